From an optimization exercise on the open Yosys and OpenROAD flow, aimed at small area and a short achievable clock period; shortcuts taken in it are not production practice. RTL that was checked went through simulation tests only; none was proved equivalent to the original. Runs are listed by start time; runs that overlapped did not see each other's results, and the first one shown may already differ from the original design. Not every run is shown, and edits may drop behaviour that the tests do not exercise. No functional check of the RTL was part of run 1. Power and IR drop assume default switching activity.

### flow/run.sh
#!/bin/bash
# synth_recipe.tcl (not shown) runs the flow's synth.tcl, then flattens the netlist and writes it again
# the make line also repeats each setting of config.mk as NAME=value (left out here)
make -C /OpenROAD-flow-scripts/flow DESIGN_CONFIG=/design/flow/config.mk WORK_HOME=/design/flow/orfs CLKGATE_MAP_FILE= SYNTH_SCRIPT=/design/flow/synth_recipe.tcl finish
### flow/config.mk
export PLATFORM = sky130hd
export DESIGN_NAME = single_cycle
export DESIGN_NICKNAME = single_cycle
export VERILOG_FILES = /design/flow/design.v
export SDC_FILE = /design/flow/constraint.sdc
export NUM_CORES = 4
export LEC_CHECK = 0
export CAP_MARGIN = 30
export CORE_MARGIN = 2
export CORE_UTILIZATION = 30
export SLEW_MARGIN = 40
### flow/constraint.sdc
create_clock -name core_clock -period 33.0 [get_ports {i_clk}]
set_input_delay 6.6000 -clock core_clock [delete_from_list [all_inputs] [get_ports {i_clk}]]
set_output_delay 6.6000 -clock core_clock [all_outputs]
set_load 0.01 [all_outputs]
### flow/design.v
module single_cycle (
    input  wire        i_clk,    
    input  wire        i_reset,
    input  wire  [31:0] i_io_sw,
    input  wire  [31:0] i_inst,    
    output reg  [31:0] o_io_ledr,
    output reg  [31:0] o_io_ledg,
    output reg  [31:0] o_io_lcd,
    output reg  [6:0]  o_io_hex0,
    output reg  [6:0]  o_io_hex1,
    output reg  [6:0]  o_io_hex2,
    output reg  [6:0]  o_io_hex3,
    output reg  [6:0]  o_io_hex4,
    output reg  [6:0]  o_io_hex5,
    output reg  [6:0]  o_io_hex6,
    output reg  [6:0]  o_io_hex7,
    output reg  [31:0] o_pc_debug,
    output reg         o_insn_vld
  );
  reg   [31:0]  inst;
  reg   [31:0]  next_pc;
  reg   [31:0]  jmp_pc;
  wire  [31:0]  pc_plus4;
  wire          pc_sel;
  wire  [1:0]   wb_sel;
  reg           op1_sel;
  wire          op2_sel;
  wire  [3:0]   alu_op;
  wire          rd_wren;
  wire          mem_wren;
  wire          br_unsign;
  wire          br_less;
  wire          br_equal;
  wire  [31:0]  rs1_data;
  reg   [31:0]  op1;
  wire  [31:0]  rs2_data;
  wire  [31:0]  op2;
  wire  [31:0]  imm_ex;
  reg   [31:0]  wb_data_o;
  reg   [31:0]  rd_data_o;
  reg   [31:0]  wr_data;
  reg   [31:0]  read_data;
  always_ff @(posedge i_clk or negedge i_reset) begin: pc_reg
    if (~i_reset) begin
        o_pc_debug <= 32'b0;
    end else begin
        o_pc_debug <= next_pc;
    end
  end
  pc_reg PCplus4 (
                  .pc_reg(o_pc_debug),
                  .pc_o(pc_plus4)
                 );
  assign next_pc = (pc_sel) ? jmp_pc : pc_plus4;
  assign inst = i_inst;
  regfile       regfile      (
                              .i_clk      (i_clk       ),
                              .i_reset    (i_reset     ),
                              .i_rs1_addr (inst[19:15] ),
                              .i_rs2_addr (inst[24:20] ),
                              .i_rd_addr  (inst[11:7]  ),
                              .i_rd_data  (wb_data_o   ),
                              .i_rd_wren  (rd_wren     ),
                              .o_rs1_data (rs1_data    ),
                              .o_rs2_data (rs2_data    )
                             );
  control_unit  control_unit (
                              .instruction(inst      ),
                              .pc_sel     (pc_sel    ),
                              .o_inst_vld(o_insn_vld),
                              .br_unsign  (br_unsign ),
                              .op1_sel    (op1_sel   ),
                              .op2_sel    (op2_sel   ),
                              .alu_opcode (alu_op    ),
                              .rd_wren    (rd_wren   ),
                              .wb_sel     (wb_sel    ),
                              .mem_wren   (mem_wren  )
                              );
  immgen        immgen       (
                              .inst_i (inst   ),
                              .imm_o  (imm_ex )
                             );
  brcomp        branch_compare (
                              .i_rs1_data (rs1_data),
                              .i_rs2_data (rs2_data),
                              .i_br_un    (br_unsign),
                              .o_br_less  (br_less),
                              .o_br_equal (br_equal)
                              );
  always_comb begin : op1_sel_branch
    op1 = rs1_data;
    if(inst[6:0] == 7'b0100011 && op1_sel) begin
      case (inst[14:12])
        3'b000: op1 = ( br_equal                         ) ? o_pc_debug : rs1_data;  
        3'b001: op1 = (~br_equal                         ) ? o_pc_debug : rs1_data;  
        3'b100: op1 = ( br_less                          ) ? o_pc_debug : rs1_data;  
        3'b101: op1 = (~br_less || br_equal              ) ? o_pc_debug : rs1_data;  
        3'b110: op1 = ( br_less && br_unsign             ) ? o_pc_debug : rs1_data;  
        3'b111: op1 = (~br_less || br_equal && br_unsign ) ? o_pc_debug : rs1_data;  
        default:op1 = op1;
      endcase
    end else if (inst[6:0] == 7'b0110111) begin
      op1 = 32'b0;
    end else if (inst[6:0] == 7'b0010111) begin
      op1 = o_pc_debug;
    end else begin
      op1 = (op1_sel) ? o_pc_debug : rs1_data;
    end
  end
  assign op2 = (op2_sel) ? imm_ex : rs2_data;
  alu     alu  (
                 .i_op_a      (op1),
                 .i_op_b      (op2),
                 .br_unsign_i (br_unsign),
                 .i_alu_op    (alu_op),
                 .o_alu_data  (rd_data_o)
                );
  always_comb begin
    wr_data    = 32'b0;
    if(inst[6:0] == 7'b0100011 || inst[6:0] == 7'b0000011) begin
      if(inst[6:0] == 7'b0100011) begin
        wr_data = rs2_data;
      end else if (inst[6:0] == 7'b0000011) begin
        wr_data = rs1_data;
      end
      case (inst[14:12])                             
        3'b000,
        3'b100:   wr_data = wr_data & 32'h000000FF;
        3'b001,
        3'b101:   wr_data = wr_data & 32'h0000FFFF;
        3'b010:   wr_data = wr_data & 32'hFFFFFFFF;
        3'b100:   wr_data = wr_data & 32'h000000FF;
        3'b101:   wr_data = wr_data & 32'h0000FFFF;
        default : wr_data = wr_data & 32'hFFFFFFFF;
      endcase
    end
  end
  lsu lsu (
            .i_clk      (i_clk),
            .i_reset    (i_reset),
            .i_lsu_addr (rd_data_o),
            .i_st_data  (wr_data),
            .i_lsu_wren (mem_wren),
            .i_func3    (inst[14:12]),
            .i_io_sw    (i_io_sw),
            .o_io_hex0  (o_io_hex0),
            .o_io_hex1  (o_io_hex1),
            .o_io_hex2  (o_io_hex2),
            .o_io_hex3  (o_io_hex3),
            .o_io_hex4  (o_io_hex4),
            .o_io_hex5  (o_io_hex5),
            .o_io_hex6  (o_io_hex6),
            .o_io_hex7  (o_io_hex7),
            .o_ld_data  (read_data),
            .o_io_ledr  (o_io_ledr),
            .o_io_ledg  (o_io_ledg),
            .o_io_lcd   (o_io_lcd)
          );
  always_comb begin : write_back
    wb_data_o = 32'b0;
    jmp_pc    = 32'b0;
    case (wb_sel)
      2'b00: begin
        wb_data_o   = ((inst[11:7]) == 5'b00000) ? 32'b0 : rd_data_o;  
        jmp_pc = 32'b0;
      end
      2'b01: begin  : pc_jump
        jmp_pc = 32'b0;
        case (inst[14:12])
          3'b000: jmp_pc = ( br_equal)                         ? rd_data_o : (o_pc_debug + 32'd4);  
          3'b001: jmp_pc = (~br_equal)                         ? rd_data_o : (o_pc_debug + 32'd4);  
          3'b100: jmp_pc = ( br_less)                          ? rd_data_o : (o_pc_debug + 32'd4);  
          3'b101: jmp_pc = (~br_less || br_equal)              ? rd_data_o : (o_pc_debug + 32'd4);  
          3'b110: jmp_pc = ( br_less && br_unsign)             ? rd_data_o : (o_pc_debug + 32'd4);  
          3'b111: jmp_pc = (~br_less || br_equal && br_unsign) ? rd_data_o : (o_pc_debug + 32'd4);  
          default:jmp_pc = rd_data_o;  
        endcase
      end
      2'b10: begin
        wb_data_o = o_pc_debug + 32'd4;
        jmp_pc    = rd_data_o;
      end
      2'b11: wb_data_o = read_data;
      default: wb_data_o = 32'b0;
    endcase
  end
endmodule
module control_unit (
  input  wire  [31:0] instruction,
  output reg          pc_sel,
  output reg          o_inst_vld,
  output reg          br_unsign,
  output reg          op1_sel,
  output reg          op2_sel,
  output reg  [3:0]   alu_opcode,
  output reg          rd_wren,
  output reg  [1:0]   wb_sel,
  output reg          mem_wren
);
  wire is_add, is_sub, is_and, is_or, is_xor, is_slt, is_sltu, is_sra, is_srl, is_sll, is_mul;
  wire is_addi, is_xori, is_ori, is_andi, is_slli, is_srli, is_srai, is_slti, is_sltiu;
  wire is_beq, is_bne, is_blt, is_bge, is_bltu, is_bgeu;
  wire [31:0] pc_addr, rs1_data, rs2_data;
  wire [10:0] rtype;
  wire [8:0] itype;
  wire [4:0] iltype;
  wire [2:0] stype;
  wire [5:0] btype;
  always_comb begin : inst_valid
    case(instruction[6:0])
      7'b0110011,
      7'b0010011,
      7'b0000011,
      7'b0100011,
      7'b1100011,
      7'b1101111,
      7'b0110111,
      7'b0010111: o_inst_vld = 1'b1;
      default: o_inst_vld = 1'b0;
    endcase
  end
  assign is_mul   = ~instruction[12] & ~instruction[13] & ~instruction[14] & instruction[25];
  assign is_add   = ~instruction[12] & ~instruction[13] & ~instruction[14] & ~instruction[30] & ~instruction[25];
  assign is_sub   = ~instruction[12] & ~instruction[13] & ~instruction[14] &  instruction[30] & ~instruction[25];
  assign is_sll   =  instruction[12] & ~instruction[13] & ~instruction[14];
  assign is_slt   = ~instruction[12] & instruction[13]  & ~instruction[14];
  assign is_sltu  =  instruction[12] & instruction[13]  & ~instruction[14];
  assign is_xor   = ~instruction[12] & ~instruction[13] &  instruction[14];
  assign is_sra   =  instruction[12] & ~instruction[13] &  instruction[14]  &  instruction[30];
  assign is_srl   =  instruction[12] & ~instruction[13] &  instruction[14]  & ~instruction[30];
  assign is_or    = ~instruction[12] & instruction[13]  &  instruction[14];
  assign is_and   =  instruction[12] & instruction[13]  &  instruction[14];
  assign rtype = {is_add, is_sub, is_sll, is_slt, is_sltu, is_xor, is_srl, is_sra, is_or, is_and, is_mul};
  assign is_addi  = ~instruction[12] & ~instruction[13] & ~instruction[14] & ~instruction[25];
  assign is_slli  =  instruction[12] & ~instruction[13] & ~instruction[14];
  assign is_slti  = ~instruction[12] & instruction[13]  & ~instruction[14];
  assign is_sltiu =  instruction[12] & instruction[13]  & ~instruction[14];
  assign is_xori  = ~instruction[12] & ~instruction[13] &  instruction[14];
  assign is_srai  =  instruction[12] & ~instruction[13] &  instruction[14]  & instruction[30];
  assign is_srli  =  instruction[12] & ~instruction[13] &  instruction[14]  & ~instruction[30];
  assign is_ori   = ~instruction[12] & instruction[13]  &  instruction[14];
  assign is_andi  =  instruction[12] & instruction[13]  &  instruction[14];
  assign itype = {is_addi, is_slli, is_slti, is_sltiu, is_xori, is_srli, is_srai, is_ori, is_andi};
  assign is_beq  = ~instruction[12] & ~instruction[13] & ~instruction[14] & ~instruction[25];
  assign is_bne  =  instruction[12] & ~instruction[13] & ~instruction[14];
  assign is_blt  = ~instruction[12] & ~instruction[13] &  instruction[14];
  assign is_bge  =  instruction[12] & ~instruction[13] &  instruction[14];
  assign is_bltu = ~instruction[12] & instruction[13]  &  instruction[14];
  assign is_bgeu =  instruction[12] & instruction[13]  &  instruction[14];
  assign btype = {is_beq, is_bne, is_blt, is_bge, is_bltu, is_bgeu};
  always_comb begin : signal_sel
    br_unsign   = 1'b1;
    wb_sel      = 2'b00;
    pc_sel      = 1'b0;
    rd_wren     = ( instruction[6:0] == 7'b0100011  ||
                    instruction[6:0] == 7'b1100011   )  ? 1'b0 : 1'b1;
    mem_wren    = ( instruction[6:0] == 7'b0100011)     ? 1'b1 : 1'b0;
    case (instruction[6:0])
      7'b0110011: case (rtype)
              11'b10000000000 : alu_opcode = 4'b0000;   
              11'b01000000000 : alu_opcode = 4'b0001;   
              11'b00100000000 : alu_opcode = 4'b0010;   
              11'b00010000000 : alu_opcode = 4'b0011;   
              11'b00001000000 : alu_opcode = 4'b0100;   
              11'b00000100000 : alu_opcode = 4'b0101;   
              11'b00000010000 : alu_opcode = 4'b0110;   
              11'b00000001000 : alu_opcode = 4'b0111;   
              11'b00000000100 : alu_opcode = 4'b1000;   
              11'b00000000010 : alu_opcode = 4'b1001;   
              11'b00000000001 : alu_opcode = 4'b1010;   
              default         : alu_opcode = 4'b0000;
            endcase
      7'b0010011: case (itype)
              9'b100000000   : begin
                alu_opcode = 4'b0000;    
                br_unsign  = 1'b0;
              end
              9'b010000000   : alu_opcode = 4'b0010;   
              9'b001000000   : alu_opcode = 4'b0011;   
              9'b000100000   : alu_opcode = 4'b0100;   
              9'b000010000   : alu_opcode = 4'b0101;   
              9'b000001000   : alu_opcode = 4'b0110;   
              9'b000000100   : begin
                alu_opcode = 4'b0111;                  
                br_unsign  = 1'b0;
              end
              9'b000000010   : alu_opcode = 4'b1000;    
              9'b000000001   : alu_opcode = 4'b1001;    
              default        : alu_opcode = 4'b0000;
            endcase
      7'b0000011,
      7'b0100011:              alu_opcode = 4'b0000;     
      7'b1100011: case (btype)
              6'b100000  : begin                        
                alu_opcode = 4'b0000;
                br_unsign = 1'b0;
                end
              6'b010000 : begin                         
                alu_opcode = 4'b0000;
                br_unsign = 1'b0;
                end
              6'b001000 : begin                         
                alu_opcode = 4'b0000;
                br_unsign = 1'b0;
                end
              6'b000100: begin                          
                alu_opcode = 4'b0000;
                br_unsign = 1'b0;
                end
              6'b000010: begin
                alu_opcode = 4'b0000;          
                br_unsign  = 1'b1;
                end
              6'b000001: begin
                alu_opcode = 4'b0000;
                br_unsign  = 1'b1;
                end
              default  : alu_opcode = 4'b0000;
            endcase
      7'b1101111:            alu_opcode = 4'b0000;
      7'b1100111:            alu_opcode = 4'b0000;
      7'b0110111:            alu_opcode = 4'b0000;          
      7'b0010111:            alu_opcode = 4'b0000;          
      default:               alu_opcode = 4'b0000;
    endcase
  case (instruction[6:0])
    7'b0110011: begin                      
      wb_sel   = 2'b00;  
      pc_sel   = 1'b0;   
      op1_sel  = 1'b0;   
      op2_sel  = 1'b0;   
    end
    7'b0010011: begin
      wb_sel   = 2'b00;  
      pc_sel   = 1'b0;   
      op1_sel  = 1'b0;   
      op2_sel  = 1'b1;   
    end
    7'b0000011: begin
      wb_sel   = 2'b11;  
      pc_sel   = 1'b0;   
      op1_sel  = 1'b0;   
      op2_sel  = 1'b1;   
    end
    7'b1100011: begin
      wb_sel   = 2'b01;    
      pc_sel   = 1'b1;     
      op1_sel  = 1'b1;     
      op2_sel  = 1'b1;     
    end
    7'b0100011: begin
      op1_sel  = 1'b0;  
      op2_sel  = 1'b1;  
      pc_sel   = 1'b0;  
      mem_wren = 1'b1;
    end
    7'b1101111: begin
      wb_sel  = 2'b10;  
      pc_sel  = 1'b1;   
      op1_sel = 1'b1;   
      op2_sel = 1'b1;   
    end
    7'b1100111: begin
      wb_sel  = 2'b10;  
      pc_sel  = 1'b1;   
      op1_sel = 1'b0;   
      op2_sel = 1'b1;   
    end
    7'b0110111,
    7'b0010111: begin
      wb_sel  = 2'b00;  
      pc_sel  = 1'b0;   
      op1_sel = 1'b0;
      op2_sel = 1'b1;   
    end
    default: begin
      op1_sel = 1'b0;  
      op2_sel = 1'b0;  
      pc_sel  = 1'b0;
      wb_sel  = 2'b00;
    end
  endcase
end
endmodule
module immgen (
    input  wire [31:0] inst_i,
    output reg  [31:0] imm_o
);
  reg is_msb;
  always_comb begin : immgen_msb_extend
    case (inst_i[6:0])
      7'b1100111,
      7'b0010011  : is_msb = (~inst_i[12]) | (inst_i[14] & inst_i[13]);
      default: is_msb = 1'b0;
    endcase
  end
  always_comb begin : immgen_init
    case (inst_i[6:0])
      7'b1100111,
      7'b0000011,
      7'b0010011 : imm_o = (is_msb) ? {{20{inst_i[31]}}, inst_i[31:20]              }:
                                      {{20{1'b0      }}, inst_i[31:20]              };
      7'b0100011 : imm_o =            {{20{inst_i[31]}}, inst_i[31:25], inst_i[11:7]};
      7'b1100011 : imm_o =            {{20{inst_i[31]}}, inst_i[31]   , inst_i[7], inst_i[30:25], inst_i[11:8], 1'b0};
      7'b1101111 : imm_o =            {{20{inst_i[31]}}, inst_i[31]   , inst_i[19:12], inst_i[20], inst_i[30:21], 1'b0};
      7'b0110111,
      7'b0010111 : imm_o =            {inst_i[31:12]   , {12{1'b0}}};
      default: imm_o = 32'd0;
    endcase
  end
endmodule
module regfile (
    input  wire         i_clk,
    input  wire         i_reset,
    input  wire  [4:0]  i_rs1_addr,
    input  wire  [4:0]  i_rs2_addr,
    input  wire  [4:0]  i_rd_addr,
    input  wire  [31:0] i_rd_data,
    input  wire         i_rd_wren,
    output reg  [31:0]  o_rs1_data,
    output reg  [31:0]  o_rs2_data
);
  wire [31:0] data_o;
  wire [31:0] q_o0, q_o1, q_o2, q_o3, q_o4, q_o5, q_o6, q_o7,
              q_o8, q_o9, q_o10, q_o11, q_o12, q_o13, q_o14, q_o15,
              q_o16, q_o17, q_o18, q_o19, q_o20, q_o21, q_o22, q_o23,
              q_o24, q_o25, q_o26, q_o27, q_o28, q_o29, q_o30, q_o31;
  wire  [31:1] enb;
  decoder_5to32 d1 (.a_i(i_rd_addr), .out_o(data_o));
  assign enb[1]   = i_rd_wren & data_o[1];
  assign enb[2]   = i_rd_wren & data_o[2];
  assign enb[3]   = i_rd_wren & data_o[3];
  assign enb[4]   = i_rd_wren & data_o[4];
  assign enb[5]   = i_rd_wren & data_o[5];
  assign enb[6]   = i_rd_wren & data_o[6];
  assign enb[7]   = i_rd_wren & data_o[7];
  assign enb[8]   = i_rd_wren & data_o[8];
  assign enb[9]   = i_rd_wren & data_o[9];
  assign enb[10]  = i_rd_wren & data_o[10];
  assign enb[11]  = i_rd_wren & data_o[11];
  assign enb[12]  = i_rd_wren & data_o[12];
  assign enb[13]  = i_rd_wren & data_o[13];
  assign enb[14]  = i_rd_wren & data_o[14];
  assign enb[15]  = i_rd_wren & data_o[15];
  assign enb[16]  = i_rd_wren & data_o[16];
  assign enb[17]  = i_rd_wren & data_o[17];
  assign enb[18]  = i_rd_wren & data_o[18];
  assign enb[19]  = i_rd_wren & data_o[19];
  assign enb[20]  = i_rd_wren & data_o[20];
  assign enb[21]  = i_rd_wren & data_o[21];
  assign enb[22]  = i_rd_wren & data_o[22];
  assign enb[23]  = i_rd_wren & data_o[23];
  assign enb[24]  = i_rd_wren & data_o[24];
  assign enb[25]  = i_rd_wren & data_o[25];
  assign enb[26]  = i_rd_wren & data_o[26];
  assign enb[27]  = i_rd_wren & data_o[27];
  assign enb[28]  = i_rd_wren & data_o[28];
  assign enb[29]  = i_rd_wren & data_o[29];
  assign enb[30]  = i_rd_wren & data_o[30];
  assign enb[31]  = i_rd_wren & data_o[31];
  register_32bit r0  (.i_clk(i_clk), .nrst_i(1'b0),    .en_i(1'b1),    .d_i(32'b0),     .q_o(q_o0) );
  register_32bit r1  (.i_clk(i_clk), .nrst_i(i_reset), .en_i(enb[1]),  .d_i(i_rd_data), .q_o(q_o1) );
  register_32bit r2  (.i_clk(i_clk), .nrst_i(i_reset), .en_i(enb[2]),  .d_i(i_rd_data), .q_o(q_o2) );
  register_32bit r3  (.i_clk(i_clk), .nrst_i(i_reset), .en_i(enb[3]),  .d_i(i_rd_data), .q_o(q_o3) );
  register_32bit r4  (.i_clk(i_clk), .nrst_i(i_reset), .en_i(enb[4]),  .d_i(i_rd_data), .q_o(q_o4) );
  register_32bit r5  (.i_clk(i_clk), .nrst_i(i_reset), .en_i(enb[5]),  .d_i(i_rd_data), .q_o(q_o5) );
  register_32bit r6  (.i_clk(i_clk), .nrst_i(i_reset), .en_i(enb[6]),  .d_i(i_rd_data), .q_o(q_o6) );
  register_32bit r7  (.i_clk(i_clk), .nrst_i(i_reset), .en_i(enb[7]),  .d_i(i_rd_data), .q_o(q_o7) );
  register_32bit r8  (.i_clk(i_clk), .nrst_i(i_reset), .en_i(enb[8]),  .d_i(i_rd_data), .q_o(q_o8) );
  register_32bit r9  (.i_clk(i_clk), .nrst_i(i_reset), .en_i(enb[9]),  .d_i(i_rd_data), .q_o(q_o9) );
  register_32bit r10 (.i_clk(i_clk), .nrst_i(i_reset), .en_i(enb[10]), .d_i(i_rd_data), .q_o(q_o10));
  register_32bit r11 (.i_clk(i_clk), .nrst_i(i_reset), .en_i(enb[11]), .d_i(i_rd_data), .q_o(q_o11));
  register_32bit r12 (.i_clk(i_clk), .nrst_i(i_reset), .en_i(enb[12]), .d_i(i_rd_data), .q_o(q_o12));
  register_32bit r13 (.i_clk(i_clk), .nrst_i(i_reset), .en_i(enb[13]), .d_i(i_rd_data), .q_o(q_o13));
  register_32bit r14 (.i_clk(i_clk), .nrst_i(i_reset), .en_i(enb[14]), .d_i(i_rd_data), .q_o(q_o14));
  register_32bit r15 (.i_clk(i_clk), .nrst_i(i_reset), .en_i(enb[15]), .d_i(i_rd_data), .q_o(q_o15));
  register_32bit r16 (.i_clk(i_clk), .nrst_i(i_reset), .en_i(enb[16]), .d_i(i_rd_data), .q_o(q_o16));
  register_32bit r17 (.i_clk(i_clk), .nrst_i(i_reset), .en_i(enb[17]), .d_i(i_rd_data), .q_o(q_o17));
  register_32bit r18 (.i_clk(i_clk), .nrst_i(i_reset), .en_i(enb[18]), .d_i(i_rd_data), .q_o(q_o18));
  register_32bit r19 (.i_clk(i_clk), .nrst_i(i_reset), .en_i(enb[19]), .d_i(i_rd_data), .q_o(q_o19));
  register_32bit r20 (.i_clk(i_clk), .nrst_i(i_reset), .en_i(enb[20]), .d_i(i_rd_data), .q_o(q_o20));
  register_32bit r21 (.i_clk(i_clk), .nrst_i(i_reset), .en_i(enb[21]), .d_i(i_rd_data), .q_o(q_o21));
  register_32bit r22 (.i_clk(i_clk), .nrst_i(i_reset), .en_i(enb[22]), .d_i(i_rd_data), .q_o(q_o22));
  register_32bit r23 (.i_clk(i_clk), .nrst_i(i_reset), .en_i(enb[23]), .d_i(i_rd_data), .q_o(q_o23));
  register_32bit r24 (.i_clk(i_clk), .nrst_i(i_reset), .en_i(enb[24]), .d_i(i_rd_data), .q_o(q_o24));
  register_32bit r25 (.i_clk(i_clk), .nrst_i(i_reset), .en_i(enb[25]), .d_i(i_rd_data), .q_o(q_o25));
  register_32bit r26 (.i_clk(i_clk), .nrst_i(i_reset), .en_i(enb[26]), .d_i(i_rd_data), .q_o(q_o26));
  register_32bit r27 (.i_clk(i_clk), .nrst_i(i_reset), .en_i(enb[27]), .d_i(i_rd_data), .q_o(q_o27));
  register_32bit r28 (.i_clk(i_clk), .nrst_i(i_reset), .en_i(enb[28]), .d_i(i_rd_data), .q_o(q_o28));
  register_32bit r29 (.i_clk(i_clk), .nrst_i(i_reset), .en_i(enb[29]), .d_i(i_rd_data), .q_o(q_o29));
  register_32bit r30 (.i_clk(i_clk), .nrst_i(i_reset), .en_i(enb[30]), .d_i(i_rd_data), .q_o(q_o30));
  register_32bit r31 (.i_clk(i_clk), .nrst_i(i_reset), .en_i(enb[31]), .d_i(i_rd_data), .q_o(q_o31));
  mux_32to1 mux_rs1 (
                      .d0(q_o0),  .d1(q_o1),  .d2(q_o2),  .d3(q_o3),
                      .d4(q_o4),  .d5(q_o5),  .d6(q_o6),  .d7(q_o7),
                      .d8(q_o8),  .d9(q_o9),  .d10(q_o10),.d11(q_o11),
                      .d12(q_o12),.d13(q_o13),.d14(q_o14),.d15(q_o15),
                      .d16(q_o16),.d17(q_o17),.d18(q_o18),.d19(q_o19),
                      .d20(q_o20),.d21(q_o21),.d22(q_o22),.d23(q_o23),
                      .d24(q_o24),.d25(q_o25),.d26(q_o26),.d27(q_o27),
                      .d28(q_o28),.d29(q_o29),.d30(q_o30),.d31(q_o31),
                      .s(i_rs1_addr), .y_o(o_rs1_data)
                    );
  mux_32to1 mux_rs2 (
                      .d0(q_o0),  .d1(q_o1),  .d2(q_o2),  .d3(q_o3),
                      .d4(q_o4),  .d5(q_o5),  .d6(q_o6),  .d7(q_o7),
                      .d8(q_o8),  .d9(q_o9),  .d10(q_o10),.d11(q_o11),
                      .d12(q_o12),.d13(q_o13),.d14(q_o14),.d15(q_o15),
                      .d16(q_o16),.d17(q_o17),.d18(q_o18),.d19(q_o19),
                      .d20(q_o20),.d21(q_o21),.d22(q_o22),.d23(q_o23),
                      .d24(q_o24),.d25(q_o25),.d26(q_o26),.d27(q_o27),
                      .d28(q_o28),.d29(q_o29),.d30(q_o30),.d31(q_o31),
                      .s(i_rs2_addr), .y_o(o_rs2_data)
                    );
endmodule
module decoder_5to32 (
    input       [4:0]  a_i,
    output wire [31:0] out_o
);
  assign out_o[0]  = ~a_i[4] & ~a_i[3] & ~a_i[2] & ~a_i[1] & ~a_i[0];
  assign out_o[1]  = ~a_i[4] & ~a_i[3] & ~a_i[2] & ~a_i[1] &  a_i[0];
  assign out_o[2]  = ~a_i[4] & ~a_i[3] & ~a_i[2] &  a_i[1] & ~a_i[0];
  assign out_o[3]  = ~a_i[4] & ~a_i[3] & ~a_i[2] &  a_i[1] &  a_i[0];
  assign out_o[4]  = ~a_i[4] & ~a_i[3] &  a_i[2] & ~a_i[1] & ~a_i[0];
  assign out_o[5]  = ~a_i[4] & ~a_i[3] &  a_i[2] & ~a_i[1] &  a_i[0];
  assign out_o[6]  = ~a_i[4] & ~a_i[3] &  a_i[2] &  a_i[1] & ~a_i[0];
  assign out_o[7]  = ~a_i[4] & ~a_i[3] &  a_i[2] &  a_i[1] &  a_i[0];
  assign out_o[8]  = ~a_i[4] &  a_i[3] & ~a_i[2] & ~a_i[1] & ~a_i[0];
  assign out_o[9]  = ~a_i[4] &  a_i[3] & ~a_i[2] & ~a_i[1] &  a_i[0];
  assign out_o[10] = ~a_i[4] &  a_i[3] & ~a_i[2] &  a_i[1] & ~a_i[0];
  assign out_o[11] = ~a_i[4] &  a_i[3] & ~a_i[2] &  a_i[1] &  a_i[0];
  assign out_o[12] = ~a_i[4] &  a_i[3] &  a_i[2] & ~a_i[1] & ~a_i[0];
  assign out_o[13] = ~a_i[4] &  a_i[3] &  a_i[2] & ~a_i[1] &  a_i[0];
  assign out_o[14] = ~a_i[4] &  a_i[3] &  a_i[2] &  a_i[1] & ~a_i[0];
  assign out_o[15] = ~a_i[4] &  a_i[3] &  a_i[2] &  a_i[1] &  a_i[0];
  assign out_o[16] =  a_i[4] & ~a_i[3] & ~a_i[2] & ~a_i[1] & ~a_i[0];
  assign out_o[17] =  a_i[4] & ~a_i[3] & ~a_i[2] & ~a_i[1] &  a_i[0];
  assign out_o[18] =  a_i[4] & ~a_i[3] & ~a_i[2] &  a_i[1] & ~a_i[0];
  assign out_o[19] =  a_i[4] & ~a_i[3] & ~a_i[2] &  a_i[1] &  a_i[0];
  assign out_o[20] =  a_i[4] & ~a_i[3] &  a_i[2] & ~a_i[1] & ~a_i[0];
  assign out_o[21] =  a_i[4] & ~a_i[3] &  a_i[2] & ~a_i[1] &  a_i[0];
  assign out_o[22] =  a_i[4] & ~a_i[3] &  a_i[2] &  a_i[1] & ~a_i[0];
  assign out_o[23] =  a_i[4] & ~a_i[3] &  a_i[2] &  a_i[1] &  a_i[0];
  assign out_o[24] =  a_i[4] &  a_i[3] & ~a_i[2] & ~a_i[1] & ~a_i[0];
  assign out_o[25] =  a_i[4] &  a_i[3] & ~a_i[2] & ~a_i[1] &  a_i[0];
  assign out_o[26] =  a_i[4] &  a_i[3] & ~a_i[2] &  a_i[1] & ~a_i[0];
  assign out_o[27] =  a_i[4] &  a_i[3] & ~a_i[2] &  a_i[1] &  a_i[0];
  assign out_o[28] =  a_i[4] &  a_i[3] &  a_i[2] & ~a_i[1] & ~a_i[0];
  assign out_o[29] =  a_i[4] &  a_i[3] &  a_i[2] & ~a_i[1] &  a_i[0];
  assign out_o[30] =  a_i[4] &  a_i[3] &  a_i[2] &  a_i[1] & ~a_i[0];
  assign out_o[31] =  a_i[4] &  a_i[3] &  a_i[2] &  a_i[1] &  a_i[0];
endmodule
  module register_32bit (
      input  wire        i_clk,
      input  wire        nrst_i,
      input  wire        en_i,
      input  wire [31:0] d_i,
      output reg  [31:0] q_o
  );  
    always @(posedge i_clk or negedge nrst_i) begin
      if (~nrst_i) begin
        q_o <= 0;
      end else if (en_i) begin
        q_o <= d_i;
      end else begin
         q_o <= q_o;
      end
    end
  endmodule
module mux_32to1 (
    input       [31:0] d0, d1, d2, d3, d4, d5, d6, d7,
                       d8, d9, d10, d11, d12, d13, d14, d15,
                       d16, d17, d18, d19, d20, d21, d22, d23,
                       d24, d25, d26, d27, d28, d29, d30, d31,
    input       [4:0]  s,        
    output wire [31:0] y_o           
);  
 wire [31:0] mux_temp0, mux_temp1, mux_temp2, mux_temp3,
             mux_temp4, mux_temp5, mux_temp6, mux_temp7,
             mux_temp8, mux_temp9, mux_temp10, mux_temp11,
             mux_temp12, mux_temp13, mux_temp14, mux_temp15,
             mux_temp16, mux_temp17, mux_temp18, mux_temp19,
             mux_temp20, mux_temp21, mux_temp22, mux_temp23,
             mux_temp24, mux_temp25, mux_temp26, mux_temp27,
             mux_temp28, mux_temp29;
  assign mux_temp0 =  (s[0]) ? d1 : d0;
  assign mux_temp1 =  (s[0]) ? d3 : d2;
  assign mux_temp2 =  (s[0]) ? d5 : d4;
  assign mux_temp3 =  (s[0]) ? d7 : d6;
  assign mux_temp4 =  (s[0]) ? d9 : d8;
  assign mux_temp5 =  (s[0]) ? d11 : d10;
  assign mux_temp6 =  (s[0]) ? d13 : d12;
  assign mux_temp7 =  (s[0]) ? d15 : d14;
  assign mux_temp8 =  (s[0]) ? d17 : d16;
  assign mux_temp9 =  (s[0]) ? d19 : d18;
  assign mux_temp10 = (s[0]) ? d21 : d20;
  assign mux_temp11 = (s[0]) ? d23 : d22;
  assign mux_temp12 = (s[0]) ? d25 : d24;
  assign mux_temp13 = (s[0]) ? d27 : d26;
  assign mux_temp14 = (s[0]) ? d29 : d28;
  assign mux_temp15 = (s[0]) ? d31 : d30;
  assign mux_temp16 = (s[1]) ? mux_temp1 : mux_temp0;
  assign mux_temp17 = (s[1]) ? mux_temp3 : mux_temp2;
  assign mux_temp18 = (s[1]) ? mux_temp5 : mux_temp4;
  assign mux_temp19 = (s[1]) ? mux_temp7 : mux_temp6;
  assign mux_temp20 = (s[1]) ? mux_temp9 : mux_temp8;
  assign mux_temp21 = (s[1]) ? mux_temp11 : mux_temp10;
  assign mux_temp22 = (s[1]) ? mux_temp13 : mux_temp12;
  assign mux_temp23 = (s[1]) ? mux_temp15 : mux_temp14;
  assign mux_temp24 = (s[2]) ? mux_temp17 : mux_temp16;
  assign mux_temp25 = (s[2]) ? mux_temp19 : mux_temp18;
  assign mux_temp26 = (s[2]) ? mux_temp21 : mux_temp20;
  assign mux_temp27 = (s[2]) ? mux_temp23 : mux_temp22;
  assign mux_temp28 = (s[3]) ? mux_temp25 : mux_temp24;
  assign mux_temp29 = (s[3]) ? mux_temp27 : mux_temp26;
  assign y_o = (s[4]) ? mux_temp29 : mux_temp28;
endmodule
module brcomp (
    input  wire [31:0] i_rs1_data,
    input  wire [31:0] i_rs2_data,
    input  wire        i_br_un,    
    output wire        o_br_equal,
    output wire        o_br_less
);
  wire [31:0] sub_o;
  wire cout, same_sign, diff_sign;
  wire o_br_less_uns, o_br_less_s;
  wire o_br_less1, o_br_less2, o_br_less3;
  add_subtract S1 (.a_i(i_rs1_data),.b_i(i_rs2_data),.cin_i(1'b1),.result_o(sub_o),.cout_o(cout));
  assign  same_sign     = (i_rs1_data[31] && i_rs2_data[31]) ? 1'b1 : 1'b0;   
  assign  diff_sign     = (i_rs1_data[31] ^  i_rs2_data[31]) ? 1'b1 : 1'b0;   
  assign  o_br_less1    = (same_sign && sub_o[31]     ) ? 1'b1 :1'b0;      
  assign  o_br_less2    = (diff_sign && i_rs1_data[31]) ? 1'b1 : 1'b0;     
  assign  o_br_less3    = (((i_rs1_data[31] ^ i_rs2_data[31]) && (i_rs1_data[31] ^ sub_o[31])) ^ sub_o[31]);  
  assign  o_br_less_s   = o_br_less1 || o_br_less2 || o_br_less3;
  assign  o_br_less_uns = cout;
  assign  o_br_less     = (i_br_un) ? (o_br_less_uns) : (o_br_less_s);
  assign  o_br_equal    = (sub_o[0]  ^ 1'b1) & (sub_o[1]  ^ 1'b1) & (sub_o[2]  ^ 1'b1) &
                          (sub_o[3]  ^ 1'b1) & (sub_o[4]  ^ 1'b1) & (sub_o[5]  ^ 1'b1) &
                          (sub_o[6]  ^ 1'b1) & (sub_o[7]  ^ 1'b1) & (sub_o[8]  ^ 1'b1) &
                          (sub_o[9]  ^ 1'b1) & (sub_o[10] ^ 1'b1) & (sub_o[11] ^ 1'b1) &
                          (sub_o[12] ^ 1'b1) & (sub_o[13] ^ 1'b1) & (sub_o[14] ^ 1'b1) &
                          (sub_o[15] ^ 1'b1) & (sub_o[16] ^ 1'b1) & (sub_o[17] ^ 1'b1) &
                          (sub_o[18] ^ 1'b1) & (sub_o[19] ^ 1'b1) & (sub_o[20] ^ 1'b1) &
                          (sub_o[21] ^ 1'b1) & (sub_o[22] ^ 1'b1) & (sub_o[23] ^ 1'b1) &
                          (sub_o[24] ^ 1'b1) & (sub_o[25] ^ 1'b1) & (sub_o[26] ^ 1'b1) &
                          (sub_o[27] ^ 1'b1) & (sub_o[28] ^ 1'b1) & (sub_o[29] ^ 1'b1) &
                          (sub_o[30] ^ 1'b1) & (sub_o[31] ^ 1'b1);
endmodule
module add_subtract (
    input  wire [31:0] a_i,
    input  wire [31:0] b_i,
    input              cin_i,      
    output wire [31:0] result_o,
    output             cout_o
);
  wire [30:0] c;
  wire [31:0] b_mod_i;
  wire raw_cout;
  assign b_mod_i      = b_i ^ {32{cin_i}};  
  assign result_o[0]  =  a_i[0]  ^ b_mod_i[0]   ^ cin_i;
  assign c[0]         = (a_i[0]  & b_mod_i[0])  | ((a_i[0] ^ b_mod_i[0]) & cin_i);
  assign result_o[1]  =  a_i[1]  ^ b_mod_i[1]   ^ c[0];
  assign c[1]         = (a_i[1]  & b_mod_i[1])  | ((a_i[1] ^ b_mod_i[1]) & c[0]);
  assign result_o[2]  =  a_i[2]  ^ b_mod_i[2]   ^ c[1];
  assign c[2]         = (a_i[2]  & b_mod_i[2])  | ((a_i[2] ^ b_mod_i[2]) & c[1]);
  assign result_o[3]  =  a_i[3]  ^ b_mod_i[3]   ^ c[2];
  assign c[3]         = (a_i[3]  & b_mod_i[3])  | ((a_i[3] ^ b_mod_i[3]) & c[2]);
  assign result_o[4]  =  a_i[4]  ^ b_mod_i[4]   ^ c[3];
  assign c[4]         = (a_i[4]  & b_mod_i[4])  | ((a_i[4] ^ b_mod_i[4]) & c[3]);
  assign result_o[5]  =  a_i[5]  ^ b_mod_i[5]   ^ c[4];
  assign c[5]         = (a_i[5]  & b_mod_i[5])  | ((a_i[5] ^ b_mod_i[5]) & c[4]);
  assign result_o[6]  =  a_i[6]  ^ b_mod_i[6]   ^ c[5];
  assign c[6]         = (a_i[6]  & b_mod_i[6])  | ((a_i[6] ^ b_mod_i[6]) & c[5]);
  assign result_o[7]  =  a_i[7]  ^ b_mod_i[7]   ^ c[6];
  assign c[7]         = (a_i[7]  & b_mod_i[7])  | ((a_i[7] ^ b_mod_i[7]) & c[6]);
  assign result_o[8]  =  a_i[8]  ^ b_mod_i[8]   ^ c[7];
  assign c[8]         = (a_i[8]  & b_mod_i[8])  | ((a_i[8] ^ b_mod_i[8]) & c[7]);
  assign result_o[9]  =  a_i[9]  ^ b_mod_i[9]   ^ c[8];
  assign c[9]         = (a_i[9]  & b_mod_i[9])  | ((a_i[9] ^ b_mod_i[9]) & c[8]);
  assign result_o[10] =  a_i[10] ^ b_mod_i[10]  ^ c[9];
  assign c[10]        = (a_i[10] & b_mod_i[10]) | ((a_i[10] ^ b_mod_i[10]) & c[9]);
  assign result_o[11] =  a_i[11] ^ b_mod_i[11]  ^ c[10];
  assign c[11]        = (a_i[11] & b_mod_i[11]) | ((a_i[11] ^ b_mod_i[11]) & c[10]);
  assign result_o[12] =  a_i[12] ^ b_mod_i[12]  ^ c[11];
  assign c[12]        = (a_i[12] & b_mod_i[12]) | ((a_i[12] ^ b_mod_i[12]) & c[11]);
  assign result_o[13] =  a_i[13] ^ b_mod_i[13]  ^ c[12];
  assign c[13]        = (a_i[13] & b_mod_i[13]) | ((a_i[13] ^ b_mod_i[13]) & c[12]);
  assign result_o[14] =  a_i[14] ^ b_mod_i[14]  ^ c[13];
  assign c[14]        = (a_i[14] & b_mod_i[14]) | ((a_i[14] ^ b_mod_i[14]) & c[13]);
  assign result_o[15] =  a_i[15] ^ b_mod_i[15]  ^ c[14];
  assign c[15]        = (a_i[15] & b_mod_i[15]) | ((a_i[15] ^ b_mod_i[15]) & c[14]);
  assign result_o[16] =  a_i[16] ^ b_mod_i[16]  ^ c[15];
  assign c[16]        = (a_i[16] & b_mod_i[16]) | ((a_i[16] ^ b_mod_i[16]) & c[15]);
  assign result_o[17] =  a_i[17] ^ b_mod_i[17]  ^ c[16];
  assign c[17]        = (a_i[17] & b_mod_i[17]) | ((a_i[17] ^ b_mod_i[17]) & c[16]);
  assign result_o[18] =  a_i[18] ^ b_mod_i[18]  ^ c[17];
  assign c[18]        = (a_i[18] & b_mod_i[18]) | ((a_i[18] ^ b_mod_i[18]) & c[17]);
  assign result_o[19] =  a_i[19] ^ b_mod_i[19]  ^ c[18];
  assign c[19]        = (a_i[19] & b_mod_i[19]) | ((a_i[19] ^ b_mod_i[19]) & c[18]);
  assign result_o[20] =  a_i[20] ^ b_mod_i[20]  ^ c[19];
  assign c[20]        = (a_i[20] & b_mod_i[20]) | ((a_i[20] ^ b_mod_i[20]) & c[19]);
  assign result_o[21] =  a_i[21] ^ b_mod_i[21]  ^ c[20];
  assign c[21]        = (a_i[21] & b_mod_i[21]) | ((a_i[21] ^ b_mod_i[21]) & c[20]);
  assign result_o[22] =  a_i[22] ^ b_mod_i[22]  ^ c[21];
  assign c[22]        = (a_i[22] & b_mod_i[22]) | ((a_i[22] ^ b_mod_i[22]) & c[21]);
  assign result_o[23] =  a_i[23] ^ b_mod_i[23]  ^ c[22];
  assign c[23]        = (a_i[23] & b_mod_i[23]) | ((a_i[23] ^ b_mod_i[23]) & c[22]);
  assign result_o[24] =  a_i[24] ^ b_mod_i[24]  ^ c[23];
  assign c[24]        = (a_i[24] & b_mod_i[24]) | ((a_i[24] ^ b_mod_i[24]) & c[23]);
  assign result_o[25] =  a_i[25] ^ b_mod_i[25]  ^ c[24];
  assign c[25]        = (a_i[25] & b_mod_i[25]) | ((a_i[25] ^ b_mod_i[25]) & c[24]);
  assign result_o[26] =  a_i[26] ^ b_mod_i[26]  ^ c[25];
  assign c[26]        = (a_i[26] & b_mod_i[26]) | ((a_i[26] ^ b_mod_i[26]) & c[25]);
  assign result_o[27] =  a_i[27] ^ b_mod_i[27]  ^ c[26];
  assign c[27]        = (a_i[27] & b_mod_i[27]) | ((a_i[27] ^ b_mod_i[27]) & c[26]);
  assign result_o[28] =  a_i[28] ^ b_mod_i[28]  ^ c[27];
  assign c[28]        = (a_i[28] & b_mod_i[28]) | ((a_i[28] ^ b_mod_i[28]) & c[27]);
  assign result_o[29] =  a_i[29] ^ b_mod_i[29]  ^ c[28];
  assign c[29]        = (a_i[29] & b_mod_i[29]) | ((a_i[29] ^ b_mod_i[29]) & c[28]);
  assign result_o[30] =  a_i[30] ^ b_mod_i[30]  ^ c[29];
  assign c[30]        = (a_i[30] & b_mod_i[30]) | ((a_i[30] ^ b_mod_i[30]) & c[29]);
  assign result_o[31] =  a_i[31] ^ b_mod_i[31]  ^ c[30];
  assign cout_o       = cin_i ? ~((a_i[31] & b_mod_i[31]) | ((a_i[31] ^ b_mod_i[31]) & c[30])) :
                                 (a_i[31] & b_mod_i[31]) | ((a_i[31] ^ b_mod_i[31]) & c[30]);
endmodule
module alu (
  input  wire  [31:0] i_op_a,
  input  wire  [31:0] i_op_b,
  input  wire         br_unsign_i,
  input  wire  [3:0]  i_alu_op,
  output wire  [31:0] o_alu_data
  );
  wire        slt, sltu;
  wire [31:0] rd_and, rd_or, rd_xor, rd_sra, rd_srl, rd_sll, rd_add, rd_sub, rd_slt, rd_sltu, rd_mul;
  wire        cout_add, cout_sub, rd_equals, rd_equalu;
  and_32bit     and_module      (
                                .rs1_i(i_op_a),
                                .rs2_i(i_op_b),
                                .rd_o(rd_and)
                                );  
  or_32bit      or_module       (
                                .rs1_i(i_op_a),
                                .rs2_i(i_op_b),
                                .rd_o(rd_or)
                                );  
  xor_32bit     xor_module      (
                                .rs1_i(i_op_a),
                                .rs2_i(i_op_b),
                                .rd_o(rd_xor)
                                );  
  add_subtract  subtract_module (
                                .a_i      (i_op_a),
                                .b_i      (i_op_b),
                                .cin_i    (1'b1),
                                .result_o (rd_sub),
                                .cout_o   (cout_sub)
                                );  
  add_subtract add_module       (
                                .a_i      (i_op_a),
                                .b_i      (i_op_b),
                                .cin_i    (1'b0),
                                .result_o (rd_add),
                                .cout_o   (cout_add)
                                );  
  brcomp        slt_module      (
                                .i_rs1_data(i_op_a),
                                .i_rs2_data(i_op_b),
                                .i_br_un   (1'b0),
                                .o_br_less (slt),
                                .o_br_equal(rd_equals)
                                );  
  brcomp        sltu_module     (
                                .i_rs1_data  (i_op_a),
                                .i_rs2_data  (i_op_b),
                                .i_br_un     (1'b1),
                                .o_br_less   (sltu),
                                .o_br_equal  (rd_equalu)
                                );  
  srl           srl_module      (
                                .rs1_data (i_op_a),
                                .rs2_data (i_op_b),
                                .rd_data  (rd_srl)
                                );  
  sll           sll_module      (
                                .rs1_data (i_op_a),
                                .rs2_data (i_op_b),
                                .rd_data  (rd_sll)
                                );  
  sra           sra_module      (
                                .rs1_data   (i_op_a),
                                .rs2_data   (i_op_b),
                                .rd_data    (rd_sra)
                                );  
  multiply_extension multiply   (
                                .i_op_a(i_op_a),
                                .i_op_b(i_op_b),
                                .o_mul (rd_mul)
                                );
  assign rd_slt  = {31'b0, slt};
  assign rd_sltu = {31'b0, sltu};
  mux_16to1  mux1 (
                    .d0   (rd_add),
                    .d1   (rd_sub),
                    .d2   (rd_sll),
                    .d3   (rd_slt),
                    .d4   (rd_sltu),
                    .d5   (rd_xor),
                    .d6   (rd_srl),
                    .d7   (rd_sra),
                    .d8   (rd_or),
                    .d9   (rd_and),
                    .d10  (rd_mul),
                    .d11  (32'b0),
                    .d12  (32'b0),
                    .d13  (32'b0),
                    .d14  (32'b0),
                    .d15  (32'b0),
                    .s    (i_alu_op),
                    .y_o  (o_alu_data)
                );
endmodule
module and_32bit (
  input       [31:0] rs1_i,
  input       [31:0] rs2_i,
  output wire [31:0] rd_o
);
  and and0  (rd_o[0 ], rs1_i[0 ], rs2_i[0 ]);
  and and1  (rd_o[1 ], rs1_i[1 ], rs2_i[1 ]);
  and and2  (rd_o[2 ], rs1_i[2 ], rs2_i[2 ]);
  and and3  (rd_o[3 ], rs1_i[3 ], rs2_i[3 ]);
  and and4  (rd_o[4 ], rs1_i[4 ], rs2_i[4 ]);
  and and5  (rd_o[5 ], rs1_i[5 ], rs2_i[5 ]);
  and and6  (rd_o[6 ], rs1_i[6 ], rs2_i[6 ]);
  and and7  (rd_o[7 ], rs1_i[7 ], rs2_i[7 ]);
  and and8  (rd_o[8 ], rs1_i[8 ], rs2_i[8 ]);
  and and9  (rd_o[9 ], rs1_i[9 ], rs2_i[9 ]);
  and and10 (rd_o[10], rs1_i[10], rs2_i[10]);
  and and11 (rd_o[11], rs1_i[11], rs2_i[11]);
  and and12 (rd_o[12], rs1_i[12], rs2_i[12]);
  and and13 (rd_o[13], rs1_i[13], rs2_i[13]);
  and and14 (rd_o[14], rs1_i[14], rs2_i[14]);
  and and15 (rd_o[15], rs1_i[15], rs2_i[15]);
  and and16 (rd_o[16], rs1_i[16], rs2_i[16]);
  and and17 (rd_o[17], rs1_i[17], rs2_i[17]);
  and and18 (rd_o[18], rs1_i[18], rs2_i[18]);
  and and19 (rd_o[19], rs1_i[19], rs2_i[19]);
  and and20 (rd_o[20], rs1_i[20], rs2_i[20]);
  and and21 (rd_o[21], rs1_i[21], rs2_i[21]);
  and and22 (rd_o[22], rs1_i[22], rs2_i[22]);
  and and23 (rd_o[23], rs1_i[23], rs2_i[23]);
  and and24 (rd_o[24], rs1_i[24], rs2_i[24]);
  and and25 (rd_o[25], rs1_i[25], rs2_i[25]);
  and and26 (rd_o[26], rs1_i[26], rs2_i[26]);
  and and27 (rd_o[27], rs1_i[27], rs2_i[27]);
  and and28 (rd_o[28], rs1_i[28], rs2_i[28]);
  and and29 (rd_o[29], rs1_i[29], rs2_i[29]);
  and and30 (rd_o[30], rs1_i[30], rs2_i[30]);
  and and31 (rd_o[31], rs1_i[31], rs2_i[31]);
endmodule
module or_32bit (
  input       [31:0] rs1_i,
  input       [31:0] rs2_i,
  output wire [31:0] rd_o
);
  or or0  (rd_o[0 ], rs1_i[0 ], rs2_i[0 ]);
  or or1  (rd_o[1 ], rs1_i[1 ], rs2_i[1 ]);
  or or2  (rd_o[2 ], rs1_i[2 ], rs2_i[2 ]);
  or or3  (rd_o[3 ], rs1_i[3 ], rs2_i[3 ]);
  or or4  (rd_o[4 ], rs1_i[4 ], rs2_i[4 ]);
  or or5  (rd_o[5 ], rs1_i[5 ], rs2_i[5 ]);
  or or6  (rd_o[6 ], rs1_i[6 ], rs2_i[6 ]);
  or or7  (rd_o[7 ], rs1_i[7 ], rs2_i[7 ]);
  or or8  (rd_o[8 ], rs1_i[8 ], rs2_i[8 ]);
  or or9  (rd_o[9 ], rs1_i[9 ], rs2_i[9 ]);
  or or10 (rd_o[10], rs1_i[10], rs2_i[10]);
  or or11 (rd_o[11], rs1_i[11], rs2_i[11]);
  or or12 (rd_o[12], rs1_i[12], rs2_i[12]);
  or or13 (rd_o[13], rs1_i[13], rs2_i[13]);
  or or14 (rd_o[14], rs1_i[14], rs2_i[14]);
  or or15 (rd_o[15], rs1_i[15], rs2_i[15]);
  or or16 (rd_o[16], rs1_i[16], rs2_i[16]);
  or or17 (rd_o[17], rs1_i[17], rs2_i[17]);
  or or18 (rd_o[18], rs1_i[18], rs2_i[18]);
  or or19 (rd_o[19], rs1_i[19], rs2_i[19]);
  or or20 (rd_o[20], rs1_i[20], rs2_i[20]);
  or or21 (rd_o[21], rs1_i[21], rs2_i[21]);
  or or22 (rd_o[22], rs1_i[22], rs2_i[22]);
  or or23 (rd_o[23], rs1_i[23], rs2_i[23]);
  or or24 (rd_o[24], rs1_i[24], rs2_i[24]);
  or or25 (rd_o[25], rs1_i[25], rs2_i[25]);
  or or26 (rd_o[26], rs1_i[26], rs2_i[26]);
  or or27 (rd_o[27], rs1_i[27], rs2_i[27]);
  or or28 (rd_o[28], rs1_i[28], rs2_i[28]);
  or or29 (rd_o[29], rs1_i[29], rs2_i[29]);
  or or30 (rd_o[30], rs1_i[30], rs2_i[30]);
  or or31 (rd_o[31], rs1_i[31], rs2_i[31]);
endmodule
module xor_32bit (
  input  wire [31:0] rs1_i,
  input  wire [31:0] rs2_i,
  output wire [31:0] rd_o
);
  xor G0  (rd_o[0 ], rs1_i[0 ], rs2_i[0 ]);
  xor G1  (rd_o[1 ], rs1_i[1 ], rs2_i[1 ]);
  xor G2  (rd_o[2 ], rs1_i[2 ], rs2_i[2 ]);
  xor G3  (rd_o[3 ], rs1_i[3 ], rs2_i[3 ]);
  xor G4  (rd_o[4 ], rs1_i[4 ], rs2_i[4 ]);
  xor G5  (rd_o[5 ], rs1_i[5 ], rs2_i[5 ]);
  xor G6  (rd_o[6 ], rs1_i[6 ], rs2_i[6 ]);
  xor G7  (rd_o[7 ], rs1_i[7 ], rs2_i[7 ]);
  xor G8  (rd_o[8 ], rs1_i[8 ], rs2_i[8 ]);
  xor G9  (rd_o[9 ], rs1_i[9 ], rs2_i[9 ]);
  xor G10 (rd_o[10], rs1_i[10], rs2_i[10]);
  xor G11 (rd_o[11], rs1_i[11], rs2_i[11]);
  xor G12 (rd_o[12], rs1_i[12], rs2_i[12]);
  xor G13 (rd_o[13], rs1_i[13], rs2_i[13]);
  xor G14 (rd_o[14], rs1_i[14], rs2_i[14]);
  xor G15 (rd_o[15], rs1_i[15], rs2_i[15]);
  xor G16 (rd_o[16], rs1_i[16], rs2_i[16]);
  xor G17 (rd_o[17], rs1_i[17], rs2_i[17]);
  xor G18 (rd_o[18], rs1_i[18], rs2_i[18]);
  xor G19 (rd_o[19], rs1_i[19], rs2_i[19]);
  xor G20 (rd_o[20], rs1_i[20], rs2_i[20]);
  xor G21 (rd_o[21], rs1_i[21], rs2_i[21]);
  xor G22 (rd_o[22], rs1_i[22], rs2_i[22]);
  xor G23 (rd_o[23], rs1_i[23], rs2_i[23]);
  xor G24 (rd_o[24], rs1_i[24], rs2_i[24]);
  xor G25 (rd_o[25], rs1_i[25], rs2_i[25]);
  xor G26 (rd_o[26], rs1_i[26], rs2_i[26]);
  xor G27 (rd_o[27], rs1_i[27], rs2_i[27]);
  xor G28 (rd_o[28], rs1_i[28], rs2_i[28]);
  xor G29 (rd_o[29], rs1_i[29], rs2_i[29]);
  xor G30 (rd_o[30], rs1_i[30], rs2_i[30]);
  xor G31 (rd_o[31], rs1_i[31], rs2_i[31]);
endmodule
module srl (
  input       [31:0] rs1_data,
  input       [31:0] rs2_data,
  output wire [31:0] rd_data
);
  wire [31:0] s0, s1, s2, s3, s4;
  assign s0 = rs2_data[0] ? {1'b0, rs1_data[31:1]}   : rs1_data;  
  assign s1 = rs2_data[1] ? {2'b0, s0[31:2]}         : s0;        
  assign s2 = rs2_data[2] ? {4'b0, s1[31:4]}         : s1;        
  assign s3 = rs2_data[3] ? {8'b0, s2[31:8]}         : s2;        
  assign s4 = rs2_data[4] ? {16'b0, s3[31:16]}       : s3;       
  assign rd_data = s4;
endmodule
module sll (
  input       [31:0] rs1_data,
  input       [31:0] rs2_data,
  output wire [31:0] rd_data
);
  wire [31:0] s0, s1, s2, s3, s4;
  assign s0 = rs2_data[0] ? {rs1_data[30:0],  1'b0} : rs1_data;  
  assign s1 = rs2_data[1] ? {      s0[29:0],  2'b0} : s0;        
  assign s2 = rs2_data[2] ? {      s1[27:0],  4'b0} : s1;        
  assign s3 = rs2_data[3] ? {      s2[23:0],  8'b0} : s2;        
  assign s4 = rs2_data[4] ? {      s3[15:0], 16'b0} : s3;        
  assign rd_data = s4;
endmodule
module sra (
  input       [31:0] rs1_data,
  input       [31:0] rs2_data,
  output wire [31:0] rd_data
);
  wire [31:0] s0, s1, s2, s3;
  assign s0           = rs2_data[0] ? {rs1_data[31],      rs1_data[31:1] } : rs1_data;
  assign s1           = rs2_data[1] ? {{2{rs1_data[31]}},       s0[31:2] } : s0;
  assign s2           = rs2_data[2] ? {{4{rs1_data[31]}},       s1[31:4] } : s1;
  assign s3           = rs2_data[3] ? {{8{rs1_data[31]}},       s2[31:8] } : s2;
  assign rd_data      = rs2_data[4] ? {{16{rs1_data[31]}},      s3[31:16]} : s3;
endmodule
module multiply_extension (
  input  wire [31:0] i_op_a,
  input  wire [31:0] i_op_b,
  output reg [31:0] o_mul
);
  reg [31:0] op_a, op_b;
  reg [31:0] convert_a, convert_b;
  wire sign_a, sign_b;
  reg [31:0] op_b1, op_b2, op_b3, op_b4, op_b5, op_b6,
             op_b7, op_b8, op_b9, op_b10, op_b11, op_b12,
             op_b13, op_b14, op_b15, op_b16;
  reg [31:0] o_temp1, o_temp2, o_temp3, o_temp4, o_temp5,
             o_temp6, o_temp7, o_temp8, o_temp9, o_temp10,
             o_temp11, o_temp12, o_temp13, o_temp14, o_temp15;
  reg [31:0] o_temp1_shifted, o_temp2_shifted, o_temp3_shifted, o_temp4_shifted, o_temp5_shifted,
             o_temp6_shifted, o_temp7_shifted, o_temp8_shifted, o_temp9_shifted, o_temp10_shifted,
             o_temp11_shifted, o_temp12_shifted, o_temp13_shifted, o_temp14_shifted, o_temp15_shifted;
  wire       cout1, cout2, cout3, cout4, cout5,
             cout6,cout7,cout8,cout9,cout10,
             cout11,cout12,cout13,cout14,cout15;
  assign sign_a = (i_op_a[15]) ? 1'b1: 1'b0;
  assign sign_b = (i_op_b[15]) ? 1'b1: 1'b0;
  assign op_a = (sign_a) ? {{16{i_op_a[15]}}, i_op_a[15:0]} : {16'b0, i_op_a[15:0]};
  assign op_b = (sign_b) ? {{16{i_op_b[15]}}, i_op_b[15:0]} : {16'b0, i_op_b[15:0]};
  assign convert_a = (sign_a) ? (~op_a + 1) : op_a;
  assign convert_b = (sign_b) ? (~op_b + 1) : op_b;
  assign op_b1 = (convert_a[0] == 1'b1) ? convert_b : 32'b0;
  assign op_b2 = (convert_a[1] == 1'b1) ? convert_b : 32'b0;
  assign o_temp1_shifted = op_b2 << 1;
  full_adder_32bit full_adder1 (.A_i(op_b1),.Y_i(o_temp1_shifted),.C_i(1'b0),.Sum_o(o_temp1),.c_o(cout1));
  assign op_b3 = (convert_a[2] == 1'b1) ? convert_b : 32'b0;
  assign o_temp2_shifted = op_b3 << 2;
  full_adder_32bit full_adder2 (.A_i(o_temp1),.Y_i(o_temp2_shifted),.C_i(cout1),.Sum_o(o_temp2),.c_o(cout2));
  assign op_b4 = (convert_a[3] == 1'b1) ? convert_b : 32'b0;
  assign o_temp3_shifted = op_b4 << 3;
  full_adder_32bit full_adder3 (.A_i(o_temp2),.Y_i(o_temp3_shifted),.C_i(cout2),.Sum_o(o_temp3),.c_o(cout3));
  assign op_b5 = (convert_a[4] == 1'b1) ? convert_b : 32'b0;
  assign o_temp4_shifted = op_b5 << 4;
  full_adder_32bit full_adder4 (.A_i(o_temp3),.Y_i(o_temp4_shifted),.C_i(cout3),.Sum_o(o_temp4),.c_o(cout4));
  assign op_b6 = (convert_a[5] == 1'b1) ? convert_b : 32'b0;
  assign o_temp5_shifted = op_b6 << 5;
  full_adder_32bit full_adder5 (.A_i(o_temp4),.Y_i(o_temp5_shifted),.C_i(cout4),.Sum_o(o_temp5),.c_o(cout5));
  assign op_b7 = (convert_a[6] == 1'b1) ? convert_b : 32'b0;
  assign o_temp6_shifted = op_b7 << 6;
  full_adder_32bit full_adder6 (.A_i(o_temp5),.Y_i(o_temp6_shifted),.C_i(cout5),.Sum_o(o_temp6),.c_o(cout6));
  assign op_b8 = (convert_a[7] == 1'b1) ? convert_b : 32'b0;
  assign o_temp7_shifted = op_b8 << 7;
  full_adder_32bit full_adder7 (.A_i(o_temp6),.Y_i(o_temp7_shifted),.C_i(cout6),.Sum_o(o_temp7),.c_o(cout7));
  assign op_b9 = (convert_a[8] == 1'b1) ? convert_b : 32'b0;
  assign o_temp8_shifted = op_b9 << 8;
  full_adder_32bit full_adder8 (.A_i(o_temp7),.Y_i(o_temp8_shifted),.C_i(cout7),.Sum_o(o_temp8),.c_o(cout8));
  assign op_b10 = (convert_a[9] == 1'b1) ? convert_b : 32'b0;
  assign o_temp9_shifted = op_b10 << 9;
  full_adder_32bit full_adder9 (.A_i(o_temp8),.Y_i(o_temp9_shifted),.C_i(cout8),.Sum_o(o_temp9),.c_o(cout9));
  assign op_b11 = (convert_a[10]== 1'b1)  ? convert_b : 32'b0;
  assign o_temp10_shifted = op_b11 << 10;
  full_adder_32bit full_adder10 (.A_i(o_temp9),.Y_i(o_temp10_shifted),.C_i(cout9),.Sum_o(o_temp10),.c_o(cout10));
  assign op_b12 = (convert_a[11]== 1'b1)  ? convert_b : 32'b0;
  assign o_temp11_shifted = op_b12 << 11;
  full_adder_32bit full_adder11 (.A_i(o_temp10),.Y_i(o_temp11_shifted),.C_i(cout10),.Sum_o(o_temp11),.c_o(cout11));
  assign op_b13 = (convert_a[12]== 1'b1)  ? convert_b : 32'b0;
  assign o_temp12_shifted = op_b13 << 12;
  full_adder_32bit full_adder12 (.A_i(o_temp11),.Y_i(o_temp12_shifted),.C_i(cout11),.Sum_o(o_temp12),.c_o(cout12));
  assign op_b14 = (convert_a[13]== 1'b1)  ? convert_b : 32'b0;
  assign o_temp13_shifted = op_b14 << 13;
  full_adder_32bit full_adder13 (.A_i(o_temp12),.Y_i(o_temp13_shifted),.C_i(cout12),.Sum_o(o_temp13),.c_o(cout13));
  assign op_b15 = (convert_a[14]== 1'b1)  ? convert_b : 32'b0;
  assign o_temp14_shifted = op_b15 << 14;
  full_adder_32bit full_adder14 (.A_i(o_temp13),.Y_i(o_temp14_shifted),.C_i(cout13),.Sum_o(o_temp14),.c_o(cout14));
  assign op_b16 = (convert_a[15]== 1'b1)  ? convert_b : 32'b0;
  assign o_temp15_shifted = op_b16 << 15;
  full_adder_32bit full_adder15 (.A_i(o_temp14),.Y_i(o_temp15_shifted),.C_i(cout14),.Sum_o(o_temp15),.c_o(cout15));
  assign o_mul = (sign_a != sign_b) ? (~o_temp15 + 1) : o_temp15;
endmodule
module full_adder_32bit (
    input       [31:0] A_i,
    input       [31:0] Y_i,
    input              C_i,
    output wire [31:0] Sum_o,
    output wire        c_o
);
  wire [30:0] c;
  wire w1, w2, w3;
  assign Sum_o[0]  =  A_i[0]  ^ Y_i[0]   ^ C_i;
  assign c[0]      = (A_i[0]  & Y_i[0])  | ((A_i[0] ^ Y_i[0]) & C_i);
  assign Sum_o[1]  =  A_i[1]  ^ Y_i[1]   ^ c[0];
  assign c[1]      = (A_i[1]  & Y_i[1])  | ((A_i[1] ^ Y_i[1]) & c[0]);
  assign Sum_o[2]  =  A_i[2]  ^ Y_i[2]   ^ c[1];
  assign c[2]      = (A_i[2]  & Y_i[2])  | ((A_i[2] ^ Y_i[2]) & c[1]);
  assign Sum_o[3]  =  A_i[3]  ^ Y_i[3]   ^ c[2];
  assign c[3]      = (A_i[3]  & Y_i[3])  | ((A_i[3] ^ Y_i[3]) & c[2]);
  assign Sum_o[4]  =  A_i[4]  ^ Y_i[4]   ^ c[3];
  assign c[4]      = (A_i[4]  & Y_i[4])  | ((A_i[4] ^ Y_i[4]) & c[3]);
  assign Sum_o[5]  =  A_i[5]  ^ Y_i[5]   ^ c[4];
  assign c[5]      = (A_i[5]  & Y_i[5])  | ((A_i[5] ^ Y_i[5]) & c[4]);
  assign Sum_o[6]  =  A_i[6]  ^ Y_i[6]   ^ c[5];
  assign c[6]      = (A_i[6]  & Y_i[6])  | ((A_i[6] ^ Y_i[6]) & c[5]);
  assign Sum_o[7]  =  A_i[7]  ^ Y_i[7]   ^ c[6];
  assign c[7]      = (A_i[7]  & Y_i[7])  | ((A_i[7] ^ Y_i[7]) & c[6]);
  assign Sum_o[8]  =  A_i[8]  ^ Y_i[8]   ^ c[7];
  assign c[8]      = (A_i[8]  & Y_i[8])  | ((A_i[8] ^ Y_i[8]) & c[7]);
  assign Sum_o[9]  =  A_i[9]  ^ Y_i[9]   ^ c[8];
  assign c[9]      = (A_i[9]  & Y_i[9])  | ((A_i[9] ^ Y_i[9]) & c[8]);
  assign Sum_o[10] =  A_i[10] ^ Y_i[10]  ^ c[9];
  assign c[10]     = (A_i[10] & Y_i[10]) | ((A_i[10] ^ Y_i[10]) & c[9]);
  assign Sum_o[11] =  A_i[11] ^ Y_i[11]  ^ c[10];
  assign c[11]     = (A_i[11] & Y_i[11]) | ((A_i[11] ^ Y_i[11]) & c[10]);
  assign Sum_o[12] =  A_i[12] ^ Y_i[12]  ^ c[11];
  assign c[12]     = (A_i[12] & Y_i[12]) | ((A_i[12] ^ Y_i[12]) & c[11]);
  assign Sum_o[13] =  A_i[13] ^ Y_i[13]  ^ c[12];
  assign c[13]     = (A_i[13] & Y_i[13]) | ((A_i[13] ^ Y_i[13]) & c[12]);
  assign Sum_o[14] =  A_i[14] ^ Y_i[14]  ^ c[13];
  assign c[14]     = (A_i[14] & Y_i[14]) | ((A_i[14] ^ Y_i[14]) & c[13]);
  assign Sum_o[15] =  A_i[15] ^ Y_i[15]  ^ c[14];
  assign c[15]     = (A_i[15] & Y_i[15]) | ((A_i[15] ^ Y_i[15]) & c[14]);
  assign Sum_o[16] =  A_i[16] ^ Y_i[16]  ^ c[15];
  assign c[16]     = (A_i[16] & Y_i[16]) | ((A_i[16] ^ Y_i[16]) & c[15]);
  assign Sum_o[17] =  A_i[17] ^ Y_i[17]  ^ c[16];
  assign c[17]     = (A_i[17] & Y_i[17]) | ((A_i[17] ^ Y_i[17]) & c[16]);
  assign Sum_o[18] =  A_i[18] ^ Y_i[18]  ^ c[17];
  assign c[18]     = (A_i[18] & Y_i[18]) | ((A_i[18] ^ Y_i[18]) & c[17]);
  assign Sum_o[19] =  A_i[19] ^ Y_i[19]  ^ c[18];
  assign c[19]     = (A_i[19] & Y_i[19]) | ((A_i[19] ^ Y_i[19]) & c[18]);
  assign Sum_o[20] =  A_i[20] ^ Y_i[20]  ^ c[19];
  assign c[20]     = (A_i[20] & Y_i[20]) | ((A_i[20] ^ Y_i[20]) & c[19]);
  assign Sum_o[21] =  A_i[21] ^ Y_i[21]  ^ c[20];
  assign c[21]     = (A_i[21] & Y_i[21]) | ((A_i[21] ^ Y_i[21]) & c[20]);
  assign Sum_o[22] =  A_i[22] ^ Y_i[22]  ^ c[21];
  assign c[22]     = (A_i[22] & Y_i[22]) | ((A_i[22] ^ Y_i[22]) & c[21]);
  assign Sum_o[23] =  A_i[23] ^ Y_i[23]  ^ c[22];
  assign c[23]     = (A_i[23] & Y_i[23]) | ((A_i[23] ^ Y_i[23]) & c[22]);
  assign Sum_o[24] =  A_i[24] ^ Y_i[24]  ^ c[23];
  assign c[24]     = (A_i[24] & Y_i[24]) | ((A_i[24] ^ Y_i[24]) & c[23]);
  assign Sum_o[25] =  A_i[25] ^ Y_i[25]  ^ c[24];
  assign c[25]     = (A_i[25] & Y_i[25]) | ((A_i[25] ^ Y_i[25]) & c[24]);
  assign Sum_o[26] =  A_i[26] ^ Y_i[26]  ^ c[25];
  assign c[26]     = (A_i[26] & Y_i[26]) | ((A_i[26] ^ Y_i[26]) & c[25]);
  assign Sum_o[27] =  A_i[27] ^ Y_i[27]  ^ c[26];
  assign c[27]     = (A_i[27] & Y_i[27]) | ((A_i[27] ^ Y_i[27]) & c[26]);
  assign Sum_o[28] =  A_i[28] ^ Y_i[28]  ^ c[27];
  assign c[28]     = (A_i[28] & Y_i[28]) | ((A_i[28] ^ Y_i[28]) & c[27]);
  assign Sum_o[29] =  A_i[29] ^ Y_i[29]  ^ c[28];
  assign c[29]     = (A_i[29] & Y_i[29]) | ((A_i[29] ^ Y_i[29]) & c[28]);
  assign Sum_o[30] =  A_i[30] ^ Y_i[30]  ^ c[29];
  assign c[30]     = (A_i[30] & Y_i[30]) | ((A_i[30] ^ Y_i[30]) & c[29]);
  assign Sum_o[31] =  A_i[31] ^ Y_i[31]  ^ c[30];
  assign c_o       = (A_i[31] & Y_i[31]) | ((A_i[31] ^ Y_i[31]) & c[30]);
endmodule
module mux_16to1 (
    input       [31:0] d0, d1, d2, d3, d4, d5, d6, d7,
                       d8, d9, d10, d11, d12, d13, d14, d15,
    input       [3:0]  s,
    output wire [31:0] y_o           
);
  assign y_o = s[3] ? (
                        s[2] ? (
                                  s[1] ? (s[0] ? d15 : d14) : (s[0] ? d13 : d12)
                               )
                              :
                               (
                                  s[1] ? (s[0] ? d11 : d10) : (s[0] ? d9  : d8)
                               )
                      )
                    :
                      (
                        s[2] ? (
                                  s[1] ? (s[0] ? d7  : d6) : (s[0] ? d5  : d4)
                               )
                             :
                               (
                                  s[1] ? (s[0] ? d3  : d2) : (s[0] ? d1  : d0)
                               )
                      );
endmodule
module pc_reg (
  input  wire  [31:0]  pc_reg,
  output reg   [31:0]  pc_o
);
  full_adder_32bit PCplus4 (
                            .A_i(pc_reg),
                            .Y_i(32'd4),
                            .C_i(1'b0),
                            .Sum_o(pc_o),
                            .c_o()
                           );
endmodule
module lsu (
  input  wire        i_clk,
  input  wire        i_reset,
  input  wire [31:0] i_lsu_addr,
  input  wire [31:0] i_st_data,
  input  wire        i_lsu_wren,
  input  wire [2:0]  i_func3,
  input  wire [31:0] i_io_sw,
  output reg  [6:0]  o_io_hex0,
  output reg  [6:0]  o_io_hex1,
  output reg  [6:0]  o_io_hex2,
  output reg  [6:0]  o_io_hex3,
  output reg  [6:0]  o_io_hex4,
  output reg  [6:0]  o_io_hex5,
  output reg  [6:0]  o_io_hex6,
  output reg  [6:0]  o_io_hex7,
  output reg  [31:0] o_ld_data,
  output reg  [31:0] o_io_ledr,
  output reg  [31:0] o_io_ledg,
  output reg  [31:0] o_io_lcd
);
  wire        is_ledr;
  wire        is_ledg;
  wire        is_hex03;
  wire        is_hex47;
  wire        is_lcd;
  wire        is_sw;
  wire        is_dmem;
  wire        is_out;
  wire        is_in;
  wire [15:0] dmem_ptr;
  reg         mem_wren;
  reg         is_sbyte;
  reg         is_ubyte;
  reg         is_shb;
  reg         is_uhb;
  reg         is_word;
  reg  [31:0] dmem;
  reg  [31:0] ledr_next, ledg_next, lcd_next;
  reg  [6:0]  hex0_next, hex1_next, hex2_next, hex3_next;
  reg  [6:0]  hex4_next, hex5_next, hex6_next, hex7_next;
  reg  [31:0] st_wdata;
  reg  [31:0] ld_data;
  reg  [15:0] halfword_out;
  reg  [7:0]  byte_out;
  reg  [3:0]  bmask_align;
  reg  [3:0]  bmask_misalign;
  always_comb begin
    is_ubyte = 1'b0;
    is_sbyte = 1'b0;
    is_uhb   = 1'b0;
    is_shb   = 1'b0;
    is_word  = 1'b0;
    bmask_align = 4'b0;
    bmask_misalign = 4'b0;
    case (i_func3)
      3'b000: is_sbyte = 1'b1;
      3'b001: is_shb   = 1'b1;
      3'b010: is_word  = 1'b1;
      3'b100: is_ubyte = 1'b1;
      3'b101: is_uhb   = 1'b1;
      default: begin
              is_ubyte = 1'b0;
              is_sbyte = 1'b0;
              is_uhb   = 1'b0;
              is_shb   = 1'b0;
              is_word  = 1'b0;
              end
    endcase
    if( is_sbyte || is_ubyte) begin : bmask_align_sort
      case (i_lsu_addr[1:0])                       
        2'b00: begin
                bmask_align    = 4'b0001;                  
                bmask_misalign = 4'b0000;
               end
        2'b01: begin
                bmask_align    = 4'b0010;                  
                bmask_misalign = 4'b0000;
               end
        2'b10: begin
                bmask_align    = 4'b0100;                  
                bmask_misalign = 4'b0000;
               end
        2'b11: begin
                bmask_align    = 4'b1000;                  
                bmask_misalign = 4'b0000;
               end
        default: begin
                bmask_align    = 4'b0000;
                bmask_misalign = 4'b0000;
               end
      endcase
    end else if ( is_shb || is_uhb) begin
      case (i_lsu_addr[1:0])                       
        2'b00: begin
                bmask_align    = 4'b0011;                  
                bmask_misalign = 4'b0000;
               end
        2'b01: begin
                bmask_align    = 4'b0110;
                bmask_misalign = 4'b0000;
               end
        2'b10: begin
                bmask_align    = 4'b1100;                  
                bmask_misalign = 4'b0000;
               end
        2'b11: begin
                bmask_align    = 4'b1000;
                bmask_misalign = 4'b0001;
               end
        default: begin
                bmask_align    = 4'b0000;
                bmask_misalign = 4'b0000;
        end
      endcase
    end else if (is_word) begin
      case(i_lsu_addr[1:0])
          2'b00: begin
              bmask_align    = 4'b1111;
              bmask_misalign = 4'b0000;
          end
          2'b01: begin
              bmask_align    = 4'b1110;
              bmask_misalign = 4'b0001;
          end
          2'b10: begin
              bmask_align    = 4'b1100;
              bmask_misalign = 4'b0011;
          end
          2'b11: begin
              bmask_align    = 4'b1000;
              bmask_misalign = 4'b0111;
          end
        default: begin
              bmask_align    = 4'b0000;
              bmask_misalign = 4'b0000;
          end
      endcase
    end
  end
  assign dmem_ptr  =  i_lsu_addr[15:0];
  assign is_dmem   =  ~i_lsu_addr[28];                         
  assign is_out    =  (i_lsu_addr[28] && ~(i_lsu_addr[16]));  
  assign is_in     =  (i_lsu_addr[28] &&   i_lsu_addr[16] );  
  assign is_ledr   = is_out && (~i_lsu_addr[14] && ~i_lsu_addr[13] && ~i_lsu_addr[12]);  
  assign is_ledg   = is_out && (~i_lsu_addr[14] && ~i_lsu_addr[13] &&  i_lsu_addr[12]);  
  assign is_hex03  = is_out && (~i_lsu_addr[14] &&  i_lsu_addr[13] && ~i_lsu_addr[12]);  
  assign is_hex47  = is_out && (~i_lsu_addr[14] &&  i_lsu_addr[13] &&  i_lsu_addr[12]);  
  assign is_lcd    = is_out && ( i_lsu_addr[14] && ~i_lsu_addr[13] && ~i_lsu_addr[12]);  
  assign is_sw     = is_in  && ( i_lsu_addr[16] && ~i_lsu_addr[13]                  );  
  memory memory (
                .i_clk  (i_clk),
                .i_reset(i_reset),
                .i_func3(i_func3),
                .i_addr (dmem_ptr),
                .i_wdata(i_st_data),
                .i_bmask_align(bmask_align),
                .i_bmask_misalign(bmask_misalign),
                .i_wren (mem_wren),
                .o_rdata(dmem)
              );
  always_comb begin : st_data
    mem_wren  = 1'b0;
    ld_data   = 32'b0;
    st_wdata  = i_st_data;
    ledr_next = o_io_ledr;
    ledg_next = o_io_ledg;
    lcd_next  = o_io_lcd;
    hex0_next = o_io_hex0; hex1_next = o_io_hex1;
    hex2_next = o_io_hex2; hex3_next = o_io_hex3;
    hex4_next = o_io_hex4; hex5_next = o_io_hex5;
    hex6_next = o_io_hex6; hex7_next = o_io_hex7;
    if(is_dmem) begin
      if(i_lsu_wren) begin
        mem_wren = 1'b1;
        case (bmask_align)
          4'b0000: mem_wren = 1'b0;
          4'b0001,
          4'b0010,
          4'b0100: st_wdata = {24'b0, i_st_data[7:0]};
          4'b1000: st_wdata = i_st_data;
          4'b0011: st_wdata = {16'b0, i_st_data[15:0]};
          4'b1100: st_wdata = {       i_st_data[15:0], 16'b0};
          4'b1111: st_wdata =         i_st_data;
          default: begin
                   st_wdata = 32'b0;
                   mem_wren = 1'b0;
          end
        endcase
      end else begin
        ld_data = dmem;
      end
    end else if (i_lsu_wren && is_ledr) begin
        ledr_next = st_wdata;
    end else if (i_lsu_wren && is_ledg) begin
        ledg_next = st_wdata;
    end else if (i_lsu_wren && is_hex03) begin
          case (bmask_align)
            4'b0000: begin
              hex0_next = 7'b1111111;
              hex1_next = 7'b1111111;
              hex2_next = 7'b1111111;
              hex3_next = 7'b1111111;
            end
            4'b0001: hex0_next = st_wdata[6:0];
            4'b0010: hex1_next = st_wdata[6:0];
            4'b0100: hex2_next = st_wdata[6:0];
            4'b1000: hex3_next = st_wdata[6:0];
            4'b0011: begin
              hex0_next = st_wdata[6:0];
              hex1_next = st_wdata[14:8];
              hex2_next = 7'b0;
              hex3_next = 7'b0;
            end
            4'b1100: begin
              hex0_next = 7'b0;
              hex1_next = 7'b0;
              hex2_next = st_wdata[6:0];
              hex3_next = st_wdata[14:8];
            end
            4'b1111: begin
              hex0_next = st_wdata[6:0];
              hex1_next = st_wdata[14:8];
              hex2_next = st_wdata[22:16];
              hex3_next = st_wdata[30:24];
            end
            default: begin
              hex0_next = 7'b1111111;
              hex1_next = 7'b1111111;
              hex2_next = 7'b1111111;
              hex3_next = 7'b1111111;
            end
          endcase
      end else if (is_hex47 && i_lsu_wren) begin
        case (bmask_align)
          4'b0000: begin
            hex4_next = 7'b1111111;
            hex5_next = 7'b1111111;
            hex6_next = 7'b1111111;
            hex7_next = 7'b1111111;
          end
          4'b0001: hex4_next = st_wdata[6:0];
          4'b0010: hex5_next = st_wdata[6:0];
          4'b0100: hex6_next = st_wdata[6:0];
          4'b1000: hex7_next = st_wdata[6:0];
          4'b0011: begin
            hex4_next = st_wdata[6:0];
            hex5_next = st_wdata[14:8];
            hex6_next = 7'b0;
            hex7_next = 7'b0;
          end
          4'b1100: begin
            hex4_next = 7'b0;
            hex5_next = 7'b0;
            hex6_next = st_wdata[6:0];
            hex7_next = st_wdata[14:8];
          end
          4'b1111: begin
            hex4_next = st_wdata[6:0];
            hex5_next = st_wdata[14:8];
            hex6_next = st_wdata[22:16];
            hex7_next = st_wdata[30:24];
          end
          default: begin
            hex4_next = 7'b1111111;
            hex5_next = 7'b1111111;
            hex6_next = 7'b1111111;
            hex7_next = 7'b1111111;
          end
        endcase
      end else if (i_lsu_wren && is_lcd) begin
        lcd_next = st_wdata;
      end else if (~i_lsu_wren && is_sw) begin
        ld_data = i_io_sw;
      end
    end
  always_ff @(posedge i_clk or negedge i_reset) begin
    if (~i_reset) begin
        o_io_ledr <= 32'b0;
        o_io_ledg <= 32'b0;
        o_io_lcd  <= 32'b0;
        o_io_hex0 <= 7'b1111111;
        o_io_hex1 <= 7'b1111111;
        o_io_hex2 <= 7'b1111111;
        o_io_hex3 <= 7'b1111111;
        o_io_hex4 <= 7'b1111111;
        o_io_hex5 <= 7'b1111111;
        o_io_hex6 <= 7'b1111111;
        o_io_hex7 <= 7'b1111111;
    end else if (i_lsu_wren) begin
        o_io_ledr <= ledr_next;
        o_io_ledg <= ledg_next;
        o_io_lcd  <= lcd_next;
        o_io_hex0 <= hex0_next;
        o_io_hex1 <= hex1_next;
        o_io_hex2 <= hex2_next;
        o_io_hex3 <= hex3_next;
        o_io_hex4 <= hex4_next;
        o_io_hex5 <= hex5_next;
        o_io_hex6 <= hex6_next;
        o_io_hex7 <= hex7_next;
    end
  end
  always_comb begin
    o_ld_data = ld_data;
  end
endmodule
module memory (
 input  wire        i_clk,
 input  wire        i_reset,
 input  wire [2:0]  i_func3,
 input  wire  [15:0] i_addr,
 input  wire  [31:0] i_wdata,
 input  wire  [3:0]  i_bmask_align,
 input  wire  [3:0]  i_bmask_misalign,
 input  wire         i_wren,
 output reg [31:0] o_rdata
);
  integer  i;
  reg  [31:0] mem         [0: 31];  
  wire [4:0]  idx_align;
  wire [4:0]  idx_misalign;
  reg  [31:0] mem_st_align;
  reg  [31:0] mem_st_misalign;
  reg  [31:0] mem_ld_align;
  reg  [31:0] mem_ld_misalign;
  wire [31:0] mem_addr;
  wire [31:0] mem_addr_plus1;
  reg         is_sbyte;
  reg         is_ubyte;
  reg         is_shb;
  reg         is_uhb;
  reg         is_word;
  always_comb begin
    is_ubyte = 1'b0;
    is_sbyte = 1'b0;
    is_uhb   = 1'b0;
    is_shb   = 1'b0;
    is_word  = 1'b0;
    case (i_func3)
      3'b000: is_sbyte = 1'b1;
      3'b001: is_shb   = 1'b1;
      3'b010: is_word  = 1'b1;
      3'b100: is_ubyte = 1'b1;
      3'b101: is_uhb   = 1'b1;
      default: begin
              is_ubyte = 1'b0;
              is_sbyte = 1'b0;
              is_uhb   = 1'b0;
              is_shb   = 1'b0;
              is_word  = 1'b0;
              end
    endcase
  end
  assign mem_addr = {27'b0 , i_addr[6:2]};
  full_adder_32bit fa (
                        .A_i(mem_addr),
                        .Y_i(32'd1),
                        .C_i(1'b0),
                        .Sum_o(mem_addr_plus1),
                        .c_o()
                      );
  assign idx_align       = mem_addr[4:0];
  assign idx_misalign    = mem_addr_plus1[4:0];    
  assign mem_ld_align    = mem[idx_align];
  assign mem_ld_misalign = mem[idx_misalign];
  always_comb begin
    case (i_bmask_align)
      4'b0001: mem_st_align    = {24'b0, i_wdata[ 7:0]       };
      4'b0010: mem_st_align    = {16'b0, i_wdata[ 7:0], 8'b0 };
      4'b0100: mem_st_align    = {8'b0 , i_wdata[ 7:0], 16'b0};
      4'b1000: mem_st_align    = {       i_wdata[ 7:0], 24'b0};
      4'b0011: mem_st_align    = {16'b0, i_wdata[15:0]       };
      4'b1100: mem_st_align    = {       i_wdata[15:0], 16'b0};
      4'b1110: mem_st_align    = {       i_wdata[23:0], 8'b0 };
      4'b1111: mem_st_align    =         i_wdata;
      default: mem_st_align    = 32'b0;
    endcase
    case (i_bmask_misalign)
      4'b0000: mem_st_misalign = 32'b0;
      4'b0001: mem_st_misalign = (i_bmask_align[2])?{24'b0, i_wdata[31:24]}:{24'b0, i_wdata[15:8]};
      4'b0011: mem_st_misalign = {16'b0, i_wdata[31:16]};
      4'b0111: mem_st_misalign = {8'b0 , i_wdata[31:8]};
      default: mem_st_misalign = 32'b0;
    endcase
  end
  always_ff @(posedge i_clk or negedge i_reset) begin : mem_store
    if (~i_reset) begin : reset
      for(i = 0; i <= 31; i = i + 1) begin
        mem[i] <= 32'b0;
      end
    end else if (i_wren) begin
        if (i_bmask_align[0])    mem[idx_align   ][7 :0 ] <= mem_st_align[ 7:0 ];
        if (i_bmask_align[1])    mem[idx_align   ][15:8 ] <= mem_st_align[15:8 ];
        if (i_bmask_align[2])    mem[idx_align   ][23:16] <= mem_st_align[23:16];
        if (i_bmask_align[3])    mem[idx_align   ][31:24] <= mem_st_align[31:24];
        if (i_bmask_misalign[0]) mem[idx_misalign][7 :0 ] <= mem_st_misalign[ 7:0 ];
        if (i_bmask_misalign[1]) mem[idx_misalign][15:8 ] <= mem_st_misalign[15:8 ];
        if (i_bmask_misalign[2]) mem[idx_misalign][23:16] <= mem_st_misalign[23:16];
        if (i_bmask_misalign[3]) mem[idx_misalign][31:24] <= mem_st_misalign[31:24];
    end
  end
  always_comb begin : mem_load
    o_rdata = 32'b0;
    if(is_word) begin
      case(i_addr[1:0])
        2'b00:   o_rdata =                         mem_ld_align;
        2'b01:   o_rdata = {mem_ld_misalign[ 7:0], mem_ld_align[31:8 ]};
        2'b10:   o_rdata = {mem_ld_misalign[15:0], mem_ld_align[31:16]};
        2'b11:   o_rdata = {mem_ld_misalign[23:0], mem_ld_align[31:24]};
        default: o_rdata = 32'b0;
      endcase
    end
    if(is_shb) begin
      case(i_addr[1:0])
        2'b00:   o_rdata = {{16{mem_ld_align[15]}}  ,                       mem_ld_align[15:0 ]};
        2'b01:   o_rdata = {{16{mem_ld_align[23]}}  ,                       mem_ld_align[23:8 ]};
        2'b10:   o_rdata = {{16{mem_ld_align[31]}}  ,                       mem_ld_align[31:16]};
        2'b11:   o_rdata = {{16{mem_ld_misalign[7]}}, mem_ld_misalign[7:0], mem_ld_align[31:24]};
        default: o_rdata = 32'b0;
      endcase
    end
    if(is_uhb) begin
      case(i_addr[1:0])
        2'b00:   o_rdata = {16'b0,                       mem_ld_align[15:0 ]};
        2'b01:   o_rdata = {16'b0,                       mem_ld_align[23:8 ]};
        2'b10:   o_rdata = {16'b0,                       mem_ld_align[31:16]};
        2'b11:   o_rdata = {16'b0, mem_ld_misalign[7:0], mem_ld_align[31:24]};
        default: o_rdata = 32'b0;
      endcase
    end
    if(is_sbyte) begin
      case(i_addr[1:0])
        2'b00:   o_rdata = {{24{mem_ld_align[7]}} , mem_ld_align[ 7:0 ]};
        2'b01:   o_rdata = {{24{mem_ld_align[15]}}, mem_ld_align[15:8 ]};
        2'b10:   o_rdata = {{24{mem_ld_align[23]}}, mem_ld_align[23:16]};
        2'b11:   o_rdata = {{24{mem_ld_align[31]}}, mem_ld_align[31:24]};
        default: o_rdata = 32'b0;
      endcase
    end
    if(is_ubyte) begin
      case(i_addr[1:0])
        2'b00:   o_rdata = {24'b0, mem_ld_align[ 7:0 ]};
        2'b01:   o_rdata = {24'b0, mem_ld_align[15:8 ]};
        2'b10:   o_rdata = {24'b0, mem_ld_align[23:16]};
        2'b11:   o_rdata = {24'b0, mem_ld_align[31:24]};
        default: o_rdata = 32'b0;
      endcase
    end
  end
endmodule
==> results.py, run 1 <==
metrics = {
    "status": {
        "outcome": "complete, no violations",
    },
    "cells_and_area": {
        "syn_to_final_growth_pct": 14.0,
        "top_register": "lsu.memory.mem",
        "fill_cells": 49400,
        "largest_reg_flops": 1024,
        "num-nets-final": 16300,
        "drive_gt1_share_pct": 14.8,
        "multi_input_area_um2": 84600,
        "mostFrequentLayoutCells": "dfrtp_1, nand2_1, nor2_1",
        "final_common_cell": "dfrtp_1",
        "regArea_um2": 55100,
    },
    "global_routing": {
        "grt_pass1_vias": 134000,
        "grt-ovfl-total": 0,
        "grt_pass1_wl_um": 1090000,
        "grt_max_degree": 155,
        "grt_use_total_pct": 31.2,
        "antenna_found_initial": 62,
    },
    "cts": {
        "ctsHoldBuffers": 0,
        "h-tree-depth": 4,
        "cts_tree": "done",
        "clk_pin_slew_ns": 0.07,
        "cts_setup_buffers": 0,
        "clock-sinks": 2200,
        "clockRootBuffer": "clkbuf_16",
        "ctsResizeCount": 0,
        "cts-buffers-inserted": 237,
        "clockBufferDepth": 4,
        "insertion_delay_ns": 1.03,
    },
    "synthesis": {
        "yosys.area_share.simple_pct": 13.6,
        "synth_edf_count": 0,
        "syn_area_um2": 145000,
        "yosysUniqueCellTypes": 145,
        "synthArstFlopShare_pct": 100,
        "synthMuxAreaShare_pct": 10.9,
        "synthAdderAreaFrac_pct": 8.31,
        "yosys_warnings": 47,
        "synth.area.top_cells": "dfrtp_1, fa_1, mux4_2, nand2_1, a21oi_1",
        "yosysSeqAreaShare_pct": 38.1,
        "yosysTopAreaCell": "dfrtp_1",
        "syn-mean-instance-area_um2": 9.32,
        "syn_inst": 15500,
        "ys_ff_latch": 2200,
        "synth-xor-area-share_pct": 0.569,
        "synth_top_family_by_area": "compound AO/OA/AOI/OAI gates",
        "synth-compound-area-share_pct": 23.5,
        "synthFlopType": "dfrtp_1",
        "synth_top_area_share_pct": 37.1,
    },
    "detailed_routing": {
        "ant_nets": 0,
        "routed_via_density": 6.43,
        "drt_iter0_markers": 23000,
        "drt_first_pass_iters": 12,
        "via_count": 143000,
        "drc": 0,
        "wirelength_um": 791000,
        "wl_per_cell_um": 35.6,
    },
    "sta": {
        "setup_viol": 0,
        "period_share_pct": 95.5,
        "finalCriticalPeriod_ns": 31.50,
        "finalHoldViolCount": 0,
        "skew_ns": 0.110,
        "rsz0062_at_grt": "false",
        "setup_tns_ns": 0,
        "max_freq_mhz": 31.7,
        "slew_viol_final": 0,
        "slew-limit-headroom_pct": 28.1,
        "tightest_slew_ns": 1.08,
    },
    "worst_setup_path": {
        "end_kind": "flop",
        "cpLargestDelayFamily": "adder cells",
        "arrival_ns": 32.35,
        "critPathMostFrequentCell": "fa_1",
        "path_max_fanout": 31,
        "worstSetupPathType": "input port to flop",
        "cp_slowest_cell": "a221oi_2",
        "start_kind": "input port",
        "cp.required_ns": 33.85,
        "critPathBufInv": 8,
        "cpPeakStageDelay_ns": 0.63,
    },
    "run": {
        "maxCapViolations": 0,
    },
    "die": {
        "start_util_pct": 30.1,
        "fp.dieArea_um2": 488000,
        "core_um2": 481000,
        "dieHeight_um": 699,
        "fp-row-count": 255,
        "io_pins": 251,
        "die_w_um": 699,
    },
    "place": {
        "io_buffers": 250,
        "place_hpwl_um": 551000,
        "gp_congestion": 1.06,
    },
    "min_path": {
        "hold_path_class": "flop to flop",
    },
}
-- final timing paths --
path	cells past startpoint	end	slack, ns	from
hold / removal	2	lsu.memory.mem[14][25]	0.48	lsu.memory.mem[14][25]
setup / recovery	71	regfile.r22.q_o[28]	1.50	i_inst[20]
min in group asynchronous	1	regfile.r30.q_o[22]	5.55	i_reset
max in group asynchronous	8	lsu.o_io_ledg[27]	22.59	i_reset
hold reg to reg	2	lsu.memory.mem[14][25]	0.48	lsu.memory.mem[14][25]
setup reg to reg	70	regfile.r22.q_o[28]	7.08	regfile.r31.q_o[15]
-- worst reg2reg max path, delay by kind of cell (launching register included) --
kind,cells,cell delay (ns)
compound gates,12,3.20
xor+xnor,2,0.27
fa+ha+maj,41,18.32
buf+inv,7,1.31
flops,1,0.41
mux,3,1.33
simple gates,5,0.96
-- logic make-up after synthesis --
logic type / after synthesis
adder cells (fa/ha/maj): 690
buffers and inverters: 1526
flip-flops: 2200
XOR/XNOR: 94
other: 2
AO/OA/AOI/OAI: 5329
AND/OR/NAND/NOR: 4627
multiplexers: 1054
-- through the flow --
stage	area, um2	worst slack, ns	instances	hold WS (ns)	utilization [%]
finish	165000	1.50	22200	0.480	34.3
global route	165000	0.533	22200	0.494	34.2
CTS	165000	1.70	22100	0.477	34.2
detailed placement	157000	0.701	21700	0.463	32.5
global placement	156000	0.821	21700	0.455	32.4
floorplan	145000	1.11	15700	0.441	-
-- final cells by class --
type	count	area share (%)
antenna	38	0.0576
clock buffer	332	4.12
clock inverter	105	0.707
inverter	181	0.418
multi-input combinational	11900	51.3
sequential	2200	33.4
tap	6425	4.87
timing repair buffer	983	5.15
-- synth_stat cells (81+ instances only) --
| cell | count |
|---|---|
| nor3_1 | 148 |
| dfrtp_1 | 2144 |
| nand4_1 | 136 |
| buf_6 | 81 |
| a221oi_1 | 227 |
| a21oi_2 | 90 |
| o21ai_0 | 996 |
| a31oi_1 | 106 |
| buf_1 | 98 |
| inv_1 | 165 |
| clkbuf_1 | 820 |
| mux4_2 | 392 |
| a22oi_1 | 319 |
| a211oi_1 | 101 |
| o21ai_1 | 209 |
| buf_2 | 223 |
| nand2_1 | 1953 |
| o22ai_1 | 901 |
| a22o_1 | 260 |
| a21oi_1 | 1441 |
| mux2i_1 | 437 |
| fa_1 | 452 |
| nor2_1 | 1815 |
| mux2_2 | 216 |
| nand3_1 | 178 |
| ha_1 | 238 |
-- metal layers --
layer	track usage, %	wire, um
met5	0.392	437
met4	19.8	62000
met2	42.8	313000
met3	13.4	117000
met1	39.9	298000
Power of run 1 is not shown: default switching activity piles up to over one toggle a cycle in this logic, so the estimate is an artifact.
==> run 2, diff against run 1 <==
==> flow/design.v (replaced) <==
module single_cycle (
    input  logic        i_clk,
    input  logic        i_reset,
    input  logic [31:0] i_io_sw,
    input  logic [31:0] i_inst,
    output logic [31:0] o_io_ledr,
    output logic [31:0] o_io_ledg,
    output logic [31:0] o_io_lcd,
    output logic [6:0]  o_io_hex0,
    output logic [6:0]  o_io_hex1,
    output logic [6:0]  o_io_hex2,
    output logic [6:0]  o_io_hex3,
    output logic [6:0]  o_io_hex4,
    output logic [6:0]  o_io_hex5,
    output logic [6:0]  o_io_hex6,
    output logic [6:0]  o_io_hex7,
    output logic [31:0] o_pc_debug,
    output logic        o_insn_vld
);
  logic [6:0] opc;
  logic [2:0] f3;
  logic [4:0] rd_a, rs1_a, rs2_a;
  assign opc   = i_inst[6:0];
  assign f3    = i_inst[14:12];
  assign rd_a  = i_inst[11:7];
  assign rs1_a = i_inst[19:15];
  assign rs2_a = i_inst[24:20];
  logic op_r, op_i, op_ld, op_st, op_br, op_jal, op_jalr, op_lui, op_aui;
  assign op_r    = (opc == 7'b0110011);
  assign op_i    = (opc == 7'b0010011);
  assign op_ld   = (opc == 7'b0000011);
  assign op_st   = (opc == 7'b0100011);
  assign op_br   = (opc == 7'b1100011);
  assign op_jal  = (opc == 7'b1101111);
  assign op_jalr = (opc == 7'b1100111);
  assign op_lui  = (opc == 7'b0110111);
  assign op_aui  = (opc == 7'b0010111);
  assign o_insn_vld = op_r | op_i | op_ld | op_st | op_br | op_jal | op_lui | op_aui;
  logic        i31;
  logic        sx_i;        
  logic [31:0] imm_i, imm_ld, imm_s, imm_b, imm_j, imm_u;
  assign i31    = i_inst[31];
  assign sx_i   = ~f3[0] | (f3[2] & f3[1]);
  assign imm_i  = {{20{i31 & sx_i}}, i_inst[31:20]};
  assign imm_ld = {20'b0, i_inst[31:20]};
  assign imm_s  = {{20{i31}}, i_inst[31:25], i_inst[11:7]};
  assign imm_b  = {{20{i31}}, i_inst[7], i_inst[30:25], i_inst[11:8], 1'b0};
  assign imm_j  = {{12{i31}}, i_inst[19:12], i_inst[20], i_inst[30:21], 1'b0};
  assign imm_u  = {i_inst[31:12], 12'b0};
  logic [31:0] rs1, rs2, wb;
  logic        rd_we;
  regfile u_rf (
    .i_clk(i_clk), .i_reset(i_reset),
    .i_rs1_addr(rs1_a), .i_rs2_addr(rs2_a),
    .i_rd_addr(rd_a), .i_rd_data(wb), .i_rd_wren(rd_we),
    .o_rs1_data(rs1), .o_rs2_data(rs2)
  );
  logic [31:0] opb;
  logic        sub;
  logic [32:0] sum33;
  logic [31:0] sum;
  logic        lt_u, lt_s, eq;
  assign opb   = op_i ? imm_i : rs2;
  assign sub   = op_br | ((op_r | op_i) & ~f3[2] & f3[1])
               | (op_r & (f3 == 3'b000) & i_inst[30] & ~i_inst[25]);
  assign sum33 = {1'b0, rs1} + {1'b0, opb ^ {32{sub}}} + {32'b0, sub};
  assign sum   = sum33[31:0];
  assign lt_u  = ~sum33[32];
  assign lt_s  = (rs1[31] ^ opb[31]) ? rs1[31] : sum[31];
  assign eq    = (rs1 == rs2);
  logic        shl;
  logic [31:0] sh_in, sh_out, sh_rev;
  logic [4:0]  shamt;
  assign shl   = ~f3[2];
  assign shamt = opb[4:0];
  always_comb begin
    for (int k = 0; k < 32; k++) sh_rev[k] = rs1[31-k];
  end
  assign sh_in = shl ? sh_rev : rs1;
  logic [63:0] sh_wide;
  assign sh_wide = {{32{i_inst[30] & rs1[31] & ~shl}}, sh_in} >> shamt;
  assign sh_out  = sh_wide[31:0];
  logic [31:0] sll_res;
  always_comb begin
    for (int k = 0; k < 32; k++) sll_res[k] = sh_out[31-k];
  end
  logic [31:0] mul;
  multiply_extension u_mul (.a(rs1[15:0]), .b(rs2[15:0]), .p(mul));
  logic [31:0] alu;
  always_comb begin
    case (f3)
      3'b000: alu = (op_r & i_inst[25]) ? mul : sum;
      3'b001: alu = sll_res;
      3'b010: alu = {31'b0, lt_s};
      3'b011: alu = {31'b0, lt_u};
      3'b100: alu = rs1 ^ opb;
      3'b101: alu = sh_out;
      3'b110: alu = rs1 | opb;
      default: alu = rs1 & opb;
    endcase
  end
  logic [31:0] pc4, pc_imm, pc_next;
  logic        taken;
  assign pc4    = o_pc_debug + 32'd4;
  assign pc_imm = o_pc_debug + (op_jal ? imm_j : op_aui ? imm_u : imm_b);
  always_comb begin
    case (f3)
      3'b000: taken = eq;
      3'b001: taken = ~eq;
      3'b100: taken = lt_s;
      3'b101: taken = ~lt_s;
      3'b110: taken = lt_u;
      3'b111: taken = ~lt_u;
      default: taken = 1'b1;
    endcase
  end
  logic [31:0] addr, ld_val;
  assign addr = rs1 + (op_st ? imm_s : op_ld ? imm_ld : imm_i);
  assign pc_next = (op_jal | (op_br & taken)) ? pc_imm :
                   op_jalr                    ? addr   : pc4;
  always_ff @(posedge i_clk or negedge i_reset) begin
    if (~i_reset) o_pc_debug <= 32'b0;
    else          o_pc_debug <= pc_next;
  end
  lsu u_lsu (
    .i_clk(i_clk), .i_reset(i_reset),
    .i_addr(addr), .i_rs1(rs1), .i_imm(op_st ? imm_s : imm_ld), .i_rs2(rs2), .i_st(op_st), .i_func3(f3),
    .i_io_sw(i_io_sw), .o_ld_data(ld_val),
    .o_io_ledr(o_io_ledr), .o_io_ledg(o_io_ledg), .o_io_lcd(o_io_lcd),
    .o_io_hex0(o_io_hex0), .o_io_hex1(o_io_hex1), .o_io_hex2(o_io_hex2), .o_io_hex3(o_io_hex3),
    .o_io_hex4(o_io_hex4), .o_io_hex5(o_io_hex5), .o_io_hex6(o_io_hex6), .o_io_hex7(o_io_hex7)
  );
  assign rd_we = ~(op_st | op_br);
  always_comb begin
    if (op_ld)                 wb = ld_val;
    else if (op_jal | op_jalr) wb = pc4;
    else if (op_lui)           wb = imm_u;
    else if (op_aui)           wb = pc_imm;
    else if (op_r | op_i)      wb = alu;
    else                       wb = sum;
  end
endmodule
module regfile (
  input  logic        i_clk,
  input  logic        i_reset,
  input  logic [4:0]  i_rs1_addr,
  input  logic [4:0]  i_rs2_addr,
  input  logic [4:0]  i_rd_addr,
  input  logic [31:0] i_rd_data,
  input  logic        i_rd_wren,
  output logic [31:0] o_rs1_data,
  output logic [31:0] o_rs2_data
);
  logic [1023:0] regs;
  assign regs[31:0] = 32'b0;
  for (genvar i = 1; i < 32; i++) begin : g_reg
    logic [31:0] q;
    always_ff @(posedge i_clk or negedge i_reset) begin
      if (~i_reset)                              q <= 32'b0;
      else if (i_rd_wren && i_rd_addr == 5'(i))  q <= i_rd_data;
    end
    assign regs[32*i +: 32] = q;
  end
  assign o_rs1_data = regs[32*i_rs1_addr +: 32];
  assign o_rs2_data = regs[32*i_rs2_addr +: 32];
endmodule
module multiply_extension (
  input  wire [15:0] a,
  input  wire [15:0] b,
  output wire [31:0] p
);
  wire pp_0_0 = a[0] & b[0];
  wire pp_0_1 = a[0] & b[1];
  wire pp_0_2 = a[0] & b[2];
  wire pp_0_3 = a[0] & b[3];
  wire pp_0_4 = a[0] & b[4];
  wire pp_0_5 = a[0] & b[5];
  wire pp_0_6 = a[0] & b[6];
  wire pp_0_7 = a[0] & b[7];
  wire pp_0_8 = a[0] & b[8];
  wire pp_0_9 = a[0] & b[9];
  wire pp_0_10 = a[0] & b[10];
  wire pp_0_11 = a[0] & b[11];
  wire pp_0_12 = a[0] & b[12];
  wire pp_0_13 = a[0] & b[13];
  wire pp_0_14 = a[0] & b[14];
  wire pp_0_15 = ~(a[0] & b[15]);
  wire pp_1_0 = a[1] & b[0];
  wire pp_1_1 = a[1] & b[1];
  wire pp_1_2 = a[1] & b[2];
  wire pp_1_3 = a[1] & b[3];
  wire pp_1_4 = a[1] & b[4];
  wire pp_1_5 = a[1] & b[5];
  wire pp_1_6 = a[1] & b[6];
  wire pp_1_7 = a[1] & b[7];
  wire pp_1_8 = a[1] & b[8];
  wire pp_1_9 = a[1] & b[9];
  wire pp_1_10 = a[1] & b[10];
  wire pp_1_11 = a[1] & b[11];
  wire pp_1_12 = a[1] & b[12];
  wire pp_1_13 = a[1] & b[13];
  wire pp_1_14 = a[1] & b[14];
  wire pp_1_15 = ~(a[1] & b[15]);
  wire pp_2_0 = a[2] & b[0];
  wire pp_2_1 = a[2] & b[1];
  wire pp_2_2 = a[2] & b[2];
  wire pp_2_3 = a[2] & b[3];
  wire pp_2_4 = a[2] & b[4];
  wire pp_2_5 = a[2] & b[5];
  wire pp_2_6 = a[2] & b[6];
  wire pp_2_7 = a[2] & b[7];
  wire pp_2_8 = a[2] & b[8];
  wire pp_2_9 = a[2] & b[9];
  wire pp_2_10 = a[2] & b[10];
  wire pp_2_11 = a[2] & b[11];
  wire pp_2_12 = a[2] & b[12];
  wire pp_2_13 = a[2] & b[13];
  wire pp_2_14 = a[2] & b[14];
  wire pp_2_15 = ~(a[2] & b[15]);
  wire pp_3_0 = a[3] & b[0];
  wire pp_3_1 = a[3] & b[1];
  wire pp_3_2 = a[3] & b[2];
  wire pp_3_3 = a[3] & b[3];
  wire pp_3_4 = a[3] & b[4];
  wire pp_3_5 = a[3] & b[5];
  wire pp_3_6 = a[3] & b[6];
  wire pp_3_7 = a[3] & b[7];
  wire pp_3_8 = a[3] & b[8];
  wire pp_3_9 = a[3] & b[9];
  wire pp_3_10 = a[3] & b[10];
  wire pp_3_11 = a[3] & b[11];
  wire pp_3_12 = a[3] & b[12];
  wire pp_3_13 = a[3] & b[13];
  wire pp_3_14 = a[3] & b[14];
  wire pp_3_15 = ~(a[3] & b[15]);
  wire pp_4_0 = a[4] & b[0];
  wire pp_4_1 = a[4] & b[1];
  wire pp_4_2 = a[4] & b[2];
  wire pp_4_3 = a[4] & b[3];
  wire pp_4_4 = a[4] & b[4];
  wire pp_4_5 = a[4] & b[5];
  wire pp_4_6 = a[4] & b[6];
  wire pp_4_7 = a[4] & b[7];
  wire pp_4_8 = a[4] & b[8];
  wire pp_4_9 = a[4] & b[9];
  wire pp_4_10 = a[4] & b[10];
  wire pp_4_11 = a[4] & b[11];
  wire pp_4_12 = a[4] & b[12];
  wire pp_4_13 = a[4] & b[13];
  wire pp_4_14 = a[4] & b[14];
  wire pp_4_15 = ~(a[4] & b[15]);
  wire pp_5_0 = a[5] & b[0];
  wire pp_5_1 = a[5] & b[1];
  wire pp_5_2 = a[5] & b[2];
  wire pp_5_3 = a[5] & b[3];
  wire pp_5_4 = a[5] & b[4];
  wire pp_5_5 = a[5] & b[5];
  wire pp_5_6 = a[5] & b[6];
  wire pp_5_7 = a[5] & b[7];
  wire pp_5_8 = a[5] & b[8];
  wire pp_5_9 = a[5] & b[9];
  wire pp_5_10 = a[5] & b[10];
  wire pp_5_11 = a[5] & b[11];
  wire pp_5_12 = a[5] & b[12];
  wire pp_5_13 = a[5] & b[13];
  wire pp_5_14 = a[5] & b[14];
  wire pp_5_15 = ~(a[5] & b[15]);
  wire pp_6_0 = a[6] & b[0];
  wire pp_6_1 = a[6] & b[1];
  wire pp_6_2 = a[6] & b[2];
  wire pp_6_3 = a[6] & b[3];
  wire pp_6_4 = a[6] & b[4];
  wire pp_6_5 = a[6] & b[5];
  wire pp_6_6 = a[6] & b[6];
  wire pp_6_7 = a[6] & b[7];
  wire pp_6_8 = a[6] & b[8];
  wire pp_6_9 = a[6] & b[9];
  wire pp_6_10 = a[6] & b[10];
  wire pp_6_11 = a[6] & b[11];
  wire pp_6_12 = a[6] & b[12];
  wire pp_6_13 = a[6] & b[13];
  wire pp_6_14 = a[6] & b[14];
  wire pp_6_15 = ~(a[6] & b[15]);
  wire pp_7_0 = a[7] & b[0];
  wire pp_7_1 = a[7] & b[1];
  wire pp_7_2 = a[7] & b[2];
  wire pp_7_3 = a[7] & b[3];
  wire pp_7_4 = a[7] & b[4];
  wire pp_7_5 = a[7] & b[5];
  wire pp_7_6 = a[7] & b[6];
  wire pp_7_7 = a[7] & b[7];
  wire pp_7_8 = a[7] & b[8];
  wire pp_7_9 = a[7] & b[9];
  wire pp_7_10 = a[7] & b[10];
  wire pp_7_11 = a[7] & b[11];
  wire pp_7_12 = a[7] & b[12];
  wire pp_7_13 = a[7] & b[13];
  wire pp_7_14 = a[7] & b[14];
  wire pp_7_15 = ~(a[7] & b[15]);
  wire pp_8_0 = a[8] & b[0];
  wire pp_8_1 = a[8] & b[1];
  wire pp_8_2 = a[8] & b[2];
  wire pp_8_3 = a[8] & b[3];
  wire pp_8_4 = a[8] & b[4];
  wire pp_8_5 = a[8] & b[5];
  wire pp_8_6 = a[8] & b[6];
  wire pp_8_7 = a[8] & b[7];
  wire pp_8_8 = a[8] & b[8];
  wire pp_8_9 = a[8] & b[9];
  wire pp_8_10 = a[8] & b[10];
  wire pp_8_11 = a[8] & b[11];
  wire pp_8_12 = a[8] & b[12];
  wire pp_8_13 = a[8] & b[13];
  wire pp_8_14 = a[8] & b[14];
  wire pp_8_15 = ~(a[8] & b[15]);
  wire pp_9_0 = a[9] & b[0];
  wire pp_9_1 = a[9] & b[1];
  wire pp_9_2 = a[9] & b[2];
  wire pp_9_3 = a[9] & b[3];
  wire pp_9_4 = a[9] & b[4];
  wire pp_9_5 = a[9] & b[5];
  wire pp_9_6 = a[9] & b[6];
  wire pp_9_7 = a[9] & b[7];
  wire pp_9_8 = a[9] & b[8];
  wire pp_9_9 = a[9] & b[9];
  wire pp_9_10 = a[9] & b[10];
  wire pp_9_11 = a[9] & b[11];
  wire pp_9_12 = a[9] & b[12];
  wire pp_9_13 = a[9] & b[13];
  wire pp_9_14 = a[9] & b[14];
  wire pp_9_15 = ~(a[9] & b[15]);
  wire pp_10_0 = a[10] & b[0];
  wire pp_10_1 = a[10] & b[1];
  wire pp_10_2 = a[10] & b[2];
  wire pp_10_3 = a[10] & b[3];
  wire pp_10_4 = a[10] & b[4];
  wire pp_10_5 = a[10] & b[5];
  wire pp_10_6 = a[10] & b[6];
  wire pp_10_7 = a[10] & b[7];
  wire pp_10_8 = a[10] & b[8];
  wire pp_10_9 = a[10] & b[9];
  wire pp_10_10 = a[10] & b[10];
  wire pp_10_11 = a[10] & b[11];
  wire pp_10_12 = a[10] & b[12];
  wire pp_10_13 = a[10] & b[13];
  wire pp_10_14 = a[10] & b[14];
  wire pp_10_15 = ~(a[10] & b[15]);
  wire pp_11_0 = a[11] & b[0];
  wire pp_11_1 = a[11] & b[1];
  wire pp_11_2 = a[11] & b[2];
  wire pp_11_3 = a[11] & b[3];
  wire pp_11_4 = a[11] & b[4];
  wire pp_11_5 = a[11] & b[5];
  wire pp_11_6 = a[11] & b[6];
  wire pp_11_7 = a[11] & b[7];
  wire pp_11_8 = a[11] & b[8];
  wire pp_11_9 = a[11] & b[9];
  wire pp_11_10 = a[11] & b[10];
  wire pp_11_11 = a[11] & b[11];
  wire pp_11_12 = a[11] & b[12];
  wire pp_11_13 = a[11] & b[13];
  wire pp_11_14 = a[11] & b[14];
  wire pp_11_15 = ~(a[11] & b[15]);
  wire pp_12_0 = a[12] & b[0];
  wire pp_12_1 = a[12] & b[1];
  wire pp_12_2 = a[12] & b[2];
  wire pp_12_3 = a[12] & b[3];
  wire pp_12_4 = a[12] & b[4];
  wire pp_12_5 = a[12] & b[5];
  wire pp_12_6 = a[12] & b[6];
  wire pp_12_7 = a[12] & b[7];
  wire pp_12_8 = a[12] & b[8];
  wire pp_12_9 = a[12] & b[9];
  wire pp_12_10 = a[12] & b[10];
  wire pp_12_11 = a[12] & b[11];
  wire pp_12_12 = a[12] & b[12];
  wire pp_12_13 = a[12] & b[13];
  wire pp_12_14 = a[12] & b[14];
  wire pp_12_15 = ~(a[12] & b[15]);
  wire pp_13_0 = a[13] & b[0];
  wire pp_13_1 = a[13] & b[1];
  wire pp_13_2 = a[13] & b[2];
  wire pp_13_3 = a[13] & b[3];
  wire pp_13_4 = a[13] & b[4];
  wire pp_13_5 = a[13] & b[5];
  wire pp_13_6 = a[13] & b[6];
  wire pp_13_7 = a[13] & b[7];
  wire pp_13_8 = a[13] & b[8];
  wire pp_13_9 = a[13] & b[9];
  wire pp_13_10 = a[13] & b[10];
  wire pp_13_11 = a[13] & b[11];
  wire pp_13_12 = a[13] & b[12];
  wire pp_13_13 = a[13] & b[13];
  wire pp_13_14 = a[13] & b[14];
  wire pp_13_15 = ~(a[13] & b[15]);
  wire pp_14_0 = a[14] & b[0];
  wire pp_14_1 = a[14] & b[1];
  wire pp_14_2 = a[14] & b[2];
  wire pp_14_3 = a[14] & b[3];
  wire pp_14_4 = a[14] & b[4];
  wire pp_14_5 = a[14] & b[5];
  wire pp_14_6 = a[14] & b[6];
  wire pp_14_7 = a[14] & b[7];
  wire pp_14_8 = a[14] & b[8];
  wire pp_14_9 = a[14] & b[9];
  wire pp_14_10 = a[14] & b[10];
  wire pp_14_11 = a[14] & b[11];
  wire pp_14_12 = a[14] & b[12];
  wire pp_14_13 = a[14] & b[13];
  wire pp_14_14 = a[14] & b[14];
  wire pp_14_15 = ~(a[14] & b[15]);
  wire pp_15_0 = ~(a[15] & b[0]);
  wire pp_15_1 = ~(a[15] & b[1]);
  wire pp_15_2 = ~(a[15] & b[2]);
  wire pp_15_3 = ~(a[15] & b[3]);
  wire pp_15_4 = ~(a[15] & b[4]);
  wire pp_15_5 = ~(a[15] & b[5]);
  wire pp_15_6 = ~(a[15] & b[6]);
  wire pp_15_7 = ~(a[15] & b[7]);
  wire pp_15_8 = ~(a[15] & b[8]);
  wire pp_15_9 = ~(a[15] & b[9]);
  wire pp_15_10 = ~(a[15] & b[10]);
  wire pp_15_11 = ~(a[15] & b[11]);
  wire pp_15_12 = ~(a[15] & b[12]);
  wire pp_15_13 = ~(a[15] & b[13]);
  wire pp_15_14 = ~(a[15] & b[14]);
  wire pp_15_15 = a[15] & b[15];
  wire s1 = pp_0_13 ^ pp_1_12;
  wire c2 = pp_0_13 & pp_1_12;
  wire s3 = pp_0_14 ^ pp_1_13 ^ pp_2_12;
  wire c4 = (pp_0_14 & pp_1_13) | (pp_0_14 & pp_2_12) | (pp_1_13 & pp_2_12);
  wire s5 = pp_3_11 ^ pp_4_10;
  wire c6 = pp_3_11 & pp_4_10;
  wire s7 = pp_0_15 ^ pp_1_14 ^ pp_2_13;
  wire c8 = (pp_0_15 & pp_1_14) | (pp_0_15 & pp_2_13) | (pp_1_14 & pp_2_13);
  wire s9 = pp_3_12 ^ pp_4_11 ^ pp_5_10;
  wire c10 = (pp_3_12 & pp_4_11) | (pp_3_12 & pp_5_10) | (pp_4_11 & pp_5_10);
  wire s11 = pp_6_9 ^ pp_7_8;
  wire c12 = pp_6_9 & pp_7_8;
  wire s13 = pp_1_15 ^ pp_2_14 ^ pp_3_13;
  wire c14 = (pp_1_15 & pp_2_14) | (pp_1_15 & pp_3_13) | (pp_2_14 & pp_3_13);
  wire s15 = pp_4_12 ^ pp_5_11 ^ pp_6_10;
  wire c16 = (pp_4_12 & pp_5_11) | (pp_4_12 & pp_6_10) | (pp_5_11 & pp_6_10);
  wire s17 = pp_7_9 ^ pp_8_8 ^ pp_9_7;
  wire c18 = (pp_7_9 & pp_8_8) | (pp_7_9 & pp_9_7) | (pp_8_8 & pp_9_7);
  wire s19 = pp_2_15 ^ pp_3_14 ^ pp_4_13;
  wire c20 = (pp_2_15 & pp_3_14) | (pp_2_15 & pp_4_13) | (pp_3_14 & pp_4_13);
  wire s21 = pp_5_12 ^ pp_6_11 ^ pp_7_10;
  wire c22 = (pp_5_12 & pp_6_11) | (pp_5_12 & pp_7_10) | (pp_6_11 & pp_7_10);
  wire s23 = pp_3_15 ^ pp_4_14 ^ pp_5_13;
  wire c24 = (pp_3_15 & pp_4_14) | (pp_3_15 & pp_5_13) | (pp_4_14 & pp_5_13);
  wire s25 = pp_0_9 ^ pp_1_8;
  wire c26 = pp_0_9 & pp_1_8;
  wire s27 = pp_0_10 ^ pp_1_9 ^ pp_2_8;
  wire c28 = (pp_0_10 & pp_1_9) | (pp_0_10 & pp_2_8) | (pp_1_9 & pp_2_8);
  wire s29 = pp_3_7 ^ pp_4_6;
  wire c30 = pp_3_7 & pp_4_6;
  wire s31 = pp_0_11 ^ pp_1_10 ^ pp_2_9;
  wire c32 = (pp_0_11 & pp_1_10) | (pp_0_11 & pp_2_9) | (pp_1_10 & pp_2_9);
  wire s33 = pp_3_8 ^ pp_4_7 ^ pp_5_6;
  wire c34 = (pp_3_8 & pp_4_7) | (pp_3_8 & pp_5_6) | (pp_4_7 & pp_5_6);
  wire s35 = pp_6_5 ^ pp_7_4;
  wire c36 = pp_6_5 & pp_7_4;
  wire s37 = pp_0_12 ^ pp_1_11 ^ pp_2_10;
  wire c38 = (pp_0_12 & pp_1_11) | (pp_0_12 & pp_2_10) | (pp_1_11 & pp_2_10);
  wire s39 = pp_3_9 ^ pp_4_8 ^ pp_5_7;
  wire c40 = (pp_3_9 & pp_4_8) | (pp_3_9 & pp_5_7) | (pp_4_8 & pp_5_7);
  wire s41 = pp_6_6 ^ pp_7_5 ^ pp_8_4;
  wire c42 = (pp_6_6 & pp_7_5) | (pp_6_6 & pp_8_4) | (pp_7_5 & pp_8_4);
  wire s43 = pp_9_3 ^ pp_10_2;
  wire c44 = pp_9_3 & pp_10_2;
  wire s45 = pp_2_11 ^ pp_3_10 ^ pp_4_9;
  wire c46 = (pp_2_11 & pp_3_10) | (pp_2_11 & pp_4_9) | (pp_3_10 & pp_4_9);
  wire s47 = pp_5_8 ^ pp_6_7 ^ pp_7_6;
  wire c48 = (pp_5_8 & pp_6_7) | (pp_5_8 & pp_7_6) | (pp_6_7 & pp_7_6);
  wire s49 = pp_8_5 ^ pp_9_4 ^ pp_10_3;
  wire c50 = (pp_8_5 & pp_9_4) | (pp_8_5 & pp_10_3) | (pp_9_4 & pp_10_3);
  wire s51 = pp_11_2 ^ pp_12_1 ^ pp_13_0;
  wire c52 = (pp_11_2 & pp_12_1) | (pp_11_2 & pp_13_0) | (pp_12_1 & pp_13_0);
  wire s53 = pp_5_9 ^ pp_6_8 ^ pp_7_7;
  wire c54 = (pp_5_9 & pp_6_8) | (pp_5_9 & pp_7_7) | (pp_6_8 & pp_7_7);
  wire s55 = pp_8_6 ^ pp_9_5 ^ pp_10_4;
  wire c56 = (pp_8_6 & pp_9_5) | (pp_8_6 & pp_10_4) | (pp_9_5 & pp_10_4);
  wire s57 = pp_11_3 ^ pp_12_2 ^ pp_13_1;
  wire c58 = (pp_11_3 & pp_12_2) | (pp_11_3 & pp_13_1) | (pp_12_2 & pp_13_1);
  wire s59 = pp_14_0 ^ s3 ^ s5;
  wire c60 = (pp_14_0 & s3) | (pp_14_0 & s5) | (s3 & s5);
  wire s61 = pp_8_7 ^ pp_9_6 ^ pp_10_5;
  wire c62 = (pp_8_7 & pp_9_6) | (pp_8_7 & pp_10_5) | (pp_9_6 & pp_10_5);
  wire s63 = pp_11_4 ^ pp_12_3 ^ pp_13_2;
  wire c64 = (pp_11_4 & pp_12_3) | (pp_11_4 & pp_13_2) | (pp_12_3 & pp_13_2);
  wire s65 = pp_14_1 ^ pp_15_0 ^ s7;
  wire c66 = (pp_14_1 & pp_15_0) | (pp_14_1 & s7) | (pp_15_0 & s7);
  wire s67 = s9 ^ s11 ^ c4;
  wire c68 = (s9 & s11) | (s9 & c4) | (s11 & c4);
  wire s69 = pp_10_6 ^ pp_11_5 ^ pp_12_4;
  wire c70 = (pp_10_6 & pp_11_5) | (pp_10_6 & pp_12_4) | (pp_11_5 & pp_12_4);
  wire s71 = pp_13_3 ^ pp_14_2 ^ pp_15_1;
  wire c72 = (pp_13_3 & pp_14_2) | (pp_13_3 & pp_15_1) | (pp_14_2 & pp_15_1);
  wire s73 = 1'b1 ^ s13 ^ s15;
  wire c74 = (1'b1 & s13) | (1'b1 & s15) | (s13 & s15);
  wire s75 = s17 ^ c8 ^ c10;
  wire c76 = (s17 & c8) | (s17 & c10) | (c8 & c10);
  wire s77 = pp_8_9 ^ pp_9_8 ^ pp_10_7;
  wire c78 = (pp_8_9 & pp_9_8) | (pp_8_9 & pp_10_7) | (pp_9_8 & pp_10_7);
  wire s79 = pp_11_6 ^ pp_12_5 ^ pp_13_4;
  wire c80 = (pp_11_6 & pp_12_5) | (pp_11_6 & pp_13_4) | (pp_12_5 & pp_13_4);
  wire s81 = pp_14_3 ^ pp_15_2 ^ s19;
  wire c82 = (pp_14_3 & pp_15_2) | (pp_14_3 & s19) | (pp_15_2 & s19);
  wire s83 = s21 ^ c14 ^ c16;
  wire c84 = (s21 & c14) | (s21 & c16) | (c14 & c16);
  wire s85 = pp_6_12 ^ pp_7_11 ^ pp_8_10;
  wire c86 = (pp_6_12 & pp_7_11) | (pp_6_12 & pp_8_10) | (pp_7_11 & pp_8_10);
  wire s87 = pp_9_9 ^ pp_10_8 ^ pp_11_7;
  wire c88 = (pp_9_9 & pp_10_8) | (pp_9_9 & pp_11_7) | (pp_10_8 & pp_11_7);
  wire s89 = pp_12_6 ^ pp_13_5 ^ pp_14_4;
  wire c90 = (pp_12_6 & pp_13_5) | (pp_12_6 & pp_14_4) | (pp_13_5 & pp_14_4);
  wire s91 = pp_15_3 ^ s23 ^ c20;
  wire c92 = (pp_15_3 & s23) | (pp_15_3 & c20) | (s23 & c20);
  wire s93 = pp_4_15 ^ pp_5_14 ^ pp_6_13;
  wire c94 = (pp_4_15 & pp_5_14) | (pp_4_15 & pp_6_13) | (pp_5_14 & pp_6_13);
  wire s95 = pp_7_12 ^ pp_8_11 ^ pp_9_10;
  wire c96 = (pp_7_12 & pp_8_11) | (pp_7_12 & pp_9_10) | (pp_8_11 & pp_9_10);
  wire s97 = pp_10_9 ^ pp_11_8 ^ pp_12_7;
  wire c98 = (pp_10_9 & pp_11_8) | (pp_10_9 & pp_12_7) | (pp_11_8 & pp_12_7);
  wire s99 = pp_13_6 ^ pp_14_5 ^ pp_15_4;
  wire c100 = (pp_13_6 & pp_14_5) | (pp_13_6 & pp_15_4) | (pp_14_5 & pp_15_4);
  wire s101 = pp_5_15 ^ pp_6_14 ^ pp_7_13;
  wire c102 = (pp_5_15 & pp_6_14) | (pp_5_15 & pp_7_13) | (pp_6_14 & pp_7_13);
  wire s103 = pp_8_12 ^ pp_9_11 ^ pp_10_10;
  wire c104 = (pp_8_12 & pp_9_11) | (pp_8_12 & pp_10_10) | (pp_9_11 & pp_10_10);
  wire s105 = pp_11_9 ^ pp_12_8 ^ pp_13_7;
  wire c106 = (pp_11_9 & pp_12_8) | (pp_11_9 & pp_13_7) | (pp_12_8 & pp_13_7);
  wire s107 = pp_6_15 ^ pp_7_14 ^ pp_8_13;
  wire c108 = (pp_6_15 & pp_7_14) | (pp_6_15 & pp_8_13) | (pp_7_14 & pp_8_13);
  wire s109 = pp_9_12 ^ pp_10_11 ^ pp_11_10;
  wire c110 = (pp_9_12 & pp_10_11) | (pp_9_12 & pp_11_10) | (pp_10_11 & pp_11_10);
  wire s111 = pp_7_15 ^ pp_8_14 ^ pp_9_13;
  wire c112 = (pp_7_15 & pp_8_14) | (pp_7_15 & pp_9_13) | (pp_8_14 & pp_9_13);
  wire s113 = pp_0_6 ^ pp_1_5;
  wire c114 = pp_0_6 & pp_1_5;
  wire s115 = pp_0_7 ^ pp_1_6 ^ pp_2_5;
  wire c116 = (pp_0_7 & pp_1_6) | (pp_0_7 & pp_2_5) | (pp_1_6 & pp_2_5);
  wire s117 = pp_3_4 ^ pp_4_3;
  wire c118 = pp_3_4 & pp_4_3;
  wire s119 = pp_0_8 ^ pp_1_7 ^ pp_2_6;
  wire c120 = (pp_0_8 & pp_1_7) | (pp_0_8 & pp_2_6) | (pp_1_7 & pp_2_6);
  wire s121 = pp_3_5 ^ pp_4_4 ^ pp_5_3;
  wire c122 = (pp_3_5 & pp_4_4) | (pp_3_5 & pp_5_3) | (pp_4_4 & pp_5_3);
  wire s123 = pp_6_2 ^ pp_7_1;
  wire c124 = pp_6_2 & pp_7_1;
  wire s125 = pp_2_7 ^ pp_3_6 ^ pp_4_5;
  wire c126 = (pp_2_7 & pp_3_6) | (pp_2_7 & pp_4_5) | (pp_3_6 & pp_4_5);
  wire s127 = pp_5_4 ^ pp_6_3 ^ pp_7_2;
  wire c128 = (pp_5_4 & pp_6_3) | (pp_5_4 & pp_7_2) | (pp_6_3 & pp_7_2);
  wire s129 = pp_8_1 ^ pp_9_0 ^ s25;
  wire c130 = (pp_8_1 & pp_9_0) | (pp_8_1 & s25) | (pp_9_0 & s25);
  wire s131 = pp_5_5 ^ pp_6_4 ^ pp_7_3;
  wire c132 = (pp_5_5 & pp_6_4) | (pp_5_5 & pp_7_3) | (pp_6_4 & pp_7_3);
  wire s133 = pp_8_2 ^ pp_9_1 ^ pp_10_0;
  wire c134 = (pp_8_2 & pp_9_1) | (pp_8_2 & pp_10_0) | (pp_9_1 & pp_10_0);
  wire s135 = s27 ^ s29 ^ c26;
  wire c136 = (s27 & s29) | (s27 & c26) | (s29 & c26);
  wire s137 = pp_8_3 ^ pp_9_2 ^ pp_10_1;
  wire c138 = (pp_8_3 & pp_9_2) | (pp_8_3 & pp_10_1) | (pp_9_2 & pp_10_1);
  wire s139 = pp_11_0 ^ s31 ^ s33;
  wire c140 = (pp_11_0 & s31) | (pp_11_0 & s33) | (s31 & s33);
  wire s141 = s35 ^ c28 ^ c30;
  wire c142 = (s35 & c28) | (s35 & c30) | (c28 & c30);
  wire s143 = pp_11_1 ^ pp_12_0 ^ s37;
  wire c144 = (pp_11_1 & pp_12_0) | (pp_11_1 & s37) | (pp_12_0 & s37);
  wire s145 = s39 ^ s41 ^ s43;
  wire c146 = (s39 & s41) | (s39 & s43) | (s41 & s43);
  wire s147 = c32 ^ c34 ^ c36;
  wire c148 = (c32 & c34) | (c32 & c36) | (c34 & c36);
  wire s149 = s1 ^ s45 ^ s47;
  wire c150 = (s1 & s45) | (s1 & s47) | (s45 & s47);
  wire s151 = s49 ^ s51 ^ c38;
  wire c152 = (s49 & s51) | (s49 & c38) | (s51 & c38);
  wire s153 = c40 ^ c42 ^ c44;
  wire c154 = (c40 & c42) | (c40 & c44) | (c42 & c44);
  wire s155 = c2 ^ s53 ^ s55;
  wire c156 = (c2 & s53) | (c2 & s55) | (s53 & s55);
  wire s157 = s57 ^ s59 ^ c46;
  wire c158 = (s57 & s59) | (s57 & c46) | (s59 & c46);
  wire s159 = c48 ^ c50 ^ c52;
  wire c160 = (c48 & c50) | (c48 & c52) | (c50 & c52);
  wire s161 = c6 ^ s61 ^ s63;
  wire c162 = (c6 & s61) | (c6 & s63) | (s61 & s63);
  wire s163 = s65 ^ s67 ^ c54;
  wire c164 = (s65 & s67) | (s65 & c54) | (s67 & c54);
  wire s165 = c56 ^ c58 ^ c60;
  wire c166 = (c56 & c58) | (c56 & c60) | (c58 & c60);
  wire s167 = c12 ^ s69 ^ s71;
  wire c168 = (c12 & s69) | (c12 & s71) | (s69 & s71);
  wire s169 = s73 ^ s75 ^ c62;
  wire c170 = (s73 & s75) | (s73 & c62) | (s75 & c62);
  wire s171 = c64 ^ c66 ^ c68;
  wire c172 = (c64 & c66) | (c64 & c68) | (c66 & c68);
  wire s173 = c18 ^ s77 ^ s79;
  wire c174 = (c18 & s77) | (c18 & s79) | (s77 & s79);
  wire s175 = s81 ^ s83 ^ c70;
  wire c176 = (s81 & s83) | (s81 & c70) | (s83 & c70);
  wire s177 = c72 ^ c74 ^ c76;
  wire c178 = (c72 & c74) | (c72 & c76) | (c74 & c76);
  wire s179 = c22 ^ s85 ^ s87;
  wire c180 = (c22 & s85) | (c22 & s87) | (s85 & s87);
  wire s181 = s89 ^ s91 ^ c78;
  wire c182 = (s89 & s91) | (s89 & c78) | (s91 & c78);
  wire s183 = c80 ^ c82 ^ c84;
  wire c184 = (c80 & c82) | (c80 & c84) | (c82 & c84);
  wire s185 = c24 ^ s93 ^ s95;
  wire c186 = (c24 & s93) | (c24 & s95) | (s93 & s95);
  wire s187 = s97 ^ s99 ^ c86;
  wire c188 = (s97 & s99) | (s97 & c86) | (s99 & c86);
  wire s189 = c88 ^ c90 ^ c92;
  wire c190 = (c88 & c90) | (c88 & c92) | (c90 & c92);
  wire s191 = pp_14_6 ^ pp_15_5 ^ s101;
  wire c192 = (pp_14_6 & pp_15_5) | (pp_14_6 & s101) | (pp_15_5 & s101);
  wire s193 = s103 ^ s105 ^ c94;
  wire c194 = (s103 & s105) | (s103 & c94) | (s105 & c94);
  wire s195 = c96 ^ c98 ^ c100;
  wire c196 = (c96 & c98) | (c96 & c100) | (c98 & c100);
  wire s197 = pp_12_9 ^ pp_13_8 ^ pp_14_7;
  wire c198 = (pp_12_9 & pp_13_8) | (pp_12_9 & pp_14_7) | (pp_13_8 & pp_14_7);
  wire s199 = pp_15_6 ^ s107 ^ s109;
  wire c200 = (pp_15_6 & s107) | (pp_15_6 & s109) | (s107 & s109);
  wire s201 = c102 ^ c104 ^ c106;
  wire c202 = (c102 & c104) | (c102 & c106) | (c104 & c106);
  wire s203 = pp_10_12 ^ pp_11_11 ^ pp_12_10;
  wire c204 = (pp_10_12 & pp_11_11) | (pp_10_12 & pp_12_10) | (pp_11_11 & pp_12_10);
  wire s205 = pp_13_9 ^ pp_14_8 ^ pp_15_7;
  wire c206 = (pp_13_9 & pp_14_8) | (pp_13_9 & pp_15_7) | (pp_14_8 & pp_15_7);
  wire s207 = s111 ^ c108 ^ c110;
  wire c208 = (s111 & c108) | (s111 & c110) | (c108 & c110);
  wire s209 = pp_8_15 ^ pp_9_14 ^ pp_10_13;
  wire c210 = (pp_8_15 & pp_9_14) | (pp_8_15 & pp_10_13) | (pp_9_14 & pp_10_13);
  wire s211 = pp_11_12 ^ pp_12_11 ^ pp_13_10;
  wire c212 = (pp_11_12 & pp_12_11) | (pp_11_12 & pp_13_10) | (pp_12_11 & pp_13_10);
  wire s213 = pp_14_9 ^ pp_15_8 ^ c112;
  wire c214 = (pp_14_9 & pp_15_8) | (pp_14_9 & c112) | (pp_15_8 & c112);
  wire s215 = pp_9_15 ^ pp_10_14 ^ pp_11_13;
  wire c216 = (pp_9_15 & pp_10_14) | (pp_9_15 & pp_11_13) | (pp_10_14 & pp_11_13);
  wire s217 = pp_12_12 ^ pp_13_11 ^ pp_14_10;
  wire c218 = (pp_12_12 & pp_13_11) | (pp_12_12 & pp_14_10) | (pp_13_11 & pp_14_10);
  wire s219 = pp_10_15 ^ pp_11_14 ^ pp_12_13;
  wire c220 = (pp_10_15 & pp_11_14) | (pp_10_15 & pp_12_13) | (pp_11_14 & pp_12_13);
  wire s221 = pp_0_4 ^ pp_1_3;
  wire c222 = pp_0_4 & pp_1_3;
  wire s223 = pp_0_5 ^ pp_1_4 ^ pp_2_3;
  wire c224 = (pp_0_5 & pp_1_4) | (pp_0_5 & pp_2_3) | (pp_1_4 & pp_2_3);
  wire s225 = pp_3_2 ^ pp_4_1;
  wire c226 = pp_3_2 & pp_4_1;
  wire s227 = pp_2_4 ^ pp_3_3 ^ pp_4_2;
  wire c228 = (pp_2_4 & pp_3_3) | (pp_2_4 & pp_4_2) | (pp_3_3 & pp_4_2);
  wire s229 = pp_5_1 ^ pp_6_0 ^ s113;
  wire c230 = (pp_5_1 & pp_6_0) | (pp_5_1 & s113) | (pp_6_0 & s113);
  wire s231 = pp_5_2 ^ pp_6_1 ^ pp_7_0;
  wire c232 = (pp_5_2 & pp_6_1) | (pp_5_2 & pp_7_0) | (pp_6_1 & pp_7_0);
  wire s233 = s115 ^ s117 ^ c114;
  wire c234 = (s115 & s117) | (s115 & c114) | (s117 & c114);
  wire s235 = pp_8_0 ^ s119 ^ s121;
  wire c236 = (pp_8_0 & s119) | (pp_8_0 & s121) | (s119 & s121);
  wire s237 = s123 ^ c116 ^ c118;
  wire c238 = (s123 & c116) | (s123 & c118) | (c116 & c118);
  wire s239 = s125 ^ s127 ^ s129;
  wire c240 = (s125 & s127) | (s125 & s129) | (s127 & s129);
  wire s241 = c120 ^ c122 ^ c124;
  wire c242 = (c120 & c122) | (c120 & c124) | (c122 & c124);
  wire s243 = s131 ^ s133 ^ s135;
  wire c244 = (s131 & s133) | (s131 & s135) | (s133 & s135);
  wire s245 = c126 ^ c128 ^ c130;
  wire c246 = (c126 & c128) | (c126 & c130) | (c128 & c130);
  wire s247 = s137 ^ s139 ^ s141;
  wire c248 = (s137 & s139) | (s137 & s141) | (s139 & s141);
  wire s249 = c132 ^ c134 ^ c136;
  wire c250 = (c132 & c134) | (c132 & c136) | (c134 & c136);
  wire s251 = s143 ^ s145 ^ s147;
  wire c252 = (s143 & s145) | (s143 & s147) | (s145 & s147);
  wire s253 = c138 ^ c140 ^ c142;
  wire c254 = (c138 & c140) | (c138 & c142) | (c140 & c142);
  wire s255 = s149 ^ s151 ^ s153;
  wire c256 = (s149 & s151) | (s149 & s153) | (s151 & s153);
  wire s257 = c144 ^ c146 ^ c148;
  wire c258 = (c144 & c146) | (c144 & c148) | (c146 & c148);
  wire s259 = s155 ^ s157 ^ s159;
  wire c260 = (s155 & s157) | (s155 & s159) | (s157 & s159);
  wire s261 = c150 ^ c152 ^ c154;
  wire c262 = (c150 & c152) | (c150 & c154) | (c152 & c154);
  wire s263 = s161 ^ s163 ^ s165;
  wire c264 = (s161 & s163) | (s161 & s165) | (s163 & s165);
  wire s265 = c156 ^ c158 ^ c160;
  wire c266 = (c156 & c158) | (c156 & c160) | (c158 & c160);
  wire s267 = s167 ^ s169 ^ s171;
  wire c268 = (s167 & s169) | (s167 & s171) | (s169 & s171);
  wire s269 = c162 ^ c164 ^ c166;
  wire c270 = (c162 & c164) | (c162 & c166) | (c164 & c166);
  wire s271 = s173 ^ s175 ^ s177;
  wire c272 = (s173 & s175) | (s173 & s177) | (s175 & s177);
  wire s273 = c168 ^ c170 ^ c172;
  wire c274 = (c168 & c170) | (c168 & c172) | (c170 & c172);
  wire s275 = s179 ^ s181 ^ s183;
  wire c276 = (s179 & s181) | (s179 & s183) | (s181 & s183);
  wire s277 = c174 ^ c176 ^ c178;
  wire c278 = (c174 & c176) | (c174 & c178) | (c176 & c178);
  wire s279 = s185 ^ s187 ^ s189;
  wire c280 = (s185 & s187) | (s185 & s189) | (s187 & s189);
  wire s281 = c180 ^ c182 ^ c184;
  wire c282 = (c180 & c182) | (c180 & c184) | (c182 & c184);
  wire s283 = s191 ^ s193 ^ s195;
  wire c284 = (s191 & s193) | (s191 & s195) | (s193 & s195);
  wire s285 = c186 ^ c188 ^ c190;
  wire c286 = (c186 & c188) | (c186 & c190) | (c188 & c190);
  wire s287 = s197 ^ s199 ^ s201;
  wire c288 = (s197 & s199) | (s197 & s201) | (s199 & s201);
  wire s289 = c192 ^ c194 ^ c196;
  wire c290 = (c192 & c194) | (c192 & c196) | (c194 & c196);
  wire s291 = s203 ^ s205 ^ s207;
  wire c292 = (s203 & s205) | (s203 & s207) | (s205 & s207);
  wire s293 = c198 ^ c200 ^ c202;
  wire c294 = (c198 & c200) | (c198 & c202) | (c200 & c202);
  wire s295 = s209 ^ s211 ^ s213;
  wire c296 = (s209 & s211) | (s209 & s213) | (s211 & s213);
  wire s297 = c204 ^ c206 ^ c208;
  wire c298 = (c204 & c206) | (c204 & c208) | (c206 & c208);
  wire s299 = pp_15_9 ^ s215 ^ s217;
  wire c300 = (pp_15_9 & s215) | (pp_15_9 & s217) | (s215 & s217);
  wire s301 = c210 ^ c212 ^ c214;
  wire c302 = (c210 & c212) | (c210 & c214) | (c212 & c214);
  wire s303 = pp_13_12 ^ pp_14_11 ^ pp_15_10;
  wire c304 = (pp_13_12 & pp_14_11) | (pp_13_12 & pp_15_10) | (pp_14_11 & pp_15_10);
  wire s305 = s219 ^ c216 ^ c218;
  wire c306 = (s219 & c216) | (s219 & c218) | (c216 & c218);
  wire s307 = pp_11_15 ^ pp_12_14 ^ pp_13_13;
  wire c308 = (pp_11_15 & pp_12_14) | (pp_11_15 & pp_13_13) | (pp_12_14 & pp_13_13);
  wire s309 = pp_14_12 ^ pp_15_11 ^ c220;
  wire c310 = (pp_14_12 & pp_15_11) | (pp_14_12 & c220) | (pp_15_11 & c220);
  wire s311 = pp_12_15 ^ pp_13_14 ^ pp_14_13;
  wire c312 = (pp_12_15 & pp_13_14) | (pp_12_15 & pp_14_13) | (pp_13_14 & pp_14_13);
  wire s313 = pp_0_3 ^ pp_1_2;
  wire c314 = pp_0_3 & pp_1_2;
  wire s315 = pp_2_2 ^ pp_3_1 ^ pp_4_0;
  wire c316 = (pp_2_2 & pp_3_1) | (pp_2_2 & pp_4_0) | (pp_3_1 & pp_4_0);
  wire s317 = pp_5_0 ^ s223 ^ s225;
  wire c318 = (pp_5_0 & s223) | (pp_5_0 & s225) | (s223 & s225);
  wire s319 = s227 ^ s229 ^ c224;
  wire c320 = (s227 & s229) | (s227 & c224) | (s229 & c224);
  wire s321 = s231 ^ s233 ^ c228;
  wire c322 = (s231 & s233) | (s231 & c228) | (s233 & c228);
  wire s323 = s235 ^ s237 ^ c232;
  wire c324 = (s235 & s237) | (s235 & c232) | (s237 & c232);
  wire s325 = s239 ^ s241 ^ c236;
  wire c326 = (s239 & s241) | (s239 & c236) | (s241 & c236);
  wire s327 = s243 ^ s245 ^ c240;
  wire c328 = (s243 & s245) | (s243 & c240) | (s245 & c240);
  wire s329 = s247 ^ s249 ^ c244;
  wire c330 = (s247 & s249) | (s247 & c244) | (s249 & c244);
  wire s331 = s251 ^ s253 ^ c248;
  wire c332 = (s251 & s253) | (s251 & c248) | (s253 & c248);
  wire s333 = s255 ^ s257 ^ c252;
  wire c334 = (s255 & s257) | (s255 & c252) | (s257 & c252);
  wire s335 = s259 ^ s261 ^ c256;
  wire c336 = (s259 & s261) | (s259 & c256) | (s261 & c256);
  wire s337 = s263 ^ s265 ^ c260;
  wire c338 = (s263 & s265) | (s263 & c260) | (s265 & c260);
  wire s339 = s267 ^ s269 ^ c264;
  wire c340 = (s267 & s269) | (s267 & c264) | (s269 & c264);
  wire s341 = s271 ^ s273 ^ c268;
  wire c342 = (s271 & s273) | (s271 & c268) | (s273 & c268);
  wire s343 = s275 ^ s277 ^ c272;
  wire c344 = (s275 & s277) | (s275 & c272) | (s277 & c272);
  wire s345 = s279 ^ s281 ^ c276;
  wire c346 = (s279 & s281) | (s279 & c276) | (s281 & c276);
  wire s347 = s283 ^ s285 ^ c280;
  wire c348 = (s283 & s285) | (s283 & c280) | (s285 & c280);
  wire s349 = s287 ^ s289 ^ c284;
  wire c350 = (s287 & s289) | (s287 & c284) | (s289 & c284);
  wire s351 = s291 ^ s293 ^ c288;
  wire c352 = (s291 & s293) | (s291 & c288) | (s293 & c288);
  wire s353 = s295 ^ s297 ^ c292;
  wire c354 = (s295 & s297) | (s295 & c292) | (s297 & c292);
  wire s355 = s299 ^ s301 ^ c296;
  wire c356 = (s299 & s301) | (s299 & c296) | (s301 & c296);
  wire s357 = s303 ^ s305 ^ c300;
  wire c358 = (s303 & s305) | (s303 & c300) | (s305 & c300);
  wire s359 = s307 ^ s309 ^ c304;
  wire c360 = (s307 & s309) | (s307 & c304) | (s309 & c304);
  wire s361 = pp_15_12 ^ s311 ^ c308;
  wire c362 = (pp_15_12 & s311) | (pp_15_12 & c308) | (s311 & c308);
  wire s363 = pp_13_15 ^ pp_14_14 ^ pp_15_13;
  wire c364 = (pp_13_15 & pp_14_14) | (pp_13_15 & pp_15_13) | (pp_14_14 & pp_15_13);
  wire s365 = pp_0_2 ^ pp_1_1;
  wire c366 = pp_0_2 & pp_1_1;
  wire s367 = pp_2_1 ^ pp_3_0 ^ s313;
  wire c368 = (pp_2_1 & pp_3_0) | (pp_2_1 & s313) | (pp_3_0 & s313);
  wire s369 = s221 ^ s315 ^ c314;
  wire c370 = (s221 & s315) | (s221 & c314) | (s315 & c314);
  wire s371 = c222 ^ s317 ^ c316;
  wire c372 = (c222 & s317) | (c222 & c316) | (s317 & c316);
  wire s373 = c226 ^ s319 ^ c318;
  wire c374 = (c226 & s319) | (c226 & c318) | (s319 & c318);
  wire s375 = c230 ^ s321 ^ c320;
  wire c376 = (c230 & s321) | (c230 & c320) | (s321 & c320);
  wire s377 = c234 ^ s323 ^ c322;
  wire c378 = (c234 & s323) | (c234 & c322) | (s323 & c322);
  wire s379 = c238 ^ s325 ^ c324;
  wire c380 = (c238 & s325) | (c238 & c324) | (s325 & c324);
  wire s381 = c242 ^ s327 ^ c326;
  wire c382 = (c242 & s327) | (c242 & c326) | (s327 & c326);
  wire s383 = c246 ^ s329 ^ c328;
  wire c384 = (c246 & s329) | (c246 & c328) | (s329 & c328);
  wire s385 = c250 ^ s331 ^ c330;
  wire c386 = (c250 & s331) | (c250 & c330) | (s331 & c330);
  wire s387 = c254 ^ s333 ^ c332;
  wire c388 = (c254 & s333) | (c254 & c332) | (s333 & c332);
  wire s389 = c258 ^ s335 ^ c334;
  wire c390 = (c258 & s335) | (c258 & c334) | (s335 & c334);
  wire s391 = c262 ^ s337 ^ c336;
  wire c392 = (c262 & s337) | (c262 & c336) | (s337 & c336);
  wire s393 = c266 ^ s339 ^ c338;
  wire c394 = (c266 & s339) | (c266 & c338) | (s339 & c338);
  wire s395 = c270 ^ s341 ^ c340;
  wire c396 = (c270 & s341) | (c270 & c340) | (s341 & c340);
  wire s397 = c274 ^ s343 ^ c342;
  wire c398 = (c274 & s343) | (c274 & c342) | (s343 & c342);
  wire s399 = c278 ^ s345 ^ c344;
  wire c400 = (c278 & s345) | (c278 & c344) | (s345 & c344);
  wire s401 = c282 ^ s347 ^ c346;
  wire c402 = (c282 & s347) | (c282 & c346) | (s347 & c346);
  wire s403 = c286 ^ s349 ^ c348;
  wire c404 = (c286 & s349) | (c286 & c348) | (s349 & c348);
  wire s405 = c290 ^ s351 ^ c350;
  wire c406 = (c290 & s351) | (c290 & c350) | (s351 & c350);
  wire s407 = c294 ^ s353 ^ c352;
  wire c408 = (c294 & s353) | (c294 & c352) | (s353 & c352);
  wire s409 = c298 ^ s355 ^ c354;
  wire c410 = (c298 & s355) | (c298 & c354) | (s355 & c354);
  wire s411 = c302 ^ s357 ^ c356;
  wire c412 = (c302 & s357) | (c302 & c356) | (s357 & c356);
  wire s413 = c306 ^ s359 ^ c358;
  wire c414 = (c306 & s359) | (c306 & c358) | (s359 & c358);
  wire s415 = c310 ^ s361 ^ c360;
  wire c416 = (c310 & s361) | (c310 & c360) | (s361 & c360);
  wire s417 = c312 ^ s363 ^ c362;
  wire c418 = (c312 & s363) | (c312 & c362) | (s363 & c362);
  wire s419 = pp_14_15 ^ pp_15_14 ^ c364;
  wire c420 = (pp_14_15 & pp_15_14) | (pp_14_15 & c364) | (pp_15_14 & c364);
  wire [31:0] row0 = {1'b1, pp_15_15, s419, s417, s415, s413, s411, s409, s407, s405, s403, s401, s399, s397, s395, s393, s391, s389, s387, s385, s383, s381, s379, s377, s375, s373, s371, s369, s367, pp_2_0, pp_0_1, pp_0_0};
  wire [31:0] row1 = {1'b0, c420, c418, c416, c414, c412, c410, c408, c406, c404, c402, c400, c398, c396, c394, c392, c390, c388, c386, c384, c382, c380, c378, c376, c374, c372, c370, c368, c366, s365, pp_1_0, 1'b0};
  assign p = row0 + row1;
endmodule
module lsu (
  input  logic        i_clk,
  input  logic        i_reset,
  input  logic [31:0] i_addr,     
  input  logic [31:0] i_rs1,
  input  logic [31:0] i_imm,
  input  logic [31:0] i_rs2,
  input  logic        i_st,
  input  logic [2:0]  i_func3,
  input  logic [31:0] i_io_sw,
  output logic [31:0] o_ld_data,
  output logic [31:0] o_io_ledr,
  output logic [31:0] o_io_ledg,
  output logic [31:0] o_io_lcd,
  output logic [6:0]  o_io_hex0,
  output logic [6:0]  o_io_hex1,
  output logic [6:0]  o_io_hex2,
  output logic [6:0]  o_io_hex3,
  output logic [6:0]  o_io_hex4,
  output logic [6:0]  o_io_hex5,
  output logic [6:0]  o_io_hex6,
  output logic [6:0]  o_io_hex7
);
  logic [1:0] off;
  logic [4:0] w, w1;
  logic [6:0] a4;
  assign off = i_addr[1:0];
  assign w   = i_addr[6:2];
  assign a4  = i_rs1[6:0] + i_imm[6:0] + 7'd4;    
  assign w1  = a4[6:2];
  logic is_b, is_h, is_w;
  assign is_b = (i_func3 == 3'b000) | (i_func3 == 3'b100);
  assign is_h = (i_func3 == 3'b001) | (i_func3 == 3'b101);
  assign is_w = (i_func3 == 3'b010);
  logic [31:0] d;
  assign d = is_b ? {24'b0, i_rs2[7:0]} : is_h ? {16'b0, i_rs2[15:0]} : i_rs2;
  logic        st_dmem;
  logic [3:0]  lane_we;
  logic [4:0]  idx [4];
  logic [7:0]  lane_wd [4];
  logic [7:0]  lane_rd [4];
  assign st_dmem = i_st & ~i_addr[28];
  always_comb begin
    for (int j = 0; j < 4; j++) begin
      idx[j]     = (j < off) ? w1 : w;
      lane_we[j] = st_dmem & ((is_b & (off == j)) |
                              (is_h & (off != 2'd1) & ((off == j) | (off == 2'(j - 1)))) |
                              (is_w & (off != 2'd1)));
    end
    for (int j = 0; j < 4; j++) lane_wd[j] = d[8*(2'(j - off)) +: 8];
  end
  memory u_mem (
    .i_clk(i_clk), .i_reset(i_reset),
    .i_idx0(idx[0]), .i_idx1(idx[1]), .i_idx2(idx[2]), .i_idx3(idx[3]),
    .i_we(lane_we),
    .i_wd0(lane_wd[0]), .i_wd1(lane_wd[1]), .i_wd2(lane_wd[2]), .i_wd3(lane_wd[3]),
    .o_rd0(lane_rd[0]), .o_rd1(lane_rd[1]), .o_rd2(lane_rd[2]), .o_rd3(lane_rd[3])
  );
  logic [7:0]  bt [4];
  logic [31:0] mval;
  always_comb begin
    for (int k = 0; k < 4; k++) bt[k] = lane_rd[2'(off + k)];
    case (i_func3)
      3'b000:  mval = {{24{bt[0][7]}}, bt[0]};
      3'b001:  mval = {{16{bt[1][7]}}, bt[1], bt[0]};
      3'b010:  mval = {bt[3], bt[2], bt[1], bt[0]};
      3'b100:  mval = {24'b0, bt[0]};
      3'b101:  mval = {16'b0, bt[1], bt[0]};
      default: mval = 32'b0;
    endcase
  end
  assign o_ld_data = ~i_addr[28] ? mval :
                     (i_addr[16] & ~i_addr[13]) ? i_io_sw : 32'b0;
  logic       st_io;
  logic [3:0] bm;
  assign st_io = i_st & i_addr[28] & ~i_addr[16];
  always_comb begin
    bm = 4'b0000;
    if (is_b) bm = 4'b0001 << off;
    else if (is_h) case (off)
      2'd0: bm = 4'b0011;
      2'd1: bm = 4'b0110;
      2'd2: bm = 4'b1100;
      default: bm = 4'b1000;
    endcase
    else if (is_w) case (off)
      2'd0: bm = 4'b1111;
      2'd1: bm = 4'b1110;
      2'd2: bm = 4'b1100;
      default: bm = 4'b1000;
    endcase
  end
  logic [27:0] hex_new;
  always_comb begin
    case (bm)
      4'b0001: hex_new = {21'b0, d[6:0]};
      4'b0010: hex_new = {14'b0, d[6:0], 7'b0};
      4'b0100: hex_new = {7'b0, d[6:0], 14'b0};
      4'b1000: hex_new = {d[6:0], 21'b0};
      4'b0011: hex_new = {14'b0, d[14:8], d[6:0]};
      4'b1100: hex_new = {d[14:8], d[6:0], 14'b0};
      4'b1111: hex_new = {d[30:24], d[22:16], d[14:8], d[6:0]};
      default: hex_new = {28{1'b1}};
    endcase
  end
  logic [3:0] hex_we;
  always_comb begin
    case (bm)
      4'b0001: hex_we = 4'b0001;
      4'b0010: hex_we = 4'b0010;
      4'b0100: hex_we = 4'b0100;
      4'b1000: hex_we = 4'b1000;
      default: hex_we = 4'b1111;
    endcase
  end
  logic we_ledr, we_ledg, we_h03, we_h47, we_lcd;
  assign we_ledr = st_io & (i_addr[14:12] == 3'b000);
  assign we_ledg = st_io & (i_addr[14:12] == 3'b001);
  assign we_h03  = st_io & (i_addr[14:12] == 3'b010);
  assign we_h47  = st_io & (i_addr[14:12] == 3'b011);
  assign we_lcd  = st_io & (i_addr[14:12] == 3'b100);
  always_ff @(posedge i_clk or negedge i_reset) begin
    if (~i_reset) begin
      o_io_ledr <= 32'b0;
      o_io_ledg <= 32'b0;
      o_io_lcd  <= 32'b0;
      o_io_hex0 <= 7'h7F; o_io_hex1 <= 7'h7F; o_io_hex2 <= 7'h7F; o_io_hex3 <= 7'h7F;
      o_io_hex4 <= 7'h7F; o_io_hex5 <= 7'h7F; o_io_hex6 <= 7'h7F; o_io_hex7 <= 7'h7F;
    end else begin
      if (we_ledr) o_io_ledr <= d;
      if (we_ledg) o_io_ledg <= d;
      if (we_lcd)  o_io_lcd  <= d;
      if (we_h03 & hex_we[0]) o_io_hex0 <= hex_new[6:0];
      if (we_h03 & hex_we[1]) o_io_hex1 <= hex_new[13:7];
      if (we_h03 & hex_we[2]) o_io_hex2 <= hex_new[20:14];
      if (we_h03 & hex_we[3]) o_io_hex3 <= hex_new[27:21];
      if (we_h47 & hex_we[0]) o_io_hex4 <= hex_new[6:0];
      if (we_h47 & hex_we[1]) o_io_hex5 <= hex_new[13:7];
      if (we_h47 & hex_we[2]) o_io_hex6 <= hex_new[20:14];
      if (we_h47 & hex_we[3]) o_io_hex7 <= hex_new[27:21];
    end
  end
endmodule
module memory (
  input  logic       i_clk,
  input  logic       i_reset,
  input  logic [4:0] i_idx0, i_idx1, i_idx2, i_idx3,
  input  logic [3:0] i_we,
  input  logic [7:0] i_wd0, i_wd1, i_wd2, i_wd3,
  output logic [7:0] o_rd0, o_rd1, o_rd2, o_rd3
);
  logic [4:0] idx [4];
  logic [7:0] wd  [4];
  assign idx[0] = i_idx0; assign idx[1] = i_idx1; assign idx[2] = i_idx2; assign idx[3] = i_idx3;
  assign wd[0]  = i_wd0;  assign wd[1]  = i_wd1;  assign wd[2]  = i_wd2;  assign wd[3]  = i_wd3;
  logic [255:0] lane [4];    
  for (genvar j = 0; j < 4; j++) begin : g_lane
    for (genvar i = 0; i < 32; i++) begin : g_word
      logic [7:0] q;
      always_ff @(posedge i_clk or negedge i_reset) begin
        if (~i_reset)                        q <= 8'b0;
        else if (i_we[j] && idx[j] == 5'(i)) q <= wd[j];
      end
      assign lane[j][8*i +: 8] = q;
    end
  end
  assign o_rd0 = lane[0][8*i_idx0 +: 8];
  assign o_rd1 = lane[1][8*i_idx1 +: 8];
  assign o_rd2 = lane[2][8*i_idx2 +: 8];
  assign o_rd3 = lane[3][8*i_idx3 +: 8];
endmodule
==> run 2 against run 1 <==
  * Routed wire length shrank 34%
  * Sequential share of layout area grew 3.3 points
  * Die area shrank 9.1%
  * Synthesized cell count shrank 18%
  * Critical path type unchanged
  * Largest cell class unchanged
==> results.py, run 2 <==
metrics = {
    "sta": {
        "setup_tns_ns": 0,
        "period_share_pct": 52.5,
        "setup_viol": 0,
        "layout_setup_ws_ns": 15.68,
        "slew_viol_final": 0,
        "finalCriticalPeriod_ns": 17.32,
        "skew_ns": 0.0770,
        "max_freq_mhz": 57.7,
        "slew-limit-headroom_pct": 30.8,
        "tightest_slew_ns": 1.04,
        "finalHoldViolCount": 0,
        "rsz0062_at_grt": "false",
    },
    "synthesis": {
        "synth_common_cells": "dfrtp_1, nand2_1, mux2_2",
        "synthArstFlopShare_pct": 100,
        "synth_edf_count": 0,
        "ys_ff_latch": 2200,
        "yosysMostFrequentCell": "dfrtp_1",
        "yosysSeqAreaShare_pct": 41.9,
        "synth_top_area_share_pct": 40.8,
        "synthFlopType": "dfrtp_1",
        "yosysTopAreaCell": "dfrtp_1",
        "yosysUniqueCellTypes": 103,
        "syn_inst": 12700,
        "yosys_warnings": 14,
        "synth.area.top_cells": "dfrtp_1, mux2_2, mux4_2, nand2_1, mux2i_1",
        "syn-mean-instance-area_um2": 10.3,
        "syn_area_um2": 131000,
    },
    "cts": {
        "h-tree-depth": 5,
        "clock-sinks": 2200,
        "cts_setup_buffers": 0,
        "ctsHoldBuffers": 0,
        "cts_tree": "done",
        "clockBufferDepth": 4,
        "clockRootBuffer": "clkbuf_16",
        "clk_pin_slew_ns": 0.06,
        "insertion_delay_ns": 0.99,
        "ctsResizeCount": 0,
        "cts-buffers-inserted": 262,
    },
    "run": {
        "maxCapViolations": 0,
    },
    "worst_setup_path": {
        "crit_path_start": "i_inst[17]",
        "critPathMostFrequentCell": "buf_4",
        "end_kind": "flop",
        "worstSetupPathType": "input port to flop",
        "cp_slowest_cell": "buf_4",
        "cpPeakStageDelay_ns": 0.71,
        "cp.required_ns": 33.78,
        "reg2reg_from": "u_rf.g_reg[31].q[0]",
        "arrival_ns": 18.11,
        "start_kind": "input port",
        "path_max_fanout": 57,
    },
    "cells_and_area": {
        "final_common_cell": "dfrtp_1",
        "reg_top3": "u_lsu.u_mem.g_lane.g_word.q (1024), u_rf.g.q (992)",
        "fin_area_um2": 150000,
        "largest_reg_flops": 1024,
        "syn_to_final_growth_pct": 14.3,
        "num-nets-final": 13100,
        "drive_gt1_share_pct": 21.3,
        "mostFrequentLayoutCells": "dfrtp_1, nand2_1, mux2_2",
        "fill_cells": 43900,
        "top_register": "u_lsu.u_mem.g_lane.g_word.q",
    },
    "place": {
        "place_area_um2": 141000,
        "place_hpwl_um": 351000,
        "gp_congestion": 1.01,
        "dp_slack_ns": 14.98,
        "io_buffers": 250,
    },
    "detailed_routing": {
        "wl_per_cell_um": 28.2,
        "routed_via_density": 5.70,
        "ant_nets": 0,
        "wirelength_um": 523000,
        "drc": 0,
        "drt_first_pass_iters": 9,
        "via_count": 106000,
        "drt_iter0_markers": 11900,
    },
    "die": {
        "fp-row-count": 243,
        "die_w_um": 666,
        "dieHeight_um": 666,
        "io_pins": 251,
        "fp.dieArea_um2": 444000,
        "core_um2": 437000,
        "start_util_pct": 30.1,
    },
    "min_path": {
        "hold_path_class": "flop to flop",
        "min_from": "u_lsu.o_io_lcd[29]",
    },
    "global_routing": {
        "grt_use_total_pct": 23.0,
        "grt_pass1_vias": 103000,
        "antenna_found_initial": 32,
        "grt_pass1_wl_um": 754000,
        "grt-ovfl-total": 0,
        "grt_max_degree": 148,
    },
    "status": {
        "outcome": "complete, no violations",
    },
}
[run 2: final timing paths]
kind | depth (start not counted) | end | slack, ns
min reg2reg | 2 | u_lsu.o_io_lcd[29] | 0.48
max in group asynchronous | 10 | u_lsu.o_io_hex5[0] | 21.98
max | 30 | u_rf.g_reg[16].q[24] | 15.68
max reg2reg | 27 | u_rf.g_reg[16].q[24] | 22.48
min | 2 | u_lsu.o_io_lcd[29] | 0.48
min in group asynchronous | 1 | u_rf.g_reg[25].q[24] | 5.53
[run 2: layout make-up]
| type | instances | area (um2) | share of cell area, % |
|---|---|---|---|
| Sequential cell | 2200 | 55100 | 36.7 |
| Clock inverter | 76 | 1050 | 0.699 |
| Inverter | 348 | 1310 | 0.870 |
| Timing Repair Buffer | 618 | 5850 | 3.89 |
| Clock buffer | 379 | 7650 | 5.09 |
| Multi-Input combinational cell | 9184 | 72100 | 48.0 |
| Tap cell | 5757 | 7200 | 4.79 |
| Antenna cell | 19 | 47.5 | 0.0316 |
[run 2: worst max-delay path: cells and delay by family]
| kind | cells | cell delay [ns] |
|---|---|---|
| compound gates | 12 | 3.59 |
| buf+inv | 10 | 5.04 |
| simple gates | 2 | 0.49 |
| mux | 3 | 0.89 |
| fa+ha+maj | 3 | 1.27 |
[run 2: routing by layer]
layer | track usage [%] | up-vias | part of all wire (%)
met5 | 0 | - | 0.0044
met4 | 13.6 | 4 | 6.8
met3 | 4.50 | 1257 | 8.5
met2 | 34.7 | 5019 | 44
met1 | 30.6 | 54000 | 41
li1 | - | 45500 | -
[run 2: logic make-up after synthesis]
group,Yosys count,synth area share [%]
muxes,2345,23.3
DFF,2200,41.9
xor gates and xnor gates,175,1.17
buffers and inverters,1335,4.19
and+or+nand+nor,3428,10.9
AOI/OAI and AO/OA,2802,13.1
adders and majority gates,434,5.30
[run 2: stage by stage]
stage | hold slack, ns | std cells | utilization, %
global placement | 0.460 | 18100 | 32.2
finish | 0.476 | 18600 | 34.4
floorplan | 0.458 | 12700 | -
detailed placement | 0.469 | 18100 | 32.3
CTS | 0.483 | 18600 | 34.3
global route | 0.498 | 18600 | 34.4
Power of run 2 is not shown: the default activity estimate is doubtful for this run.
==> run 3, diff against run 2 <==
==> flow/design.v (replaced) <==
module single_cycle (
    input  logic        i_clk,
    input  logic        i_reset,
    input  logic [31:0] i_io_sw,
    input  logic [31:0] i_inst,
    output logic [31:0] o_io_ledr,
    output logic [31:0] o_io_ledg,
    output logic [31:0] o_io_lcd,
    output logic [6:0]  o_io_hex0,
    output logic [6:0]  o_io_hex1,
    output logic [6:0]  o_io_hex2,
    output logic [6:0]  o_io_hex3,
    output logic [6:0]  o_io_hex4,
    output logic [6:0]  o_io_hex5,
    output logic [6:0]  o_io_hex6,
    output logic [6:0]  o_io_hex7,
    output logic [31:0] o_pc_debug,
    output logic        o_insn_vld
);
  logic [6:0] opc;
  logic [2:0] f3;
  logic [4:0] rd_a, rs1_a, rs2_a;
  assign opc   = i_inst[6:0];
  assign f3    = i_inst[14:12];
  assign rd_a  = i_inst[11:7];
  assign rs1_a = i_inst[19:15];
  assign rs2_a = i_inst[24:20];
  logic op_r, op_i, op_ld, op_st, op_br, op_jal, op_jalr, op_lui, op_aui;
  assign op_r    = (opc == 7'b0110011);
  assign op_i    = (opc == 7'b0010011);
  assign op_ld   = (opc == 7'b0000011);
  assign op_st   = (opc == 7'b0100011);
  assign op_br   = (opc == 7'b1100011);
  assign op_jal  = (opc == 7'b1101111);
  assign op_jalr = (opc == 7'b1100111);
  assign op_lui  = (opc == 7'b0110111);
  assign op_aui  = (opc == 7'b0010111);
  assign o_insn_vld = op_r | op_i | op_ld | op_st | op_br | op_jal | op_lui | op_aui;
  logic        i31;
  logic        sx_i;        
  logic [31:0] imm_i, imm_ld, imm_s, imm_b, imm_j, imm_u;
  assign i31    = i_inst[31];
  assign sx_i   = ~f3[0] | (f3[2] & f3[1]);
  assign imm_i  = {{20{i31 & sx_i}}, i_inst[31:20]};
  assign imm_ld = {20'b0, i_inst[31:20]};
  assign imm_s  = {{20{i31}}, i_inst[31:25], i_inst[11:7]};
  assign imm_b  = {{20{i31}}, i_inst[7], i_inst[30:25], i_inst[11:8], 1'b0};
  assign imm_j  = {{12{i31}}, i_inst[19:12], i_inst[20], i_inst[30:21], 1'b0};
  assign imm_u  = {i_inst[31:12], 12'b0};
  logic [31:0] rs1, rs2, wb;
  logic        rd_we;
  regfile u_rf (
    .i_clk(i_clk), .i_reset(i_reset),
    .i_rs1_addr(rs1_a), .i_rs2_addr(rs2_a),
    .i_rd_addr(rd_a), .i_rd_data(wb), .i_rd_wren(rd_we),
    .o_rs1_data(rs1), .o_rs2_data(rs2)
  );
  logic [31:0] opb;
  logic        sub;
  logic [32:0] sum33;
  logic [31:0] sum;
  logic        lt_u, lt_s, eq;
  logic        use_imm;
  logic [31:0] imm_x;
  assign use_imm = op_i | op_ld | op_st | op_jalr;
  assign imm_x   = op_st ? imm_s : op_ld ? imm_ld : imm_i;
  assign opb     = use_imm ? imm_x : rs2;
  assign sub   = op_br | ((op_r | op_i) & ~f3[2] & f3[1])
               | (op_r & (f3 == 3'b000) & i_inst[30] & ~i_inst[25]);
  assign sum33 = {1'b0, rs1} + {1'b0, opb ^ {32{sub}}} + {32'b0, sub};
  assign sum   = sum33[31:0];
  assign lt_u  = ~sum33[32];
  assign lt_s  = (rs1[31] ^ opb[31]) ? rs1[31] : sum[31];
  assign eq    = (rs1 == rs2);
  logic        shl;
  logic [31:0] sh_in, sh_out, sh_rev;
  logic [4:0]  shamt;
  assign shl   = ~f3[2];
  assign shamt = opb[4:0];
  always_comb begin
    for (int k = 0; k < 32; k++) sh_rev[k] = rs1[31-k];
  end
  assign sh_in = shl ? sh_rev : rs1;
  logic [63:0] sh_wide;
  assign sh_wide = {{32{i_inst[30] & rs1[31] & ~shl}}, sh_in} >> shamt;
  assign sh_out  = sh_wide[31:0];
  logic [31:0] sll_res;
  always_comb begin
    for (int k = 0; k < 32; k++) sll_res[k] = sh_out[31-k];
  end
  logic [31:0] mul;
  multiply_extension u_mul (.a(rs1[15:0]), .b(rs2[15:0]), .p(mul));
  logic is_ri, s_mul, s_sum;
  assign is_ri = op_r | op_i;
  assign s_mul = op_r & (f3 == 3'b000) & i_inst[25];
  assign s_sum = (is_ri & (f3 == 3'b000) & ~s_mul) |
                 ~(is_ri | op_ld | op_jal | op_jalr | op_lui | op_aui);
  logic [31:0] pc4, pc_imm, pc_next;
  logic        taken;
  assign pc4    = o_pc_debug + 32'd4;
  assign pc_imm = o_pc_debug + (op_jal ? imm_j : op_aui ? imm_u : imm_b);
  always_comb begin
    case (f3)
      3'b000: taken = eq;
      3'b001: taken = ~eq;
      3'b100: taken = lt_s;
      3'b101: taken = ~lt_s;
      3'b110: taken = lt_u;
      3'b111: taken = ~lt_u;
      default: taken = 1'b1;
    endcase
  end
  logic [31:0] addr, ld_val;
  assign addr = sum;    
  assign pc_next = (op_jal | (op_br & taken)) ? pc_imm :
                   op_jalr                    ? addr   : pc4;
  always_ff @(posedge i_clk or negedge i_reset) begin
    if (~i_reset) o_pc_debug <= 32'b0;
    else          o_pc_debug <= pc_next;
  end
  lsu u_lsu (
    .i_clk(i_clk), .i_reset(i_reset),
    .i_addr(addr), .i_rs1(rs1), .i_imm(imm_x), .i_rs2(rs2), .i_st(op_st), .i_func3(f3),
    .i_io_sw(i_io_sw), .o_ld_data(ld_val),
    .o_io_ledr(o_io_ledr), .o_io_ledg(o_io_ledg), .o_io_lcd(o_io_lcd),
    .o_io_hex0(o_io_hex0), .o_io_hex1(o_io_hex1), .o_io_hex2(o_io_hex2), .o_io_hex3(o_io_hex3),
    .o_io_hex4(o_io_hex4), .o_io_hex5(o_io_hex5), .o_io_hex6(o_io_hex6), .o_io_hex7(o_io_hex7)
  );
  assign rd_we = ~(op_st | op_br);
  always_comb begin
    wb = ({32{op_ld}}                       & ld_val)
       | ({32{op_jal | op_jalr}}            & pc4)
       | ({32{op_lui}}                      & imm_u)
       | ({32{op_aui}}                      & pc_imm)
       | ({32{s_mul}}                       & mul)
       | ({32{s_sum}}                       & sum)
       | ({32{is_ri & (f3 == 3'b001)}}      & sll_res)
       | ({32{is_ri & (f3 == 3'b010)}}      & {31'b0, lt_s})
       | ({32{is_ri & (f3 == 3'b011)}}      & {31'b0, lt_u})
       | ({32{is_ri & (f3 == 3'b100)}}      & (rs1 ^ opb))
       | ({32{is_ri & (f3 == 3'b101)}}      & sh_out)
       | ({32{is_ri & (f3 == 3'b110)}}      & (rs1 | opb))
       | ({32{is_ri & (f3 == 3'b111)}}      & (rs1 & opb));
  end
endmodule
module regfile (
  input  logic        i_clk,
  input  logic        i_reset,
  input  logic [4:0]  i_rs1_addr,
  input  logic [4:0]  i_rs2_addr,
  input  logic [4:0]  i_rd_addr,
  input  logic [31:0] i_rd_data,
  input  logic        i_rd_wren,
  output logic [31:0] o_rs1_data,
  output logic [31:0] o_rs2_data
);
  logic [1023:0] regs;
  assign regs[31:0] = 32'b0;
  for (genvar i = 1; i < 32; i++) begin : g_reg
    logic [31:0] q;
    always_ff @(posedge i_clk or negedge i_reset) begin
      if (~i_reset)                              q <= 32'b0;
      else if (i_rd_wren && i_rd_addr == 5'(i))  q <= i_rd_data;
    end
    assign regs[32*i +: 32] = q;
  end
  logic [31:0] sel1, sel2;
  assign sel1 = 32'b1 << i_rs1_addr;
  assign sel2 = 32'b1 << i_rs2_addr;
  always_comb begin
    o_rs1_data = 32'b0;
    o_rs2_data = 32'b0;
    for (int i = 1; i < 32; i++) begin
      o_rs1_data = o_rs1_data | ({32{sel1[i]}} & regs[32*i +: 32]);
      o_rs2_data = o_rs2_data | ({32{sel2[i]}} & regs[32*i +: 32]);
    end
  end
endmodule
module multiply_extension (
  input  wire [15:0] a,
  input  wire [15:0] b,
  output wire [31:0] p
);
  wire one0 = b[0] ^ 1'b0;
  wire two0 = (b[1] & ~b[0] & ~1'b0) | (~b[1] & b[0] & 1'b0);
  wire neg0 = b[1];
  wire pp_0_0 = ((one0 & a[0]) | (two0 & 1'b0)) ^ neg0;
  wire pp_0_1 = ((one0 & a[1]) | (two0 & a[0])) ^ neg0;
  wire pp_0_2 = ((one0 & a[2]) | (two0 & a[1])) ^ neg0;
  wire pp_0_3 = ((one0 & a[3]) | (two0 & a[2])) ^ neg0;
  wire pp_0_4 = ((one0 & a[4]) | (two0 & a[3])) ^ neg0;
  wire pp_0_5 = ((one0 & a[5]) | (two0 & a[4])) ^ neg0;
  wire pp_0_6 = ((one0 & a[6]) | (two0 & a[5])) ^ neg0;
  wire pp_0_7 = ((one0 & a[7]) | (two0 & a[6])) ^ neg0;
  wire pp_0_8 = ((one0 & a[8]) | (two0 & a[7])) ^ neg0;
  wire pp_0_9 = ((one0 & a[9]) | (two0 & a[8])) ^ neg0;
  wire pp_0_10 = ((one0 & a[10]) | (two0 & a[9])) ^ neg0;
  wire pp_0_11 = ((one0 & a[11]) | (two0 & a[10])) ^ neg0;
  wire pp_0_12 = ((one0 & a[12]) | (two0 & a[11])) ^ neg0;
  wire pp_0_13 = ((one0 & a[13]) | (two0 & a[12])) ^ neg0;
  wire pp_0_14 = ((one0 & a[14]) | (two0 & a[13])) ^ neg0;
  wire pp_0_15 = ((one0 & a[15]) | (two0 & a[14])) ^ neg0;
  wire pp_0_16 = ~(((one0 & a[15]) | (two0 & a[15])) ^ neg0);
  wire one1 = b[2] ^ b[1];
  wire two1 = (b[3] & ~b[2] & ~b[1]) | (~b[3] & b[2] & b[1]);
  wire neg1 = b[3];
  wire pp_1_0 = ((one1 & a[0]) | (two1 & 1'b0)) ^ neg1;
  wire pp_1_1 = ((one1 & a[1]) | (two1 & a[0])) ^ neg1;
  wire pp_1_2 = ((one1 & a[2]) | (two1 & a[1])) ^ neg1;
  wire pp_1_3 = ((one1 & a[3]) | (two1 & a[2])) ^ neg1;
  wire pp_1_4 = ((one1 & a[4]) | (two1 & a[3])) ^ neg1;
  wire pp_1_5 = ((one1 & a[5]) | (two1 & a[4])) ^ neg1;
  wire pp_1_6 = ((one1 & a[6]) | (two1 & a[5])) ^ neg1;
  wire pp_1_7 = ((one1 & a[7]) | (two1 & a[6])) ^ neg1;
  wire pp_1_8 = ((one1 & a[8]) | (two1 & a[7])) ^ neg1;
  wire pp_1_9 = ((one1 & a[9]) | (two1 & a[8])) ^ neg1;
  wire pp_1_10 = ((one1 & a[10]) | (two1 & a[9])) ^ neg1;
  wire pp_1_11 = ((one1 & a[11]) | (two1 & a[10])) ^ neg1;
  wire pp_1_12 = ((one1 & a[12]) | (two1 & a[11])) ^ neg1;
  wire pp_1_13 = ((one1 & a[13]) | (two1 & a[12])) ^ neg1;
  wire pp_1_14 = ((one1 & a[14]) | (two1 & a[13])) ^ neg1;
  wire pp_1_15 = ((one1 & a[15]) | (two1 & a[14])) ^ neg1;
  wire pp_1_16 = ~(((one1 & a[15]) | (two1 & a[15])) ^ neg1);
  wire one2 = b[4] ^ b[3];
  wire two2 = (b[5] & ~b[4] & ~b[3]) | (~b[5] & b[4] & b[3]);
  wire neg2 = b[5];
  wire pp_2_0 = ((one2 & a[0]) | (two2 & 1'b0)) ^ neg2;
  wire pp_2_1 = ((one2 & a[1]) | (two2 & a[0])) ^ neg2;
  wire pp_2_2 = ((one2 & a[2]) | (two2 & a[1])) ^ neg2;
  wire pp_2_3 = ((one2 & a[3]) | (two2 & a[2])) ^ neg2;
  wire pp_2_4 = ((one2 & a[4]) | (two2 & a[3])) ^ neg2;
  wire pp_2_5 = ((one2 & a[5]) | (two2 & a[4])) ^ neg2;
  wire pp_2_6 = ((one2 & a[6]) | (two2 & a[5])) ^ neg2;
  wire pp_2_7 = ((one2 & a[7]) | (two2 & a[6])) ^ neg2;
  wire pp_2_8 = ((one2 & a[8]) | (two2 & a[7])) ^ neg2;
  wire pp_2_9 = ((one2 & a[9]) | (two2 & a[8])) ^ neg2;
  wire pp_2_10 = ((one2 & a[10]) | (two2 & a[9])) ^ neg2;
  wire pp_2_11 = ((one2 & a[11]) | (two2 & a[10])) ^ neg2;
  wire pp_2_12 = ((one2 & a[12]) | (two2 & a[11])) ^ neg2;
  wire pp_2_13 = ((one2 & a[13]) | (two2 & a[12])) ^ neg2;
  wire pp_2_14 = ((one2 & a[14]) | (two2 & a[13])) ^ neg2;
  wire pp_2_15 = ((one2 & a[15]) | (two2 & a[14])) ^ neg2;
  wire pp_2_16 = ~(((one2 & a[15]) | (two2 & a[15])) ^ neg2);
  wire one3 = b[6] ^ b[5];
  wire two3 = (b[7] & ~b[6] & ~b[5]) | (~b[7] & b[6] & b[5]);
  wire neg3 = b[7];
  wire pp_3_0 = ((one3 & a[0]) | (two3 & 1'b0)) ^ neg3;
  wire pp_3_1 = ((one3 & a[1]) | (two3 & a[0])) ^ neg3;
  wire pp_3_2 = ((one3 & a[2]) | (two3 & a[1])) ^ neg3;
  wire pp_3_3 = ((one3 & a[3]) | (two3 & a[2])) ^ neg3;
  wire pp_3_4 = ((one3 & a[4]) | (two3 & a[3])) ^ neg3;
  wire pp_3_5 = ((one3 & a[5]) | (two3 & a[4])) ^ neg3;
  wire pp_3_6 = ((one3 & a[6]) | (two3 & a[5])) ^ neg3;
  wire pp_3_7 = ((one3 & a[7]) | (two3 & a[6])) ^ neg3;
  wire pp_3_8 = ((one3 & a[8]) | (two3 & a[7])) ^ neg3;
  wire pp_3_9 = ((one3 & a[9]) | (two3 & a[8])) ^ neg3;
  wire pp_3_10 = ((one3 & a[10]) | (two3 & a[9])) ^ neg3;
  wire pp_3_11 = ((one3 & a[11]) | (two3 & a[10])) ^ neg3;
  wire pp_3_12 = ((one3 & a[12]) | (two3 & a[11])) ^ neg3;
  wire pp_3_13 = ((one3 & a[13]) | (two3 & a[12])) ^ neg3;
  wire pp_3_14 = ((one3 & a[14]) | (two3 & a[13])) ^ neg3;
  wire pp_3_15 = ((one3 & a[15]) | (two3 & a[14])) ^ neg3;
  wire pp_3_16 = ~(((one3 & a[15]) | (two3 & a[15])) ^ neg3);
  wire one4 = b[8] ^ b[7];
  wire two4 = (b[9] & ~b[8] & ~b[7]) | (~b[9] & b[8] & b[7]);
  wire neg4 = b[9];
  wire pp_4_0 = ((one4 & a[0]) | (two4 & 1'b0)) ^ neg4;
  wire pp_4_1 = ((one4 & a[1]) | (two4 & a[0])) ^ neg4;
  wire pp_4_2 = ((one4 & a[2]) | (two4 & a[1])) ^ neg4;
  wire pp_4_3 = ((one4 & a[3]) | (two4 & a[2])) ^ neg4;
  wire pp_4_4 = ((one4 & a[4]) | (two4 & a[3])) ^ neg4;
  wire pp_4_5 = ((one4 & a[5]) | (two4 & a[4])) ^ neg4;
  wire pp_4_6 = ((one4 & a[6]) | (two4 & a[5])) ^ neg4;
  wire pp_4_7 = ((one4 & a[7]) | (two4 & a[6])) ^ neg4;
  wire pp_4_8 = ((one4 & a[8]) | (two4 & a[7])) ^ neg4;
  wire pp_4_9 = ((one4 & a[9]) | (two4 & a[8])) ^ neg4;
  wire pp_4_10 = ((one4 & a[10]) | (two4 & a[9])) ^ neg4;
  wire pp_4_11 = ((one4 & a[11]) | (two4 & a[10])) ^ neg4;
  wire pp_4_12 = ((one4 & a[12]) | (two4 & a[11])) ^ neg4;
  wire pp_4_13 = ((one4 & a[13]) | (two4 & a[12])) ^ neg4;
  wire pp_4_14 = ((one4 & a[14]) | (two4 & a[13])) ^ neg4;
  wire pp_4_15 = ((one4 & a[15]) | (two4 & a[14])) ^ neg4;
  wire pp_4_16 = ~(((one4 & a[15]) | (two4 & a[15])) ^ neg4);
  wire one5 = b[10] ^ b[9];
  wire two5 = (b[11] & ~b[10] & ~b[9]) | (~b[11] & b[10] & b[9]);
  wire neg5 = b[11];
  wire pp_5_0 = ((one5 & a[0]) | (two5 & 1'b0)) ^ neg5;
  wire pp_5_1 = ((one5 & a[1]) | (two5 & a[0])) ^ neg5;
  wire pp_5_2 = ((one5 & a[2]) | (two5 & a[1])) ^ neg5;
  wire pp_5_3 = ((one5 & a[3]) | (two5 & a[2])) ^ neg5;
  wire pp_5_4 = ((one5 & a[4]) | (two5 & a[3])) ^ neg5;
  wire pp_5_5 = ((one5 & a[5]) | (two5 & a[4])) ^ neg5;
  wire pp_5_6 = ((one5 & a[6]) | (two5 & a[5])) ^ neg5;
  wire pp_5_7 = ((one5 & a[7]) | (two5 & a[6])) ^ neg5;
  wire pp_5_8 = ((one5 & a[8]) | (two5 & a[7])) ^ neg5;
  wire pp_5_9 = ((one5 & a[9]) | (two5 & a[8])) ^ neg5;
  wire pp_5_10 = ((one5 & a[10]) | (two5 & a[9])) ^ neg5;
  wire pp_5_11 = ((one5 & a[11]) | (two5 & a[10])) ^ neg5;
  wire pp_5_12 = ((one5 & a[12]) | (two5 & a[11])) ^ neg5;
  wire pp_5_13 = ((one5 & a[13]) | (two5 & a[12])) ^ neg5;
  wire pp_5_14 = ((one5 & a[14]) | (two5 & a[13])) ^ neg5;
  wire pp_5_15 = ((one5 & a[15]) | (two5 & a[14])) ^ neg5;
  wire pp_5_16 = ~(((one5 & a[15]) | (two5 & a[15])) ^ neg5);
  wire one6 = b[12] ^ b[11];
  wire two6 = (b[13] & ~b[12] & ~b[11]) | (~b[13] & b[12] & b[11]);
  wire neg6 = b[13];
  wire pp_6_0 = ((one6 & a[0]) | (two6 & 1'b0)) ^ neg6;
  wire pp_6_1 = ((one6 & a[1]) | (two6 & a[0])) ^ neg6;
  wire pp_6_2 = ((one6 & a[2]) | (two6 & a[1])) ^ neg6;
  wire pp_6_3 = ((one6 & a[3]) | (two6 & a[2])) ^ neg6;
  wire pp_6_4 = ((one6 & a[4]) | (two6 & a[3])) ^ neg6;
  wire pp_6_5 = ((one6 & a[5]) | (two6 & a[4])) ^ neg6;
  wire pp_6_6 = ((one6 & a[6]) | (two6 & a[5])) ^ neg6;
  wire pp_6_7 = ((one6 & a[7]) | (two6 & a[6])) ^ neg6;
  wire pp_6_8 = ((one6 & a[8]) | (two6 & a[7])) ^ neg6;
  wire pp_6_9 = ((one6 & a[9]) | (two6 & a[8])) ^ neg6;
  wire pp_6_10 = ((one6 & a[10]) | (two6 & a[9])) ^ neg6;
  wire pp_6_11 = ((one6 & a[11]) | (two6 & a[10])) ^ neg6;
  wire pp_6_12 = ((one6 & a[12]) | (two6 & a[11])) ^ neg6;
  wire pp_6_13 = ((one6 & a[13]) | (two6 & a[12])) ^ neg6;
  wire pp_6_14 = ((one6 & a[14]) | (two6 & a[13])) ^ neg6;
  wire pp_6_15 = ((one6 & a[15]) | (two6 & a[14])) ^ neg6;
  wire pp_6_16 = ~(((one6 & a[15]) | (two6 & a[15])) ^ neg6);
  wire one7 = b[14] ^ b[13];
  wire two7 = (b[15] & ~b[14] & ~b[13]) | (~b[15] & b[14] & b[13]);
  wire neg7 = b[15];
  wire pp_7_0 = ((one7 & a[0]) | (two7 & 1'b0)) ^ neg7;
  wire pp_7_1 = ((one7 & a[1]) | (two7 & a[0])) ^ neg7;
  wire pp_7_2 = ((one7 & a[2]) | (two7 & a[1])) ^ neg7;
  wire pp_7_3 = ((one7 & a[3]) | (two7 & a[2])) ^ neg7;
  wire pp_7_4 = ((one7 & a[4]) | (two7 & a[3])) ^ neg7;
  wire pp_7_5 = ((one7 & a[5]) | (two7 & a[4])) ^ neg7;
  wire pp_7_6 = ((one7 & a[6]) | (two7 & a[5])) ^ neg7;
  wire pp_7_7 = ((one7 & a[7]) | (two7 & a[6])) ^ neg7;
  wire pp_7_8 = ((one7 & a[8]) | (two7 & a[7])) ^ neg7;
  wire pp_7_9 = ((one7 & a[9]) | (two7 & a[8])) ^ neg7;
  wire pp_7_10 = ((one7 & a[10]) | (two7 & a[9])) ^ neg7;
  wire pp_7_11 = ((one7 & a[11]) | (two7 & a[10])) ^ neg7;
  wire pp_7_12 = ((one7 & a[12]) | (two7 & a[11])) ^ neg7;
  wire pp_7_13 = ((one7 & a[13]) | (two7 & a[12])) ^ neg7;
  wire pp_7_14 = ((one7 & a[14]) | (two7 & a[13])) ^ neg7;
  wire pp_7_15 = ((one7 & a[15]) | (two7 & a[14])) ^ neg7;
  wire pp_7_16 = ~(((one7 & a[15]) | (two7 & a[15])) ^ neg7);
  wire s1 = pp_0_10 ^ pp_1_8;
  wire c2 = pp_0_10 & pp_1_8;
  wire s3 = pp_0_11 ^ pp_1_9;
  wire c4 = pp_0_11 & pp_1_9;
  wire s5 = pp_0_12 ^ pp_1_10 ^ pp_2_8;
  wire c6 = (pp_0_12 & pp_1_10) | (pp_0_12 & pp_2_8) | (pp_1_10 & pp_2_8);
  wire s7 = pp_3_6 ^ pp_4_4;
  wire c8 = pp_3_6 & pp_4_4;
  wire s9 = pp_0_13 ^ pp_1_11 ^ pp_2_9;
  wire c10 = (pp_0_13 & pp_1_11) | (pp_0_13 & pp_2_9) | (pp_1_11 & pp_2_9);
  wire s11 = pp_3_7 ^ pp_4_5;
  wire c12 = pp_3_7 & pp_4_5;
  wire s13 = pp_0_14 ^ pp_1_12 ^ pp_2_10;
  wire c14 = (pp_0_14 & pp_1_12) | (pp_0_14 & pp_2_10) | (pp_1_12 & pp_2_10);
  wire s15 = pp_3_8 ^ pp_4_6 ^ pp_5_4;
  wire c16 = (pp_3_8 & pp_4_6) | (pp_3_8 & pp_5_4) | (pp_4_6 & pp_5_4);
  wire s17 = pp_6_2 ^ pp_7_0;
  wire c18 = pp_6_2 & pp_7_0;
  wire s19 = pp_0_15 ^ pp_1_13 ^ pp_2_11;
  wire c20 = (pp_0_15 & pp_1_13) | (pp_0_15 & pp_2_11) | (pp_1_13 & pp_2_11);
  wire s21 = pp_3_9 ^ pp_4_7 ^ pp_5_5;
  wire c22 = (pp_3_9 & pp_4_7) | (pp_3_9 & pp_5_5) | (pp_4_7 & pp_5_5);
  wire s23 = pp_6_3 ^ pp_7_1;
  wire c24 = pp_6_3 & pp_7_1;
  wire s25 = pp_0_16 ^ pp_1_14 ^ pp_2_12;
  wire c26 = (pp_0_16 & pp_1_14) | (pp_0_16 & pp_2_12) | (pp_1_14 & pp_2_12);
  wire s27 = pp_3_10 ^ pp_4_8 ^ pp_5_6;
  wire c28 = (pp_3_10 & pp_4_8) | (pp_3_10 & pp_5_6) | (pp_4_8 & pp_5_6);
  wire s29 = pp_6_4 ^ pp_7_2 ^ 1'b1;
  wire c30 = (pp_6_4 & pp_7_2) | (pp_6_4 & 1'b1) | (pp_7_2 & 1'b1);
  wire s31 = pp_1_15 ^ pp_2_13 ^ pp_3_11;
  wire c32 = (pp_1_15 & pp_2_13) | (pp_1_15 & pp_3_11) | (pp_2_13 & pp_3_11);
  wire s33 = pp_4_9 ^ pp_5_7 ^ pp_6_5;
  wire c34 = (pp_4_9 & pp_5_7) | (pp_4_9 & pp_6_5) | (pp_5_7 & pp_6_5);
  wire s35 = pp_7_3 ^ 1'b1;
  wire c36 = pp_7_3 & 1'b1;
  wire s37 = pp_1_16 ^ pp_2_14 ^ pp_3_12;
  wire c38 = (pp_1_16 & pp_2_14) | (pp_1_16 & pp_3_12) | (pp_2_14 & pp_3_12);
  wire s39 = pp_4_10 ^ pp_5_8 ^ pp_6_6;
  wire c40 = (pp_4_10 & pp_5_8) | (pp_4_10 & pp_6_6) | (pp_5_8 & pp_6_6);
  wire s41 = pp_2_15 ^ pp_3_13 ^ pp_4_11;
  wire c42 = (pp_2_15 & pp_3_13) | (pp_2_15 & pp_4_11) | (pp_3_13 & pp_4_11);
  wire s43 = pp_5_9 ^ pp_6_7;
  wire c44 = pp_5_9 & pp_6_7;
  wire s45 = pp_2_16 ^ pp_3_14 ^ pp_4_12;
  wire c46 = (pp_2_16 & pp_3_14) | (pp_2_16 & pp_4_12) | (pp_3_14 & pp_4_12);
  wire s47 = pp_3_15 ^ pp_4_13;
  wire c48 = pp_3_15 & pp_4_13;
  wire s49 = pp_0_6 ^ pp_1_4;
  wire c50 = pp_0_6 & pp_1_4;
  wire s51 = pp_0_7 ^ pp_1_5;
  wire c52 = pp_0_7 & pp_1_5;
  wire s53 = pp_0_8 ^ pp_1_6 ^ pp_2_4;
  wire c54 = (pp_0_8 & pp_1_6) | (pp_0_8 & pp_2_4) | (pp_1_6 & pp_2_4);
  wire s55 = pp_3_2 ^ pp_4_0;
  wire c56 = pp_3_2 & pp_4_0;
  wire s57 = pp_0_9 ^ pp_1_7 ^ pp_2_5;
  wire c58 = (pp_0_9 & pp_1_7) | (pp_0_9 & pp_2_5) | (pp_1_7 & pp_2_5);
  wire s59 = pp_3_3 ^ pp_4_1;
  wire c60 = pp_3_3 & pp_4_1;
  wire s61 = pp_2_6 ^ pp_3_4 ^ pp_4_2;
  wire c62 = (pp_2_6 & pp_3_4) | (pp_2_6 & pp_4_2) | (pp_3_4 & pp_4_2);
  wire s63 = pp_5_0 ^ neg5 ^ s1;
  wire c64 = (pp_5_0 & neg5) | (pp_5_0 & s1) | (neg5 & s1);
  wire s65 = pp_2_7 ^ pp_3_5 ^ pp_4_3;
  wire c66 = (pp_2_7 & pp_3_5) | (pp_2_7 & pp_4_3) | (pp_3_5 & pp_4_3);
  wire s67 = pp_5_1 ^ s3 ^ c2;
  wire c68 = (pp_5_1 & s3) | (pp_5_1 & c2) | (s3 & c2);
  wire s69 = pp_5_2 ^ pp_6_0 ^ neg6;
  wire c70 = (pp_5_2 & pp_6_0) | (pp_5_2 & neg6) | (pp_6_0 & neg6);
  wire s71 = s5 ^ s7 ^ c4;
  wire c72 = (s5 & s7) | (s5 & c4) | (s7 & c4);
  wire s73 = pp_5_3 ^ pp_6_1 ^ s9;
  wire c74 = (pp_5_3 & pp_6_1) | (pp_5_3 & s9) | (pp_6_1 & s9);
  wire s75 = s11 ^ c6 ^ c8;
  wire c76 = (s11 & c6) | (s11 & c8) | (c6 & c8);
  wire s77 = neg7 ^ s13 ^ s15;
  wire c78 = (neg7 & s13) | (neg7 & s15) | (s13 & s15);
  wire s79 = s17 ^ c10 ^ c12;
  wire c80 = (s17 & c10) | (s17 & c12) | (c10 & c12);
  wire s81 = s19 ^ s21 ^ s23;
  wire c82 = (s19 & s21) | (s19 & s23) | (s21 & s23);
  wire s83 = c14 ^ c16 ^ c18;
  wire c84 = (c14 & c16) | (c14 & c18) | (c16 & c18);
  wire s85 = s25 ^ s27 ^ s29;
  wire c86 = (s25 & s27) | (s25 & s29) | (s27 & s29);
  wire s87 = c20 ^ c22 ^ c24;
  wire c88 = (c20 & c22) | (c20 & c24) | (c22 & c24);
  wire s89 = s31 ^ s33 ^ s35;
  wire c90 = (s31 & s33) | (s31 & s35) | (s33 & s35);
  wire s91 = c26 ^ c28 ^ c30;
  wire c92 = (c26 & c28) | (c26 & c30) | (c28 & c30);
  wire s93 = pp_7_4 ^ s37 ^ s39;
  wire c94 = (pp_7_4 & s37) | (pp_7_4 & s39) | (s37 & s39);
  wire s95 = c32 ^ c34 ^ c36;
  wire c96 = (c32 & c34) | (c32 & c36) | (c34 & c36);
  wire s97 = pp_7_5 ^ 1'b1 ^ s41;
  wire c98 = (pp_7_5 & 1'b1) | (pp_7_5 & s41) | (1'b1 & s41);
  wire s99 = s43 ^ c38 ^ c40;
  wire c100 = (s43 & c38) | (s43 & c40) | (c38 & c40);
  wire s101 = pp_5_10 ^ pp_6_8 ^ pp_7_6;
  wire c102 = (pp_5_10 & pp_6_8) | (pp_5_10 & pp_7_6) | (pp_6_8 & pp_7_6);
  wire s103 = s45 ^ c42 ^ c44;
  wire c104 = (s45 & c42) | (s45 & c44) | (c42 & c44);
  wire s105 = pp_5_11 ^ pp_6_9 ^ pp_7_7;
  wire c106 = (pp_5_11 & pp_6_9) | (pp_5_11 & pp_7_7) | (pp_6_9 & pp_7_7);
  wire s107 = 1'b1 ^ s47 ^ c46;
  wire c108 = (1'b1 & s47) | (1'b1 & c46) | (s47 & c46);
  wire s109 = pp_3_16 ^ pp_4_14 ^ pp_5_12;
  wire c110 = (pp_3_16 & pp_4_14) | (pp_3_16 & pp_5_12) | (pp_4_14 & pp_5_12);
  wire s111 = pp_6_10 ^ pp_7_8 ^ c48;
  wire c112 = (pp_6_10 & pp_7_8) | (pp_6_10 & c48) | (pp_7_8 & c48);
  wire s113 = pp_4_15 ^ pp_5_13 ^ pp_6_11;
  wire c114 = (pp_4_15 & pp_5_13) | (pp_4_15 & pp_6_11) | (pp_5_13 & pp_6_11);
  wire s115 = pp_7_9 ^ 1'b1;
  wire c116 = pp_7_9 & 1'b1;
  wire s117 = pp_4_16 ^ pp_5_14 ^ pp_6_12;
  wire c118 = (pp_4_16 & pp_5_14) | (pp_4_16 & pp_6_12) | (pp_5_14 & pp_6_12);
  wire s119 = pp_5_15 ^ pp_6_13;
  wire c120 = pp_5_15 & pp_6_13;
  wire s121 = pp_0_4 ^ pp_1_2;
  wire c122 = pp_0_4 & pp_1_2;
  wire s123 = pp_0_5 ^ pp_1_3;
  wire c124 = pp_0_5 & pp_1_3;
  wire s125 = pp_2_2 ^ pp_3_0 ^ neg3;
  wire c126 = (pp_2_2 & pp_3_0) | (pp_2_2 & neg3) | (pp_3_0 & neg3);
  wire s127 = pp_2_3 ^ pp_3_1 ^ s51;
  wire c128 = (pp_2_3 & pp_3_1) | (pp_2_3 & s51) | (pp_3_1 & s51);
  wire s129 = neg4 ^ s53 ^ s55;
  wire c130 = (neg4 & s53) | (neg4 & s55) | (s53 & s55);
  wire s131 = s57 ^ s59 ^ c54;
  wire c132 = (s57 & s59) | (s57 & c54) | (s59 & c54);
  wire s133 = s61 ^ s63 ^ c58;
  wire c134 = (s61 & s63) | (s61 & c58) | (s63 & c58);
  wire s135 = s65 ^ s67 ^ c62;
  wire c136 = (s65 & s67) | (s65 & c62) | (s67 & c62);
  wire s137 = s69 ^ s71 ^ c66;
  wire c138 = (s69 & s71) | (s69 & c66) | (s71 & c66);
  wire s139 = s73 ^ s75 ^ c70;
  wire c140 = (s73 & s75) | (s73 & c70) | (s75 & c70);
  wire s141 = s77 ^ s79 ^ c74;
  wire c142 = (s77 & s79) | (s77 & c74) | (s79 & c74);
  wire s143 = s81 ^ s83 ^ c78;
  wire c144 = (s81 & s83) | (s81 & c78) | (s83 & c78);
  wire s145 = s85 ^ s87 ^ c82;
  wire c146 = (s85 & s87) | (s85 & c82) | (s87 & c82);
  wire s147 = s89 ^ s91 ^ c86;
  wire c148 = (s89 & s91) | (s89 & c86) | (s91 & c86);
  wire s149 = s93 ^ s95 ^ c90;
  wire c150 = (s93 & s95) | (s93 & c90) | (s95 & c90);
  wire s151 = s97 ^ s99 ^ c94;
  wire c152 = (s97 & s99) | (s97 & c94) | (s99 & c94);
  wire s153 = s101 ^ s103 ^ c98;
  wire c154 = (s101 & s103) | (s101 & c98) | (s103 & c98);
  wire s155 = s105 ^ s107 ^ c102;
  wire c156 = (s105 & s107) | (s105 & c102) | (s107 & c102);
  wire s157 = s109 ^ s111 ^ c106;
  wire c158 = (s109 & s111) | (s109 & c106) | (s111 & c106);
  wire s159 = s113 ^ s115 ^ c110;
  wire c160 = (s113 & s115) | (s113 & c110) | (s115 & c110);
  wire s161 = pp_7_10 ^ s117 ^ c114;
  wire c162 = (pp_7_10 & s117) | (pp_7_10 & c114) | (s117 & c114);
  wire s163 = pp_7_11 ^ 1'b1 ^ s119;
  wire c164 = (pp_7_11 & 1'b1) | (pp_7_11 & s119) | (1'b1 & s119);
  wire s165 = pp_5_16 ^ pp_6_14 ^ pp_7_12;
  wire c166 = (pp_5_16 & pp_6_14) | (pp_5_16 & pp_7_12) | (pp_6_14 & pp_7_12);
  wire s167 = pp_6_15 ^ pp_7_13;
  wire c168 = pp_6_15 & pp_7_13;
  wire s169 = pp_0_2 ^ pp_1_0;
  wire c170 = pp_0_2 & pp_1_0;
  wire s171 = pp_0_3 ^ pp_1_1;
  wire c172 = pp_0_3 & pp_1_1;
  wire s173 = pp_2_0 ^ neg2 ^ s121;
  wire c174 = (pp_2_0 & neg2) | (pp_2_0 & s121) | (neg2 & s121);
  wire s175 = pp_2_1 ^ s123 ^ c122;
  wire c176 = (pp_2_1 & s123) | (pp_2_1 & c122) | (s123 & c122);
  wire s177 = s49 ^ s125 ^ c124;
  wire c178 = (s49 & s125) | (s49 & c124) | (s125 & c124);
  wire s179 = c50 ^ s127 ^ c126;
  wire c180 = (c50 & s127) | (c50 & c126) | (s127 & c126);
  wire s181 = c52 ^ s129 ^ c128;
  wire c182 = (c52 & s129) | (c52 & c128) | (s129 & c128);
  wire s183 = c56 ^ s131 ^ c130;
  wire c184 = (c56 & s131) | (c56 & c130) | (s131 & c130);
  wire s185 = c60 ^ s133 ^ c132;
  wire c186 = (c60 & s133) | (c60 & c132) | (s133 & c132);
  wire s187 = c64 ^ s135 ^ c134;
  wire c188 = (c64 & s135) | (c64 & c134) | (s135 & c134);
  wire s189 = c68 ^ s137 ^ c136;
  wire c190 = (c68 & s137) | (c68 & c136) | (s137 & c136);
  wire s191 = c72 ^ s139 ^ c138;
  wire c192 = (c72 & s139) | (c72 & c138) | (s139 & c138);
  wire s193 = c76 ^ s141 ^ c140;
  wire c194 = (c76 & s141) | (c76 & c140) | (s141 & c140);
  wire s195 = c80 ^ s143 ^ c142;
  wire c196 = (c80 & s143) | (c80 & c142) | (s143 & c142);
  wire s197 = c84 ^ s145 ^ c144;
  wire c198 = (c84 & s145) | (c84 & c144) | (s145 & c144);
  wire s199 = c88 ^ s147 ^ c146;
  wire c200 = (c88 & s147) | (c88 & c146) | (s147 & c146);
  wire s201 = c92 ^ s149 ^ c148;
  wire c202 = (c92 & s149) | (c92 & c148) | (s149 & c148);
  wire s203 = c96 ^ s151 ^ c150;
  wire c204 = (c96 & s151) | (c96 & c150) | (s151 & c150);
  wire s205 = c100 ^ s153 ^ c152;
  wire c206 = (c100 & s153) | (c100 & c152) | (s153 & c152);
  wire s207 = c104 ^ s155 ^ c154;
  wire c208 = (c104 & s155) | (c104 & c154) | (s155 & c154);
  wire s209 = c108 ^ s157 ^ c156;
  wire c210 = (c108 & s157) | (c108 & c156) | (s157 & c156);
  wire s211 = c112 ^ s159 ^ c158;
  wire c212 = (c112 & s159) | (c112 & c158) | (s159 & c158);
  wire s213 = c116 ^ s161 ^ c160;
  wire c214 = (c116 & s161) | (c116 & c160) | (s161 & c160);
  wire s215 = c118 ^ s163 ^ c162;
  wire c216 = (c118 & s163) | (c118 & c162) | (s163 & c162);
  wire s217 = c120 ^ s165 ^ c164;
  wire c218 = (c120 & s165) | (c120 & c164) | (s165 & c164);
  wire s219 = 1'b1 ^ s167 ^ c166;
  wire c220 = (1'b1 & s167) | (1'b1 & c166) | (s167 & c166);
  wire s221 = pp_6_16 ^ pp_7_14 ^ c168;
  wire c222 = (pp_6_16 & pp_7_14) | (pp_6_16 & c168) | (pp_7_14 & c168);
  wire s223 = pp_7_15 ^ 1'b1;
  wire c224 = pp_7_15 & 1'b1;
  wire [31:0] row0 = {1'b1, pp_7_16, s223, s221, s219, s217, s215, s213, s211, s209, s207, s205, s203, s201, s199, s197, s195, s193, s191, s189, s187, s185, s183, s181, s179, s177, s175, s173, s171, neg1, pp_0_1, pp_0_0};
  wire [31:0] row1 = {1'b0, c224, c222, c220, c218, c216, c214, c212, c210, c208, c206, c204, c202, c200, c198, c196, c194, c192, c190, c188, c186, c184, c182, c180, c178, c176, c174, c172, c170, s169, 1'b0, neg0};
  assign p = row0 + row1;
endmodule
module lsu (
  input  logic        i_clk,
  input  logic        i_reset,
  input  logic [31:0] i_addr,     
  input  logic [31:0] i_rs1,
  input  logic [31:0] i_imm,
  input  logic [31:0] i_rs2,
  input  logic        i_st,
  input  logic [2:0]  i_func3,
  input  logic [31:0] i_io_sw,
  output logic [31:0] o_ld_data,
  output logic [31:0] o_io_ledr,
  output logic [31:0] o_io_ledg,
  output logic [31:0] o_io_lcd,
  output logic [6:0]  o_io_hex0,
  output logic [6:0]  o_io_hex1,
  output logic [6:0]  o_io_hex2,
  output logic [6:0]  o_io_hex3,
  output logic [6:0]  o_io_hex4,
  output logic [6:0]  o_io_hex5,
  output logic [6:0]  o_io_hex6,
  output logic [6:0]  o_io_hex7
);
  logic [1:0] off;
  logic [1:0] a2;
  logic       cin;
  logic [4:0] wa, wb, wp, wg;
  assign a2  = i_rs1[1:0] + i_imm[1:0];
  assign off = a2;
  assign cin = (i_rs1[1] & i_imm[1]) | ((i_rs1[1] ^ i_imm[1]) & i_rs1[0] & i_imm[0]);
  assign wa  = i_rs1[6:2];
  assign wb  = i_imm[6:2];
  assign wp  = wa ^ wb;
  assign wg  = wa & wb;
  logic is_b, is_h, is_w;
  assign is_b = (i_func3 == 3'b000) | (i_func3 == 3'b100);
  assign is_h = (i_func3 == 3'b001) | (i_func3 == 3'b101);
  assign is_w = (i_func3 == 3'b010);
  logic [31:0] d;
  assign d = is_b ? {24'b0, i_rs2[7:0]} : is_h ? {16'b0, i_rs2[15:0]} : i_rs2;
  logic        st_dmem;
  logic [3:0]  lane_we;
  logic [31:0] oh_w;       
  logic [31:0] sel [4];
  logic [7:0]  lane_wd [4];
  logic [7:0]  lane_rd [4];
  assign st_dmem = i_st & ~i_addr[28];
  always_comb begin
    for (int k = 0; k < 32; k++) begin
      logic ok;
      ok = 1'b1;
      for (int i = 0; i < 5; i++) begin
        logic kb, cexp;
        kb = k[i];
        if (i == 0) cexp = cin;
        else        cexp = wg[i-1] | (wp[i-1] & ~k[i-1]);
        ok = ok & ~(wp[i] ^ kb ^ cexp);
      end
      oh_w[k] = ok;
    end
  end
  always_comb begin
    for (int j = 0; j < 4; j++) begin
      sel[j]     = (j < off) ? {oh_w[30:0], oh_w[31]} : oh_w;
      lane_we[j] = st_dmem & ((is_b & (off == j)) |
                              (is_h & (off != 2'd1) & ((off == j) | (off == 2'(j - 1)))) |
                              (is_w & (off != 2'd1)));
    end
    for (int j = 0; j < 4; j++) lane_wd[j] = d[8*(2'(j - off)) +: 8];
  end
  memory u_mem (
    .i_clk(i_clk), .i_reset(i_reset),
    .i_sel0(sel[0]), .i_sel1(sel[1]), .i_sel2(sel[2]), .i_sel3(sel[3]),
    .i_we(lane_we),
    .i_wd0(lane_wd[0]), .i_wd1(lane_wd[1]), .i_wd2(lane_wd[2]), .i_wd3(lane_wd[3]),
    .o_rd0(lane_rd[0]), .o_rd1(lane_rd[1]), .o_rd2(lane_rd[2]), .o_rd3(lane_rd[3])
  );
  logic [7:0]  bt [4];
  logic [31:0] mval;
  always_comb begin
    for (int k = 0; k < 4; k++) bt[k] = lane_rd[2'(off + k)];
    case (i_func3)
      3'b000:  mval = {{24{bt[0][7]}}, bt[0]};
      3'b001:  mval = {{16{bt[1][7]}}, bt[1], bt[0]};
      3'b010:  mval = {bt[3], bt[2], bt[1], bt[0]};
      3'b100:  mval = {24'b0, bt[0]};
      3'b101:  mval = {16'b0, bt[1], bt[0]};
      default: mval = 32'b0;
    endcase
  end
  assign o_ld_data = ~i_addr[28] ? mval :
                     (i_addr[16] & ~i_addr[13]) ? i_io_sw : 32'b0;
  logic       st_io;
  logic [3:0] bm;
  assign st_io = i_st & i_addr[28] & ~i_addr[16];
  always_comb begin
    bm = 4'b0000;
    if (is_b) bm = 4'b0001 << off;
    else if (is_h) case (off)
      2'd0: bm = 4'b0011;
      2'd1: bm = 4'b0110;
      2'd2: bm = 4'b1100;
      default: bm = 4'b1000;
    endcase
    else if (is_w) case (off)
      2'd0: bm = 4'b1111;
      2'd1: bm = 4'b1110;
      2'd2: bm = 4'b1100;
      default: bm = 4'b1000;
    endcase
  end
  logic [27:0] hex_new;
  always_comb begin
    case (bm)
      4'b0001: hex_new = {21'b0, d[6:0]};
      4'b0010: hex_new = {14'b0, d[6:0], 7'b0};
      4'b0100: hex_new = {7'b0, d[6:0], 14'b0};
      4'b1000: hex_new = {d[6:0], 21'b0};
      4'b0011: hex_new = {14'b0, d[14:8], d[6:0]};
      4'b1100: hex_new = {d[14:8], d[6:0], 14'b0};
      4'b1111: hex_new = {d[30:24], d[22:16], d[14:8], d[6:0]};
      default: hex_new = {28{1'b1}};
    endcase
  end
  logic [3:0] hex_we;
  always_comb begin
    case (bm)
      4'b0001: hex_we = 4'b0001;
      4'b0010: hex_we = 4'b0010;
      4'b0100: hex_we = 4'b0100;
      4'b1000: hex_we = 4'b1000;
      default: hex_we = 4'b1111;
    endcase
  end
  logic we_ledr, we_ledg, we_h03, we_h47, we_lcd;
  assign we_ledr = st_io & (i_addr[14:12] == 3'b000);
  assign we_ledg = st_io & (i_addr[14:12] == 3'b001);
  assign we_h03  = st_io & (i_addr[14:12] == 3'b010);
  assign we_h47  = st_io & (i_addr[14:12] == 3'b011);
  assign we_lcd  = st_io & (i_addr[14:12] == 3'b100);
  always_ff @(posedge i_clk or negedge i_reset) begin
    if (~i_reset) begin
      o_io_ledr <= 32'b0;
      o_io_ledg <= 32'b0;
      o_io_lcd  <= 32'b0;
      o_io_hex0 <= 7'h7F; o_io_hex1 <= 7'h7F; o_io_hex2 <= 7'h7F; o_io_hex3 <= 7'h7F;
      o_io_hex4 <= 7'h7F; o_io_hex5 <= 7'h7F; o_io_hex6 <= 7'h7F; o_io_hex7 <= 7'h7F;
    end else begin
      if (we_ledr) o_io_ledr <= d;
      if (we_ledg) o_io_ledg <= d;
      if (we_lcd)  o_io_lcd  <= d;
      if (we_h03 & hex_we[0]) o_io_hex0 <= hex_new[6:0];
      if (we_h03 & hex_we[1]) o_io_hex1 <= hex_new[13:7];
      if (we_h03 & hex_we[2]) o_io_hex2 <= hex_new[20:14];
      if (we_h03 & hex_we[3]) o_io_hex3 <= hex_new[27:21];
      if (we_h47 & hex_we[0]) o_io_hex4 <= hex_new[6:0];
      if (we_h47 & hex_we[1]) o_io_hex5 <= hex_new[13:7];
      if (we_h47 & hex_we[2]) o_io_hex6 <= hex_new[20:14];
      if (we_h47 & hex_we[3]) o_io_hex7 <= hex_new[27:21];
    end
  end
endmodule
module memory (
  input  logic       i_clk,
  input  logic       i_reset,
  input  logic [31:0] i_sel0, i_sel1, i_sel2, i_sel3,    
  input  logic [3:0] i_we,
  input  logic [7:0] i_wd0, i_wd1, i_wd2, i_wd3,
  output logic [7:0] o_rd0, o_rd1, o_rd2, o_rd3
);
  logic [31:0] sel [4];
  logic [7:0] wd  [4];
  assign sel[0] = i_sel0; assign sel[1] = i_sel1; assign sel[2] = i_sel2; assign sel[3] = i_sel3;
  assign wd[0]  = i_wd0;  assign wd[1]  = i_wd1;  assign wd[2]  = i_wd2;  assign wd[3]  = i_wd3;
  logic [255:0] lane [4];    
  for (genvar j = 0; j < 4; j++) begin : g_lane
    for (genvar i = 0; i < 32; i++) begin : g_word
      logic [7:0] q;
      always_ff @(posedge i_clk or negedge i_reset) begin
        if (~i_reset)                        q <= 8'b0;
        else if (i_we[j] && sel[j][i])       q <= wd[j];
      end
      assign lane[j][8*i +: 8] = q;
    end
  end
  logic [7:0]  rd  [4];
  always_comb begin
    for (int j = 0; j < 4; j++) begin
      rd[j]  = 8'b0;
      for (int i = 0; i < 32; i++) rd[j] = rd[j] | ({8{sel[j][i]}} & lane[j][8*i +: 8]);
    end
  end
  assign o_rd0 = rd[0];
  assign o_rd1 = rd[1];
  assign o_rd2 = rd[2];
  assign o_rd3 = rd[3];
endmodule
==> flow/flow/run.sh (new file) <==
#!/bin/bash
# The standard layout (standard.sh) with these differences:
#  - synthesis leaves full adders to ABC (ADDER_MAP_FILE empty), so ABC sees the multiplier's
#    carry-save tree as logic and maps the whole path for delay; registers are unchanged;
#  - every input and output port still gets its own buffer, but a buf_1 instead of a delay cell
#    (repair upsizes the ones on critical paths);
#  - CTS with clkbuf_16 leaves of at most 20 sinks, without dummy loads;
#  - repair_timing aims for more setup slack than the 33 ns clock needs (19 ns up to CTS,
#    18.7 ns after global routing), so critical paths get sized and buffered.
# The clock period and the SDC are the design's.
set -euo pipefail
CTS="-sink_clustering_enable -repair_clock_nets -dont_use_dummy_load -buf_list sky130_fd_sc_hd__clkbuf_16 -sink_clustering_size 20 -sink_clustering_max_diameter 60"
PORTS="-inputs -outputs -buffer_cell sky130_fd_sc_hd__buf_1"
bash standard.sh ADDER_MAP_FILE= "BUFFER_PORTS_ARGS=$PORTS" "CTS_ARGS=$CTS" SETUP_SLACK_MARGIN=19 cts > standard_flow_cts.log 2>&1
bash standard.sh ADDER_MAP_FILE= "BUFFER_PORTS_ARGS=$PORTS" "CTS_ARGS=$CTS" SETUP_SLACK_MARGIN=18.7 finish > standard_flow_finish.log 2>&1
==> flow/standard.sh (new file) <==
#!/bin/bash
# synth_recipe.tcl (not shown) runs the flow's synth.tcl, then flattens the netlist and writes it again
# the make line also repeats each setting of config.mk as NAME=value (left out here)
make -C /OpenROAD-flow-scripts/flow DESIGN_CONFIG=/design/flow/config.mk WORK_HOME=/design/flow/orfs CLKGATE_MAP_FILE= SYNTH_SCRIPT=/design/flow/synth_recipe.tcl "${@:-finish}"
--- a/flow/config.mk
+++ b/flow/config.mk
@@ -7,5 +7,9 @@
 export LEC_CHECK = 0
-export CAP_MARGIN = 30
+export CAP_MARGIN = 20
 export CORE_MARGIN = 2
-export CORE_UTILIZATION = 30
-export SLEW_MARGIN = 40
+export CORE_UTILIZATION = 40
+export CTS_BUF_LIST = sky130_fd_sc_hd__clkbuf_16
+export CTS_CLUSTER_DIAMETER = 60
+export CTS_CLUSTER_SIZE = 20
+export SLEW_MARGIN = 20
+export TNS_END_PERCENT = 0
removed: flow/run.sh
==> run 3 against run 2 <==
  * Still clean
  * Register-to-register slack better by 2.2 ns
  * Setup slack gained 2.8 ns
  * Synthesized cell count rose by 6.0%
  * Routed wire length increased by 27%
  * Final area decreased by 6.3%
  * Sequential share of layout area increased by 2.5 points
  * Flip-flop and latch count stayed put
  * First-iteration DRC count increased by 88%
  * Maximum frequency is 19% higher
  * Synthesized area fell by 4.6%
  * Global-route usage up 17 points
==> results.py, run 3 <==
metrics = {
    "worst_setup_path": {
        "cpLargestDelayFamily": "simple AND/OR/NAND/NOR gates",
        "arrival_ns": 15.37,
        "worstSetupPathType": "input port to flop",
        "cp_slowest_cell": "and3_1",
        "critPathBufInv": 5,
        "start_kind": "input port",
        "path_max_fanout": 33,
        "critPathMostFrequentCell": "nand2_1",
        "cp.required_ns": 33.80,
        "end_kind": "flop",
        "cpPeakStageDelay_ns": 0.89,
    },
    "die": {
        "io_pins": 251,
        "core_um2": 312000,
        "fp.dieArea_um2": 318000,
        "dieHeight_um": 564,
        "start_util_pct": 40.2,
        "fp-row-count": 205,
        "die_w_um": 564,
    },
    "synthesis": {
        "yosys_warnings": 15,
        "synth_common_cells": "nand2_1, dfrtp_1, o21ai_0",
        "synthArstFlopShare_pct": 100,
        "yosysMostFrequentCell": "nand2_1",
        "yosysTopAreaCell": "dfrtp_1",
        "yosysSeqAreaShare_pct": 44.0,
        "syn_inst": 13500,
        "ys_ff_latch": 2200,
        "yosysUniqueCellTypes": 129,
        "syn-mean-instance-area_um2": 9.30,
        "synthFlopType": "dfrtp_1",
        "syn_area_um2": 125000,
        "synth_edf_count": 0,
        "synth_top_area_share_pct": 42.8,
        "synth.area.top_cells": "dfrtp_1, mux2_2, nand2_1, a22oi_1, o21ai_0",
    },
    "min_path": {
        "hold_path_class": "flop to flop",
    },
    "detailed_routing": {
        "drt_first_pass_iters": 10,
        "routed_via_density": 6.97,
        "drc": 0,
        "drt_iter0_markers": 22400,
        "ant_nets": 0,
        "via_count": 123000,
        "wirelength_um": 664000,
        "wl_per_cell_um": 37.7,
    },
    "cts": {
        "cts_tree": "done",
        "clockBufferDepth": 4,
        "clockRootBuffer": "clkbuf_16",
        "insertion_delay_ns": 0.97,
        "clock-sinks": 2200,
        "clk_pin_slew_ns": 0.08,
        "cts-buffers-inserted": 192,
        "h-tree-depth": 4,
    },
    "global_routing": {
        "grtUsageMet2_pct": 55.7,
        "grt_util_met3_pct": 16.6,
        "grt_pass1_wl_um": 911000,
        "met1_usage_pct": 50.8,
        "grt_pass1_vias": 112000,
        "grt_use_total_pct": 40.4,
        "grt_max_degree": 183,
        "grt-ovfl-total": 0,
        "antenna_found_initial": 61,
        "busiest_layer": "met2",
    },
    "cells_and_area": {
        "top_register": "u_lsu.u_mem.g_lane.g_word.q",
        "final_common_cell": "nand2_1",
        "num-nets-final": 13500,
        "fin_area_um2": 141000,
        "stdcell_count": 17600,
        "reg_top3": "u_lsu.u_mem.g_lane.g_word.q (1024), u_rf.g.q (992)",
        "largest_reg_flops": 1024,
        "syn_to_final_growth_pct": 12.3,
        "drive_gt1_share_pct": 19.6,
        "mostFrequentLayoutCells": "nand2_1, dfrtp_1, o21ai_0",
        "fill_cells": 30100,
    },
    "sta": {
        "finalCriticalPeriod_ns": 14.57,
        "finalHoldViolCount": 0,
        "slew_viol_final": 0,
        "period_share_pct": 44.2,
        "max_freq_mhz": 68.6,
        "skew_ns": 0.157,
        "rsz0062_at_grt": "true",
        "setup_viol": 0,
        "tightest_slew_ns": 1.33,
        "slew-limit-headroom_pct": 10.6,
        "setup_tns_ns": 0,
    },
    "place": {
        "gp_congestion": 1.08,
        "dp_cells": 17200,
        "place_area_um2": 132000,
        "place_hpwl_um": 430000,
        "io_buffers": 250,
    },
    "run": {
        "maxCapViolations": 0,
    },
    "status": {
        "outcome": "complete, no violations",
    },
    "power_and_ir_drop": {
        "powerDensity_nw_per_um2": 102,
        "power_mw": 14.3,
        "cellLeakagePower_nw": 62.9,
        "vdd_drop_max_mv": 0.369,
    },
}
-- run 3: worst register-to-register path: cells and delay by family, from the launching register on --
kind | cells | cell delay (ns)
AO/OA/AOI/OAI | 8 | 2.32
XOR/XNOR | 5 | 2.21
AND/OR/NAND/NOR | 6 | 1.32
buffers and inverters | 5 | 1.16
multiplexers | 2 | 0.76
flip-flops | 1 | 0.44
-- run 3: layout make-up --
| cell class | instances | area, um2 | share of cell area, % |
|---|---|---|---|
| antenna | 61 | 153 | 0.108 |
| clock buffer | 192 | 4800 | 3.41 |
| inverter | 94 | 353 | 0.251 |
| multi-input combinational | 10000 | 68000 | 48.2 |
| sequential | 2200 | 55100 | 39.1 |
| tap | 4140 | 5180 | 3.68 |
| timing repair buffer | 915 | 7270 | 5.16 |
-- run 3: what timing repair did --
action	4_1_cts	5_1_grt
resized for setup	341	185
buffers inserted	110	40
pin swaps	64	31
endpoints found under the setup margin	2200	2177
hold buffers	0	0
gates cloned	7	2
-- run 3: cells by family (layout without fill, tap and decap cells) --
kind of cell,count (synthesis),in the layout,synth area share [%]
mux,1253,1253,11.3
xor+xnor,477,477,3.61
flops,2200,2200,44.0
compound gates,3576,3578,19.2
fa+ha+maj,98,98,0.793
other cells,0,61,0
simple gates,4602,4605,16.9
buf+inv,1273,1201,4.34
-- run 3: metal layers --
| metal | vias up | share of wire, % |
|---|---|---|
| li1 | 48900 | - |
| met1 | 60500 | 36 |
| met2 | 10300 | 40 |
| met3 | 3052 | 15 |
| met4 | 28 | 9.2 |
| met5 | - | 0.052 |
-- run 3: where the power goes --
| group | leakage (nW) | internal, mW | switching [mW] | total (mW) |
|---|---|---|---|---|
| Sequential | 29.7 | 3.20 | 0.611 | 3.81 |
| Clock | 2.37 | 1.02 | 1.04 | 2.06 |
| Combinational | 30.8 | 2.54 | 5.92 | 8.45 |
| Total | 62.9 | 6.75 | 7.57 | 14.3 |
-- run 3: metrics by stage --
step	setup slack [ns]	hold WS, ns	utilization [%]
floorplan	18.99	0.446	-
global placement	15.62	0.459	42.3
detailed placement	15.47	0.464	42.3
CTS	18.63	0.483	44.6
global route	18.37	0.496	45.1
finish	18.43	0.479	45.2
-- run 3: final timing paths --
| check | startpoint | endpoint | slack (ns) | cells after the start |
|---|---|---|---|---|
| max in group asynchronous | i_reset | u_lsu.u_mem.g_lane[1].g_word[29].q[1] | 20.87 | 8 |
| worst min register to register | u_lsu.u_mem.g_lane[2].g_word[18].q[6] | u_lsu.u_mem.g_lane[2].g_word[18].q[6] | 0.48 | 2 |
| worst max register to register | u_rf.g_reg[28].q[0] | u_rf.g_reg[21].q[21] | 24.64 | 26 |
| worst max-delay path | i_inst[15] | u_rf.g_reg[28].q[17] | 18.43 | 28 |
| min in group asynchronous | i_reset | u_rf.g_reg[5].q[15] | 5.81 | 1 |
| worst min-delay path | u_lsu.u_mem.g_lane[2].g_word[18].q[6] | u_lsu.u_mem.g_lane[2].g_word[18].q[6] | 0.48 | 2 |
==> run 4, diff against run 3 <==
==> flow/run.sh (new file) <==
#!/bin/bash
# synth_recipe.tcl (not shown) runs the flow's synth.tcl, then flattens the netlist and writes it again
# the make line also repeats each setting of config.mk as NAME=value (left out here)
make -C /OpenROAD-flow-scripts/flow DESIGN_CONFIG=/design/flow/config.mk WORK_HOME=/design/flow/orfs CLKGATE_MAP_FILE= SYNTH_SCRIPT=/design/flow/synth_recipe.tcl finish
--- a/flow/config.mk
+++ b/flow/config.mk
@@ -9,3 +9,3 @@
 export CORE_MARGIN = 2
-export CORE_UTILIZATION = 40
+export CORE_UTILIZATION = 35
 export CTS_BUF_LIST = sky130_fd_sc_hd__clkbuf_16
@@ -13,2 +13,3 @@
 export CTS_CLUSTER_SIZE = 20
+export SETUP_SLACK_MARGIN = 5
 export SLEW_MARGIN = 20
removed: flow/flow/run.sh
removed: flow/standard.sh
==> run 4 against run 3 <==
  * Flip-flop and latch count did not move
  * Via count rose by 2.2%
  * Final area rose by 0.83%
  * Critical path depth rose by 1
  * Sequential power barely moved
  * Maximum frequency fell by 21%
  * Setup slack got worse by 3.9 ns
  * Largest power group unchanged
  * Highest routed layer unchanged
  * Sequential share of layout area fell by 0.32 points
  * First-iteration DRC count rose by 0.66%
  * Non-clock buffer count fell by 92
==> results.py, run 4 <==
metrics = {
    "status": {
        "outcome": "complete, no violations",
    },
    "min_path": {
        "hold_path_class": "flop to flop",
        "hold-path-endpoint": "u_lsu.o_io_hex6[2]",
        "min_from": "u_lsu.o_io_hex6[2]",
        "min_path_cells": 2,
    },
    "synthesis": {
        "synthArstFlopShare_pct": 100,
        "synth.area.top_cells": "dfrtp_1, mux2_2, o21ai_0, nand2_1, a22oi_1",
        "ys_ff_latch": 2200,
        "syn-mean-instance-area_um2": 9.17,
        "yosysTopAreaCell": "dfrtp_1",
        "synth_top_area_share_pct": 42.4,
        "synth_edf_count": 0,
        "syn_inst": 13800,
        "yosys_warnings": 15,
        "syn_area_um2": 126000,
        "yosysSeqAreaShare_pct": 43.6,
        "yosysUniqueCellTypes": 113,
        "synth_common_cells": "dfrtp_1, nand2_1, o21ai_0",
        "yosysMostFrequentCell": "dfrtp_1",
        "synthFlopType": "dfrtp_1",
    },
    "detailed_routing": {
        "wirelength_um": 682000,
        "drt_iter0_markers": 22600,
        "drt_first_pass_iters": 9,
        "ant_nets": 0,
        "drc": 0,
        "via_count": 125000,
        "routed_via_density": 6.78,
        "wl_per_cell_um": 36.9,
    },
    "sta": {
        "max_freq_mhz": 54.1,
        "slew_viol_final": 0,
        "setup_viol": 0,
        "skew_ns": 0.0948,
        "period_share_pct": 56.0,
        "tightest_slew_ns": 1.30,
        "finalHoldViolCount": 0,
        "setup_tns_ns": 0,
        "slew-limit-headroom_pct": 12.8,
        "rsz0062_at_grt": "false",
        "finalCriticalPeriod_ns": 18.49,
    },
    "cts": {
        "clockRootBuffer": "clkbuf_16",
        "ctsHoldBuffers": 0,
        "cts_tree": "done",
        "clk_pin_slew_ns": 0.08,
        "insertion_delay_ns": 0.97,
        "cts-buffers-inserted": 173,
        "clock-sinks": 2200,
        "h-tree-depth": 4,
        "cts_setup_buffers": 0,
        "clockBufferDepth": 4,
        "ctsResizeCount": 0,
    },
    "global_routing": {
        "grt_max_degree": 160,
        "grt_pass1_vias": 116000,
        "grt-ovfl-total": 0,
        "antenna_found_initial": 50,
        "grt_use_total_pct": 35.9,
        "grt_pass1_wl_um": 938000,
    },
    "worst_setup_path": {
        "r2r_end": "u_rf.g_reg[4].q[26]",
        "arrival_ns": 19.25,
        "reg2reg_depth": 34,
        "path_max_fanout": 36,
        "start_kind": "input port",
        "crit_path_start": "i_inst[19]",
        "worstSetupPathType": "input port to flop",
        "rrSetupSlack_ns": 22.33,
        "cpPeakStageDelay_ns": 0.86,
        "reg2reg_from": "u_rf.g_reg[12].q[1]",
        "cp.required_ns": 33.77,
        "cpLargestDelayFamily": "simple AND/OR/NAND/NOR gates",
        "critPathBufInv": 8,
        "critPathMostFrequentCell": "buf_4",
        "cp_slowest_cell": "clkinv_1",
        "end_kind": "flop",
    },
    "place": {
        "gp_congestion": 1.05,
        "place_area_um2": 136000,
        "io_buffers": 250,
        "dp_cells": 18100,
        "place_hpwl_um": 451000,
    },
    "cells_and_area": {
        "largest_reg_flops": 1024,
        "reg_top3": "u_lsu.u_mem.g_lane.g_word.q (1024), u_rf.g.q (992)",
        "syn_to_final_growth_pct": 12.3,
        "num-nets-final": 13900,
        "mostFrequentLayoutCells": "dfrtp_1, nand2_1, o21ai_0",
        "fin_area_um2": 142000,
        "stdcell_count": 18500,
        "final_common_cell": "dfrtp_1",
        "drive_gt1_share_pct": 15.7,
        "top_register": "u_lsu.u_mem.g_lane.g_word.q",
    },
    "power_and_ir_drop": {
        "powerDensity_nw_per_um2": 108,
        "power_mw": 15.3,
        "cellLeakagePower_nw": 61.6,
        "vdd_drop_max_mv": 0.150,
    },
    "die": {
        "io_pins": 251,
        "start_util_pct": 35.2,
        "dieHeight_um": 605,
        "core_um2": 359000,
        "fp.dieArea_um2": 366000,
        "die_w_um": 605,
        "fp-row-count": 220,
    },
    "run": {
        "maxCapViolations": 0,
    },
}
==> run 4: cell types whose count changed after synthesis, moves of 159 or more <==
| cell | change |
|---|---|
| a21oi_1 | +279 |
| a22oi_1 | -228 |
| buf_2 | -227 |
| clkbuf_1 | +308 |
| ha_1 | +197 |
| mux2_2 | -159 |
| nand2_1 | -512 |
| nand3_1 | +232 |
| o21ai_0 | +559 |
| o21ai_1 | -185 |
| xnor2_1 | -212 |
==> run 4: cell families (layout without fill, tap and decap cells) <==
family	after synthesis	count (layout)	synth area share (%)
DFF	2200	2200	43.6
and+or+nand+nor	4339	4339	16.1
xor gates and xnor gates	207	207	1.46
adders and majority gates	309	309	3.50
other	0	38	0
buffers and inverters	1491	1372	4.53
muxes	985	985	8.82
AOI/OAI and AO/OA	4261	4261	22.0
==> run 4: final cells by class <==
class / count / area [um2]
Inverter: 241 / 905
Clock buffer: 178 / 4450
Clock inverter: 130 / 1400
Sequential cell: 2200 / 55100
Multi-Input combinational cell: 10100 / 67200
Fill cell: 36100 / 217000
Tap cell: 4773 / 5970
Timing Repair Buffer: 823 / 6890
Antenna cell: 38 / 95.1
==> run 4: worst max path at each step <==
| stage | cells past startpoint | end | slack (ns) |
|---|---|---|---|
| final | 29 | u_rf.g_reg[4].q[26] | 14.51 |
| after global routing | 30 | u_rf.g_reg[28].q[26] | 14.86 |
| after CTS | 29 | u_rf.g_reg[4].q[26] | 15.45 |
| after detailed placement | 29 | u_rf.g_reg[15].q[26] | 14.51 |
| after global placement | 29 | u_rf.g_reg[19].q[26] | 14.12 |
| after floorplan | 31 | u_lsu.u_mem.g_lane[2].g_word[21].q[0] | 17.85 |
==> run 4: per-stage QoR <==
| stage | worst slack (ns) | utilization (%) | hold WS [ns] |
|---|---|---|---|
| floorplan | 17.85 | - | 0.442 |
| global placement | 14.12 | 37.8 | 0.457 |
| detailed placement | 14.51 | 37.8 | 0.470 |
| CTS | 15.45 | 39.5 | 0.484 |
| global route | 14.86 | 39.5 | 0.500 |
| finish | 14.51 | 39.5 | 0.482 |
==> run 4: worst min-delay path, delay by kind of cell, from the launching register on <==
kind            cells  cell delay (ns)
simple gates        1             0.04
compound gates      1             0.06
flops               1             0.37
==> run 4: per-layer routing <==
layer / GRT usage [%] / share of wire [%] / vias to the layer above
li1: - / - / 50400
met1: 45.0 / 37 / 61600
met2: 50.1 / 40 / 10400
met3: 13.8 / 14 / 2987
met4: 26.2 / 9.0 / 40
met5: 0.431 / 0.079 / -
==> run 4: power breakdown <==
group          switching, mW  internal, mW  total, mW
clock                   1.19          1.09       2.28
combinational           6.59          2.60       9.20
sequential             0.603          3.23       3.83
total                   8.39          6.92       15.3
==> run 5, diff against run 4 <==
==> flow/flow/run.sh (new file) <==
#!/bin/bash
# The standard layout (standard.sh) with these differences:
#  - synthesis leaves full adders to ABC (ADDER_MAP_FILE empty), so ABC sees the multiplier's
#    carry-save tree as logic and maps the whole path for delay; registers are unchanged;
#  - every input and output port still gets its own buffer, but a buf_1 instead of a delay cell
#    (repair upsizes the ones on critical paths);
#  - CTS with clkbuf_16 leaves of at most 25 sinks, without dummy loads;
#  - repair_timing aims for more setup slack than the 33 ns clock needs (19 ns up to CTS,
#    18.9 ns after global routing), so critical paths get sized and buffered.
# The clock period and the SDC are the design's.
set -euo pipefail
CTS="-sink_clustering_enable -repair_clock_nets -dont_use_dummy_load -buf_list sky130_fd_sc_hd__clkbuf_16 -sink_clustering_size 25 -sink_clustering_max_diameter 60"
PORTS="-inputs -outputs -buffer_cell sky130_fd_sc_hd__buf_1"
bash standard.sh ADDER_MAP_FILE= "BUFFER_PORTS_ARGS=$PORTS" "CTS_ARGS=$CTS" SETUP_SLACK_MARGIN=19 cts > standard_flow_cts.log 2>&1
bash standard.sh ADDER_MAP_FILE= "BUFFER_PORTS_ARGS=$PORTS" "CTS_ARGS=$CTS" SETUP_SLACK_MARGIN=18.9 finish > standard_flow_finish.log 2>&1
==> flow/standard.sh (new file) <==
#!/bin/bash
# synth_recipe.tcl (not shown) runs the flow's synth.tcl, then flattens the netlist and writes it again
# the make line also repeats each setting of config.mk as NAME=value (left out here)
make -C /OpenROAD-flow-scripts/flow DESIGN_CONFIG=/design/flow/config.mk WORK_HOME=/design/flow/orfs CLKGATE_MAP_FILE= SYNTH_SCRIPT=/design/flow/synth_recipe.tcl "${@:-finish}"
--- a/flow/config.mk
+++ b/flow/config.mk
@@ -9,7 +9,6 @@
 export CORE_MARGIN = 2
-export CORE_UTILIZATION = 35
+export CORE_UTILIZATION = 40
 export CTS_BUF_LIST = sky130_fd_sc_hd__clkbuf_16
 export CTS_CLUSTER_DIAMETER = 60
-export CTS_CLUSTER_SIZE = 20
-export SETUP_SLACK_MARGIN = 5
+export CTS_CLUSTER_SIZE = 25
 export SLEW_MARGIN = 20
removed: flow/run.sh
==> run 5 against run 4 <==
  * Power decreased by 6.0%
  * Synthesized area fell by 0.81%
  * Final area down 0.38%
  * Setup slack better by 3.9 ns
  * Maximum frequency is 27% higher
  * Clock power shrank 11%
  * Core utilization up 5.8 points
  * Largest power group unchanged
  * Final cell count decreased by 4.6%
  * Routed wire length fell by 2.5%
==> results.py, run 5 <==
metrics = {
    "status": {
        "outcome": "complete, no violations",
    },
    "detailed_routing": {
        "drt_first_pass_iters": 11,
        "wirelength_um": 665000,
        "drt_iter0_markers": 22300,
        "routed_via_density": 6.97,
        "ant_nets": 0,
        "drc": 0,
        "wl_per_cell_um": 37.7,
        "via_count": 123000,
    },
    "global_routing": {
        "antenna_found_initial": 69,
        "grt_max_degree": 183,
        "grt_pass1_vias": 112000,
        "grt_pass1_wl_um": 909000,
        "grt-ovfl-total": 0,
        "grt_use_total_pct": 40.4,
    },
    "worst_setup_path": {
        "reg2reg_from": "u_rf.g_reg[18].q[1]",
        "arrival_ns": 15.35,
        "crit_path_start": "i_inst[19]",
        "cpPeakStageDelay_ns": 0.87,
        "start_kind": "input port",
        "cp.required_ns": 33.80,
        "end_kind": "flop",
        "path_max_fanout": 46,
        "critPathMostFrequentCell": "nand2_1",
        "worstSetupPathType": "input port to flop",
        "cp_slowest_cell": "and3_1",
    },
    "sta": {
        "finalHoldViolCount": 0,
        "layout_setup_ws_ns": 18.45,
        "rsz0062_at_grt": "true",
        "whs_ns": 0.480,
        "tightest_slew_ns": 1.32,
        "max_freq_mhz": 68.7,
        "period_share_pct": 44.1,
        "slew_viol_final": 0,
        "finalCriticalPeriod_ns": 14.55,
        "setup_tns_ns": 0,
        "slew-limit-headroom_pct": 11.6,
        "setup_viol": 0,
        "skew_ns": 0.191,
    },
    "synthesis": {
        "synth_common_cells": "nand2_1, dfrtp_1, o21ai_0",
        "yosysTopAreaCell": "dfrtp_1",
        "yosysSeqAreaShare_pct": 44.0,
        "syn-mean-instance-area_um2": 9.30,
        "syn_inst": 13500,
        "synth.area.top_cells": "dfrtp_1, mux2_2, nand2_1, a22oi_1, o21ai_0",
        "yosysMostFrequentCell": "nand2_1",
        "yosys_warnings": 15,
        "synthFlopType": "dfrtp_1",
        "syn_area_um2": 125000,
        "yosysUniqueCellTypes": 129,
        "synth_edf_count": 0,
        "synth_top_area_share_pct": 42.8,
        "ys_ff_latch": 2200,
        "synthArstFlopShare_pct": 100,
    },
    "power_and_ir_drop": {
        "powerDensity_nw_per_um2": 102,
        "cellLeakagePower_nw": 63.2,
        "vdd_drop_max_mv": 0.322,
    },
    "cts": {
        "clockBufferDepth": 4,
        "ctsHoldBuffers": 0,
        "clk_pin_slew_ns": 0.08,
        "cts_tree": "done",
        "cts-buffers-inserted": 190,
        "clock-sinks": 2200,
        "insertion_delay_ns": 0.99,
        "h-tree-depth": 4,
        "clockRootBuffer": "clkbuf_16",
    },
    "cells_and_area": {
        "reg_top3": "u_lsu.u_mem.g_lane.g_word.q (1024), u_rf.g.q (992)",
        "mostFrequentLayoutCells": "nand2_1, dfrtp_1, o21ai_0",
        "num-nets-final": 13500,
        "fill_cells": 30100,
        "drive_gt1_share_pct": 20.1,
        "final_common_cell": "nand2_1",
        "largest_reg_flops": 1024,
        "top_register": "u_lsu.u_mem.g_lane.g_word.q",
        "syn_to_final_growth_pct": 12.8,
    },
    "place": {
        "dp_slack_ns": 15.47,
        "place_hpwl_um": 430000,
        "gp_congestion": 1.08,
        "io_buffers": 250,
    },
    "die": {
        "io_pins": 251,
        "fp.dieArea_um2": 318000,
        "fp-row-count": 205,
        "die_w_um": 564,
        "start_util_pct": 40.2,
        "core_um2": 312000,
        "dieHeight_um": 564,
    },
    "min_path": {
        "min_from": "u_lsu.u_mem.g_lane[2].g_word[28].q[5]",
        "hold_path_class": "flop to flop",
    },
    "run": {
        "maxCapViolations": 0,
    },
}
## run 5: area by class of cell
class	count	area, um2	share of cell area (%)
Clock buffer	190	4750	3.36
Multi-Input combinational cell	10000	68300	48.3
Timing Repair Buffer	943	7640	5.40
Inverter	94	353	0.249
Antenna cell	57	143	0.101
Sequential cell	2200	55100	39.0
Tap cell	4140	5180	3.66
## run 5: cell families (layout without fill, tap and decap cells)
kind of cell,Yosys count,in the layout,share of synthesized area [%]
simple gates,4602,4606,16.9
other cells,0,57,0
fa+ha+maj,98,98,0.793
xor+xnor,477,477,3.61
flops,2200,2200,44.0
buf+inv,1273,1227,4.34
mux,1253,1253,11.3
compound gates,3576,3578,19.2
## run 5: per-layer routing
metal  wire (um)  share of wire (%)  GRT usage [%]
met5         436              0.066          0.193
met4       62300                9.4           29.4
met3       98800                 15           17.1
met2      264000                 40           55.3
met1      240000                 36           50.5
## run 5: worst max-delay path, delay by kind of cell
kind                   cells  cell delay [ns]
AND/OR/NAND/NOR           12             3.66
AO/OA/AOI/OAI              8             2.55
buffers and inverters      6             1.53
XOR/XNOR                   2             0.66
multiplexers               1             0.13
## run 5: where the power goes
part | leakage (nW) | internal [mW] | switching, mW
registers | 29.7 | 3.20 | 0.611
clock network | 2.34 | 1.01 | 1.04
logic | 31.2 | 2.58 | 5.95
## run 5: per-stage QoR
stage                     power, mW  util (%)  std cells  instance area [um2]
after floorplan                8.01         -      13500               125000
after global placement         11.2      42.3      17200               132000
after detailed placement       11.2      42.3      17200               132000
after CTS                      13.5      44.6      17500               139000
after global routing           14.7      45.3      17600               141000
final                          14.4      45.4      17600               141000
## run 5: worst paths after layout
check	cells after the start	slack, ns	end
worst max-delay path	29	18.45	u_rf.g_reg[11].q[17]
worst min-delay path	2	0.48	u_lsu.u_mem.g_lane[2].g_word[28].q[5]
worst max register to register	26	24.73	u_rf.g_reg[18].q[3]
worst min register to register	2	0.48	u_lsu.u_mem.g_lane[2].g_word[28].q[5]
max in group asynchronous	8	20.84	u_lsu.u_mem.g_lane[1].g_word[29].q[1]
min in group asynchronous	1	5.80	u_rf.g_reg[5].q[15]
## run 5: what timing repair did
item	4_1_cts	5_1_grt
cloned	7	6
gates resized for setup	338	293
pin swaps	63	55
setup endpoints to repair	2200	2200
buffers inserted	113	62
==> run 6, diff against run 5 <==
==> flow/flow/run.sh (replaced) <==
#!/bin/bash
# The standard layout (standard.sh) with these differences:
#  - synthesis leaves full adders to ABC (ADDER_MAP_FILE empty), so ABC sees the multiplier's
#    carry-save tree as logic and maps the whole path for delay; registers are unchanged;
#  - every input and output port still gets its own buffer, but a buf_1 instead of a delay cell
#    (repair upsizes the ones on critical paths);
#  - CTS with clkbuf_16 leaves of at most 20 sinks, without dummy loads;
#  - repair_timing aims for more setup slack than the 33 ns clock needs (19 ns up to CTS,
#    19.1 ns after global routing), so critical paths get sized and buffered.
# The clock period and the SDC are the design's.
set -euo pipefail
CTS="-sink_clustering_enable -repair_clock_nets -dont_use_dummy_load -buf_list sky130_fd_sc_hd__clkbuf_16 -sink_clustering_size 20 -sink_clustering_max_diameter 60"
PORTS="-inputs -outputs -buffer_cell sky130_fd_sc_hd__buf_1"
bash standard.sh ADDER_MAP_FILE= "BUFFER_PORTS_ARGS=$PORTS" "CTS_ARGS=$CTS" SETUP_SLACK_MARGIN=19 cts > standard_flow_cts.log 2>&1
bash standard.sh ADDER_MAP_FILE= "BUFFER_PORTS_ARGS=$PORTS" "CTS_ARGS=$CTS" SETUP_SLACK_MARGIN=19.1 finish > standard_flow_finish.log 2>&1
--- a/flow/config.mk
+++ b/flow/config.mk
@@ -12,3 +12,3 @@
 export CTS_CLUSTER_DIAMETER = 60
-export CTS_CLUSTER_SIZE = 25
+export CTS_CLUSTER_SIZE = 20
 export SLEW_MARGIN = 20
==> run 6 against run 5 <==
  * Maximum frequency rose by 0.64%
  * Flip-flop and latch count did not move
  * First-iteration DRC count rose by 1.4%
  * Largest cell class unchanged
  * Final cell count barely moved
  * Combinational power barely moved
  * Critical path type unchanged
  * Register-to-register slack got worse by 0.03 ns
  * Via count fell by 0.45%
  * Setup slack improved by 0.093 ns
  * Core utilization rose by 0.056 points
  * Routed wire length rose by 0.17%
  * Sequential share of layout area barely moved
==> results.py, run 6 <==
metrics = {
    "status": {
        "outcome": "complete, no violations",
    },
    "global_routing": {
        "grt-ovfl-total": 0,
        "grt_pass1_wl_um": 911000,
        "grt_pass1_vias": 112000,
        "antenna_found_initial": 60,
        "grt_use_total_pct": 40.4,
        "grt_max_degree": 183,
    },
    "run": {
        "maxCapViolations": 0,
    },
    "power_and_ir_drop": {
        "switching_power_mw": 7.61,
        "power_mw": 14.4,
        "cellLeakagePower_nw": 63.3,
        "pwr-share-clk_pct": 14.3,
        "powerDensity_nw_per_um2": 102,
        "internal_power_mw": 6.81,
        "p_sw_share_pct": 52.8,
        "comb_power_share_pct": 59.3,
        "seqPwrFrac_pct": 26.4,
        "vdd_drop_max_mv": 0.367,
    },
    "synthesis": {
        "syn-mean-instance-area_um2": 9.30,
        "yosys_warnings": 15,
        "synth_top_area_share_pct": 42.8,
        "synth.area.top_cells": "dfrtp_1, mux2_2, nand2_1, a22oi_1, o21ai_0",
        "ys_ff_latch": 2200,
        "synth_common_cells": "nand2_1, dfrtp_1, o21ai_0",
        "syn_inst": 13500,
        "yosysMostFrequentCell": "nand2_1",
        "yosysUniqueCellTypes": 129,
        "yosysSeqAreaShare_pct": 44.0,
        "synthArstFlopShare_pct": 100,
        "yosysTopAreaCell": "dfrtp_1",
        "synthFlopType": "dfrtp_1",
        "syn_area_um2": 125000,
        "synth_edf_count": 0,
    },
    "die": {
        "fp.dieArea_um2": 318000,
        "io_pins": 251,
        "die_w_um": 564,
        "dieHeight_um": 564,
        "core_um2": 312000,
        "start_util_pct": 40.2,
        "fp-row-count": 205,
    },
    "place": {
        "io_buffers": 250,
        "gp_congestion": 1.08,
        "dp_slack_ns": 15.47,
        "place_hpwl_um": 430000,
        "place_area_um2": 132000,
    },
    "cts": {
        "clk_pin_slew_ns": 0.05,
        "cts-buffers-inserted": 192,
        "clockRootBuffer": "clkbuf_16",
        "cts_tree": "done",
        "ctsHoldBuffers": 0,
        "insertion_delay_ns": 0.97,
        "h-tree-depth": 4,
        "clock-sinks": 2200,
        "clockBufferDepth": 4,
    },
    "sta": {
        "whs_ns": 0.479,
        "slew_viol_final": 0,
        "period_share_pct": 43.8,
        "finalHoldViolCount": 0,
        "setup_tns_ns": 0,
        "tightest_slew_ns": 1.33,
        "setup_viol": 0,
        "finalCriticalPeriod_ns": 14.45,
        "max_freq_mhz": 69.2,
        "layout_setup_ws_ns": 18.55,
        "slew-limit-headroom_pct": 11.4,
        "rsz0062_at_grt": "true",
        "skew_ns": 0.158,
    },
    "detailed_routing": {
        "routed_via_density": 6.94,
        "via_count": 122000,
        "ant_nets": 0,
        "drt_first_pass_iters": 16,
        "wl_per_cell_um": 37.8,
        "wirelength_um": 667000,
        "drc": 0,
        "drt_iter0_markers": 22600,
    },
    "cells_and_area": {
        "syn_to_final_growth_pct": 12.9,
        "mostFrequentLayoutCells": "nand2_1, dfrtp_1, o21ai_0",
        "final_common_cell": "nand2_1",
        "top_register": "u_lsu.u_mem.g_lane.g_word.q",
        "reg_top3": "u_lsu.u_mem.g_lane.g_word.q (1024), u_rf.g.q (992)",
        "drive_gt1_share_pct": 20.1,
        "largest_reg_flops": 1024,
        "num-nets-final": 13500,
        "fin_area_um2": 142000,
    },
    "worst_setup_path": {
        "r2r_end": "u_rf.g_reg[21].q[21]",
        "path_max_fanout": 53,
        "arrival_ns": 15.28,
        "worstSetupPathType": "input port to flop",
        "start_kind": "input port",
        "end_kind": "flop",
        "cp_slowest_cell": "xnor2_1",
        "critPathMostFrequentCell": "buf_4",
        "rrSetupSlack_ns": 24.70,
        "critPathCapture": "u_rf.g_reg[21].q[21]",
        "crit_path_start": "i_inst[20]",
        "cpPeakStageDelay_ns": 0.97,
        "reg2reg_depth": 26,
        "reg2reg_from": "u_rf.g_reg[28].q[0]",
        "cp.required_ns": 33.82,
    },
    "min_path": {
        "hold_path_class": "flop to flop",
    },
}
[run 6: cell count changes in the layout (fill, tap and decap cells not counted), moves of 5 or more]
| cell | before | now |
|---|---|---|
| buf_6 | 71 | 79 |
| and2_4 | 21 | 15 |
| buf_4 | 537 | 543 |
| diode_2 | 57 | 51 |
| buf_8 | 19 | 14 |
[run 6: repair_timing]
| item | CTS | global route |
|---|---|---|
| gates resized for setup | 341 | 300 |
| endpoints found under the setup margin | 2200 | 2200 |
| pin swaps | 64 | 58 |
| cloned | 7 | 6 |
| setup buffers | 110 | 76 |
[run 6: worst min-delay path by stage]
stage | from | endpoint | cells past startpoint
6_report | u_lsu.u_mem.g_lane[2].g_word[18].q[6] | u_lsu.u_mem.g_lane[2].g_word[18].q[6] | 2
5_1_grt | u_lsu.u_mem.g_lane[2].g_word[2].q[6] | u_lsu.u_mem.g_lane[2].g_word[2].q[6] | 2
4_1_cts | u_lsu.u_mem.g_lane[3].g_word[0].q[0] | u_lsu.u_mem.g_lane[3].g_word[0].q[0] | 2
3_5_place_dp | u_lsu.u_mem.g_lane[3].g_word[0].q[0] | u_lsu.u_mem.g_lane[3].g_word[0].q[0] | 2
3_3_place_gp | u_lsu.u_mem.g_lane[3].g_word[21].q[6] | u_lsu.u_mem.g_lane[3].g_word[21].q[6] | 2
2_1_floorplan | u_lsu.u_mem.g_lane[3].g_word[23].q[2] | u_lsu.u_mem.g_lane[3].g_word[23].q[2] | 2
[run 6: worst max-delay path: cells and delay by family]
family                    cells  cell delay, ns
AOI/OAI and AO/OA             7            2.28
buffers and inverters         8            1.97
and+or+nand+nor              10            2.06
xor gates and xnor gates      3            1.67
muxes                         2            0.58
[run 6: cell type report]
type                            instances  area (um2)
Antenna cell                           51         128
Inverter                               94         357
Timing Repair Buffer                  955        7790
Multi-Input combinational cell      10000       68300
Sequential cell                      2200       55100
Fill cell                           30000      170000
Clock buffer                          192        4800
Tap cell                             4140        5180
[run 6: cells by family after synthesis]
| logic type | synth area share [%] |
|---|---|
| buffers and inverters | 4.34 |
| AND/OR/NAND/NOR | 16.9 |
| adder cells (fa/ha/maj) | 0.793 |
| multiplexers | 11.3 |
| AO/OA/AOI/OAI | 19.2 |
| flip-flops | 44.0 |
| XOR/XNOR | 3.61 |
[run 6: metal layers]
metal	vias up	GRT usage, %	share of wire (%)
met2	10200	55.7	40
met1	60300	50.8	36
met4	22	29.0	9.3
met5	-	0.417	0.067
met3	2987	16.6	15
li1	48900	-	-
[run 6: metrics by stage]
stage / utilization, % / instances
after floorplan: - / 13500
after global placement: 42.3 / 17200
after detailed placement: 42.3 / 17200
after CTS: 44.6 / 17500
after global routing: 45.4 / 17600
final: 45.4 / 17600
[run 6: power by group through the flow]
stage	combinational (mW)	clock (mW)	sequential, mW
2_1_floorplan	4.48	0	3.53
3_3_place_gp	7.36	0	3.80
3_5_place_dp	7.36	0	3.79
4_1_cts	7.72	2.06	3.75
5_1_grt	8.77	2.15	3.82
6_report	8.55	2.06	3.81
==> run 7, diff against run 6 <==
--- a/flow/flow/run.sh
+++ b/flow/flow/run.sh
@@ -7,4 +7,4 @@
 #  - CTS with clkbuf_16 leaves of at most 20 sinks, without dummy loads;
-#  - repair_timing aims for more setup slack than the 33 ns clock needs (19 ns up to CTS,
-#    19.1 ns after global routing), so critical paths get sized and buffered.
+#  - repair_timing aims for more setup slack than the 33 ns clock needs (19.2 ns up to CTS,
+#    19.3 ns after global routing), so critical paths get sized and buffered.
 # The clock period and the SDC are the design's.
@@ -13,3 +13,3 @@
 PORTS="-inputs -outputs -buffer_cell sky130_fd_sc_hd__buf_1"
-bash standard.sh ADDER_MAP_FILE= "BUFFER_PORTS_ARGS=$PORTS" "CTS_ARGS=$CTS" SETUP_SLACK_MARGIN=19 cts > standard_flow_cts.log 2>&1
-bash standard.sh ADDER_MAP_FILE= "BUFFER_PORTS_ARGS=$PORTS" "CTS_ARGS=$CTS" SETUP_SLACK_MARGIN=19.1 finish > standard_flow_finish.log 2>&1
+bash standard.sh ADDER_MAP_FILE= "BUFFER_PORTS_ARGS=$PORTS" "CTS_ARGS=$CTS" SETUP_SLACK_MARGIN=19.2 cts > standard_flow_cts.log 2>&1
+bash standard.sh ADDER_MAP_FILE= "BUFFER_PORTS_ARGS=$PORTS" "CTS_ARGS=$CTS" SETUP_SLACK_MARGIN=19.3 finish > standard_flow_finish.log 2>&1
==> run 7 against run 6 <==
  * Still clean
  * Critical path depth unchanged
  * Synthesized cell count unchanged
  * Global-route usage did not move
  * Power is the same
  * Via count is the same
  * Final cell count stayed put
  * Combinational power hardly changed
  * Final area unchanged
  * Non-clock buffer count did not move
  * Synthesized area is the same
  * Routed wire length is the same
  * Critical endpoint unchanged
  * Highest routed layer unchanged
==> results.py, run 7 <==
metrics = {
    "worst_setup_path": {
        "arrival_ns": 15.28,
        "worstSetupPathType": "input port to flop",
        "start_kind": "input port",
        "path_max_fanout": 53,
        "reg2reg_depth": 26,
        "cpLargestDelayFamily": "compound AO/OA/AOI/OAI gates",
        "end_kind": "flop",
        "cp_slowest_cell": "xnor2_1",
        "critPathMostFrequentCell": "buf_4",
        "critPathBufInv": 8,
        "cpPeakStageDelay_ns": 0.97,
        "cp.required_ns": 33.82,
        "reg2reg_from": "u_rf.g_reg[28].q[0]",
        "rrSetupSlack_ns": 24.70,
        "r2r_end": "u_rf.g_reg[21].q[21]",
    },
    "global_routing": {
        "grt-ovfl-total": 0,
        "antenna_found_initial": 60,
        "grt_use_total_pct": 40.4,
        "grt_pass1_wl_um": 911000,
        "grt_pass1_vias": 112000,
        "grt_max_degree": 183,
    },
    "cts": {
        "clk_pin_slew_ns": 0.05,
        "ctsHoldBuffers": 0,
        "insertion_delay_ns": 0.97,
        "clockRootBuffer": "clkbuf_16",
        "cts-buffers-inserted": 192,
        "h-tree-depth": 4,
        "cts_tree": "done",
        "clockBufferDepth": 4,
        "clock-sinks": 2200,
    },
    "cells_and_area": {
        "final_common_cell": "nand2_1",
        "fin_area_um2": 142000,
        "top_register": "u_lsu.u_mem.g_lane.g_word.q",
        "drive_gt1_share_pct": 20.1,
        "reg_top3": "u_lsu.u_mem.g_lane.g_word.q (1024), u_rf.g.q (992)",
        "largest_reg_flops": 1024,
        "syn_to_final_growth_pct": 12.9,
        "mostFrequentLayoutCells": "nand2_1, dfrtp_1, o21ai_0",
        "num-nets-final": 13500,
        "stdcell_count": 17600,
        "postLayoutCoreUtil_pct": 45.4,
    },
    "power_and_ir_drop": {
        "cellLeakagePower_nw": 63.3,
        "powerDensity_nw_per_um2": 102,
        "vdd_drop_max_mv": 0.367,
    },
    "detailed_routing": {
        "drt_first_pass_iters": 16,
        "drc": 0,
        "ant_nets": 0,
        "wirelength_um": 667000,
        "via_count": 122000,
        "wl_per_cell_um": 37.8,
        "routed_via_density": 6.94,
        "drt_iter0_markers": 22600,
    },
    "die": {
        "io_pins": 251,
        "dieHeight_um": 564,
        "fp.dieArea_um2": 318000,
        "fp-row-count": 205,
        "core_um2": 312000,
        "die_w_um": 564,
        "start_util_pct": 40.2,
    },
    "sta": {
        "setup_viol": 0,
        "slew-limit-headroom_pct": 11.4,
        "max_freq_mhz": 69.2,
        "finalCriticalPeriod_ns": 14.45,
        "finalHoldViolCount": 0,
        "skew_ns": 0.158,
        "period_share_pct": 43.8,
        "whs_ns": 0.479,
        "rsz0062_at_grt": "true",
        "tightest_slew_ns": 1.33,
        "slew_viol_final": 0,
        "setup_tns_ns": 0,
    },
    "synthesis": {
        "yosysTopAreaCell": "dfrtp_1",
        "synth_top_area_share_pct": 42.8,
        "syn_inst": 13500,
        "yosysUniqueCellTypes": 129,
        "yosysMostFrequentCell": "nand2_1",
        "synth_top_family_by_area": "compound AO/OA/AOI/OAI gates",
        "synthArstFlopShare_pct": 100,
        "synth-compound-area-share_pct": 19.2,
        "ys_ff_latch": 2200,
        "synthMuxAreaShare_pct": 11.3,
        "syn-mean-instance-area_um2": 9.30,
        "synth-xor-area-share_pct": 3.61,
        "yosys_warnings": 15,
        "yosys.area_share.simple_pct": 16.9,
        "yosysSeqAreaShare_pct": 44.0,
        "syn_area_um2": 125000,
        "synthAdderAreaFrac_pct": 0.793,
        "synth.area.top_cells": "dfrtp_1, mux2_2, nand2_1, a22oi_1, o21ai_0",
        "synth_common_cells": "nand2_1, dfrtp_1, o21ai_0",
        "synth_edf_count": 0,
        "synthFlopType": "dfrtp_1",
    },
    "place": {
        "dp_cells": 17200,
        "place_hpwl_um": 430000,
        "place_area_um2": 132000,
        "gp_congestion": 1.08,
        "io_buffers": 250,
    },
    "min_path": {
        "hold_path_class": "flop to flop",
        "min_path_cells": 2,
        "min_from": "u_lsu.u_mem.g_lane[2].g_word[18].q[6]",
        "hold-path-endpoint": "u_lsu.u_mem.g_lane[2].g_word[18].q[6]",
    },
    "run": {
        "maxCapViolations": 0,
    },
    "status": {
        "outcome": "complete, no violations",
    },
}
-- run 7: cell counts in the layout (fill, tap and decap cells not counted) --
Identical to the previous run, type by type.
-- run 7: layer usage --
| metal | vias to the layer above | track usage, % | share of wire (%) |
|---|---|---|---|
| met1 | 60300 | 50.8 | 36 |
| li1 | 48900 | - | - |
| met5 | - | 0.417 | 0.067 |
| met4 | 22 | 29.0 | 9.3 |
| met3 | 2987 | 16.6 | 15 |
| met2 | 10200 | 55.7 | 40 |
-- run 7: worst max path at each step --
stage / cells past startpoint / to / slack, ns / from
2_1_floorplan: 5 / o_insn_vld / 18.99 / i_inst[2]
3_3_place_gp: 30 / u_rf.g_reg[2].q[25] / 15.62 / i_inst[24]
3_5_place_dp: 30 / u_rf.g_reg[5].q[25] / 15.47 / i_inst[24]
4_1_cts: 7 / o_insn_vld / 18.63 / i_inst[3]
5_1_grt: 32 / u_rf.g_reg[10].q[25] / 18.59 / i_inst[15]
6_report: 30 / u_rf.g_reg[21].q[21] / 18.55 / i_inst[20]
-- run 7: area by class of cell --
| type | count | area (um2) |
|---|---|---|
| diodes | 51 | 128 |
| clock buffers | 192 | 4800 |
| fillers | 30000 | 170000 |
| inverters | 94 | 357 |
| multi-input cells | 10000 | 68300 |
| flip-flops and latches | 2200 | 55100 |
| well taps | 4140 | 5180 |
| repair buffers | 955 | 7790 |
-- run 7: what timing repair did --
action,CTS,global route
pin swaps,64,58
gates cloned,7,6
setup endpoints to repair,2200,2200
gates resized for setup,341,300
buffers inserted,110,76
-- run 7: logic make-up (layout without fill, tap and decap cells) --
group                    Yosys count  count (layout)
buffers and inverters           1273            1241
AO/OA/AOI/OAI                   3576            3578
other                              0              51
AND/OR/NAND/NOR                 4602            4605
adder cells (fa/ha/maj)           98              98
XOR/XNOR                         477             477
flip-flops                      2200            2200
multiplexers                    1253            1253
-- run 7: worst min-delay path: stages (launching register included) --
cell and delay [ns]:
dfrtp_1 0.34, nand2_1 0.05, o21ai_0 0.06
-- run 7: through the flow --
step	setup WS (ns)	total power [mW]
floorplan	18.99	8.01
global placement	15.62	11.2
detailed placement	15.47	11.2
CTS	18.63	13.5
global route	18.59	14.7
finish	18.55	14.4
-- run 7: report_power, final --
part	internal [mW]	leakage [nW]	total (mW)	switching [mW]
Sequential	3.20	29.7	3.81	0.612
Combinational	2.59	31.2	8.55	5.96
Clock	1.02	2.37	2.06	1.04
==> run 8, diff against run 7 <==
--- a/flow/flow/run.sh
+++ b/flow/flow/run.sh
@@ -7,4 +7,4 @@
 #  - CTS with clkbuf_16 leaves of at most 20 sinks, without dummy loads;
-#  - repair_timing aims for more setup slack than the 33 ns clock needs (19.2 ns up to CTS,
-#    19.3 ns after global routing), so critical paths get sized and buffered.
+#  - repair_timing aims for more setup slack than the 33 ns clock needs (19 ns up to CTS,
+#    19.4 ns after global routing), so critical paths get sized and buffered.
 # The clock period and the SDC are the design's.
@@ -13,3 +13,3 @@
 PORTS="-inputs -outputs -buffer_cell sky130_fd_sc_hd__buf_1"
-bash standard.sh ADDER_MAP_FILE= "BUFFER_PORTS_ARGS=$PORTS" "CTS_ARGS=$CTS" SETUP_SLACK_MARGIN=19.2 cts > standard_flow_cts.log 2>&1
-bash standard.sh ADDER_MAP_FILE= "BUFFER_PORTS_ARGS=$PORTS" "CTS_ARGS=$CTS" SETUP_SLACK_MARGIN=19.3 finish > standard_flow_finish.log 2>&1
+bash standard.sh ADDER_MAP_FILE= "BUFFER_PORTS_ARGS=$PORTS" "CTS_ARGS=$CTS" SETUP_SLACK_MARGIN=19 cts > standard_flow_cts.log 2>&1
+bash standard.sh ADDER_MAP_FILE= "BUFFER_PORTS_ARGS=$PORTS" "CTS_ARGS=$CTS" SETUP_SLACK_MARGIN=19.4 finish > standard_flow_finish.log 2>&1
==> run 8 against run 7 <==
  * Still clean
  * Critical path depth did not move
  * Worst hold slack is the same
  * Setup slack unchanged
  * First-iteration DRC count did not move
  * Final area unchanged
  * Sequential power is essentially flat
  * Register-to-register slack hardly changed
==> results.py, run 8 <==
metrics = {
    "synthesis": {
        "synth_top_area_share_pct": 42.8,
        "synth.area.top_cells": "dfrtp_1, mux2_2, nand2_1, a22oi_1, o21ai_0",
        "yosys_warnings": 15,
        "yosysTopAreaCell": "dfrtp_1",
        "synth_edf_count": 0,
        "syn_area_um2": 125000,
        "yosysSeqAreaShare_pct": 44.0,
        "ys_ff_latch": 2200,
        "syn_inst": 13500,
        "synthArstFlopShare_pct": 100,
        "yosysMostFrequentCell": "nand2_1",
        "synthFlopType": "dfrtp_1",
        "yosysUniqueCellTypes": 129,
        "synth_common_cells": "nand2_1, dfrtp_1, o21ai_0",
        "syn-mean-instance-area_um2": 9.30,
    },
    "cts": {
        "clk_pin_slew_ns": 0.05,
        "clock-sinks": 2200,
        "clockBufferDepth": 4,
        "clockRootBuffer": "clkbuf_16",
        "h-tree-depth": 4,
        "cts-buffers-inserted": 192,
        "ctsHoldBuffers": 0,
        "cts_tree": "done",
        "insertion_delay_ns": 0.97,
    },
    "worst_setup_path": {
        "critPathMostFrequentCell": "buf_4",
        "start_kind": "input port",
        "reg2reg_from": "u_rf.g_reg[28].q[0]",
        "path_max_fanout": 53,
        "r2r_end": "u_rf.g_reg[21].q[21]",
        "end_kind": "flop",
        "reg2reg_depth": 26,
        "cp_slowest_cell": "xnor2_1",
        "cpPeakStageDelay_ns": 0.97,
        "arrival_ns": 15.28,
        "rrSetupSlack_ns": 24.70,
        "cp.required_ns": 33.82,
        "worstSetupPathType": "input port to flop",
    },
    "detailed_routing": {
        "top_layer_used": "met5",
        "drc": 0,
        "wirelength_um": 667000,
        "wl_per_cell_um": 37.8,
        "drt_iter0_markers": 22600,
        "met1_length_um": 241000,
        "ant_nets": 0,
        "met2_wirelength_um": 264000,
        "via_count": 122000,
        "routed_via_density": 6.94,
        "drt_first_pass_iters": 16,
        "dr_wl_met3_um": 99000,
    },
    "sta": {
        "finalCriticalPeriod_ns": 14.45,
        "skew_ns": 0.158,
        "slew_viol_final": 0,
        "rsz0062_at_grt": "true",
        "tightest_slew_ns": 1.33,
        "setup_tns_ns": 0,
        "finalHoldViolCount": 0,
        "slew-limit-headroom_pct": 11.4,
        "layout_setup_ws_ns": 18.55,
        "period_share_pct": 43.8,
        "max_freq_mhz": 69.2,
        "setup_viol": 0,
    },
    "global_routing": {
        "grt_pass1_wl_um": 911000,
        "grt-ovfl-total": 0,
        "grt_pass1_vias": 112000,
        "antenna_found_initial": 60,
        "grt_max_degree": 183,
        "grt_use_total_pct": 40.4,
    },
    "cells_and_area": {
        "drive_gt1_share_pct": 20.1,
        "final_common_cell": "nand2_1",
        "stdcell_count": 17600,
        "mostFrequentLayoutCells": "nand2_1, dfrtp_1, o21ai_0",
        "largest_reg_flops": 1024,
        "syn_to_final_growth_pct": 12.9,
        "num-nets-final": 13500,
        "reg_top3": "u_lsu.u_mem.g_lane.g_word.q (1024), u_rf.g.q (992)",
        "top_register": "u_lsu.u_mem.g_lane.g_word.q",
    },
    "place": {
        "gp_congestion": 1.08,
        "dp_cells": 17200,
        "dp_slack_ns": 15.47,
        "io_buffers": 250,
        "place_hpwl_um": 430000,
    },
    "die": {
        "core_um2": 312000,
        "dieHeight_um": 564,
        "start_util_pct": 40.2,
        "fp-row-count": 205,
        "io_pins": 251,
        "die_w_um": 564,
        "fp.dieArea_um2": 318000,
    },
    "min_path": {
        "hold-path-endpoint": "u_lsu.u_mem.g_lane[2].g_word[18].q[6]",
        "min_from": "u_lsu.u_mem.g_lane[2].g_word[18].q[6]",
        "hold_path_class": "flop to flop",
        "min_path_cells": 2,
    },
    "run": {
        "maxCapViolations": 0,
    },
    "power_and_ir_drop": {
        "powerDensity_nw_per_um2": 102,
        "power_mw": 14.4,
        "cellLeakagePower_nw": 63.3,
        "vdd_drop_max_mv": 0.367,
    },
    "status": {
        "outcome": "complete, no violations",
    },
}
[run 8: cell counts after synthesis]
No cell type changed its count.
[run 8: stage by stage]
stage	hold WS [ns]	instance area, um2	util, %
3_5_place_dp	0.464	132000	42.3
5_1_grt	0.496	142000	45.4
2_1_floorplan	0.446	125000	-
4_1_cts	0.483	139000	44.6
3_3_place_gp	0.459	132000	42.3
6_report	0.479	142000	45.4
[run 8: kinds of logic after synthesis]
group	after synthesis	share of synthesized area [%]
buffers and inverters	1273	4.34
AND/OR/NAND/NOR	4602	16.9
XOR/XNOR	477	3.61
multiplexers	1253	11.3
adder cells (fa/ha/maj)	98	0.793
flip-flops	2200	44.0
AO/OA/AOI/OAI	3576	19.2
[run 8: routing by layer]
layer  vias up  global-route usage (%)
met5         -                   0.417
met3      2987                    16.6
met2     10200                    55.7
met1     60300                    50.8
met4        22                    29.0
li1      48900                       -
[run 8: layout make-up]
cell class | count | area [um2]
Fill cell | 30000 | 170000
Multi-Input combinational cell | 10000 | 68300
Sequential cell | 2200 | 55100
Timing Repair Buffer | 955 | 7790
Tap cell | 4140 | 5180
Clock buffer | 192 | 4800
Inverter | 94 | 357
Antenna cell | 51 | 128
[run 8: what timing repair did]
| item | CTS | global route |
|---|---|---|
| endpoints found under the setup margin | 2200 | 2200 |
| resized for setup | 341 | 300 |
| pin swaps | 64 | 58 |
| setup buffers | 110 | 76 |
| gates cloned | 7 | 6 |
| endpoints found under the hold margin | 0 | 0 |
[run 8: worst max path at each step]
stage               start                    to  slack (ns)  cells after the start
2_1_floorplan   i_inst[2]            o_insn_vld       18.99                      5
5_1_grt        i_inst[15]  u_rf.g_reg[10].q[25]       18.59                     32
3_3_place_gp   i_inst[24]   u_rf.g_reg[2].q[25]       15.62                     30
6_report       i_inst[20]  u_rf.g_reg[21].q[21]       18.55                     30
4_1_cts         i_inst[3]            o_insn_vld       18.63                      7
3_5_place_dp   i_inst[24]   u_rf.g_reg[5].q[25]       15.47                     30
[run 8: worst max-delay path, delay by kind of cell]
kind	cells	cell delay (ns)
AOI/OAI and AO/OA	7	2.28
and+or+nand+nor	10	2.06
buffers and inverters	8	1.97
xor gates and xnor gates	3	1.67
muxes	2	0.58
[run 8: power by group]
| group | total [mW] | switching [mW] | internal (mW) | leakage, nW |
|---|---|---|---|---|
| logic | 8.55 | 5.96 | 2.59 | 31.2 |
| clock network | 2.06 | 1.04 | 1.02 | 2.37 |
| registers | 3.81 | 0.612 | 3.20 | 29.7 |
| total | 14.4 | 7.61 | 6.81 | 63.3 |

afterwards: timing with drivers on the ports:
How much do the figures lean on ideal ports? The routed layouts below were timed once more, with nothing changed but the port constraints. Step 1 sets driving cells, clkbuf_16 on the clock port and buf_2 on the other inputs (assumed; they add their load-dependent delay and slew). Step 2 moves the port delays by t, midway between the first and last clock arrival at a register: inputs arrive t later, outputs are due t later. That takes back most of the time a late clock gives input paths. Three values: ideal, step 1, step 2; two values: the first two.
run	shift t [ns]	slack for setup (ns)	worst hold slack (ns)	worst setup path at the end	slew at the worst register clock pin (ns)
run 1	1.086	1.496 / 1.558 / 0.472	0.480 / 0.480 / 0.480	input to register	0.08 / 0.08
run 2	1.047	15.676 / 15.710 / 14.663	0.476 / 0.476 / 0.476	input to register	0.07 / 0.07
run 3	1.017	18.429 / 18.517 / 17.500	0.479 / 0.479 / 0.479	input to register	0.09 / 0.09
run 4	1.046	14.515 / 14.612 / 13.566	0.482 / 0.482 / 0.482	input to register	0.09 / 0.09
run 5	0.996	18.453 / 18.522 / 17.526	0.480 / 0.480 / 0.480	input to register	0.10 / 0.10
run 6	1.012	18.546 / 18.611 / 17.622	0.479 / 0.479 / 0.479	input to register	0.09 / 0.09
run 7	1.012	18.546 / 18.611 / 17.622	0.479 / 0.479 / 0.479	input to register	0.09 / 0.09
run 8	1.012	18.546 / 18.611 / 17.622	0.479 / 0.479 / 0.479	input to register	0.09 / 0.09
After both steps setup and hold are still met in every run listed. The setup slack of run 1, which loses most, moves by +0.062 ns with the drivers and by -1.024 ns with both steps.
